What follows belongs to an exercise in optimizing a design on an open flow for small area, a short achievable clock period and few clock cycles; a production flow would make more cautious choices. The RTL was checked by simulation tests, not by an equivalence proof against the original design. Order is by start time. A run may have started before the one above it ended, and the first run may already hold edits. Not every run is shown, and edits may drop behaviour that the tests do not exercise. Power and IR drop assume default switching activity.

<file path="flow/run.sh">
#!/bin/bash
# synth_recipe.tcl (not shown) runs the flow's synth.tcl, then flattens the netlist and writes it again
# the make line also repeats each setting of config.mk as NAME=value (left out here)
make -C /OpenROAD-flow-scripts/flow DESIGN_CONFIG=/design/flow/config.mk WORK_HOME=/design/flow/orfs CLKGATE_MAP_FILE= SYNTH_SCRIPT=/design/flow/synth_recipe.tcl finish
</file>
<file path="flow/config.mk">
export PLATFORM = sky130hd
export DESIGN_NAME = xillybus_wrapper
export DESIGN_NICKNAME = xillybus_wrapper
export VERILOG_FILES = /design/flow/design.v
export SDC_FILE = /design/flow/constraint.sdc
export NUM_CORES = 4
export LEC_CHECK = 0
export ABC_AREA = 1
export CAP_MARGIN = 20
export CORE_MARGIN = 2
export CORE_UTILIZATION = 40
export SETUP_SLACK_MARGIN = 5
export SLEW_MARGIN = 20
export SYNTH_MEMORY_MAX_BITS = 16384
</file>
<file path="flow/constraint.sdc">
create_clock -name core_clock -period 10.0 [get_ports {ap_clk}]
set_input_delay 2.0000 -clock core_clock [delete_from_list [all_inputs] [get_ports {ap_clk}]]
set_output_delay 2.0000 -clock core_clock [all_outputs]
set_load 0.01 [all_outputs]
</file>
<file path="flow/design.v">
`timescale 1 ns / 1 ps
module sin_fopi_win(input [7:0] q, output [15:0] w);
  localparam [255:0] FOPI = 256'h000000000000028be60db9391054a7f09d5f47d4d377036d8a5664f10e417f94;
  assign w = FOPI >> q;
endmodule
`timescale 1 ns / 1 ps
module sin_coef_rom(input [7:0] a, output reg [28:0] t1, output reg [22:0] s6, output reg [14:0] s8);
  always @(*) begin
    case (a)
      8'd0: t1 = 29'h10000000;
      8'd1: t1 = 29'hfffec43;
      8'd2: t1 = 29'hfffb10b;
      8'd3: t1 = 29'hfff4e5a;
      8'd4: t1 = 29'hffec430;
      8'd5: t1 = 29'hffe128f;
      8'd6: t1 = 29'hffd3978;
      8'd7: t1 = 29'hffc38ed;
      8'd8: t1 = 29'hffb10f2;
      8'd9: t1 = 29'hff9c188;
      8'd10: t1 = 29'hff84ab3;
      8'd11: t1 = 29'hff6ac76;
      8'd12: t1 = 29'hff4e6d6;
      8'd13: t1 = 29'hff2f9d7;
      8'd14: t1 = 29'hff0e57e;
      8'd15: t1 = 29'hfeea9d0;
      8'd16: t1 = 29'hfec46d2;
      8'd17: t1 = 29'hfe9bc8a;
      8'd18: t1 = 29'hfe70aff;
      8'd19: t1 = 29'hfe43236;
      8'd20: t1 = 29'hfe13238;
      8'd21: t1 = 29'hfde0b0c;
      8'd22: t1 = 29'hfdabcb9;
      8'd23: t1 = 29'hfd74747;
      8'd24: t1 = 29'hfd3aabf;
      8'd25: t1 = 29'hfcfe72b;
      8'd26: t1 = 29'hfcbfc92;
      8'd27: t1 = 29'hfc7eb00;
      8'd28: t1 = 29'hfc3b27d;
      8'd29: t1 = 29'hfbf5315;
      8'd30: t1 = 29'hfbaccd2;
      8'd31: t1 = 29'hfb61fbf;
      8'd32: t1 = 29'hfb14be8;
      8'd33: t1 = 29'hfac5159;
      8'd34: t1 = 29'hfa7301d;
      8'd35: t1 = 29'hfa1e843;
      8'd36: t1 = 29'hf9c79d6;
      8'd37: t1 = 29'hf96e4e4;
      8'd38: t1 = 29'hf91297c;
      8'd39: t1 = 29'hf8b47aa;
      8'd40: t1 = 29'hf853f7e;
      8'd41: t1 = 29'hf7f1106;
      8'd42: t1 = 29'hf78bc52;
      8'd43: t1 = 29'hf724171;
      8'd44: t1 = 29'hf6ba074;
      8'd45: t1 = 29'hf64d96a;
      8'd46: t1 = 29'hf5dec64;
      8'd47: t1 = 29'hf56d974;
      8'd48: t1 = 29'hf4fa0ab;
      8'd49: t1 = 29'hf48421b;
      8'd50: t1 = 29'hf40bdd5;
      8'd51: t1 = 29'hf3913ee;
      8'd52: t1 = 29'hf314476;
      8'd53: t1 = 29'hf294f82;
      8'd54: t1 = 29'hf213525;
      8'd55: t1 = 29'hf18f574;
      8'd56: t1 = 29'hf109082;
      8'd57: t1 = 29'hf080665;
      8'd58: t1 = 29'heff5731;
      8'd59: t1 = 29'hef682fc;
      8'd60: t1 = 29'heed89db;
      8'd61: t1 = 29'hee46be5;
      8'd62: t1 = 29'hedb2931;
      8'd63: t1 = 29'hed1c1d5;
      8'd64: t1 = 29'hec835e7;
      8'd65: t1 = 29'hebe8581;
      8'd66: t1 = 29'heb4b0ba;
      8'd67: t1 = 29'heaab7a9;
      8'd68: t1 = 29'hea09a69;
      8'd69: t1 = 29'he965910;
      8'd70: t1 = 29'he8bf3ba;
      8'd71: t1 = 29'he816a7f;
      8'd72: t1 = 29'he76bd7a;
      8'd73: t1 = 29'he6becc5;
      8'd74: t1 = 29'he60f87a;
      8'd75: t1 = 29'he55e0b5;
      8'd76: t1 = 29'he4aa590;
      8'd77: t1 = 29'he3f4729;
      8'd78: t1 = 29'he33c59a;
      8'd79: t1 = 29'he282100;
      8'd80: t1 = 29'he1c5979;
      8'd81: t1 = 29'he106f20;
      8'd82: t1 = 29'he046213;
      8'd83: t1 = 29'hdf83271;
      8'd84: t1 = 29'hdebe056;
      8'd85: t1 = 29'hddf6be2;
      8'd86: t1 = 29'hdd2d534;
      8'd87: t1 = 29'hdc61c69;
      8'd88: t1 = 29'hdb941a2;
      8'd89: t1 = 29'hdac44ff;
      8'd90: t1 = 29'hd9f269f;
      8'd91: t1 = 29'hd91e6a3;
      8'd92: t1 = 29'hd84852c;
      8'd93: t1 = 29'hd77025a;
      8'd94: t1 = 29'hd695e4f;
      8'd95: t1 = 29'hd5b992c;
      8'd96: t1 = 29'hd4db314;
      8'd97: t1 = 29'hd3fac29;
      8'd98: t1 = 29'hd31848d;
      8'd99: t1 = 29'hd233c64;
      8'd100: t1 = 29'hd14d3d0;
      8'd101: t1 = 29'hd064af5;
      8'd102: t1 = 29'hcf7a1f8;
      8'd103: t1 = 29'hce8d8fb;
      8'd104: t1 = 29'hcd9f024;
      8'd105: t1 = 29'hccae797;
      8'd106: t1 = 29'hcbbbf7a;
      8'd107: t1 = 29'hcac77f2;
      8'd108: t1 = 29'hc9d1125;
      8'd109: t1 = 29'hc8d8b38;
      8'd110: t1 = 29'hc7de652;
      8'd111: t1 = 29'hc6e2299;
      8'd112: t1 = 29'hc5e4035;
      8'd113: t1 = 29'hc4e3f4d;
      8'd114: t1 = 29'hc3e2008;
      8'd115: t1 = 29'hc2de28d;
      8'd116: t1 = 29'hc1d8706;
      8'd117: t1 = 29'hc0d0d9a;
      8'd118: t1 = 29'hbfc7672;
      8'd119: t1 = 29'hbebc1b6;
      8'd120: t1 = 29'hbdaef91;
      8'd121: t1 = 29'hbca002c;
      8'd122: t1 = 29'hbb8f3af;
      8'd123: t1 = 29'hba7ca47;
      8'd124: t1 = 29'hb96841c;
      8'd125: t1 = 29'hb85215a;
      8'd126: t1 = 29'hb73a22a;
      8'd127: t1 = 29'hb6206ba;
      8'd128: t1 = 29'hc90fdaa;
      8'd129: t1 = 29'hc90f87f;
      8'd130: t1 = 29'hc90e8fe;
      8'd131: t1 = 29'hc90cf28;
      8'd132: t1 = 29'hc90aafc;
      8'd133: t1 = 29'hc907c7a;
      8'd134: t1 = 29'hc9043a4;
      8'd135: t1 = 29'hc900078;
      8'd136: t1 = 29'hc8fb2f8;
      8'd137: t1 = 29'hc8f5b25;
      8'd138: t1 = 29'hc8ef8fd;
      8'd139: t1 = 29'hc8e8c83;
      8'd140: t1 = 29'hc8e15b7;
      8'd141: t1 = 29'hc8d9499;
      8'd142: t1 = 29'hc8d092a;
      8'd143: t1 = 29'hc8c736c;
      8'd144: t1 = 29'hc8bd35e;
      8'd145: t1 = 29'hc8b2902;
      8'd146: t1 = 29'hc8a7458;
      8'd147: t1 = 29'hc89b563;
      8'd148: t1 = 29'hc88ec22;
      8'd149: t1 = 29'hc881898;
      8'd150: t1 = 29'hc873ac5;
      8'd151: t1 = 29'hc8652aa;
      8'd152: t1 = 29'hc856049;
      8'd153: t1 = 29'hc8463a4;
      8'd154: t1 = 29'hc835cbc;
      8'd155: t1 = 29'hc824b91;
      8'd156: t1 = 29'hc813027;
      8'd157: t1 = 29'hc800a7e;
      8'd158: t1 = 29'hc7eda98;
      8'd159: t1 = 29'hc7da078;
      8'd160: t1 = 29'hc7c5c1e;
      8'd161: t1 = 29'hc7b0d8d;
      8'd162: t1 = 29'hc79b4c6;
      8'd163: t1 = 29'hc7851cc;
      8'd164: t1 = 29'hc76e4a1;
      8'd165: t1 = 29'hc756d46;
      8'd166: t1 = 29'hc73ebbf;
      8'd167: t1 = 29'hc72600c;
      8'd168: t1 = 29'hc70ca31;
      8'd169: t1 = 29'hc6f2a30;
      8'd170: t1 = 29'hc6d800b;
      8'd171: t1 = 29'hc6bcbc4;
      8'd172: t1 = 29'hc6a0d5f;
      8'd173: t1 = 29'hc6844dd;
      8'd174: t1 = 29'hc667242;
      8'd175: t1 = 29'hc649590;
      8'd176: t1 = 29'hc62aeca;
      8'd177: t1 = 29'hc60bdf2;
      8'd178: t1 = 29'hc5ec30c;
      8'd179: t1 = 29'hc5cbe1a;
      8'd180: t1 = 29'hc5aaf20;
      8'd181: t1 = 29'hc589620;
      8'd182: t1 = 29'hc56731e;
      8'd183: t1 = 29'hc54461c;
      8'd184: t1 = 29'hc520f1e;
      8'd185: t1 = 29'hc4fce28;
      8'd186: t1 = 29'hc4d833c;
      8'd187: t1 = 29'hc4b2e5e;
      8'd188: t1 = 29'hc48cf91;
      8'd189: t1 = 29'hc4666da;
      8'd190: t1 = 29'hc43f43a;
      8'd191: t1 = 29'hc4177b7;
      8'd192: t1 = 29'hc3ef153;
      8'd193: t1 = 29'hc3c6113;
      8'd194: t1 = 29'hc39c6fa;
      8'd195: t1 = 29'hc37230c;
      8'd196: t1 = 29'hc34754d;
      8'd197: t1 = 29'hc31bdc1;
      8'd198: t1 = 29'hc2efc6b;
      8'd199: t1 = 29'hc2c3151;
      8'd200: t1 = 29'hc295c76;
      8'd201: t1 = 29'hc267dde;
      8'd202: t1 = 29'hc23958e;
      8'd203: t1 = 29'hc20a389;
      8'd204: t1 = 29'hc1da7d4;
      8'd205: t1 = 29'hc1aa275;
      8'd206: t1 = 29'hc17936e;
      8'd207: t1 = 29'hc147ac4;
      8'd208: t1 = 29'hc11587d;
      8'd209: t1 = 29'hc0e2c9c;
      8'd210: t1 = 29'hc0af726;
      8'd211: t1 = 29'hc07b821;
      8'd212: t1 = 29'hc046f91;
      8'd213: t1 = 29'hc011d7a;
      8'd214: t1 = 29'hbfdc1e1;
      8'd215: t1 = 29'hbfa5ccd;
      8'd216: t1 = 29'hbf6ee41;
      8'd217: t1 = 29'hbf37642;
      8'd218: t1 = 29'hbeff4d6;
      8'd219: t1 = 29'hbec6a02;
      8'd220: t1 = 29'hbe8d5cb;
      8'd221: t1 = 29'hbe53836;
      8'd222: t1 = 29'hbe19149;
      8'd223: t1 = 29'hbdde109;
      8'd224: t1 = 29'hbda277c;
      8'd225: t1 = 29'hbd664a6;
      8'd226: t1 = 29'hbd2988e;
      8'd227: t1 = 29'hbcec338;
      8'd228: t1 = 29'hbcae4ac;
      8'd229: t1 = 29'hbc6fcee;
      8'd230: t1 = 29'hbc30c04;
      8'd231: t1 = 29'hbbf11f3;
      8'd232: t1 = 29'hbbb0ec3;
      8'd233: t1 = 29'hbb70278;
      8'd234: t1 = 29'hbb2ed19;
      8'd235: t1 = 29'hbaeceab;
      8'd236: t1 = 29'hbaaa735;
      8'd237: t1 = 29'hba676bc;
      8'd238: t1 = 29'hba23d48;
      8'd239: t1 = 29'hb9dfadd;
      8'd240: t1 = 29'hb99af83;
      8'd241: t1 = 29'hb955b3f;
      8'd242: t1 = 29'hb90fe18;
      8'd243: t1 = 29'hb8c9815;
      8'd244: t1 = 29'hb88293b;
      8'd245: t1 = 29'hb83b192;
      8'd246: t1 = 29'hb7f3120;
      8'd247: t1 = 29'hb7aa7eb;
      8'd248: t1 = 29'hb7615fa;
      8'd249: t1 = 29'hb717b54;
      8'd250: t1 = 29'hb6cd7ff;
      8'd251: t1 = 29'hb682c03;
      8'd252: t1 = 29'hb637766;
      8'd253: t1 = 29'hb5eba2e;
      8'd254: t1 = 29'hb59f464;
      8'd255: t1 = 29'hb55260e;
      default: t1 = 29'h0;
    endcase
  end
  always @(*) begin
    case (a)
      8'd0: s6 = 23'h7fffff;
      8'd1: s6 = 23'h7fb109;
      8'd2: s6 = 23'h7f6216;
      8'd3: s6 = 23'h7f1325;
      8'd4: s6 = 23'h7ec432;
      8'd5: s6 = 23'h7e7547;
      8'd6: s6 = 23'h7e265d;
      8'd7: s6 = 23'h7dd779;
      8'd8: s6 = 23'h7d8896;
      8'd9: s6 = 23'h7d39bd;
      8'd10: s6 = 23'h7ceaeb;
      8'd11: s6 = 23'h7c9c21;
      8'd12: s6 = 23'h7c4d5f;
      8'd13: s6 = 23'h7bfea6;
      8'd14: s6 = 23'h7baff5;
      8'd15: s6 = 23'h7b6150;
      8'd16: s6 = 23'h7b12b7;
      8'd17: s6 = 23'h7ac42b;
      8'd18: s6 = 23'h7a75a7;
      8'd19: s6 = 23'h7a2736;
      8'd20: s6 = 23'h79d8d1;
      8'd21: s6 = 23'h798a7b;
      8'd22: s6 = 23'h793c36;
      8'd23: s6 = 23'h78ee03;
      8'd24: s6 = 23'h789fdf;
      8'd25: s6 = 23'h7851cd;
      8'd26: s6 = 23'h7803cf;
      8'd27: s6 = 23'h77b5e5;
      8'd28: s6 = 23'h77680e;
      8'd29: s6 = 23'h771a4e;
      8'd30: s6 = 23'h76cca3;
      8'd31: s6 = 23'h767f10;
      8'd32: s6 = 23'h763194;
      8'd33: s6 = 23'h75e42d;
      8'd34: s6 = 23'h7596e4;
      8'd35: s6 = 23'h7549b3;
      8'd36: s6 = 23'h74fc99;
      8'd37: s6 = 23'h74af9f;
      8'd38: s6 = 23'h7462bc;
      8'd39: s6 = 23'h7415fc;
      8'd40: s6 = 23'h73c953;
      8'd41: s6 = 23'h737ccc;
      8'd42: s6 = 23'h733063;
      8'd43: s6 = 23'h72e418;
      8'd44: s6 = 23'h7297ee;
      8'd45: s6 = 23'h724be7;
      8'd46: s6 = 23'h720001;
      8'd47: s6 = 23'h71b43d;
      8'd48: s6 = 23'h71689d;
      8'd49: s6 = 23'h711d22;
      8'd50: s6 = 23'h70d1cb;
      8'd51: s6 = 23'h708695;
      8'd52: s6 = 23'h703b8d;
      8'd53: s6 = 23'h6ff0a4;
      8'd54: s6 = 23'h6fa5e9;
      8'd55: s6 = 23'h6f5b50;
      8'd56: s6 = 23'h6f10e7;
      8'd57: s6 = 23'h6ec6a5;
      8'd58: s6 = 23'h6e7c8c;
      8'd59: s6 = 23'h6e329e;
      8'd60: s6 = 23'h6de8de;
      8'd61: s6 = 23'h6d9f4c;
      8'd62: s6 = 23'h6d55e5;
      8'd63: s6 = 23'h6d0ca9;
      8'd64: s6 = 23'h6cc3a3;
      8'd65: s6 = 23'h6c7ac5;
      8'd66: s6 = 23'h6c321b;
      8'd67: s6 = 23'h6be9a3;
      8'd68: s6 = 23'h6ba158;
      8'd69: s6 = 23'h6b5945;
      8'd70: s6 = 23'h6b115f;
      8'd71: s6 = 23'h6ac9b2;
      8'd72: s6 = 23'h6a8236;
      8'd73: s6 = 23'h6a3af1;
      8'd74: s6 = 23'h69f3e3;
      8'd75: s6 = 23'h69ad08;
      8'd76: s6 = 23'h696667;
      8'd77: s6 = 23'h691ffd;
      8'd78: s6 = 23'h68d9c8;
      8'd79: s6 = 23'h6893d1;
      8'd80: s6 = 23'h684e10;
      8'd81: s6 = 23'h68088b;
      8'd82: s6 = 23'h67c340;
      8'd83: s6 = 23'h677e32;
      8'd84: s6 = 23'h673961;
      8'd85: s6 = 23'h66f4cd;
      8'd86: s6 = 23'h66b075;
      8'd87: s6 = 23'h666c5d;
      8'd88: s6 = 23'h662887;
      8'd89: s6 = 23'h65e4eb;
      8'd90: s6 = 23'h65a194;
      8'd91: s6 = 23'h655e7c;
      8'd92: s6 = 23'h651ba7;
      8'd93: s6 = 23'h64d910;
      8'd94: s6 = 23'h6496c2;
      8'd95: s6 = 23'h6454b5;
      8'd96: s6 = 23'h6412ed;
      8'd97: s6 = 23'h63d166;
      8'd98: s6 = 23'h639029;
      8'd99: s6 = 23'h634f32;
      8'd100: s6 = 23'h630e7e;
      8'd101: s6 = 23'h62ce15;
      8'd102: s6 = 23'h628df0;
      8'd103: s6 = 23'h624e1a;
      8'd104: s6 = 23'h620e8b;
      8'd105: s6 = 23'h61cf44;
      8'd106: s6 = 23'h619048;
      8'd107: s6 = 23'h615197;
      8'd108: s6 = 23'h611332;
      8'd109: s6 = 23'h60d51b;
      8'd110: s6 = 23'h60974e;
      8'd111: s6 = 23'h6059d0;
      8'd112: s6 = 23'h601ca1;
      8'd113: s6 = 23'h5fdfbd;
      8'd114: s6 = 23'h5fa32d;
      8'd115: s6 = 23'h5f66ea;
      8'd116: s6 = 23'h5f2af9;
      8'd117: s6 = 23'h5eef57;
      8'd118: s6 = 23'h5eb407;
      8'd119: s6 = 23'h5e790b;
      8'd120: s6 = 23'h5e3e5f;
      8'd121: s6 = 23'h5e0407;
      8'd122: s6 = 23'h5dca07;
      8'd123: s6 = 23'h5d9058;
      8'd124: s6 = 23'h5d56fd;
      8'd125: s6 = 23'h5d1df5;
      8'd126: s6 = 23'h5ce54c;
      8'd127: s6 = 23'h5cacf3;
      8'd128: s6 = 23'h2;
      8'd129: s6 = 23'h7feb56;
      8'd130: s6 = 23'h7fd6a8;
      8'd131: s6 = 23'h7fc1fc;
      8'd132: s6 = 23'h7fad50;
      8'd133: s6 = 23'h7f98a7;
      8'd134: s6 = 23'h7f83fb;
      8'd135: s6 = 23'h7f6f53;
      8'd136: s6 = 23'h7f5aac;
      8'd137: s6 = 23'h7f4603;
      8'd138: s6 = 23'h7f315f;
      8'd139: s6 = 23'h7f1cba;
      8'd140: s6 = 23'h7f0816;
      8'd141: s6 = 23'h7ef372;
      8'd142: s6 = 23'h7eded3;
      8'd143: s6 = 23'h7eca33;
      8'd144: s6 = 23'h7eb596;
      8'd145: s6 = 23'h7ea0fb;
      8'd146: s6 = 23'h7e8c63;
      8'd147: s6 = 23'h7e77cc;
      8'd148: s6 = 23'h7e6336;
      8'd149: s6 = 23'h7e4ea3;
      8'd150: s6 = 23'h7e3a11;
      8'd151: s6 = 23'h7e2584;
      8'd152: s6 = 23'h7e10fa;
      8'd153: s6 = 23'h7dfc70;
      8'd154: s6 = 23'h7de7eb;
      8'd155: s6 = 23'h7dd36b;
      8'd156: s6 = 23'h7dbeed;
      8'd157: s6 = 23'h7daa70;
      8'd158: s6 = 23'h7d95fb;
      8'd159: s6 = 23'h7d8186;
      8'd160: s6 = 23'h7d6d16;
      8'd161: s6 = 23'h7d58a7;
      8'd162: s6 = 23'h7d443e;
      8'd163: s6 = 23'h7d2fda;
      8'd164: s6 = 23'h7d1b7a;
      8'd165: s6 = 23'h7d071c;
      8'd166: s6 = 23'h7cf2c3;
      8'd167: s6 = 23'h7cde6f;
      8'd168: s6 = 23'h7cca20;
      8'd169: s6 = 23'h7cb5d7;
      8'd170: s6 = 23'h7ca191;
      8'd171: s6 = 23'h7c8d52;
      8'd172: s6 = 23'h7c7918;
      8'd173: s6 = 23'h7c64e1;
      8'd174: s6 = 23'h7c50b0;
      8'd175: s6 = 23'h7c3c87;
      8'd176: s6 = 23'h7c2861;
      8'd177: s6 = 23'h7c1443;
      8'd178: s6 = 23'h7c0027;
      8'd179: s6 = 23'h7bec12;
      8'd180: s6 = 23'h7bd805;
      8'd181: s6 = 23'h7bc3fd;
      8'd182: s6 = 23'h7baff9;
      8'd183: s6 = 23'h7b9bfe;
      8'd184: s6 = 23'h7b880c;
      8'd185: s6 = 23'h7b741e;
      8'd186: s6 = 23'h7b6032;
      8'd187: s6 = 23'h7b4c52;
      8'd188: s6 = 23'h7b387b;
      8'd189: s6 = 23'h7b24a5;
      8'd190: s6 = 23'h7b10db;
      8'd191: s6 = 23'h7afd17;
      8'd192: s6 = 23'h7ae959;
      8'd193: s6 = 23'h7ad5a6;
      8'd194: s6 = 23'h7ac1f8;
      8'd195: s6 = 23'h7aae52;
      8'd196: s6 = 23'h7a9ab2;
      8'd197: s6 = 23'h7a871c;
      8'd198: s6 = 23'h7a738f;
      8'd199: s6 = 23'h7a6008;
      8'd200: s6 = 23'h7a4c8d;
      8'd201: s6 = 23'h7a3913;
      8'd202: s6 = 23'h7a25a8;
      8'd203: s6 = 23'h7a1247;
      8'd204: s6 = 23'h79feec;
      8'd205: s6 = 23'h79eb94;
      8'd206: s6 = 23'h79d84b;
      8'd207: s6 = 23'h79c50a;
      8'd208: s6 = 23'h79b1d4;
      8'd209: s6 = 23'h799ea8;
      8'd210: s6 = 23'h798b84;
      8'd211: s6 = 23'h797865;
      8'd212: s6 = 23'h796554;
      8'd213: s6 = 23'h79524f;
      8'd214: s6 = 23'h793f52;
      8'd215: s6 = 23'h792c5c;
      8'd216: s6 = 23'h791972;
      8'd217: s6 = 23'h790690;
      8'd218: s6 = 23'h78f3bd;
      8'd219: s6 = 23'h78e0f1;
      8'd220: s6 = 23'h78ce33;
      8'd221: s6 = 23'h78bb7b;
      8'd222: s6 = 23'h78a8cf;
      8'd223: s6 = 23'h78962e;
      8'd224: s6 = 23'h788399;
      8'd225: s6 = 23'h78710f;
      8'd226: s6 = 23'h785e8f;
      8'd227: s6 = 23'h784c1d;
      8'd228: s6 = 23'h7839b2;
      8'd229: s6 = 23'h782755;
      8'd230: s6 = 23'h781501;
      8'd231: s6 = 23'h7802bc;
      8'd232: s6 = 23'h77f082;
      8'd233: s6 = 23'h77de54;
      8'd234: s6 = 23'h77cc2e;
      8'd235: s6 = 23'h77ba18;
      8'd236: s6 = 23'h77a80c;
      8'd237: s6 = 23'h77960f;
      8'd238: s6 = 23'h77841c;
      8'd239: s6 = 23'h777239;
      8'd240: s6 = 23'h77605f;
      8'd241: s6 = 23'h774e94;
      8'd242: s6 = 23'h773cd3;
      8'd243: s6 = 23'h772b21;
      8'd244: s6 = 23'h77197b;
      8'd245: s6 = 23'h7707de;
      8'd246: s6 = 23'h76f653;
      8'd247: s6 = 23'h76e4d5;
      8'd248: s6 = 23'h76d366;
      8'd249: s6 = 23'h76c201;
      8'd250: s6 = 23'h76b0ac;
      8'd251: s6 = 23'h769f63;
      8'd252: s6 = 23'h768e27;
      8'd253: s6 = 23'h767cfd;
      8'd254: s6 = 23'h766bdc;
      8'd255: s6 = 23'h765acb;
      default: s6 = 23'h0;
    endcase
  end
  always @(*) begin
    case (a)
      8'd0: s8 = 15'h5887;
      8'd1: s8 = 15'h5888;
      8'd2: s8 = 15'h5887;
      8'd3: s8 = 15'h5888;
      8'd4: s8 = 15'h588b;
      8'd5: s8 = 15'h588b;
      8'd6: s8 = 15'h588e;
      8'd7: s8 = 15'h588f;
      8'd8: s8 = 15'h5896;
      8'd9: s8 = 15'h5899;
      8'd10: s8 = 15'h589c;
      8'd11: s8 = 15'h589f;
      8'd12: s8 = 15'h58a3;
      8'd13: s8 = 15'h58a8;
      8'd14: s8 = 15'h58ae;
      8'd15: s8 = 15'h58b4;
      8'd16: s8 = 15'h58b9;
      8'd17: s8 = 15'h58be;
      8'd18: s8 = 15'h58c8;
      8'd19: s8 = 15'h58ce;
      8'd20: s8 = 15'h58d6;
      8'd21: s8 = 15'h58df;
      8'd22: s8 = 15'h58e6;
      8'd23: s8 = 15'h58ee;
      8'd24: s8 = 15'h58f8;
      8'd25: s8 = 15'h5902;
      8'd26: s8 = 15'h590c;
      8'd27: s8 = 15'h5915;
      8'd28: s8 = 15'h5921;
      8'd29: s8 = 15'h592c;
      8'd30: s8 = 15'h5937;
      8'd31: s8 = 15'h5942;
      8'd32: s8 = 15'h594d;
      8'd33: s8 = 15'h595c;
      8'd34: s8 = 15'h5967;
      8'd35: s8 = 15'h5973;
      8'd36: s8 = 15'h5983;
      8'd37: s8 = 15'h598f;
      8'd38: s8 = 15'h59a0;
      8'd39: s8 = 15'h59ab;
      8'd40: s8 = 15'h59bd;
      8'd41: s8 = 15'h59cc;
      8'd42: s8 = 15'h59db;
      8'd43: s8 = 15'h59ec;
      8'd44: s8 = 15'h59fe;
      8'd45: s8 = 15'h5a0e;
      8'd46: s8 = 15'h5a1f;
      8'd47: s8 = 15'h5a31;
      8'd48: s8 = 15'h5a42;
      8'd49: s8 = 15'h5a53;
      8'd50: s8 = 15'h5a65;
      8'd51: s8 = 15'h5a7b;
      8'd52: s8 = 15'h5a8b;
      8'd53: s8 = 15'h5aa2;
      8'd54: s8 = 15'h5ab4;
      8'd55: s8 = 15'h5acc;
      8'd56: s8 = 15'h5ade;
      8'd57: s8 = 15'h5af3;
      8'd58: s8 = 15'h5b0a;
      8'd59: s8 = 15'h5b21;
      8'd60: s8 = 15'h5b36;
      8'd61: s8 = 15'h5b4b;
      8'd62: s8 = 15'h5b62;
      8'd63: s8 = 15'h5b7c;
      8'd64: s8 = 15'h5b90;
      8'd65: s8 = 15'h5bac;
      8'd66: s8 = 15'h5bc4;
      8'd67: s8 = 15'h5bdb;
      8'd68: s8 = 15'h5bf7;
      8'd69: s8 = 15'h5c0e;
      8'd70: s8 = 15'h5c2b;
      8'd71: s8 = 15'h5c43;
      8'd72: s8 = 15'h5c5e;
      8'd73: s8 = 15'h5c79;
      8'd74: s8 = 15'h5c92;
      8'd75: s8 = 15'h5caf;
      8'd76: s8 = 15'h5cca;
      8'd77: s8 = 15'h5ce5;
      8'd78: s8 = 15'h5d04;
      8'd79: s8 = 15'h5d1f;
      8'd80: s8 = 15'h5d3d;
      8'd81: s8 = 15'h5d5b;
      8'd82: s8 = 15'h5d7a;
      8'd83: s8 = 15'h5d98;
      8'd84: s8 = 15'h5db6;
      8'd85: s8 = 15'h5dd5;
      8'd86: s8 = 15'h5df5;
      8'd87: s8 = 15'h5e15;
      8'd88: s8 = 15'h5e32;
      8'd89: s8 = 15'h5e55;
      8'd90: s8 = 15'h5e74;
      8'd91: s8 = 15'h5e95;
      8'd92: s8 = 15'h5eb5;
      8'd93: s8 = 15'h5ed9;
      8'd94: s8 = 15'h5ef9;
      8'd95: s8 = 15'h5f1b;
      8'd96: s8 = 15'h5f3c;
      8'd97: s8 = 15'h5f62;
      8'd98: s8 = 15'h5f84;
      8'd99: s8 = 15'h5fa6;
      8'd100: s8 = 15'h5fcb;
      8'd101: s8 = 15'h5fef;
      8'd102: s8 = 15'h6016;
      8'd103: s8 = 15'h6038;
      8'd104: s8 = 15'h605b;
      8'd105: s8 = 15'h6081;
      8'd106: s8 = 15'h60a7;
      8'd107: s8 = 15'h60cd;
      8'd108: s8 = 15'h60f3;
      8'd109: s8 = 15'h6118;
      8'd110: s8 = 15'h6141;
      8'd111: s8 = 15'h6168;
      8'd112: s8 = 15'h618e;
      8'd113: s8 = 15'h61b7;
      8'd114: s8 = 15'h61dd;
      8'd115: s8 = 15'h6207;
      8'd116: s8 = 15'h622e;
      8'd117: s8 = 15'h6258;
      8'd118: s8 = 15'h6281;
      8'd119: s8 = 15'h62aa;
      8'd120: s8 = 15'h62d5;
      8'd121: s8 = 15'h6300;
      8'd122: s8 = 15'h6327;
      8'd123: s8 = 15'h6351;
      8'd124: s8 = 15'h637e;
      8'd125: s8 = 15'h63ac;
      8'd126: s8 = 15'h63d2;
      8'd127: s8 = 15'h63ff;
      8'd128: s8 = 15'h75a8;
      8'd129: s8 = 15'h75a9;
      8'd130: s8 = 15'h75ab;
      8'd131: s8 = 15'h75ac;
      8'd132: s8 = 15'h75ad;
      8'd133: s8 = 15'h75ab;
      8'd134: s8 = 15'h75ae;
      8'd135: s8 = 15'h75ad;
      8'd136: s8 = 15'h75ad;
      8'd137: s8 = 15'h75ae;
      8'd138: s8 = 15'h75ad;
      8'd139: s8 = 15'h75ad;
      8'd140: s8 = 15'h75af;
      8'd141: s8 = 15'h75b0;
      8'd142: s8 = 15'h75b0;
      8'd143: s8 = 15'h75b1;
      8'd144: s8 = 15'h75b2;
      8'd145: s8 = 15'h75b2;
      8'd146: s8 = 15'h75b2;
      8'd147: s8 = 15'h75b3;
      8'd148: s8 = 15'h75b5;
      8'd149: s8 = 15'h75b7;
      8'd150: s8 = 15'h75ba;
      8'd151: s8 = 15'h75ba;
      8'd152: s8 = 15'h75bc;
      8'd153: s8 = 15'h75bf;
      8'd154: s8 = 15'h75c0;
      8'd155: s8 = 15'h75c0;
      8'd156: s8 = 15'h75c2;
      8'd157: s8 = 15'h75c4;
      8'd158: s8 = 15'h75c4;
      8'd159: s8 = 15'h75c6;
      8'd160: s8 = 15'h75c8;
      8'd161: s8 = 15'h75cc;
      8'd162: s8 = 15'h75ce;
      8'd163: s8 = 15'h75cf;
      8'd164: s8 = 15'h75d1;
      8'd165: s8 = 15'h75d5;
      8'd166: s8 = 15'h75d8;
      8'd167: s8 = 15'h75db;
      8'd168: s8 = 15'h75dd;
      8'd169: s8 = 15'h75df;
      8'd170: s8 = 15'h75e2;
      8'd171: s8 = 15'h75e3;
      8'd172: s8 = 15'h75e5;
      8'd173: s8 = 15'h75e9;
      8'd174: s8 = 15'h75eb;
      8'd175: s8 = 15'h75ed;
      8'd176: s8 = 15'h75ef;
      8'd177: s8 = 15'h75f1;
      8'd178: s8 = 15'h75f6;
      8'd179: s8 = 15'h75f9;
      8'd180: s8 = 15'h75fb;
      8'd181: s8 = 15'h75ff;
      8'd182: s8 = 15'h7604;
      8'd183: s8 = 15'h7606;
      8'd184: s8 = 15'h7607;
      8'd185: s8 = 15'h760a;
      8'd186: s8 = 15'h7612;
      8'd187: s8 = 15'h7614;
      8'd188: s8 = 15'h7615;
      8'd189: s8 = 15'h761c;
      8'd190: s8 = 15'h761e;
      8'd191: s8 = 15'h7622;
      8'd192: s8 = 15'h7626;
      8'd193: s8 = 15'h7628;
      8'd194: s8 = 15'h762c;
      8'd195: s8 = 15'h7630;
      8'd196: s8 = 15'h7636;
      8'd197: s8 = 15'h7639;
      8'd198: s8 = 15'h763d;
      8'd199: s8 = 15'h7641;
      8'd200: s8 = 15'h7643;
      8'd201: s8 = 15'h764c;
      8'd202: s8 = 15'h764e;
      8'd203: s8 = 15'h7650;
      8'd204: s8 = 15'h7654;
      8'd205: s8 = 15'h765e;
      8'd206: s8 = 15'h7662;
      8'd207: s8 = 15'h7667;
      8'd208: s8 = 15'h766a;
      8'd209: s8 = 15'h766d;
      8'd210: s8 = 15'h7671;
      8'd211: s8 = 15'h767a;
      8'd212: s8 = 15'h767e;
      8'd213: s8 = 15'h7680;
      8'd214: s8 = 15'h7685;
      8'd215: s8 = 15'h768c;
      8'd216: s8 = 15'h7690;
      8'd217: s8 = 15'h7698;
      8'd218: s8 = 15'h769a;
      8'd219: s8 = 15'h76a0;
      8'd220: s8 = 15'h76a4;
      8'd221: s8 = 15'h76ab;
      8'd222: s8 = 15'h76b1;
      8'd223: s8 = 15'h76b7;
      8'd224: s8 = 15'h76bb;
      8'd225: s8 = 15'h76c1;
      8'd226: s8 = 15'h76c6;
      8'd227: s8 = 15'h76ca;
      8'd228: s8 = 15'h76d2;
      8'd229: s8 = 15'h76d6;
      8'd230: s8 = 15'h76de;
      8'd231: s8 = 15'h76e3;
      8'd232: s8 = 15'h76e8;
      8'd233: s8 = 15'h76ed;
      8'd234: s8 = 15'h76f6;
      8'd235: s8 = 15'h76fc;
      8'd236: s8 = 15'h7703;
      8'd237: s8 = 15'h7707;
      8'd238: s8 = 15'h770e;
      8'd239: s8 = 15'h7713;
      8'd240: s8 = 15'h7719;
      8'd241: s8 = 15'h771f;
      8'd242: s8 = 15'h7726;
      8'd243: s8 = 15'h772c;
      8'd244: s8 = 15'h7732;
      8'd245: s8 = 15'h773d;
      8'd246: s8 = 15'h7743;
      8'd247: s8 = 15'h7749;
      8'd248: s8 = 15'h774d;
      8'd249: s8 = 15'h7755;
      8'd250: s8 = 15'h775c;
      8'd251: s8 = 15'h7762;
      8'd252: s8 = 15'h776a;
      8'd253: s8 = 15'h776f;
      8'd254: s8 = 15'h7778;
      8'd255: s8 = 15'h777e;
      default: s8 = 15'h0;
    endcase
  end
endmodule
`timescale 1 ns / 1 ps
module sin_csa_mul(input [29:0] a, input [15:0] c, output [46:0] ps, output [46:0] pc);
  wire t0, t1, t2, t3, t4, t5, t6, t7, t8, t9, t10, t11, t12, t13, t14, t15, t16, t17, t18, t19, t20, t21, t22, t23, t24, t25, t26, t27, t28, t29, t30, t31, t32, t33, t34, t35, t36, t37, t38, t39, t40, t41, t42, t43, t44, t45, t46, t47, t48, t49, t50, t51, t52, t53, t54, t55, t56, t57, t58, t59, t60, t61, t62, t63, t64, t65, t66, t67, t68, t69, t70, t71, t72, t73, t74, t75, t76, t77, t78, t79, t80, t81, t82, t83, t84, t85, t86, t87, t88, t89, t90, t91, t92, t93, t94, t95, t96, t97, t98, t99, t100, t101, t102, t103, t104, t105, t106, t107, t108, t109, t110, t111, t112, t113, t114, t115, t116, t117, t118, t119, t120, t121, t122, t123, t124, t125, t126, t127, t128, t129, t130, t131, t132, t133, t134, t135, t136, t137, t138, t139, t140, t141, t142, t143, t144, t145, t146, t147, t148, t149, t150, t151, t152, t153, t154, t155, t156, t157, t158, t159, t160, t161, t162, t163, t164, t165, t166, t167, t168, t169, t170, t171, t172, t173, t174, t175, t176, t177, t178, t179, t180, t181, t182, t183, t184, t185, t186, t187, t188, t189, t190, t191, t192, t193, t194, t195, t196, t197, t198, t199, t200, t201, t202, t203, t204, t205, t206, t207, t208, t209, t210, t211, t212, t213, t214, t215, t216, t217, t218, t219, t220, t221, t222, t223, t224, t225, t226, t227, t228, t229, t230, t231, t232, t233, t234, t235, t236, t237, t238, t239, t240, t241, t242, t243, t244, t245, t246, t247, t248, t249, t250, t251, t252, t253, t254, t255, t256, t257, t258, t259, t260, t261, t262, t263, t264, t265, t266, t267, t268, t269, t270, t271, t272, t273, t274, t275, t276, t277, t278, t279, t280, t281, t282, t283, t284, t285, t286, t287, t288, t289, t290, t291, t292, t293, t294, t295, t296, t297, t298, t299, t300, t301, t302, t303, t304, t305, t306, t307, t308, t309, t310, t311, t312, t313, t314, t315, t316, t317, t318, t319, t320, t321, t322, t323, t324, t325, t326, t327, t328, t329, t330, t331, t332, t333, t334, t335, t336, t337, t338, t339, t340, t341, t342, t343, t344, t345, t346, t347, t348, t349, t350, t351, t352, t353, t354, t355, t356, t357, t358, t359, t360, t361, t362, t363, t364, t365, t366, t367, t368, t369, t370, t371, t372, t373, t374, t375, t376, t377, t378, t379, t380, t381, t382, t383, t384, t385, t386, t387, t388, t389, t390, t391, t392, t393, t394, t395, t396, t397, t398, t399, t400, t401, t402, t403, t404, t405, t406, t407, t408, t409, t410, t411, t412, t413, t414, t415, t416, t417, t418, t419, t420, t421, t422, t423, t424, t425, t426, t427, t428, t429, t430, t431, t432, t433, t434, t435, t436, t437, t438, t439, t440, t441, t442, t443, t444, t445, t446, t447, t448, t449, t450, t451, t452, t453, t454, t455, t456, t457, t458, t459, t460, t461, t462, t463, t464, t465, t466, t467, t468, t469, t470, t471, t472, t473, t474, t475, t476, t477, t478, t479, t480, t481, t482, t483, t484, t485, t486, t487, t488, t489, t490, t491, t492, t493, t494, t495, t496, t497, t498, t499, t500, t501, t502, t503, t504, t505, t506, t507, t508, t509, t510, t511, t512, t513, t514, t515, t516, t517, t518, t519, t520, t521, t522, t523, t524, t525, t526, t527, t528, t529, t530, t531, t532, t533, t534, t535, t536, t537, t538, t539, t540, t541, t542, t543, t544, t545, t546, t547, t548, t549, t550, t551, t552, t553, t554, t555, t556, t557, t558, t559, t560, t561, t562, t563, t564, t565, t566, t567, t568, t569, t570, t571, t572, t573, t574, t575, t576, t577, t578, t579, t580, t581, t582, t583, t584, t585, t586, t587, t588, t589, t590, t591, t592, t593, t594, t595, t596, t597, t598, t599, t600, t601, t602, t603, t604, t605, t606, t607, t608, t609, t610, t611, t612, t613, t614, t615, t616, t617, t618, t619, t620, t621, t622, t623, t624, t625, t626, t627, t628, t629, t630, t631, t632, t633, t634, t635, t636, t637, t638, t639, t640, t641, t642, t643, t644, t645, t646, t647, t648, t649, t650, t651, t652, t653, t654, t655, t656, t657, t658, t659, t660, t661, t662, t663, t664, t665, t666, t667, t668, t669, t670, t671, t672, t673, t674, t675, t676, t677, t678, t679, t680, t681, t682, t683, t684, t685, t686, t687, t688, t689, t690, t691, t692, t693, t694, t695, t696, t697, t698, t699, t700, t701, t702, t703, t704, t705, t706, t707, t708, t709, t710, t711, t712, t713, t714, t715, t716, t717, t718, t719, t720, t721, t722, t723, t724, t725, t726, t727, t728, t729, t730, t731, t732, t733, t734, t735, t736, t737, t738, t739, t740, t741, t742, t743, t744, t745, t746, t747, t748, t749, t750, t751, t752, t753, t754, t755, t756, t757, t758, t759, t760, t761, t762, t763, t764, t765, t766, t767, t768, t769, t770, t771, t772, t773, t774, t775, t776, t777, t778, t779, t780, t781, t782, t783, t784, t785, t786, t787, t788, t789, t790, t791, t792, t793, t794, t795, t796, t797, t798, t799, t800, t801, t802, t803, t804, t805, t806, t807, t808, t809, t810, t811, t812, t813, t814, t815, t816, t817, t818, t819, t820, t821, t822, t823, t824, t825, t826, t827, t828, t829, t830, t831, t832, t833, t834, t835, t836, t837, t838, t839, t840, t841, t842, t843, t844, t845, t846, t847, t848, t849, t850, t851, t852, t853, t854, t855, t856, t857, t858, t859, t860, t861, t862, t863, t864, t865, t866, t867, t868, t869, t870, t871, t872, t873, t874, t875, t876, t877, t878, t879, t880, t881, t882, t883, t884, t885, t886, t887, t888, t889, t890, t891, t892, t893, t894, t895, t896, t897, t898, t899, t900, t901, t902, t903, t904, t905, t906, t907, t908, t909, t910, t911, t912, t913, t914, t915, t916, t917, t918, t919, t920, t921, t922, t923, t924, t925, t926, t927, t928, t929, t930, t931, t932, t933, t934, t935, t936, t937, t938, t939, t940, t941, t942, t943, t944, t945, t946, t947, t948, t949, t950, t951, t952, t953, t954, t955, t956, t957, t958, t959, t960, t961, t962, t963, t964, t965, t966, t967, t968, t969, t970, t971, t972, t973, t974, t975, t976, t977, t978, t979, t980, t981, t982, t983, t984, t985, t986, t987, t988, t989, t990, t991, t992, t993, t994, t995, t996, t997, t998, t999, t1000, t1001, t1002, t1003, t1004, t1005, t1006, t1007, t1008, t1009, t1010, t1011, t1012, t1013, t1014, t1015, t1016, t1017, t1018, t1019, t1020, t1021, t1022, t1023, t1024, t1025, t1026, t1027, t1028, t1029, t1030, t1031, t1032, t1033, t1034, t1035, t1036, t1037, t1038, t1039, t1040, t1041, t1042, t1043, t1044, t1045, t1046, t1047, t1048, t1049, t1050, t1051, t1052, t1053, t1054, t1055, t1056, t1057, t1058, t1059, t1060, t1061, t1062, t1063, t1064, t1065, t1066, t1067, t1068, t1069, t1070, t1071, t1072, t1073, t1074, t1075, t1076, t1077, t1078, t1079, t1080, t1081, t1082, t1083, t1084, t1085, t1086, t1087, t1088, t1089, t1090, t1091, t1092, t1093, t1094, t1095, t1096, t1097, t1098, t1099, t1100, t1101, t1102, t1103, t1104, t1105, t1106, t1107, t1108, t1109, t1110, t1111, t1112, t1113, t1114, t1115, t1116, t1117, t1118, t1119, t1120, t1121, t1122, t1123, t1124, t1125, t1126, t1127, t1128, t1129, t1130, t1131, t1132, t1133, t1134, t1135, t1136, t1137, t1138, t1139, t1140, t1141, t1142, t1143, t1144, t1145, t1146, t1147, t1148, t1149, t1150, t1151, t1152, t1153, t1154, t1155, t1156, t1157, t1158, t1159, t1160, t1161, t1162, t1163, t1164, t1165, t1166, t1167, t1168, t1169, t1170, t1171, t1172, t1173, t1174, t1175, t1176, t1177, t1178, t1179, t1180, t1181, t1182, t1183, t1184, t1185, t1186, t1187, t1188, t1189, t1190, t1191, t1192, t1193, t1194, t1195, t1196, t1197, t1198, t1199, t1200, t1201, t1202, t1203, t1204, t1205, t1206, t1207, t1208, t1209, t1210, t1211, t1212, t1213, t1214, t1215, t1216, t1217, t1218, t1219, t1220, t1221, t1222, t1223, t1224, t1225, t1226, t1227, t1228, t1229, t1230, t1231, t1232, t1233, t1234, t1235, t1236, t1237, t1238, t1239, t1240, t1241, t1242, t1243, t1244, t1245, t1246, t1247, t1248, t1249, t1250, t1251, t1252, t1253, t1254, t1255, t1256, t1257, t1258, t1259, t1260, t1261, t1262, t1263, t1264, t1265, t1266, t1267, t1268, t1269, t1270, t1271, t1272, t1273, t1274, t1275, t1276, t1277, t1278, t1279, t1280, t1281, t1282, t1283, t1284, t1285, t1286, t1287, t1288, t1289, t1290, t1291, t1292, t1293;
  assign t0 = (a[0] & c[0]);
  assign t1 = (a[1] & c[0]);
  assign t2 = (a[0] & c[1]);
  assign t3 = (a[2] & c[0]);
  assign t4 = (a[1] & c[1]);
  assign t5 = (a[0] & c[2]);
  assign t6 = (a[3] & c[0]);
  assign t7 = (a[2] & c[1]);
  assign t8 = (a[1] & c[2]);
  assign t9 = (a[0] & c[3]);
  assign t10 = (a[4] & c[0]);
  assign t11 = (a[3] & c[1]);
  assign t12 = (a[2] & c[2]);
  assign t13 = (a[1] & c[3]);
  assign t14 = (a[0] & c[4]);
  assign t15 = (a[5] & c[0]);
  assign t16 = (a[4] & c[1]);
  assign t17 = (a[3] & c[2]);
  assign t18 = (a[2] & c[3]);
  assign t19 = (a[1] & c[4]);
  assign t20 = (a[0] & c[5]);
  assign t21 = (a[6] & c[0]);
  assign t22 = (a[5] & c[1]);
  assign t23 = (a[4] & c[2]);
  assign t24 = (a[3] & c[3]);
  assign t25 = (a[2] & c[4]);
  assign t26 = (a[1] & c[5]);
  assign t27 = (a[0] & c[6]);
  assign t28 = (a[7] & c[0]);
  assign t29 = (a[6] & c[1]);
  assign t30 = (a[5] & c[2]);
  assign t31 = (a[4] & c[3]);
  assign t32 = (a[3] & c[4]);
  assign t33 = (a[2] & c[5]);
  assign t34 = (a[1] & c[6]);
  assign t35 = (a[0] & c[7]);
  assign t36 = (a[8] & c[0]);
  assign t37 = (a[7] & c[1]);
  assign t38 = (a[6] & c[2]);
  assign t39 = (a[5] & c[3]);
  assign t40 = (a[4] & c[4]);
  assign t41 = (a[3] & c[5]);
  assign t42 = (a[2] & c[6]);
  assign t43 = (a[1] & c[7]);
  assign t44 = (a[0] & c[8]);
  assign t45 = (a[9] & c[0]);
  assign t46 = (a[8] & c[1]);
  assign t47 = (a[7] & c[2]);
  assign t48 = (a[6] & c[3]);
  assign t49 = (a[5] & c[4]);
  assign t50 = (a[4] & c[5]);
  assign t51 = (a[3] & c[6]);
  assign t52 = (a[2] & c[7]);
  assign t53 = (a[1] & c[8]);
  assign t54 = (a[0] & c[9]);
  assign t55 = (a[10] & c[0]);
  assign t56 = (a[9] & c[1]);
  assign t57 = (a[8] & c[2]);
  assign t58 = (a[7] & c[3]);
  assign t59 = (a[6] & c[4]);
  assign t60 = (a[5] & c[5]);
  assign t61 = (a[4] & c[6]);
  assign t62 = (a[3] & c[7]);
  assign t63 = (a[2] & c[8]);
  assign t64 = (a[1] & c[9]);
  assign t65 = (a[0] & c[10]);
  assign t66 = (a[11] & c[0]);
  assign t67 = (a[10] & c[1]);
  assign t68 = (a[9] & c[2]);
  assign t69 = (a[8] & c[3]);
  assign t70 = (a[7] & c[4]);
  assign t71 = (a[6] & c[5]);
  assign t72 = (a[5] & c[6]);
  assign t73 = (a[4] & c[7]);
  assign t74 = (a[3] & c[8]);
  assign t75 = (a[2] & c[9]);
  assign t76 = (a[1] & c[10]);
  assign t77 = (a[0] & c[11]);
  assign t78 = (a[12] & c[0]);
  assign t79 = (a[11] & c[1]);
  assign t80 = (a[10] & c[2]);
  assign t81 = (a[9] & c[3]);
  assign t82 = (a[8] & c[4]);
  assign t83 = (a[7] & c[5]);
  assign t84 = (a[6] & c[6]);
  assign t85 = (a[5] & c[7]);
  assign t86 = (a[4] & c[8]);
  assign t87 = (a[3] & c[9]);
  assign t88 = (a[2] & c[10]);
  assign t89 = (a[1] & c[11]);
  assign t90 = (a[0] & c[12]);
  assign t91 = (a[13] & c[0]);
  assign t92 = (a[12] & c[1]);
  assign t93 = (a[11] & c[2]);
  assign t94 = (a[10] & c[3]);
  assign t95 = (a[9] & c[4]);
  assign t96 = (a[8] & c[5]);
  assign t97 = (a[7] & c[6]);
  assign t98 = (a[6] & c[7]);
  assign t99 = (a[5] & c[8]);
  assign t100 = (a[4] & c[9]);
  assign t101 = (a[3] & c[10]);
  assign t102 = (a[2] & c[11]);
  assign t103 = (a[1] & c[12]);
  assign t104 = (a[0] & c[13]);
  assign t105 = (a[14] & c[0]);
  assign t106 = (a[13] & c[1]);
  assign t107 = (a[12] & c[2]);
  assign t108 = (a[11] & c[3]);
  assign t109 = (a[10] & c[4]);
  assign t110 = (a[9] & c[5]);
  assign t111 = (a[8] & c[6]);
  assign t112 = (a[7] & c[7]);
  assign t113 = (a[6] & c[8]);
  assign t114 = (a[5] & c[9]);
  assign t115 = (a[4] & c[10]);
  assign t116 = (a[3] & c[11]);
  assign t117 = (a[2] & c[12]);
  assign t118 = (a[1] & c[13]);
  assign t119 = (a[0] & c[14]);
  assign t120 = (a[15] & c[0]);
  assign t121 = (a[14] & c[1]);
  assign t122 = (a[13] & c[2]);
  assign t123 = (a[12] & c[3]);
  assign t124 = (a[11] & c[4]);
  assign t125 = (a[10] & c[5]);
  assign t126 = (a[9] & c[6]);
  assign t127 = (a[8] & c[7]);
  assign t128 = (a[7] & c[8]);
  assign t129 = (a[6] & c[9]);
  assign t130 = (a[5] & c[10]);
  assign t131 = (a[4] & c[11]);
  assign t132 = (a[3] & c[12]);
  assign t133 = (a[2] & c[13]);
  assign t134 = (a[1] & c[14]);
  assign t135 = (a[0] & c[15]);
  assign t136 = (a[16] & c[0]);
  assign t137 = (a[15] & c[1]);
  assign t138 = (a[14] & c[2]);
  assign t139 = (a[13] & c[3]);
  assign t140 = (a[12] & c[4]);
  assign t141 = (a[11] & c[5]);
  assign t142 = (a[10] & c[6]);
  assign t143 = (a[9] & c[7]);
  assign t144 = (a[8] & c[8]);
  assign t145 = (a[7] & c[9]);
  assign t146 = (a[6] & c[10]);
  assign t147 = (a[5] & c[11]);
  assign t148 = (a[4] & c[12]);
  assign t149 = (a[3] & c[13]);
  assign t150 = (a[2] & c[14]);
  assign t151 = (a[1] & c[15]);
  assign t152 = (a[17] & c[0]);
  assign t153 = (a[16] & c[1]);
  assign t154 = (a[15] & c[2]);
  assign t155 = (a[14] & c[3]);
  assign t156 = (a[13] & c[4]);
  assign t157 = (a[12] & c[5]);
  assign t158 = (a[11] & c[6]);
  assign t159 = (a[10] & c[7]);
  assign t160 = (a[9] & c[8]);
  assign t161 = (a[8] & c[9]);
  assign t162 = (a[7] & c[10]);
  assign t163 = (a[6] & c[11]);
  assign t164 = (a[5] & c[12]);
  assign t165 = (a[4] & c[13]);
  assign t166 = (a[3] & c[14]);
  assign t167 = (a[2] & c[15]);
  assign t168 = (a[18] & c[0]);
  assign t169 = (a[17] & c[1]);
  assign t170 = (a[16] & c[2]);
  assign t171 = (a[15] & c[3]);
  assign t172 = (a[14] & c[4]);
  assign t173 = (a[13] & c[5]);
  assign t174 = (a[12] & c[6]);
  assign t175 = (a[11] & c[7]);
  assign t176 = (a[10] & c[8]);
  assign t177 = (a[9] & c[9]);
  assign t178 = (a[8] & c[10]);
  assign t179 = (a[7] & c[11]);
  assign t180 = (a[6] & c[12]);
  assign t181 = (a[5] & c[13]);
  assign t182 = (a[4] & c[14]);
  assign t183 = (a[3] & c[15]);
  assign t184 = (a[19] & c[0]);
  assign t185 = (a[18] & c[1]);
  assign t186 = (a[17] & c[2]);
  assign t187 = (a[16] & c[3]);
  assign t188 = (a[15] & c[4]);
  assign t189 = (a[14] & c[5]);
  assign t190 = (a[13] & c[6]);
  assign t191 = (a[12] & c[7]);
  assign t192 = (a[11] & c[8]);
  assign t193 = (a[10] & c[9]);
  assign t194 = (a[9] & c[10]);
  assign t195 = (a[8] & c[11]);
  assign t196 = (a[7] & c[12]);
  assign t197 = (a[6] & c[13]);
  assign t198 = (a[5] & c[14]);
  assign t199 = (a[4] & c[15]);
  assign t200 = (a[20] & c[0]);
  assign t201 = (a[19] & c[1]);
  assign t202 = (a[18] & c[2]);
  assign t203 = (a[17] & c[3]);
  assign t204 = (a[16] & c[4]);
  assign t205 = (a[15] & c[5]);
  assign t206 = (a[14] & c[6]);
  assign t207 = (a[13] & c[7]);
  assign t208 = (a[12] & c[8]);
  assign t209 = (a[11] & c[9]);
  assign t210 = (a[10] & c[10]);
  assign t211 = (a[9] & c[11]);
  assign t212 = (a[8] & c[12]);
  assign t213 = (a[7] & c[13]);
  assign t214 = (a[6] & c[14]);
  assign t215 = (a[5] & c[15]);
  assign t216 = (a[21] & c[0]);
  assign t217 = (a[20] & c[1]);
  assign t218 = (a[19] & c[2]);
  assign t219 = (a[18] & c[3]);
  assign t220 = (a[17] & c[4]);
  assign t221 = (a[16] & c[5]);
  assign t222 = (a[15] & c[6]);
  assign t223 = (a[14] & c[7]);
  assign t224 = (a[13] & c[8]);
  assign t225 = (a[12] & c[9]);
  assign t226 = (a[11] & c[10]);
  assign t227 = (a[10] & c[11]);
  assign t228 = (a[9] & c[12]);
  assign t229 = (a[8] & c[13]);
  assign t230 = (a[7] & c[14]);
  assign t231 = (a[6] & c[15]);
  assign t232 = (a[22] & c[0]);
  assign t233 = (a[21] & c[1]);
  assign t234 = (a[20] & c[2]);
  assign t235 = (a[19] & c[3]);
  assign t236 = (a[18] & c[4]);
  assign t237 = (a[17] & c[5]);
  assign t238 = (a[16] & c[6]);
  assign t239 = (a[15] & c[7]);
  assign t240 = (a[14] & c[8]);
  assign t241 = (a[13] & c[9]);
  assign t242 = (a[12] & c[10]);
  assign t243 = (a[11] & c[11]);
  assign t244 = (a[10] & c[12]);
  assign t245 = (a[9] & c[13]);
  assign t246 = (a[8] & c[14]);
  assign t247 = (a[7] & c[15]);
  assign t248 = (a[23] & c[0]);
  assign t249 = (a[22] & c[1]);
  assign t250 = (a[21] & c[2]);
  assign t251 = (a[20] & c[3]);
  assign t252 = (a[19] & c[4]);
  assign t253 = (a[18] & c[5]);
  assign t254 = (a[17] & c[6]);
  assign t255 = (a[16] & c[7]);
  assign t256 = (a[15] & c[8]);
  assign t257 = (a[14] & c[9]);
  assign t258 = (a[13] & c[10]);
  assign t259 = (a[12] & c[11]);
  assign t260 = (a[11] & c[12]);
  assign t261 = (a[10] & c[13]);
  assign t262 = (a[9] & c[14]);
  assign t263 = (a[8] & c[15]);
  assign t264 = (a[24] & c[0]);
  assign t265 = (a[23] & c[1]);
  assign t266 = (a[22] & c[2]);
  assign t267 = (a[21] & c[3]);
  assign t268 = (a[20] & c[4]);
  assign t269 = (a[19] & c[5]);
  assign t270 = (a[18] & c[6]);
  assign t271 = (a[17] & c[7]);
  assign t272 = (a[16] & c[8]);
  assign t273 = (a[15] & c[9]);
  assign t274 = (a[14] & c[10]);
  assign t275 = (a[13] & c[11]);
  assign t276 = (a[12] & c[12]);
  assign t277 = (a[11] & c[13]);
  assign t278 = (a[10] & c[14]);
  assign t279 = (a[9] & c[15]);
  assign t280 = (a[25] & c[0]);
  assign t281 = (a[24] & c[1]);
  assign t282 = (a[23] & c[2]);
  assign t283 = (a[22] & c[3]);
  assign t284 = (a[21] & c[4]);
  assign t285 = (a[20] & c[5]);
  assign t286 = (a[19] & c[6]);
  assign t287 = (a[18] & c[7]);
  assign t288 = (a[17] & c[8]);
  assign t289 = (a[16] & c[9]);
  assign t290 = (a[15] & c[10]);
  assign t291 = (a[14] & c[11]);
  assign t292 = (a[13] & c[12]);
  assign t293 = (a[12] & c[13]);
  assign t294 = (a[11] & c[14]);
  assign t295 = (a[10] & c[15]);
  assign t296 = (a[26] & c[0]);
  assign t297 = (a[25] & c[1]);
  assign t298 = (a[24] & c[2]);
  assign t299 = (a[23] & c[3]);
  assign t300 = (a[22] & c[4]);
  assign t301 = (a[21] & c[5]);
  assign t302 = (a[20] & c[6]);
  assign t303 = (a[19] & c[7]);
  assign t304 = (a[18] & c[8]);
  assign t305 = (a[17] & c[9]);
  assign t306 = (a[16] & c[10]);
  assign t307 = (a[15] & c[11]);
  assign t308 = (a[14] & c[12]);
  assign t309 = (a[13] & c[13]);
  assign t310 = (a[12] & c[14]);
  assign t311 = (a[11] & c[15]);
  assign t312 = (a[27] & c[0]);
  assign t313 = (a[26] & c[1]);
  assign t314 = (a[25] & c[2]);
  assign t315 = (a[24] & c[3]);
  assign t316 = (a[23] & c[4]);
  assign t317 = (a[22] & c[5]);
  assign t318 = (a[21] & c[6]);
  assign t319 = (a[20] & c[7]);
  assign t320 = (a[19] & c[8]);
  assign t321 = (a[18] & c[9]);
  assign t322 = (a[17] & c[10]);
  assign t323 = (a[16] & c[11]);
  assign t324 = (a[15] & c[12]);
  assign t325 = (a[14] & c[13]);
  assign t326 = (a[13] & c[14]);
  assign t327 = (a[12] & c[15]);
  assign t328 = (a[28] & c[0]);
  assign t329 = (a[27] & c[1]);
  assign t330 = (a[26] & c[2]);
  assign t331 = (a[25] & c[3]);
  assign t332 = (a[24] & c[4]);
  assign t333 = (a[23] & c[5]);
  assign t334 = (a[22] & c[6]);
  assign t335 = (a[21] & c[7]);
  assign t336 = (a[20] & c[8]);
  assign t337 = (a[19] & c[9]);
  assign t338 = (a[18] & c[10]);
  assign t339 = (a[17] & c[11]);
  assign t340 = (a[16] & c[12]);
  assign t341 = (a[15] & c[13]);
  assign t342 = (a[14] & c[14]);
  assign t343 = (a[13] & c[15]);
  assign t344 = ~(a[29] & c[0]);
  assign t345 = (a[28] & c[1]);
  assign t346 = (a[27] & c[2]);
  assign t347 = (a[26] & c[3]);
  assign t348 = (a[25] & c[4]);
  assign t349 = (a[24] & c[5]);
  assign t350 = (a[23] & c[6]);
  assign t351 = (a[22] & c[7]);
  assign t352 = (a[21] & c[8]);
  assign t353 = (a[20] & c[9]);
  assign t354 = (a[19] & c[10]);
  assign t355 = (a[18] & c[11]);
  assign t356 = (a[17] & c[12]);
  assign t357 = (a[16] & c[13]);
  assign t358 = (a[15] & c[14]);
  assign t359 = (a[14] & c[15]);
  assign t360 = ~(a[29] & c[1]);
  assign t361 = (a[28] & c[2]);
  assign t362 = (a[27] & c[3]);
  assign t363 = (a[26] & c[4]);
  assign t364 = (a[25] & c[5]);
  assign t365 = (a[24] & c[6]);
  assign t366 = (a[23] & c[7]);
  assign t367 = (a[22] & c[8]);
  assign t368 = (a[21] & c[9]);
  assign t369 = (a[20] & c[10]);
  assign t370 = (a[19] & c[11]);
  assign t371 = (a[18] & c[12]);
  assign t372 = (a[17] & c[13]);
  assign t373 = (a[16] & c[14]);
  assign t374 = (a[15] & c[15]);
  assign t375 = ~(a[29] & c[2]);
  assign t376 = (a[28] & c[3]);
  assign t377 = (a[27] & c[4]);
  assign t378 = (a[26] & c[5]);
  assign t379 = (a[25] & c[6]);
  assign t380 = (a[24] & c[7]);
  assign t381 = (a[23] & c[8]);
  assign t382 = (a[22] & c[9]);
  assign t383 = (a[21] & c[10]);
  assign t384 = (a[20] & c[11]);
  assign t385 = (a[19] & c[12]);
  assign t386 = (a[18] & c[13]);
  assign t387 = (a[17] & c[14]);
  assign t388 = (a[16] & c[15]);
  assign t389 = ~(a[29] & c[3]);
  assign t390 = (a[28] & c[4]);
  assign t391 = (a[27] & c[5]);
  assign t392 = (a[26] & c[6]);
  assign t393 = (a[25] & c[7]);
  assign t394 = (a[24] & c[8]);
  assign t395 = (a[23] & c[9]);
  assign t396 = (a[22] & c[10]);
  assign t397 = (a[21] & c[11]);
  assign t398 = (a[20] & c[12]);
  assign t399 = (a[19] & c[13]);
  assign t400 = (a[18] & c[14]);
  assign t401 = (a[17] & c[15]);
  assign t402 = ~(a[29] & c[4]);
  assign t403 = (a[28] & c[5]);
  assign t404 = (a[27] & c[6]);
  assign t405 = (a[26] & c[7]);
  assign t406 = (a[25] & c[8]);
  assign t407 = (a[24] & c[9]);
  assign t408 = (a[23] & c[10]);
  assign t409 = (a[22] & c[11]);
  assign t410 = (a[21] & c[12]);
  assign t411 = (a[20] & c[13]);
  assign t412 = (a[19] & c[14]);
  assign t413 = (a[18] & c[15]);
  assign t414 = ~(a[29] & c[5]);
  assign t415 = (a[28] & c[6]);
  assign t416 = (a[27] & c[7]);
  assign t417 = (a[26] & c[8]);
  assign t418 = (a[25] & c[9]);
  assign t419 = (a[24] & c[10]);
  assign t420 = (a[23] & c[11]);
  assign t421 = (a[22] & c[12]);
  assign t422 = (a[21] & c[13]);
  assign t423 = (a[20] & c[14]);
  assign t424 = (a[19] & c[15]);
  assign t425 = ~(a[29] & c[6]);
  assign t426 = (a[28] & c[7]);
  assign t427 = (a[27] & c[8]);
  assign t428 = (a[26] & c[9]);
  assign t429 = (a[25] & c[10]);
  assign t430 = (a[24] & c[11]);
  assign t431 = (a[23] & c[12]);
  assign t432 = (a[22] & c[13]);
  assign t433 = (a[21] & c[14]);
  assign t434 = (a[20] & c[15]);
  assign t435 = ~(a[29] & c[7]);
  assign t436 = (a[28] & c[8]);
  assign t437 = (a[27] & c[9]);
  assign t438 = (a[26] & c[10]);
  assign t439 = (a[25] & c[11]);
  assign t440 = (a[24] & c[12]);
  assign t441 = (a[23] & c[13]);
  assign t442 = (a[22] & c[14]);
  assign t443 = (a[21] & c[15]);
  assign t444 = ~(a[29] & c[8]);
  assign t445 = (a[28] & c[9]);
  assign t446 = (a[27] & c[10]);
  assign t447 = (a[26] & c[11]);
  assign t448 = (a[25] & c[12]);
  assign t449 = (a[24] & c[13]);
  assign t450 = (a[23] & c[14]);
  assign t451 = (a[22] & c[15]);
  assign t452 = ~(a[29] & c[9]);
  assign t453 = (a[28] & c[10]);
  assign t454 = (a[27] & c[11]);
  assign t455 = (a[26] & c[12]);
  assign t456 = (a[25] & c[13]);
  assign t457 = (a[24] & c[14]);
  assign t458 = (a[23] & c[15]);
  assign t459 = ~(a[29] & c[10]);
  assign t460 = (a[28] & c[11]);
  assign t461 = (a[27] & c[12]);
  assign t462 = (a[26] & c[13]);
  assign t463 = (a[25] & c[14]);
  assign t464 = (a[24] & c[15]);
  assign t465 = ~(a[29] & c[11]);
  assign t466 = (a[28] & c[12]);
  assign t467 = (a[27] & c[13]);
  assign t468 = (a[26] & c[14]);
  assign t469 = (a[25] & c[15]);
  assign t470 = ~(a[29] & c[12]);
  assign t471 = (a[28] & c[13]);
  assign t472 = (a[27] & c[14]);
  assign t473 = (a[26] & c[15]);
  assign t474 = ~(a[29] & c[13]);
  assign t475 = (a[28] & c[14]);
  assign t476 = (a[27] & c[15]);
  assign t477 = ~(a[29] & c[14]);
  assign t478 = (a[28] & c[15]);
  assign t479 = ~(a[29] & c[15]);
  assign t480 = t91 ^ t92;
  assign t481 = t91 & t92;
  assign t482 = t105 ^ t106 ^ t107;
  assign t483 = (t105 & t106) | (t105 & t107) | (t106 & t107);
  assign t484 = t108 ^ t109;
  assign t485 = t108 & t109;
  assign t486 = t120 ^ t121 ^ t122;
  assign t487 = (t120 & t121) | (t120 & t122) | (t121 & t122);
  assign t488 = t123 ^ t124 ^ t125;
  assign t489 = (t123 & t124) | (t123 & t125) | (t124 & t125);
  assign t490 = t126 ^ t127;
  assign t491 = t126 & t127;
  assign t492 = t136 ^ t137 ^ t138;
  assign t493 = (t136 & t137) | (t136 & t138) | (t137 & t138);
  assign t494 = t139 ^ t140 ^ t141;
  assign t495 = (t139 & t140) | (t139 & t141) | (t140 & t141);
  assign t496 = t142 ^ t143 ^ t144;
  assign t497 = (t142 & t143) | (t142 & t144) | (t143 & t144);
  assign t498 = t152 ^ t153 ^ t154;
  assign t499 = (t152 & t153) | (t152 & t154) | (t153 & t154);
  assign t500 = t155 ^ t156 ^ t157;
  assign t501 = (t155 & t156) | (t155 & t157) | (t156 & t157);
  assign t502 = t158 ^ t159 ^ t160;
  assign t503 = (t158 & t159) | (t158 & t160) | (t159 & t160);
  assign t504 = t168 ^ t169 ^ t170;
  assign t505 = (t168 & t169) | (t168 & t170) | (t169 & t170);
  assign t506 = t171 ^ t172 ^ t173;
  assign t507 = (t171 & t172) | (t171 & t173) | (t172 & t173);
  assign t508 = t174 ^ t175 ^ t176;
  assign t509 = (t174 & t175) | (t174 & t176) | (t175 & t176);
  assign t510 = t184 ^ t185 ^ t186;
  assign t511 = (t184 & t185) | (t184 & t186) | (t185 & t186);
  assign t512 = t187 ^ t188 ^ t189;
  assign t513 = (t187 & t188) | (t187 & t189) | (t188 & t189);
  assign t514 = t190 ^ t191 ^ t192;
  assign t515 = (t190 & t191) | (t190 & t192) | (t191 & t192);
  assign t516 = t200 ^ t201 ^ t202;
  assign t517 = (t200 & t201) | (t200 & t202) | (t201 & t202);
  assign t518 = t203 ^ t204 ^ t205;
  assign t519 = (t203 & t204) | (t203 & t205) | (t204 & t205);
  assign t520 = t206 ^ t207 ^ t208;
  assign t521 = (t206 & t207) | (t206 & t208) | (t207 & t208);
  assign t522 = t216 ^ t217 ^ t218;
  assign t523 = (t216 & t217) | (t216 & t218) | (t217 & t218);
  assign t524 = t219 ^ t220 ^ t221;
  assign t525 = (t219 & t220) | (t219 & t221) | (t220 & t221);
  assign t526 = t222 ^ t223 ^ t224;
  assign t527 = (t222 & t223) | (t222 & t224) | (t223 & t224);
  assign t528 = t232 ^ t233 ^ t234;
  assign t529 = (t232 & t233) | (t232 & t234) | (t233 & t234);
  assign t530 = t235 ^ t236 ^ t237;
  assign t531 = (t235 & t236) | (t235 & t237) | (t236 & t237);
  assign t532 = t238 ^ t239 ^ t240;
  assign t533 = (t238 & t239) | (t238 & t240) | (t239 & t240);
  assign t534 = t248 ^ t249 ^ t250;
  assign t535 = (t248 & t249) | (t248 & t250) | (t249 & t250);
  assign t536 = t251 ^ t252 ^ t253;
  assign t537 = (t251 & t252) | (t251 & t253) | (t252 & t253);
  assign t538 = t254 ^ t255 ^ t256;
  assign t539 = (t254 & t255) | (t254 & t256) | (t255 & t256);
  assign t540 = t264 ^ t265 ^ t266;
  assign t541 = (t264 & t265) | (t264 & t266) | (t265 & t266);
  assign t542 = t267 ^ t268 ^ t269;
  assign t543 = (t267 & t268) | (t267 & t269) | (t268 & t269);
  assign t544 = t270 ^ t271 ^ t272;
  assign t545 = (t270 & t271) | (t270 & t272) | (t271 & t272);
  assign t546 = t280 ^ t281 ^ t282;
  assign t547 = (t280 & t281) | (t280 & t282) | (t281 & t282);
  assign t548 = t283 ^ t284 ^ t285;
  assign t549 = (t283 & t284) | (t283 & t285) | (t284 & t285);
  assign t550 = t286 ^ t287 ^ t288;
  assign t551 = (t286 & t287) | (t286 & t288) | (t287 & t288);
  assign t552 = t296 ^ t297 ^ t298;
  assign t553 = (t296 & t297) | (t296 & t298) | (t297 & t298);
  assign t554 = t299 ^ t300 ^ t301;
  assign t555 = (t299 & t300) | (t299 & t301) | (t300 & t301);
  assign t556 = t302 ^ t303 ^ t304;
  assign t557 = (t302 & t303) | (t302 & t304) | (t303 & t304);
  assign t558 = t312 ^ t313 ^ t314;
  assign t559 = (t312 & t313) | (t312 & t314) | (t313 & t314);
  assign t560 = t315 ^ t316 ^ t317;
  assign t561 = (t315 & t316) | (t315 & t317) | (t316 & t317);
  assign t562 = t318 ^ t319 ^ t320;
  assign t563 = (t318 & t319) | (t318 & t320) | (t319 & t320);
  assign t564 = t328 ^ t329 ^ t330;
  assign t565 = (t328 & t329) | (t328 & t330) | (t329 & t330);
  assign t566 = t331 ^ t332 ^ t333;
  assign t567 = (t331 & t332) | (t331 & t333) | (t332 & t333);
  assign t568 = t334 ^ t335 ^ t336;
  assign t569 = (t334 & t335) | (t334 & t336) | (t335 & t336);
  assign t570 = t344 ^ t345 ^ t346;
  assign t571 = (t344 & t345) | (t344 & t346) | (t345 & t346);
  assign t572 = t347 ^ t348 ^ t349;
  assign t573 = (t347 & t348) | (t347 & t349) | (t348 & t349);
  assign t574 = t350 ^ t351 ^ t352;
  assign t575 = (t350 & t351) | (t350 & t352) | (t351 & t352);
  assign t576 = t353 ^ t354;
  assign t577 = t353 & t354;
  assign t578 = t360 ^ t361 ^ t362;
  assign t579 = (t360 & t361) | (t360 & t362) | (t361 & t362);
  assign t580 = t363 ^ t364 ^ t365;
  assign t581 = (t363 & t364) | (t363 & t365) | (t364 & t365);
  assign t582 = t366 ^ t367 ^ t368;
  assign t583 = (t366 & t367) | (t366 & t368) | (t367 & t368);
  assign t584 = t375 ^ t376 ^ t377;
  assign t585 = (t375 & t376) | (t375 & t377) | (t376 & t377);
  assign t586 = t378 ^ t379 ^ t380;
  assign t587 = (t378 & t379) | (t378 & t380) | (t379 & t380);
  assign t588 = t389 ^ t390 ^ t391;
  assign t589 = (t389 & t390) | (t389 & t391) | (t390 & t391);
  assign t590 = t45 ^ t46;
  assign t591 = t45 & t46;
  assign t592 = t55 ^ t56 ^ t57;
  assign t593 = (t55 & t56) | (t55 & t57) | (t56 & t57);
  assign t594 = t58 ^ t59;
  assign t595 = t58 & t59;
  assign t596 = t66 ^ t67 ^ t68;
  assign t597 = (t66 & t67) | (t66 & t68) | (t67 & t68);
  assign t598 = t69 ^ t70 ^ t71;
  assign t599 = (t69 & t70) | (t69 & t71) | (t70 & t71);
  assign t600 = t72 ^ t73;
  assign t601 = t72 & t73;
  assign t602 = t78 ^ t79 ^ t80;
  assign t603 = (t78 & t79) | (t78 & t80) | (t79 & t80);
  assign t604 = t81 ^ t82 ^ t83;
  assign t605 = (t81 & t82) | (t81 & t83) | (t82 & t83);
  assign t606 = t84 ^ t85 ^ t86;
  assign t607 = (t84 & t85) | (t84 & t86) | (t85 & t86);
  assign t608 = t87 ^ t88;
  assign t609 = t87 & t88;
  assign t610 = t480 ^ t93 ^ t94;
  assign t611 = (t480 & t93) | (t480 & t94) | (t93 & t94);
  assign t612 = t95 ^ t96 ^ t97;
  assign t613 = (t95 & t96) | (t95 & t97) | (t96 & t97);
  assign t614 = t98 ^ t99 ^ t100;
  assign t615 = (t98 & t99) | (t98 & t100) | (t99 & t100);
  assign t616 = t101 ^ t102 ^ t103;
  assign t617 = (t101 & t102) | (t101 & t103) | (t102 & t103);
  assign t618 = t482 ^ t484 ^ t110;
  assign t619 = (t482 & t484) | (t482 & t110) | (t484 & t110);
  assign t620 = t111 ^ t112 ^ t113;
  assign t621 = (t111 & t112) | (t111 & t113) | (t112 & t113);
  assign t622 = t114 ^ t115 ^ t116;
  assign t623 = (t114 & t115) | (t114 & t116) | (t115 & t116);
  assign t624 = t117 ^ t118 ^ t119;
  assign t625 = (t117 & t118) | (t117 & t119) | (t118 & t119);
  assign t626 = t486 ^ t488 ^ t490;
  assign t627 = (t486 & t488) | (t486 & t490) | (t488 & t490);
  assign t628 = t128 ^ t129 ^ t130;
  assign t629 = (t128 & t129) | (t128 & t130) | (t129 & t130);
  assign t630 = t131 ^ t132 ^ t133;
  assign t631 = (t131 & t132) | (t131 & t133) | (t132 & t133);
  assign t632 = t134 ^ t135 ^ t483;
  assign t633 = (t134 & t135) | (t134 & t483) | (t135 & t483);
  assign t634 = t492 ^ t494 ^ t496;
  assign t635 = (t492 & t494) | (t492 & t496) | (t494 & t496);
  assign t636 = t145 ^ t146 ^ t147;
  assign t637 = (t145 & t146) | (t145 & t147) | (t146 & t147);
  assign t638 = t148 ^ t149 ^ t150;
  assign t639 = (t148 & t149) | (t148 & t150) | (t149 & t150);
  assign t640 = t151 ^ t487 ^ t489;
  assign t641 = (t151 & t487) | (t151 & t489) | (t487 & t489);
  assign t642 = t498 ^ t500 ^ t502;
  assign t643 = (t498 & t500) | (t498 & t502) | (t500 & t502);
  assign t644 = t161 ^ t162 ^ t163;
  assign t645 = (t161 & t162) | (t161 & t163) | (t162 & t163);
  assign t646 = t164 ^ t165 ^ t166;
  assign t647 = (t164 & t165) | (t164 & t166) | (t165 & t166);
  assign t648 = t167 ^ t493 ^ t495;
  assign t649 = (t167 & t493) | (t167 & t495) | (t493 & t495);
  assign t650 = t504 ^ t506 ^ t508;
  assign t651 = (t504 & t506) | (t504 & t508) | (t506 & t508);
  assign t652 = t177 ^ t178 ^ t179;
  assign t653 = (t177 & t178) | (t177 & t179) | (t178 & t179);
  assign t654 = t180 ^ t181 ^ t182;
  assign t655 = (t180 & t181) | (t180 & t182) | (t181 & t182);
  assign t656 = t183 ^ t499 ^ t501;
  assign t657 = (t183 & t499) | (t183 & t501) | (t499 & t501);
  assign t658 = t510 ^ t512 ^ t514;
  assign t659 = (t510 & t512) | (t510 & t514) | (t512 & t514);
  assign t660 = t193 ^ t194 ^ t195;
  assign t661 = (t193 & t194) | (t193 & t195) | (t194 & t195);
  assign t662 = t196 ^ t197 ^ t198;
  assign t663 = (t196 & t197) | (t196 & t198) | (t197 & t198);
  assign t664 = t199 ^ t505 ^ t507;
  assign t665 = (t199 & t505) | (t199 & t507) | (t505 & t507);
  assign t666 = t516 ^ t518 ^ t520;
  assign t667 = (t516 & t518) | (t516 & t520) | (t518 & t520);
  assign t668 = t209 ^ t210 ^ t211;
  assign t669 = (t209 & t210) | (t209 & t211) | (t210 & t211);
  assign t670 = t212 ^ t213 ^ t214;
  assign t671 = (t212 & t213) | (t212 & t214) | (t213 & t214);
  assign t672 = t215 ^ t511 ^ t513;
  assign t673 = (t215 & t511) | (t215 & t513) | (t511 & t513);
  assign t674 = t522 ^ t524 ^ t526;
  assign t675 = (t522 & t524) | (t522 & t526) | (t524 & t526);
  assign t676 = t225 ^ t226 ^ t227;
  assign t677 = (t225 & t226) | (t225 & t227) | (t226 & t227);
  assign t678 = t228 ^ t229 ^ t230;
  assign t679 = (t228 & t229) | (t228 & t230) | (t229 & t230);
  assign t680 = t231 ^ t517 ^ t519;
  assign t681 = (t231 & t517) | (t231 & t519) | (t517 & t519);
  assign t682 = t528 ^ t530 ^ t532;
  assign t683 = (t528 & t530) | (t528 & t532) | (t530 & t532);
  assign t684 = t241 ^ t242 ^ t243;
  assign t685 = (t241 & t242) | (t241 & t243) | (t242 & t243);
  assign t686 = t244 ^ t245 ^ t246;
  assign t687 = (t244 & t245) | (t244 & t246) | (t245 & t246);
  assign t688 = t247 ^ t523 ^ t525;
  assign t689 = (t247 & t523) | (t247 & t525) | (t523 & t525);
  assign t690 = t534 ^ t536 ^ t538;
  assign t691 = (t534 & t536) | (t534 & t538) | (t536 & t538);
  assign t692 = t257 ^ t258 ^ t259;
  assign t693 = (t257 & t258) | (t257 & t259) | (t258 & t259);
  assign t694 = t260 ^ t261 ^ t262;
  assign t695 = (t260 & t261) | (t260 & t262) | (t261 & t262);
  assign t696 = t263 ^ t529 ^ t531;
  assign t697 = (t263 & t529) | (t263 & t531) | (t529 & t531);
  assign t698 = t540 ^ t542 ^ t544;
  assign t699 = (t540 & t542) | (t540 & t544) | (t542 & t544);
  assign t700 = t273 ^ t274 ^ t275;
  assign t701 = (t273 & t274) | (t273 & t275) | (t274 & t275);
  assign t702 = t276 ^ t277 ^ t278;
  assign t703 = (t276 & t277) | (t276 & t278) | (t277 & t278);
  assign t704 = t279 ^ t535 ^ t537;
  assign t705 = (t279 & t535) | (t279 & t537) | (t535 & t537);
  assign t706 = t546 ^ t548 ^ t550;
  assign t707 = (t546 & t548) | (t546 & t550) | (t548 & t550);
  assign t708 = t289 ^ t290 ^ t291;
  assign t709 = (t289 & t290) | (t289 & t291) | (t290 & t291);
  assign t710 = t292 ^ t293 ^ t294;
  assign t711 = (t292 & t293) | (t292 & t294) | (t293 & t294);
  assign t712 = t295 ^ t541 ^ t543;
  assign t713 = (t295 & t541) | (t295 & t543) | (t541 & t543);
  assign t714 = t552 ^ t554 ^ t556;
  assign t715 = (t552 & t554) | (t552 & t556) | (t554 & t556);
  assign t716 = t305 ^ t306 ^ t307;
  assign t717 = (t305 & t306) | (t305 & t307) | (t306 & t307);
  assign t718 = t308 ^ t309 ^ t310;
  assign t719 = (t308 & t309) | (t308 & t310) | (t309 & t310);
  assign t720 = t311 ^ t547 ^ t549;
  assign t721 = (t311 & t547) | (t311 & t549) | (t547 & t549);
  assign t722 = t558 ^ t560 ^ t562;
  assign t723 = (t558 & t560) | (t558 & t562) | (t560 & t562);
  assign t724 = t321 ^ t322 ^ t323;
  assign t725 = (t321 & t322) | (t321 & t323) | (t322 & t323);
  assign t726 = t324 ^ t325 ^ t326;
  assign t727 = (t324 & t325) | (t324 & t326) | (t325 & t326);
  assign t728 = t327 ^ t553 ^ t555;
  assign t729 = (t327 & t553) | (t327 & t555) | (t553 & t555);
  assign t730 = t564 ^ t566 ^ t568;
  assign t731 = (t564 & t566) | (t564 & t568) | (t566 & t568);
  assign t732 = t337 ^ t338 ^ t339;
  assign t733 = (t337 & t338) | (t337 & t339) | (t338 & t339);
  assign t734 = t340 ^ t341 ^ t342;
  assign t735 = (t340 & t341) | (t340 & t342) | (t341 & t342);
  assign t736 = t343 ^ t559 ^ t561;
  assign t737 = (t343 & t559) | (t343 & t561) | (t559 & t561);
  assign t738 = t570 ^ t572 ^ t574;
  assign t739 = (t570 & t572) | (t570 & t574) | (t572 & t574);
  assign t740 = t576 ^ t355 ^ t356;
  assign t741 = (t576 & t355) | (t576 & t356) | (t355 & t356);
  assign t742 = t357 ^ t358 ^ t359;
  assign t743 = (t357 & t358) | (t357 & t359) | (t358 & t359);
  assign t744 = 1'b1 ^ t565 ^ t567;
  assign t745 = (1'b1 & t565) | (1'b1 & t567) | (t565 & t567);
  assign t746 = t578 ^ t580 ^ t582;
  assign t747 = (t578 & t580) | (t578 & t582) | (t580 & t582);
  assign t748 = t369 ^ t370 ^ t371;
  assign t749 = (t369 & t370) | (t369 & t371) | (t370 & t371);
  assign t750 = t372 ^ t373 ^ t374;
  assign t751 = (t372 & t373) | (t372 & t374) | (t373 & t374);
  assign t752 = t571 ^ t573 ^ t575;
  assign t753 = (t571 & t573) | (t571 & t575) | (t573 & t575);
  assign t754 = t584 ^ t586 ^ t381;
  assign t755 = (t584 & t586) | (t584 & t381) | (t586 & t381);
  assign t756 = t382 ^ t383 ^ t384;
  assign t757 = (t382 & t383) | (t382 & t384) | (t383 & t384);
  assign t758 = t385 ^ t386 ^ t387;
  assign t759 = (t385 & t386) | (t385 & t387) | (t386 & t387);
  assign t760 = t388 ^ t579 ^ t581;
  assign t761 = (t388 & t579) | (t388 & t581) | (t579 & t581);
  assign t762 = t588 ^ t392 ^ t393;
  assign t763 = (t588 & t392) | (t588 & t393) | (t392 & t393);
  assign t764 = t394 ^ t395 ^ t396;
  assign t765 = (t394 & t395) | (t394 & t396) | (t395 & t396);
  assign t766 = t397 ^ t398 ^ t399;
  assign t767 = (t397 & t398) | (t397 & t399) | (t398 & t399);
  assign t768 = t400 ^ t401 ^ t585;
  assign t769 = (t400 & t401) | (t400 & t585) | (t401 & t585);
  assign t770 = t402 ^ t403 ^ t404;
  assign t771 = (t402 & t403) | (t402 & t404) | (t403 & t404);
  assign t772 = t405 ^ t406 ^ t407;
  assign t773 = (t405 & t406) | (t405 & t407) | (t406 & t407);
  assign t774 = t408 ^ t409 ^ t410;
  assign t775 = (t408 & t409) | (t408 & t410) | (t409 & t410);
  assign t776 = t411 ^ t412 ^ t413;
  assign t777 = (t411 & t412) | (t411 & t413) | (t412 & t413);
  assign t778 = t414 ^ t415 ^ t416;
  assign t779 = (t414 & t415) | (t414 & t416) | (t415 & t416);
  assign t780 = t417 ^ t418 ^ t419;
  assign t781 = (t417 & t418) | (t417 & t419) | (t418 & t419);
  assign t782 = t420 ^ t421 ^ t422;
  assign t783 = (t420 & t421) | (t420 & t422) | (t421 & t422);
  assign t784 = t425 ^ t426 ^ t427;
  assign t785 = (t425 & t426) | (t425 & t427) | (t426 & t427);
  assign t786 = t428 ^ t429 ^ t430;
  assign t787 = (t428 & t429) | (t428 & t430) | (t429 & t430);
  assign t788 = t435 ^ t436 ^ t437;
  assign t789 = (t435 & t436) | (t435 & t437) | (t436 & t437);
  assign t790 = t21 ^ t22;
  assign t791 = t21 & t22;
  assign t792 = t28 ^ t29 ^ t30;
  assign t793 = (t28 & t29) | (t28 & t30) | (t29 & t30);
  assign t794 = t31 ^ t32;
  assign t795 = t31 & t32;
  assign t796 = t36 ^ t37 ^ t38;
  assign t797 = (t36 & t37) | (t36 & t38) | (t37 & t38);
  assign t798 = t39 ^ t40 ^ t41;
  assign t799 = (t39 & t40) | (t39 & t41) | (t40 & t41);
  assign t800 = t42 ^ t43;
  assign t801 = t42 & t43;
  assign t802 = t590 ^ t47 ^ t48;
  assign t803 = (t590 & t47) | (t590 & t48) | (t47 & t48);
  assign t804 = t49 ^ t50 ^ t51;
  assign t805 = (t49 & t50) | (t49 & t51) | (t50 & t51);
  assign t806 = t52 ^ t53 ^ t54;
  assign t807 = (t52 & t53) | (t52 & t54) | (t53 & t54);
  assign t808 = t592 ^ t594 ^ t60;
  assign t809 = (t592 & t594) | (t592 & t60) | (t594 & t60);
  assign t810 = t61 ^ t62 ^ t63;
  assign t811 = (t61 & t62) | (t61 & t63) | (t62 & t63);
  assign t812 = t64 ^ t65 ^ t591;
  assign t813 = (t64 & t65) | (t64 & t591) | (t65 & t591);
  assign t814 = t596 ^ t598 ^ t600;
  assign t815 = (t596 & t598) | (t596 & t600) | (t598 & t600);
  assign t816 = t74 ^ t75 ^ t76;
  assign t817 = (t74 & t75) | (t74 & t76) | (t75 & t76);
  assign t818 = t77 ^ t593 ^ t595;
  assign t819 = (t77 & t593) | (t77 & t595) | (t593 & t595);
  assign t820 = t602 ^ t604 ^ t606;
  assign t821 = (t602 & t604) | (t602 & t606) | (t604 & t606);
  assign t822 = t608 ^ t89 ^ t90;
  assign t823 = (t608 & t89) | (t608 & t90) | (t89 & t90);
  assign t824 = t597 ^ t599 ^ t601;
  assign t825 = (t597 & t599) | (t597 & t601) | (t599 & t601);
  assign t826 = t610 ^ t612 ^ t614;
  assign t827 = (t610 & t612) | (t610 & t614) | (t612 & t614);
  assign t828 = t616 ^ t104 ^ t603;
  assign t829 = (t616 & t104) | (t616 & t603) | (t104 & t603);
  assign t830 = t605 ^ t607 ^ t609;
  assign t831 = (t605 & t607) | (t605 & t609) | (t607 & t609);
  assign t832 = t618 ^ t620 ^ t622;
  assign t833 = (t618 & t620) | (t618 & t622) | (t620 & t622);
  assign t834 = t624 ^ t481 ^ t611;
  assign t835 = (t624 & t481) | (t624 & t611) | (t481 & t611);
  assign t836 = t613 ^ t615 ^ t617;
  assign t837 = (t613 & t615) | (t613 & t617) | (t615 & t617);
  assign t838 = t626 ^ t628 ^ t630;
  assign t839 = (t626 & t628) | (t626 & t630) | (t628 & t630);
  assign t840 = t632 ^ t485 ^ t619;
  assign t841 = (t632 & t485) | (t632 & t619) | (t485 & t619);
  assign t842 = t621 ^ t623 ^ t625;
  assign t843 = (t621 & t623) | (t621 & t625) | (t623 & t625);
  assign t844 = t634 ^ t636 ^ t638;
  assign t845 = (t634 & t636) | (t634 & t638) | (t636 & t638);
  assign t846 = t640 ^ t491 ^ t627;
  assign t847 = (t640 & t491) | (t640 & t627) | (t491 & t627);
  assign t848 = t629 ^ t631 ^ t633;
  assign t849 = (t629 & t631) | (t629 & t633) | (t631 & t633);
  assign t850 = t642 ^ t644 ^ t646;
  assign t851 = (t642 & t644) | (t642 & t646) | (t644 & t646);
  assign t852 = t648 ^ t497 ^ t635;
  assign t853 = (t648 & t497) | (t648 & t635) | (t497 & t635);
  assign t854 = t637 ^ t639 ^ t641;
  assign t855 = (t637 & t639) | (t637 & t641) | (t639 & t641);
  assign t856 = t650 ^ t652 ^ t654;
  assign t857 = (t650 & t652) | (t650 & t654) | (t652 & t654);
  assign t858 = t656 ^ t503 ^ t643;
  assign t859 = (t656 & t503) | (t656 & t643) | (t503 & t643);
  assign t860 = t645 ^ t647 ^ t649;
  assign t861 = (t645 & t647) | (t645 & t649) | (t647 & t649);
  assign t862 = t658 ^ t660 ^ t662;
  assign t863 = (t658 & t660) | (t658 & t662) | (t660 & t662);
  assign t864 = t664 ^ t509 ^ t651;
  assign t865 = (t664 & t509) | (t664 & t651) | (t509 & t651);
  assign t866 = t653 ^ t655 ^ t657;
  assign t867 = (t653 & t655) | (t653 & t657) | (t655 & t657);
  assign t868 = t666 ^ t668 ^ t670;
  assign t869 = (t666 & t668) | (t666 & t670) | (t668 & t670);
  assign t870 = t672 ^ t515 ^ t659;
  assign t871 = (t672 & t515) | (t672 & t659) | (t515 & t659);
  assign t872 = t661 ^ t663 ^ t665;
  assign t873 = (t661 & t663) | (t661 & t665) | (t663 & t665);
  assign t874 = t674 ^ t676 ^ t678;
  assign t875 = (t674 & t676) | (t674 & t678) | (t676 & t678);
  assign t876 = t680 ^ t521 ^ t667;
  assign t877 = (t680 & t521) | (t680 & t667) | (t521 & t667);
  assign t878 = t669 ^ t671 ^ t673;
  assign t879 = (t669 & t671) | (t669 & t673) | (t671 & t673);
  assign t880 = t682 ^ t684 ^ t686;
  assign t881 = (t682 & t684) | (t682 & t686) | (t684 & t686);
  assign t882 = t688 ^ t527 ^ t675;
  assign t883 = (t688 & t527) | (t688 & t675) | (t527 & t675);
  assign t884 = t677 ^ t679 ^ t681;
  assign t885 = (t677 & t679) | (t677 & t681) | (t679 & t681);
  assign t886 = t690 ^ t692 ^ t694;
  assign t887 = (t690 & t692) | (t690 & t694) | (t692 & t694);
  assign t888 = t696 ^ t533 ^ t683;
  assign t889 = (t696 & t533) | (t696 & t683) | (t533 & t683);
  assign t890 = t685 ^ t687 ^ t689;
  assign t891 = (t685 & t687) | (t685 & t689) | (t687 & t689);
  assign t892 = t698 ^ t700 ^ t702;
  assign t893 = (t698 & t700) | (t698 & t702) | (t700 & t702);
  assign t894 = t704 ^ t539 ^ t691;
  assign t895 = (t704 & t539) | (t704 & t691) | (t539 & t691);
  assign t896 = t693 ^ t695 ^ t697;
  assign t897 = (t693 & t695) | (t693 & t697) | (t695 & t697);
  assign t898 = t706 ^ t708 ^ t710;
  assign t899 = (t706 & t708) | (t706 & t710) | (t708 & t710);
  assign t900 = t712 ^ t545 ^ t699;
  assign t901 = (t712 & t545) | (t712 & t699) | (t545 & t699);
  assign t902 = t701 ^ t703 ^ t705;
  assign t903 = (t701 & t703) | (t701 & t705) | (t703 & t705);
  assign t904 = t714 ^ t716 ^ t718;
  assign t905 = (t714 & t716) | (t714 & t718) | (t716 & t718);
  assign t906 = t720 ^ t551 ^ t707;
  assign t907 = (t720 & t551) | (t720 & t707) | (t551 & t707);
  assign t908 = t709 ^ t711 ^ t713;
  assign t909 = (t709 & t711) | (t709 & t713) | (t711 & t713);
  assign t910 = t722 ^ t724 ^ t726;
  assign t911 = (t722 & t724) | (t722 & t726) | (t724 & t726);
  assign t912 = t728 ^ t557 ^ t715;
  assign t913 = (t728 & t557) | (t728 & t715) | (t557 & t715);
  assign t914 = t717 ^ t719 ^ t721;
  assign t915 = (t717 & t719) | (t717 & t721) | (t719 & t721);
  assign t916 = t730 ^ t732 ^ t734;
  assign t917 = (t730 & t732) | (t730 & t734) | (t732 & t734);
  assign t918 = t736 ^ t563 ^ t723;
  assign t919 = (t736 & t563) | (t736 & t723) | (t563 & t723);
  assign t920 = t725 ^ t727 ^ t729;
  assign t921 = (t725 & t727) | (t725 & t729) | (t727 & t729);
  assign t922 = t738 ^ t740 ^ t742;
  assign t923 = (t738 & t740) | (t738 & t742) | (t740 & t742);
  assign t924 = t744 ^ t569 ^ t731;
  assign t925 = (t744 & t569) | (t744 & t731) | (t569 & t731);
  assign t926 = t733 ^ t735 ^ t737;
  assign t927 = (t733 & t735) | (t733 & t737) | (t735 & t737);
  assign t928 = t746 ^ t748 ^ t750;
  assign t929 = (t746 & t748) | (t746 & t750) | (t748 & t750);
  assign t930 = t752 ^ t577 ^ t739;
  assign t931 = (t752 & t577) | (t752 & t739) | (t577 & t739);
  assign t932 = t741 ^ t743 ^ t745;
  assign t933 = (t741 & t743) | (t741 & t745) | (t743 & t745);
  assign t934 = t754 ^ t756 ^ t758;
  assign t935 = (t754 & t756) | (t754 & t758) | (t756 & t758);
  assign t936 = t760 ^ t583 ^ t747;
  assign t937 = (t760 & t583) | (t760 & t747) | (t583 & t747);
  assign t938 = t749 ^ t751 ^ t753;
  assign t939 = (t749 & t751) | (t749 & t753) | (t751 & t753);
  assign t940 = t762 ^ t764 ^ t766;
  assign t941 = (t762 & t764) | (t762 & t766) | (t764 & t766);
  assign t942 = t768 ^ t587 ^ t755;
  assign t943 = (t768 & t587) | (t768 & t755) | (t587 & t755);
  assign t944 = t757 ^ t759 ^ t761;
  assign t945 = (t757 & t759) | (t757 & t761) | (t759 & t761);
  assign t946 = t770 ^ t772 ^ t774;
  assign t947 = (t770 & t772) | (t770 & t774) | (t772 & t774);
  assign t948 = t776 ^ t589 ^ t763;
  assign t949 = (t776 & t589) | (t776 & t763) | (t589 & t763);
  assign t950 = t765 ^ t767 ^ t769;
  assign t951 = (t765 & t767) | (t765 & t769) | (t767 & t769);
  assign t952 = t778 ^ t780 ^ t782;
  assign t953 = (t778 & t780) | (t778 & t782) | (t780 & t782);
  assign t954 = t423 ^ t424 ^ t771;
  assign t955 = (t423 & t424) | (t423 & t771) | (t424 & t771);
  assign t956 = t773 ^ t775 ^ t777;
  assign t957 = (t773 & t775) | (t773 & t777) | (t775 & t777);
  assign t958 = t784 ^ t786 ^ t431;
  assign t959 = (t784 & t786) | (t784 & t431) | (t786 & t431);
  assign t960 = t432 ^ t433 ^ t434;
  assign t961 = (t432 & t433) | (t432 & t434) | (t433 & t434);
  assign t962 = t779 ^ t781 ^ t783;
  assign t963 = (t779 & t781) | (t779 & t783) | (t781 & t783);
  assign t964 = t788 ^ t438 ^ t439;
  assign t965 = (t788 & t438) | (t788 & t439) | (t438 & t439);
  assign t966 = t440 ^ t441 ^ t442;
  assign t967 = (t440 & t441) | (t440 & t442) | (t441 & t442);
  assign t968 = t443 ^ t785 ^ t787;
  assign t969 = (t443 & t785) | (t443 & t787) | (t785 & t787);
  assign t970 = t444 ^ t445 ^ t446;
  assign t971 = (t444 & t445) | (t444 & t446) | (t445 & t446);
  assign t972 = t447 ^ t448 ^ t449;
  assign t973 = (t447 & t448) | (t447 & t449) | (t448 & t449);
  assign t974 = t450 ^ t451 ^ t789;
  assign t975 = (t450 & t451) | (t450 & t789) | (t451 & t789);
  assign t976 = t452 ^ t453 ^ t454;
  assign t977 = (t452 & t453) | (t452 & t454) | (t453 & t454);
  assign t978 = t455 ^ t456 ^ t457;
  assign t979 = (t455 & t456) | (t455 & t457) | (t456 & t457);
  assign t980 = t459 ^ t460 ^ t461;
  assign t981 = (t459 & t460) | (t459 & t461) | (t460 & t461);
  assign t982 = t10 ^ t11;
  assign t983 = t10 & t11;
  assign t984 = t15 ^ t16 ^ t17;
  assign t985 = (t15 & t16) | (t15 & t17) | (t16 & t17);
  assign t986 = t18 ^ t19;
  assign t987 = t18 & t19;
  assign t988 = t790 ^ t23 ^ t24;
  assign t989 = (t790 & t23) | (t790 & t24) | (t23 & t24);
  assign t990 = t25 ^ t26 ^ t27;
  assign t991 = (t25 & t26) | (t25 & t27) | (t26 & t27);
  assign t992 = t792 ^ t794 ^ t33;
  assign t993 = (t792 & t794) | (t792 & t33) | (t794 & t33);
  assign t994 = t34 ^ t35 ^ t791;
  assign t995 = (t34 & t35) | (t34 & t791) | (t35 & t791);
  assign t996 = t796 ^ t798 ^ t800;
  assign t997 = (t796 & t798) | (t796 & t800) | (t798 & t800);
  assign t998 = t44 ^ t793 ^ t795;
  assign t999 = (t44 & t793) | (t44 & t795) | (t793 & t795);
  assign t1000 = t802 ^ t804 ^ t806;
  assign t1001 = (t802 & t804) | (t802 & t806) | (t804 & t806);
  assign t1002 = t797 ^ t799 ^ t801;
  assign t1003 = (t797 & t799) | (t797 & t801) | (t799 & t801);
  assign t1004 = t808 ^ t810 ^ t812;
  assign t1005 = (t808 & t810) | (t808 & t812) | (t810 & t812);
  assign t1006 = t803 ^ t805 ^ t807;
  assign t1007 = (t803 & t805) | (t803 & t807) | (t805 & t807);
  assign t1008 = t814 ^ t816 ^ t818;
  assign t1009 = (t814 & t816) | (t814 & t818) | (t816 & t818);
  assign t1010 = t809 ^ t811 ^ t813;
  assign t1011 = (t809 & t811) | (t809 & t813) | (t811 & t813);
  assign t1012 = t820 ^ t822 ^ t824;
  assign t1013 = (t820 & t822) | (t820 & t824) | (t822 & t824);
  assign t1014 = t815 ^ t817 ^ t819;
  assign t1015 = (t815 & t817) | (t815 & t819) | (t817 & t819);
  assign t1016 = t826 ^ t828 ^ t830;
  assign t1017 = (t826 & t828) | (t826 & t830) | (t828 & t830);
  assign t1018 = t821 ^ t823 ^ t825;
  assign t1019 = (t821 & t823) | (t821 & t825) | (t823 & t825);
  assign t1020 = t832 ^ t834 ^ t836;
  assign t1021 = (t832 & t834) | (t832 & t836) | (t834 & t836);
  assign t1022 = t827 ^ t829 ^ t831;
  assign t1023 = (t827 & t829) | (t827 & t831) | (t829 & t831);
  assign t1024 = t838 ^ t840 ^ t842;
  assign t1025 = (t838 & t840) | (t838 & t842) | (t840 & t842);
  assign t1026 = t833 ^ t835 ^ t837;
  assign t1027 = (t833 & t835) | (t833 & t837) | (t835 & t837);
  assign t1028 = t844 ^ t846 ^ t848;
  assign t1029 = (t844 & t846) | (t844 & t848) | (t846 & t848);
  assign t1030 = t839 ^ t841 ^ t843;
  assign t1031 = (t839 & t841) | (t839 & t843) | (t841 & t843);
  assign t1032 = t850 ^ t852 ^ t854;
  assign t1033 = (t850 & t852) | (t850 & t854) | (t852 & t854);
  assign t1034 = t845 ^ t847 ^ t849;
  assign t1035 = (t845 & t847) | (t845 & t849) | (t847 & t849);
  assign t1036 = t856 ^ t858 ^ t860;
  assign t1037 = (t856 & t858) | (t856 & t860) | (t858 & t860);
  assign t1038 = t851 ^ t853 ^ t855;
  assign t1039 = (t851 & t853) | (t851 & t855) | (t853 & t855);
  assign t1040 = t862 ^ t864 ^ t866;
  assign t1041 = (t862 & t864) | (t862 & t866) | (t864 & t866);
  assign t1042 = t857 ^ t859 ^ t861;
  assign t1043 = (t857 & t859) | (t857 & t861) | (t859 & t861);
  assign t1044 = t868 ^ t870 ^ t872;
  assign t1045 = (t868 & t870) | (t868 & t872) | (t870 & t872);
  assign t1046 = t863 ^ t865 ^ t867;
  assign t1047 = (t863 & t865) | (t863 & t867) | (t865 & t867);
  assign t1048 = t874 ^ t876 ^ t878;
  assign t1049 = (t874 & t876) | (t874 & t878) | (t876 & t878);
  assign t1050 = t869 ^ t871 ^ t873;
  assign t1051 = (t869 & t871) | (t869 & t873) | (t871 & t873);
  assign t1052 = t880 ^ t882 ^ t884;
  assign t1053 = (t880 & t882) | (t880 & t884) | (t882 & t884);
  assign t1054 = t875 ^ t877 ^ t879;
  assign t1055 = (t875 & t877) | (t875 & t879) | (t877 & t879);
  assign t1056 = t886 ^ t888 ^ t890;
  assign t1057 = (t886 & t888) | (t886 & t890) | (t888 & t890);
  assign t1058 = t881 ^ t883 ^ t885;
  assign t1059 = (t881 & t883) | (t881 & t885) | (t883 & t885);
  assign t1060 = t892 ^ t894 ^ t896;
  assign t1061 = (t892 & t894) | (t892 & t896) | (t894 & t896);
  assign t1062 = t887 ^ t889 ^ t891;
  assign t1063 = (t887 & t889) | (t887 & t891) | (t889 & t891);
  assign t1064 = t898 ^ t900 ^ t902;
  assign t1065 = (t898 & t900) | (t898 & t902) | (t900 & t902);
  assign t1066 = t893 ^ t895 ^ t897;
  assign t1067 = (t893 & t895) | (t893 & t897) | (t895 & t897);
  assign t1068 = t904 ^ t906 ^ t908;
  assign t1069 = (t904 & t906) | (t904 & t908) | (t906 & t908);
  assign t1070 = t899 ^ t901 ^ t903;
  assign t1071 = (t899 & t901) | (t899 & t903) | (t901 & t903);
  assign t1072 = t910 ^ t912 ^ t914;
  assign t1073 = (t910 & t912) | (t910 & t914) | (t912 & t914);
  assign t1074 = t905 ^ t907 ^ t909;
  assign t1075 = (t905 & t907) | (t905 & t909) | (t907 & t909);
  assign t1076 = t916 ^ t918 ^ t920;
  assign t1077 = (t916 & t918) | (t916 & t920) | (t918 & t920);
  assign t1078 = t911 ^ t913 ^ t915;
  assign t1079 = (t911 & t913) | (t911 & t915) | (t913 & t915);
  assign t1080 = t922 ^ t924 ^ t926;
  assign t1081 = (t922 & t924) | (t922 & t926) | (t924 & t926);
  assign t1082 = t917 ^ t919 ^ t921;
  assign t1083 = (t917 & t919) | (t917 & t921) | (t919 & t921);
  assign t1084 = t928 ^ t930 ^ t932;
  assign t1085 = (t928 & t930) | (t928 & t932) | (t930 & t932);
  assign t1086 = t923 ^ t925 ^ t927;
  assign t1087 = (t923 & t925) | (t923 & t927) | (t925 & t927);
  assign t1088 = t934 ^ t936 ^ t938;
  assign t1089 = (t934 & t936) | (t934 & t938) | (t936 & t938);
  assign t1090 = t929 ^ t931 ^ t933;
  assign t1091 = (t929 & t931) | (t929 & t933) | (t931 & t933);
  assign t1092 = t940 ^ t942 ^ t944;
  assign t1093 = (t940 & t942) | (t940 & t944) | (t942 & t944);
  assign t1094 = t935 ^ t937 ^ t939;
  assign t1095 = (t935 & t937) | (t935 & t939) | (t937 & t939);
  assign t1096 = t946 ^ t948 ^ t950;
  assign t1097 = (t946 & t948) | (t946 & t950) | (t948 & t950);
  assign t1098 = t941 ^ t943 ^ t945;
  assign t1099 = (t941 & t943) | (t941 & t945) | (t943 & t945);
  assign t1100 = t952 ^ t954 ^ t956;
  assign t1101 = (t952 & t954) | (t952 & t956) | (t954 & t956);
  assign t1102 = t947 ^ t949 ^ t951;
  assign t1103 = (t947 & t949) | (t947 & t951) | (t949 & t951);
  assign t1104 = t958 ^ t960 ^ t962;
  assign t1105 = (t958 & t960) | (t958 & t962) | (t960 & t962);
  assign t1106 = t953 ^ t955 ^ t957;
  assign t1107 = (t953 & t955) | (t953 & t957) | (t955 & t957);
  assign t1108 = t964 ^ t966 ^ t968;
  assign t1109 = (t964 & t966) | (t964 & t968) | (t966 & t968);
  assign t1110 = t959 ^ t961 ^ t963;
  assign t1111 = (t959 & t961) | (t959 & t963) | (t961 & t963);
  assign t1112 = t970 ^ t972 ^ t974;
  assign t1113 = (t970 & t972) | (t970 & t974) | (t972 & t974);
  assign t1114 = t965 ^ t967 ^ t969;
  assign t1115 = (t965 & t967) | (t965 & t969) | (t967 & t969);
  assign t1116 = t976 ^ t978 ^ t458;
  assign t1117 = (t976 & t978) | (t976 & t458) | (t978 & t458);
  assign t1118 = t971 ^ t973 ^ t975;
  assign t1119 = (t971 & t973) | (t971 & t975) | (t973 & t975);
  assign t1120 = t980 ^ t462 ^ t463;
  assign t1121 = (t980 & t462) | (t980 & t463) | (t462 & t463);
  assign t1122 = t464 ^ t977 ^ t979;
  assign t1123 = (t464 & t977) | (t464 & t979) | (t977 & t979);
  assign t1124 = t465 ^ t466 ^ t467;
  assign t1125 = (t465 & t466) | (t465 & t467) | (t466 & t467);
  assign t1126 = t468 ^ t469 ^ t981;
  assign t1127 = (t468 & t469) | (t468 & t981) | (t469 & t981);
  assign t1128 = t470 ^ t471 ^ t472;
  assign t1129 = (t470 & t471) | (t470 & t472) | (t471 & t472);
  assign t1130 = t6 ^ t7;
  assign t1131 = t6 & t7;
  assign t1132 = t982 ^ t12 ^ t13;
  assign t1133 = (t982 & t12) | (t982 & t13) | (t12 & t13);
  assign t1134 = t984 ^ t986 ^ t20;
  assign t1135 = (t984 & t986) | (t984 & t20) | (t986 & t20);
  assign t1136 = t988 ^ t990 ^ t985;
  assign t1137 = (t988 & t990) | (t988 & t985) | (t990 & t985);
  assign t1138 = t992 ^ t994 ^ t989;
  assign t1139 = (t992 & t994) | (t992 & t989) | (t994 & t989);
  assign t1140 = t996 ^ t998 ^ t993;
  assign t1141 = (t996 & t998) | (t996 & t993) | (t998 & t993);
  assign t1142 = t1000 ^ t1002 ^ t997;
  assign t1143 = (t1000 & t1002) | (t1000 & t997) | (t1002 & t997);
  assign t1144 = t1004 ^ t1006 ^ t1001;
  assign t1145 = (t1004 & t1006) | (t1004 & t1001) | (t1006 & t1001);
  assign t1146 = t1008 ^ t1010 ^ t1005;
  assign t1147 = (t1008 & t1010) | (t1008 & t1005) | (t1010 & t1005);
  assign t1148 = t1012 ^ t1014 ^ t1009;
  assign t1149 = (t1012 & t1014) | (t1012 & t1009) | (t1014 & t1009);
  assign t1150 = t1016 ^ t1018 ^ t1013;
  assign t1151 = (t1016 & t1018) | (t1016 & t1013) | (t1018 & t1013);
  assign t1152 = t1020 ^ t1022 ^ t1017;
  assign t1153 = (t1020 & t1022) | (t1020 & t1017) | (t1022 & t1017);
  assign t1154 = t1024 ^ t1026 ^ t1021;
  assign t1155 = (t1024 & t1026) | (t1024 & t1021) | (t1026 & t1021);
  assign t1156 = t1028 ^ t1030 ^ t1025;
  assign t1157 = (t1028 & t1030) | (t1028 & t1025) | (t1030 & t1025);
  assign t1158 = t1032 ^ t1034 ^ t1029;
  assign t1159 = (t1032 & t1034) | (t1032 & t1029) | (t1034 & t1029);
  assign t1160 = t1036 ^ t1038 ^ t1033;
  assign t1161 = (t1036 & t1038) | (t1036 & t1033) | (t1038 & t1033);
  assign t1162 = t1040 ^ t1042 ^ t1037;
  assign t1163 = (t1040 & t1042) | (t1040 & t1037) | (t1042 & t1037);
  assign t1164 = t1044 ^ t1046 ^ t1041;
  assign t1165 = (t1044 & t1046) | (t1044 & t1041) | (t1046 & t1041);
  assign t1166 = t1048 ^ t1050 ^ t1045;
  assign t1167 = (t1048 & t1050) | (t1048 & t1045) | (t1050 & t1045);
  assign t1168 = t1052 ^ t1054 ^ t1049;
  assign t1169 = (t1052 & t1054) | (t1052 & t1049) | (t1054 & t1049);
  assign t1170 = t1056 ^ t1058 ^ t1053;
  assign t1171 = (t1056 & t1058) | (t1056 & t1053) | (t1058 & t1053);
  assign t1172 = t1060 ^ t1062 ^ t1057;
  assign t1173 = (t1060 & t1062) | (t1060 & t1057) | (t1062 & t1057);
  assign t1174 = t1064 ^ t1066 ^ t1061;
  assign t1175 = (t1064 & t1066) | (t1064 & t1061) | (t1066 & t1061);
  assign t1176 = t1068 ^ t1070 ^ t1065;
  assign t1177 = (t1068 & t1070) | (t1068 & t1065) | (t1070 & t1065);
  assign t1178 = t1072 ^ t1074 ^ t1069;
  assign t1179 = (t1072 & t1074) | (t1072 & t1069) | (t1074 & t1069);
  assign t1180 = t1076 ^ t1078 ^ t1073;
  assign t1181 = (t1076 & t1078) | (t1076 & t1073) | (t1078 & t1073);
  assign t1182 = t1080 ^ t1082 ^ t1077;
  assign t1183 = (t1080 & t1082) | (t1080 & t1077) | (t1082 & t1077);
  assign t1184 = t1084 ^ t1086 ^ t1081;
  assign t1185 = (t1084 & t1086) | (t1084 & t1081) | (t1086 & t1081);
  assign t1186 = t1088 ^ t1090 ^ t1085;
  assign t1187 = (t1088 & t1090) | (t1088 & t1085) | (t1090 & t1085);
  assign t1188 = t1092 ^ t1094 ^ t1089;
  assign t1189 = (t1092 & t1094) | (t1092 & t1089) | (t1094 & t1089);
  assign t1190 = t1096 ^ t1098 ^ t1093;
  assign t1191 = (t1096 & t1098) | (t1096 & t1093) | (t1098 & t1093);
  assign t1192 = t1100 ^ t1102 ^ t1097;
  assign t1193 = (t1100 & t1102) | (t1100 & t1097) | (t1102 & t1097);
  assign t1194 = t1104 ^ t1106 ^ t1101;
  assign t1195 = (t1104 & t1106) | (t1104 & t1101) | (t1106 & t1101);
  assign t1196 = t1108 ^ t1110 ^ t1105;
  assign t1197 = (t1108 & t1110) | (t1108 & t1105) | (t1110 & t1105);
  assign t1198 = t1112 ^ t1114 ^ t1109;
  assign t1199 = (t1112 & t1114) | (t1112 & t1109) | (t1114 & t1109);
  assign t1200 = t1116 ^ t1118 ^ t1113;
  assign t1201 = (t1116 & t1118) | (t1116 & t1113) | (t1118 & t1113);
  assign t1202 = t1120 ^ t1122 ^ t1117;
  assign t1203 = (t1120 & t1122) | (t1120 & t1117) | (t1122 & t1117);
  assign t1204 = t1124 ^ t1126 ^ t1121;
  assign t1205 = (t1124 & t1126) | (t1124 & t1121) | (t1126 & t1121);
  assign t1206 = t1128 ^ t473 ^ t1125;
  assign t1207 = (t1128 & t473) | (t1128 & t1125) | (t473 & t1125);
  assign t1208 = t474 ^ t475 ^ t476;
  assign t1209 = (t474 & t475) | (t474 & t476) | (t475 & t476);
  assign t1210 = t3 ^ t4;
  assign t1211 = t3 & t4;
  assign t1212 = t1130 ^ t8 ^ t9;
  assign t1213 = (t1130 & t8) | (t1130 & t9) | (t8 & t9);
  assign t1214 = t1132 ^ t14 ^ t1131;
  assign t1215 = (t1132 & t14) | (t1132 & t1131) | (t14 & t1131);
  assign t1216 = t1134 ^ t983 ^ t1133;
  assign t1217 = (t1134 & t983) | (t1134 & t1133) | (t983 & t1133);
  assign t1218 = t1136 ^ t987 ^ t1135;
  assign t1219 = (t1136 & t987) | (t1136 & t1135) | (t987 & t1135);
  assign t1220 = t1138 ^ t991 ^ t1137;
  assign t1221 = (t1138 & t991) | (t1138 & t1137) | (t991 & t1137);
  assign t1222 = t1140 ^ t995 ^ t1139;
  assign t1223 = (t1140 & t995) | (t1140 & t1139) | (t995 & t1139);
  assign t1224 = t1142 ^ t999 ^ t1141;
  assign t1225 = (t1142 & t999) | (t1142 & t1141) | (t999 & t1141);
  assign t1226 = t1144 ^ t1003 ^ t1143;
  assign t1227 = (t1144 & t1003) | (t1144 & t1143) | (t1003 & t1143);
  assign t1228 = t1146 ^ t1007 ^ t1145;
  assign t1229 = (t1146 & t1007) | (t1146 & t1145) | (t1007 & t1145);
  assign t1230 = t1148 ^ t1011 ^ t1147;
  assign t1231 = (t1148 & t1011) | (t1148 & t1147) | (t1011 & t1147);
  assign t1232 = t1150 ^ t1015 ^ t1149;
  assign t1233 = (t1150 & t1015) | (t1150 & t1149) | (t1015 & t1149);
  assign t1234 = t1152 ^ t1019 ^ t1151;
  assign t1235 = (t1152 & t1019) | (t1152 & t1151) | (t1019 & t1151);
  assign t1236 = t1154 ^ t1023 ^ t1153;
  assign t1237 = (t1154 & t1023) | (t1154 & t1153) | (t1023 & t1153);
  assign t1238 = t1156 ^ t1027 ^ t1155;
  assign t1239 = (t1156 & t1027) | (t1156 & t1155) | (t1027 & t1155);
  assign t1240 = t1158 ^ t1031 ^ t1157;
  assign t1241 = (t1158 & t1031) | (t1158 & t1157) | (t1031 & t1157);
  assign t1242 = t1160 ^ t1035 ^ t1159;
  assign t1243 = (t1160 & t1035) | (t1160 & t1159) | (t1035 & t1159);
  assign t1244 = t1162 ^ t1039 ^ t1161;
  assign t1245 = (t1162 & t1039) | (t1162 & t1161) | (t1039 & t1161);
  assign t1246 = t1164 ^ t1043 ^ t1163;
  assign t1247 = (t1164 & t1043) | (t1164 & t1163) | (t1043 & t1163);
  assign t1248 = t1166 ^ t1047 ^ t1165;
  assign t1249 = (t1166 & t1047) | (t1166 & t1165) | (t1047 & t1165);
  assign t1250 = t1168 ^ t1051 ^ t1167;
  assign t1251 = (t1168 & t1051) | (t1168 & t1167) | (t1051 & t1167);
  assign t1252 = t1170 ^ t1055 ^ t1169;
  assign t1253 = (t1170 & t1055) | (t1170 & t1169) | (t1055 & t1169);
  assign t1254 = t1172 ^ t1059 ^ t1171;
  assign t1255 = (t1172 & t1059) | (t1172 & t1171) | (t1059 & t1171);
  assign t1256 = t1174 ^ t1063 ^ t1173;
  assign t1257 = (t1174 & t1063) | (t1174 & t1173) | (t1063 & t1173);
  assign t1258 = t1176 ^ t1067 ^ t1175;
  assign t1259 = (t1176 & t1067) | (t1176 & t1175) | (t1067 & t1175);
  assign t1260 = t1178 ^ t1071 ^ t1177;
  assign t1261 = (t1178 & t1071) | (t1178 & t1177) | (t1071 & t1177);
  assign t1262 = t1180 ^ t1075 ^ t1179;
  assign t1263 = (t1180 & t1075) | (t1180 & t1179) | (t1075 & t1179);
  assign t1264 = t1182 ^ t1079 ^ t1181;
  assign t1265 = (t1182 & t1079) | (t1182 & t1181) | (t1079 & t1181);
  assign t1266 = t1184 ^ t1083 ^ t1183;
  assign t1267 = (t1184 & t1083) | (t1184 & t1183) | (t1083 & t1183);
  assign t1268 = t1186 ^ t1087 ^ t1185;
  assign t1269 = (t1186 & t1087) | (t1186 & t1185) | (t1087 & t1185);
  assign t1270 = t1188 ^ t1091 ^ t1187;
  assign t1271 = (t1188 & t1091) | (t1188 & t1187) | (t1091 & t1187);
  assign t1272 = t1190 ^ t1095 ^ t1189;
  assign t1273 = (t1190 & t1095) | (t1190 & t1189) | (t1095 & t1189);
  assign t1274 = t1192 ^ t1099 ^ t1191;
  assign t1275 = (t1192 & t1099) | (t1192 & t1191) | (t1099 & t1191);
  assign t1276 = t1194 ^ t1103 ^ t1193;
  assign t1277 = (t1194 & t1103) | (t1194 & t1193) | (t1103 & t1193);
  assign t1278 = t1196 ^ t1107 ^ t1195;
  assign t1279 = (t1196 & t1107) | (t1196 & t1195) | (t1107 & t1195);
  assign t1280 = t1198 ^ t1111 ^ t1197;
  assign t1281 = (t1198 & t1111) | (t1198 & t1197) | (t1111 & t1197);
  assign t1282 = t1200 ^ t1115 ^ t1199;
  assign t1283 = (t1200 & t1115) | (t1200 & t1199) | (t1115 & t1199);
  assign t1284 = t1202 ^ t1119 ^ t1201;
  assign t1285 = (t1202 & t1119) | (t1202 & t1201) | (t1119 & t1201);
  assign t1286 = t1204 ^ t1123 ^ t1203;
  assign t1287 = (t1204 & t1123) | (t1204 & t1203) | (t1123 & t1203);
  assign t1288 = t1206 ^ t1127 ^ t1205;
  assign t1289 = (t1206 & t1127) | (t1206 & t1205) | (t1127 & t1205);
  assign t1290 = t1208 ^ t1129 ^ t1207;
  assign t1291 = (t1208 & t1129) | (t1208 & t1207) | (t1129 & t1207);
  assign t1292 = t477 ^ t478 ^ t1209;
  assign t1293 = (t477 & t478) | (t477 & t1209) | (t478 & t1209);
  assign ps[0] = t0;
  assign pc[0] = 1'b0;
  assign ps[1] = t1;
  assign pc[1] = t2;
  assign ps[2] = t1210;
  assign pc[2] = t5;
  assign ps[3] = t1212;
  assign pc[3] = t1211;
  assign ps[4] = t1214;
  assign pc[4] = t1213;
  assign ps[5] = t1216;
  assign pc[5] = t1215;
  assign ps[6] = t1218;
  assign pc[6] = t1217;
  assign ps[7] = t1220;
  assign pc[7] = t1219;
  assign ps[8] = t1222;
  assign pc[8] = t1221;
  assign ps[9] = t1224;
  assign pc[9] = t1223;
  assign ps[10] = t1226;
  assign pc[10] = t1225;
  assign ps[11] = t1228;
  assign pc[11] = t1227;
  assign ps[12] = t1230;
  assign pc[12] = t1229;
  assign ps[13] = t1232;
  assign pc[13] = t1231;
  assign ps[14] = t1234;
  assign pc[14] = t1233;
  assign ps[15] = t1236;
  assign pc[15] = t1235;
  assign ps[16] = t1238;
  assign pc[16] = t1237;
  assign ps[17] = t1240;
  assign pc[17] = t1239;
  assign ps[18] = t1242;
  assign pc[18] = t1241;
  assign ps[19] = t1244;
  assign pc[19] = t1243;
  assign ps[20] = t1246;
  assign pc[20] = t1245;
  assign ps[21] = t1248;
  assign pc[21] = t1247;
  assign ps[22] = t1250;
  assign pc[22] = t1249;
  assign ps[23] = t1252;
  assign pc[23] = t1251;
  assign ps[24] = t1254;
  assign pc[24] = t1253;
  assign ps[25] = t1256;
  assign pc[25] = t1255;
  assign ps[26] = t1258;
  assign pc[26] = t1257;
  assign ps[27] = t1260;
  assign pc[27] = t1259;
  assign ps[28] = t1262;
  assign pc[28] = t1261;
  assign ps[29] = t1264;
  assign pc[29] = t1263;
  assign ps[30] = t1266;
  assign pc[30] = t1265;
  assign ps[31] = t1268;
  assign pc[31] = t1267;
  assign ps[32] = t1270;
  assign pc[32] = t1269;
  assign ps[33] = t1272;
  assign pc[33] = t1271;
  assign ps[34] = t1274;
  assign pc[34] = t1273;
  assign ps[35] = t1276;
  assign pc[35] = t1275;
  assign ps[36] = t1278;
  assign pc[36] = t1277;
  assign ps[37] = t1280;
  assign pc[37] = t1279;
  assign ps[38] = t1282;
  assign pc[38] = t1281;
  assign ps[39] = t1284;
  assign pc[39] = t1283;
  assign ps[40] = t1286;
  assign pc[40] = t1285;
  assign ps[41] = t1288;
  assign pc[41] = t1287;
  assign ps[42] = t1290;
  assign pc[42] = t1289;
  assign ps[43] = t1292;
  assign pc[43] = t1291;
  assign ps[44] = t479;
  assign pc[44] = t1293;
  assign ps[45] = 1'b1;
  assign pc[45] = 1'b0;
  assign ps[46] = 1'b1;
  assign pc[46] = 1'b0;
endmodule
`timescale 1 ns / 1 ps
module xillybus_wrapper (
    input  wire        ap_clk,
    input  wire        ap_rst,
    input  wire [31:0] in_r_dout,
    input  wire        in_r_empty_n,
    output wire        in_r_read,
    output wire [31:0] out_r_din,
    input  wire        out_r_full_n,
    output wire        out_r_write,
    input  wire [7:0]  debug_ready,
    output wire [7:0]  debug_out,
    output wire        debug_out_ap_vld
);
reg         inx2;      
reg         x1v;       
reg         ypend;     
reg         cpend;     
reg  [31:0] X1;
reg         osin;      
reg  [4:0]  sc;        
reg         respend;   
wire rd_x1 = ~inx2 & ~x1v;
wire rd_x2 = inx2 & (sc == 5'd0);
assign in_r_read = in_r_empty_n & (rd_x1 | rd_x2);
wire ld_x1 = in_r_read & ~inx2;
wire ld_x2 = in_r_read & inx2;
wire wr_y = ~osin & x1v & ypend;
wire wr_s = osin & respend;
assign out_r_write = out_r_full_n & (wr_y | wr_s);
wire y_done = out_r_full_n & wr_y;
wire s_done = out_r_full_n & wr_s;
reg  [57:0] R;
assign out_r_din = osin ? R[31:0] : X1 + 32'd1;
reg  [1:0]  cst;       
reg  [3:0]  cstep;
reg  [39:0] bcd;
reg  [3:0]  ptr;
function [3:0] add3;
    input [3:0] d;
    add3 = (d >= 4'd5) ? d + 4'd3 : d;
endfunction
function [39:0] dab1;
    input [39:0] b;
    input        bit_in;
    integer k;
    reg [39:0] t;
    begin
        for (k = 0; k < 10; k = k + 1) t[4*k +: 4] = add3(b[4*k +: 4]);
        dab1 = {t[38:0], bit_in};
    end
endfunction
reg  [2:0]  cb;        
reg  [2:0]  cb_n;
always @(*) begin
    case (cstep)
        4'd0: cb_n = X1[26:24]; 4'd1: cb_n = X1[23:21]; 4'd2: cb_n = X1[20:18];
        4'd3: cb_n = X1[17:15]; 4'd4: cb_n = X1[14:12]; 4'd5: cb_n = X1[11:9];
        4'd6: cb_n = X1[8:6];   4'd7: cb_n = X1[5:3];   default: cb_n = X1[2:0];
    endcase
end
wire [39:0] bcd_n = dab1(dab1(dab1(bcd, cb[2]), cb[1]), cb[0]);
reg  [3:0]  msd;
integer mi;
always @(*) begin
    msd = 4'd0;
    for (mi = 1; mi < 10; mi = mi + 1)
        if (bcd[4*mi +: 4] != 4'd0) msd = mi;
end
reg  [1:0]  dph;       
reg  [3:0]  dpos;
reg  [7:0]  ctext;
always @(*) begin
    case (dpos)
        4'd0:  ctext = 8'h48; 4'd1:  ctext = 8'h65; 4'd2:  ctext = 8'h6c;
        4'd3:  ctext = 8'h6c; 4'd4:  ctext = 8'h6f; 4'd5:  ctext = 8'h2c;
        4'd6:  ctext = 8'h20; 4'd7:  ctext = 8'h77; 4'd8:  ctext = 8'h6f;
        4'd9:  ctext = 8'h72; 4'd10: ctext = 8'h6c; 4'd11: ctext = 8'h64;
        4'd12: ctext = 8'h0a; 4'd13: ctext = 8'h78; 4'd14: ctext = 8'h31;
        default: ctext = 8'h3d;
    endcase
end
wire [3:0] digit = bcd[4*ptr +: 4];
wire dvalid = (dph != 2'd1) | (cst == 2'd3);
assign debug_out_ap_vld = debug_ready[0] & dvalid;
assign debug_out = (dph == 2'd0) ? ctext : (dph == 2'd1) ? {4'h3, digit} : 8'h0a;
wire d_emit = debug_out_ap_vld;
wire last_digit = d_emit & (dph == 2'd1) & (ptr == 4'd0);
always @(posedge ap_clk) begin
    if (ap_rst) begin
        inx2 <= 1'b0; x1v <= 1'b0; ypend <= 1'b0; cpend <= 1'b0; osin <= 1'b0;
        cst <= 2'd0; dph <= 2'd0; dpos <= 4'd0;
    end else begin
        if (ld_x1) inx2 <= 1'b1;
        if (ld_x2) inx2 <= 1'b0;
        if (y_done) osin <= 1'b1;
        if (s_done) osin <= 1'b0;
        if (ld_x1) begin
            X1 <= in_r_dout; x1v <= 1'b1; ypend <= 1'b1; cpend <= 1'b1;
        end else begin
            if (y_done) ypend <= 1'b0;
            if (cst == 2'd1 && cstep == 4'd9) cpend <= 1'b0;
            if ((~ypend | y_done) & (~cpend | (cst == 2'd1 && cstep == 4'd9))) x1v <= 1'b0;
        end
        case (cst)
            2'd0: if (x1v & cpend) begin
                bcd <= {38'd0, X1[31:30]}; cb <= X1[29:27]; cstep <= 4'd0; cst <= 2'd1;
            end
            2'd1: begin
                bcd <= bcd_n; cb <= cb_n; cstep <= cstep + 4'd1;
                if (cstep == 4'd9) cst <= 2'd2;
            end
            2'd2: begin ptr <= msd; cst <= 2'd3; end
            default: begin
                if (d_emit & (dph == 2'd1)) ptr <= ptr - 4'd1;
                if (last_digit) cst <= 2'd0;
            end
        endcase
        if (d_emit) begin
            case (dph)
                2'd0: begin dpos <= dpos + 4'd1; if (dpos == 4'd15) dph <= 2'd1; end
                2'd1: if (ptr == 4'd0) dph <= 2'd2;
                default: begin dph <= 2'd0; dpos <= 4'd0; end
            endcase
        end
    end
end
reg  signed [29:0] A;
reg         [15:0] C;
reg         [46:0] PS, PC;
reg  signed [46:0] S;
reg  [2:0]  K;
reg  [7:0]  E;
reg         SG, ZF, COSB;
reg  [7:0]  Q;
reg  signed [9:0] E9;
wire cp = (E < 8'd126);
wire [15:0] win;
sin_fopi_win u_win (.q(Q), .w(win));
wire [28:0] rt1;
wire [22:0] rs6;
wire [14:0] rs8;
sin_coef_rom u_rom (.a({~COSB, R[28:22]}), .t1(rt1), .s6(rs6), .s8(rs8));
wire [46:0] ps_n, pc_n;
sin_csa_mul u_mul (.a(A), .c(C), .ps(ps_n), .pc(pc_n));
reg  [4:0]  sc_n;
reg         acc_sh, acc_mk, acc_x, a_fwd;
wire signed [46:0] accin = acc_sh ? (S >>> 16) :
                           acc_mk ? $signed({S[46:16], 16'd0}) : 47'sd0;
wire signed [46:0] xadd  = acc_x ? $signed({{2{R[28]}}, R[28:0], 16'd0}) : 47'sd0;
wire signed [46:0] macc  = accin + xadd + $signed(PS) + $signed(PC);
wire [57:0] v58 = {S[12:0], R[47:3]};
wire [2:0]  kk = cp ? 3'd0 : S[15:13];
wire [57:0] p7 = kk[0] ? (58'd0 - v58) : v58;
function [4:0] clz29;
    input [28:0] x;
    integer i;
    begin
        clz29 = 5'd29;
        for (i = 0; i < 29; i = i + 1)
            if (x[i]) clz29 = 28 - i;
    end
endfunction
wire [28:0] hi  = R[57:29];
wire [4:0]  z   = clz29(hi);
wire [57:0] nsh = R << z;
wire [28:0] Mx  = nsh[57:29];
wire [7:0]  Ex  = (cp ? (E + 8'd131) : 8'd0) - {3'd0, z};
wire        cosb = K[0] ^ K[1];
wire [7:0]  ep  = 8'd125 - E;
wire [28:0] B   = ~cp ? hi : (ep >= 8'd29) ? 29'd0 : (hi >> ep[4:0]);
wire [28:0] mxs = cosb ? 29'h1fffffff : Mx;
wire [7:0]  Exs = cosb ? 8'd0 : Ex;
wire [28:0] rv   = S[44:16];
wire [4:0]  z2   = clz29(rv);
wire [28:0] val  = rv << z2;
wire signed [9:0] ne = E9 - $signed({5'd0, z2});
wire        uf   = ne[9] | (rv == 29'd0);
wire [7:0]  fexp = uf ? 8'd0 : ne[7:0];
wire [22:0] fman = uf ? 23'd0 : val[27:5];
wire        infn = (E == 8'hff);
reg         s271;
always @(*) begin
    case ({COSB, SG, K})
        5'h13, 5'h14, 5'h15, 5'h16, 5'h19, 5'h1a, 5'h1b, 5'h1c: s271 = 1'b1;    
        5'h02, 5'h04, 5'h05, 5'h07, 5'h08, 5'h0a, 5'h0b, 5'h0d: s271 = 1'b1;    
        default: s271 = 1'b0;
    endcase
end
wire [31:0] res = ZF   ? {SG, 31'd0} :
                  infn ? 32'h7fffffff :
                         {s271, fexp, fman};
always @(*) begin
    case (sc)
        5'd0: sc_n = ld_x2 ? 5'd1 : 5'd0;
        5'd1: sc_n = respend ? 5'd1 : 5'd2;
        5'd18: sc_n = 5'd0;
        default: sc_n = sc + 5'd1;
    endcase
end
always @(posedge ap_clk) begin
    if (ap_rst) begin
        sc <= 5'd0; respend <= 1'b0;
        acc_sh <= 1'b0; acc_mk <= 1'b0; acc_x <= 1'b0; a_fwd <= 1'b0;
    end else begin
        sc <= sc_n;
        if (s_done) respend <= 1'b0;
        if (sc == 5'd18) respend <= 1'b1;
        acc_sh <= (sc_n == 5'd4) | (sc_n == 5'd5) | (sc_n == 5'd6) | (sc_n == 5'd7) |
                  (sc_n == 5'd13) | (sc_n == 5'd17);
        acc_mk <= (sc_n == 5'd14);
        acc_x  <= (sc_n == 5'd14);
        a_fwd  <= (sc_n == 5'd14);
    end
end
always @(posedge ap_clk) begin
    PS <= ps_n;
    PC <= pc_n;
    S  <= macc;
    if (ld_x2) begin
        E  <= in_r_dout[30:23];
        SG <= in_r_dout[31];
        ZF <= (in_r_dout[30:0] == 31'd0);
        Q  <= (in_r_dout[30:23] < 8'd126) ? 8'd149 : (8'd18 - in_r_dout[30:23]);
    end else if ((sc == 5'd1 && ~respend) || sc == 5'd2 || sc == 5'd3 || sc == 5'd4) begin
        Q <= Q + 8'd16;
    end
    case (sc)
        5'd9:  C <= {1'b0, B[21:7]};
        5'd10: C <= {R[6:0], 9'd0};
        5'd11: C <= {1'b0, R[21:7]};
        5'd12: C <= {1'b0, S[29:15]};
        5'd14: C <= {R[41:29], 3'd0};
        5'd15: C <= R[57:42];
        default: C <= win;
    endcase
    if (ld_x2) A <= {6'd0, 1'b1, in_r_dout[22:0]};
    else case (sc)
        5'd9:  A <= {15'd0, B[21:7]};
        5'd10: A <= {{7{rs6[22]}}, rs6};
        5'd12: A <= {{15{rs8[14]}}, rs8};
        default: if (a_fwd) A <= macc[45:16];
    endcase
    case (sc)
        5'd5, 5'd6, 5'd7: R[47:0] <= {S[15:0], R[47:16]};
        5'd8: begin R <= p7; K <= kk; end
        5'd9: begin R <= {mxs, B}; COSB <= cosb; E9 <= 10'sd127 + $signed({{2{Exs[7]}}, Exs}); end
        5'd12: R[28:0] <= rt1;
        5'd18: R[31:0] <= res;
        default: ;
    endcase
end
endmodule
</file>
==> impl_metrics.xml, run 1 <==
<?xml version="1.0" encoding="UTF-8"?>
<metrics>
  <group name="sta">
    <metric name="share_of_the_clock_period_used_by_the_worst_path" unit="%">63.4</metric>
    <metric name="maxSlewViolCount" unit="">2</metric>
    <metric name="clock_skew" unit="ps">80.4</metric>
    <metric name="report.final.setup_viol" unit="">0</metric>
    <metric name="postLayoutSetupSlackWorst" unit="ps">3660</metric>
    <metric name="setup-tns-final" unit="ps">0</metric>
    <metric name="rsz0062_at_grt" unit="">true</metric>
    <metric name="timing_worst_slew_pin_value" unit="ps">2280</metric>
    <metric name="fmaxAchievable" unit="MHz">158</metric>
    <metric name="timing_hold_violations_final" unit="">0</metric>
    <metric name="period_minus_slack" unit="ps">6340</metric>
    <metric name="slew_headroom" unit="%">-53.8</metric>
  </group>
  <group name="hold_path">
    <metric name="min_to" unit="">S[0]</metric>
    <metric name="hold_path_startpoint" unit="">PS[0]</metric>
    <metric name="hold_path_depth" unit="">1</metric>
    <metric name="worst_hold_path_type" unit="">flop to flop</metric>
  </group>
  <group name="global_route">
    <metric name="first_global_vias" unit="">71280</metric>
    <metric name="grt_antenna_before_repair" unit="">60</metric>
    <metric name="grt_first_pass_wirelength" unit="microns">573000</metric>
    <metric name="maximum_number_of_pins_on_one_net_before_global_route_repair" unit="">86</metric>
    <metric name="grtUsageTotal" unit="%">54.3</metric>
    <metric name="globalRouteOverflowTotal" unit="">0</metric>
  </group>
  <group name="setup_path">
    <metric name="timing.critical_path.arrival" unit="ps">4340</metric>
    <metric name="critical_path.startpoint_type" unit="">flop</metric>
    <metric name="reg2reg_setup_slack" unit="ps">4330</metric>
    <metric name="regToRegStartpoint" unit="">R[25]</metric>
    <metric name="regToRegEndpoint" unit="">A[4]</metric>
    <metric name="req_time_crit_path" unit="ps">8000</metric>
    <metric name="cp-end-kind" unit="">output port</metric>
    <metric name="crit_start" unit="">X1[0]</metric>
    <metric name="cells_on_worst_reg2reg_path" unit="">13</metric>
    <metric name="path_max_fanout" unit="">3</metric>
    <metric name="timing_worst_setup_path_type" unit="">flop to output port</metric>
  </group>
  <group name="logic_synthesis">
    <metric name="ys.warnings.count" unit="">2</metric>
    <metric name="ys_dominant_reg_cell" unit="">edfxtp_1</metric>
    <metric name="synth.avg_cell_area" unit="sq um">6.46</metric>
    <metric name="synth_top_cell_area_share" unit="%">15.9</metric>
    <metric name="synthDistinctLibCells" unit="">80</metric>
    <metric name="async_reset_ff_share" unit="%">0</metric>
    <metric name="postSynthRegisterBits" unit="">382</metric>
    <metric name="synth-seq-area-share" unit="%">16.3</metric>
    <metric name="synth_area" unit="sq um">58900</metric>
    <metric name="synth_top_cells_by_area" unit="">fa_1, nand2_1, inv_1</metric>
    <metric name="synth_enable_flop_cells" unit="">195</metric>
    <metric name="synthesis.nets" unit="">9862</metric>
    <metric name="netlist_instances" unit="">9120</metric>
    <metric name="netlist.top_cell.by_area" unit="">fa_1</metric>
  </group>
  <group name="floorplanning">
    <metric name="core" unit="sq um">146000</metric>
    <metric name="floorplan.initialDensity" unit="%">40.4</metric>
    <metric name="fp.dieW" unit="microns">388</metric>
    <metric name="num_rows" unit="">140</metric>
    <metric name="dieArea" unit="sq um">150000</metric>
    <metric name="i_o_pin_count" unit="">87</metric>
    <metric name="die_height" unit="microns">388</metric>
  </group>
  <group name="power_and_ir_drop">
    <metric name="p_leak" unit="nW">32.9</metric>
    <metric name="power_per_cell_area" unit="nW/um^2">303</metric>
    <metric name="irDropWorstVdd" unit="mV">0.515</metric>
  </group>
  <group name="outcome">
    <metric name="status" unit="">finished with violations</metric>
    <metric name="layout.failed_checks" unit="">max-capacitance violations, max-slew violations</metric>
  </group>
  <group name="finish">
    <metric name="finalCoreUtilization" unit="%">45.7</metric>
    <metric name="most-common-layout-cells" unit="">nand2_1, inv_1, o21ai_0</metric>
    <metric name="nFillCells" unit="">14578</metric>
    <metric name="final_layout_size_suffix_gt1_share" unit="%">9.35</metric>
    <metric name="layout.nets" unit="">9875</metric>
    <metric name="layout.cells.most_common" unit="">nand2_1</metric>
    <metric name="flow.area_growth_from_synthesis" unit="%">13.2</metric>
  </group>
  <group name="placed_design">
    <metric name="setup_slack_after_placement" unit="ps">3730</metric>
    <metric name="dp.final_hpwl" unit="microns">311000</metric>
    <metric name="io_buffers" unit="">78</metric>
    <metric name="gp_routability_congestion" unit="">1.18</metric>
  </group>
  <group name="routing">
    <metric name="drt_first_pass_iters" unit="">13</metric>
    <metric name="detail-route-antenna-nets" unit="">0</metric>
    <metric name="totalWireLength" unit="microns">423000</metric>
    <metric name="routed.top_layer" unit="">met5</metric>
    <metric name="routed_via_density" unit="">6.78</metric>
    <metric name="initialDrtViolationCount" unit="">13990</metric>
    <metric name="route.met2.wl" unit="microns">166000</metric>
    <metric name="wl_met3" unit="microns">65300</metric>
    <metric name="via_count" unit="">75564</metric>
    <metric name="wire_length_per_cell_after_detailed_routing" unit="microns">38.0</metric>
    <metric name="m1WireLength" unit="microns">144000</metric>
    <metric name="remaining_drc_errors" unit="">0</metric>
  </group>
  <group name="clocking">
    <metric name="cts_buffers" unit="">47</metric>
    <metric name="cts-root-to-sink-buffers" unit="">3</metric>
    <metric name="cts.reportedPaths.clkPinSlew" unit="ps">70</metric>
    <metric name="h-tree-depth" unit="">2</metric>
    <metric name="clock_tree_from_tritoncts" unit="">built</metric>
    <metric name="cts_root_buffer" unit="">clkbuf_16</metric>
    <metric name="clkSinkCount" unit="">382</metric>
    <metric name="clock_latency" unit="ps">690</metric>
    <metric name="postCtsHoldBufs" unit="">0</metric>
  </group>
  <group name="job">
    <metric name="drv.max_cap_violation_count" unit="">1</metric>
  </group>
</metrics>
## synthesized netlist by cell type, types with 10 or more instances
library cell  count
nand2_1        1920
inv_1          1647
o21ai_0         757
nor2_1          724
nand3_1         684
a21oi_1         616
fa_1            468
clkbuf_1        434
ha_1            230
edfxtp_1        195
dfxtp_1         187
nor3_1          106
o211ai_1        100
xor2_1           99
a31oi_1          94
o22ai_1          87
nand4_1          57
buf_1            55
a211oi_1         45
o221ai_1         44
o2111ai_1        43
a221oi_1         37
o31ai_1          36
o311ai_0         33
a2111oi_0        31
o21ai_1          31
xnor2_1          30
nor4_1           28
mux2i_1          27
or2_2            25
clkinv_1         21
a22oi_1          18
buf_2            17
inv_2            15
a311oi_1         14
o41ai_1          13
a32oi_1          10
nor3_2           10
## where the power goes
group | switching [mW] | total (mW) | internal, mW
sequential | 0.529 | 2.98 | 2.45
combinational | 9.65 | 15.3 | 5.64
clock | 0.844 | 1.91 | 1.07
## metal layers
metal  vias up  GRT usage (%)
met5         -           1.50
met4        30           47.3
met3      2340           24.9
met2      7541           74.4
met1     35770           63.3
li1      29883              -
## worst max-delay path, cell delays in order, from the launching register on
cell and delay (ps):
edfxtp_1 480, buf_6 140, inv_4 30, nor2_2 110
inv_2 50, nor2_2 80, inv_2 60, nor2_4 110
nand3_4 90, nor3_4 170, nand4_1 170, nor3_2 210
nand4_1 210, nor3_4 280, nand4_1 220, nor2_1 180
nand2_2 100, nor3_4 170, nand4_1 210, o21ai_1 200
o21a_1 220, buf_2 160
## flip-flops by register name, summed over array words and instances (netlist names), 9 cells and up
| register | flops |
|---|---|
| R | 58 |
| S | 47 |
| PS | 45 |
| PC | 44 |
| bcd | 40 |
| X1 | 32 |
| A | 30 |
| C | 16 |
| E9 | 9 |
## metrics by stage
stage	std cells	power (mW)	hold WS (ps)	instance area, sq um
after global routing	11102	21.7	487	66600
after floorplan	9120	12.6	432	58900
after CTS	11011	19.3	468	65100
after global placement	10853	16.2	444	62300
final	11138	20.2	469	66700
after detailed placement	10853	17.1	455	62300
## logic make-up (layout without fill, tap and decap cells)
group                    count (synthesis)  after routing  share of synthesized area, %
multiplexers                            27             27                         0.459
flip-flops                             382            382                          16.3
AND/OR/NAND/NOR                       3598           3600                          25.5
buffers and inverters                 2195           2245                          14.1
XOR/XNOR                               129            129                          1.92
other                                    1             50                       0.00636
AO/OA/AOI/OAI                         2090           2090                          21.0
adder cells (fa/ha/maj)                698            698                          20.8
## how the worst max path moves through the flow
stage,cells after the start,endpoint,slack [ps]
global route,21,out_r_din[31],3540
CTS,27,out_r_din[6],3630
floorplan,23,out_r_din[30],5120
finish,21,out_r_din[31],3660
detailed placement,24,out_r_din[28],3730
global placement,16,A[9],3840
## layout make-up
cell class	instances	area, sq um	share of cell area [%]
timing repair buffer	472	3940	5.91
inverter	1683	6410	9.61
multi-input combinational	6545	42500	63.7
antenna	49	123	0.184
timing repair inverter	2	12.5	0.0188
sequential	382	9620	14.4
tap	1917	2400	3.60
clock buffer	62	1380	2.07
clock inverter	26	304	0.456
## repair_timing
item / CTS / global route
buffers inserted: 68 / 69
cloned: 2 / 6
gates resized for setup: 232 / 215
setup endpoints to repair: 116 / 156
pin swaps: 34 / 52
Testbench counts, summed over its fixed seeds: cycles 13,454.
--- run 2: outline of the changes from run 1 ---
flow/design.v: 2436 -> 1909 lines; modules unchanged: 2
  sin_csa_mul: edited, 1391 -> 863 lines, not shown
  xillybus_wrapper: edited, 252 -> 253 lines
==> module xillybus_wrapper, changes in run 2 <==
@@ -15,7 +15,8 @@
 reg         x1v;       
 reg         ypend;     
 reg         cpend;     
-reg  [31:0] X1;
+reg  [31:0] Y1;        
+wire [31:0] X1 = Y1 - 32'd1;   
 reg         osin;      
 reg  [4:0]  sc;        
 reg         respend;   
@@ -30,7 +31,7 @@
 wire y_done = out_r_full_n & wr_y;
 wire s_done = out_r_full_n & wr_s;
 reg  [57:0] R;
-assign out_r_din = osin ? R[31:0] : X1 + 32'd1;
+assign out_r_din = osin ? R[31:0] : Y1;
 reg  [1:0]  cst;       
 reg  [3:0]  cstep;
 reg  [39:0] bcd;
@@ -95,7 +96,7 @@
         if (y_done) osin <= 1'b1;
         if (s_done) osin <= 1'b0;
         if (ld_x1) begin
-            X1 <= in_r_dout; x1v <= 1'b1; ypend <= 1'b1; cpend <= 1'b1;
+            Y1 <= in_r_dout + 32'd1; x1v <= 1'b1; ypend <= 1'b1; cpend <= 1'b1;
         end else begin
             if (y_done) ypend <= 1'b0;
             if (cst == 2'd1 && cstep == 4'd9) cpend <= 1'b0;
--- a/flow/config.mk
+++ b/flow/config.mk
@@ -6,9 +6,9 @@
 export NUM_CORES = 4
 export LEC_CHECK = 0
 export ABC_AREA = 1
-export CAP_MARGIN = 20
+export CAP_MARGIN = 35
 export CORE_MARGIN = 2
 export CORE_UTILIZATION = 40
 export SETUP_SLACK_MARGIN = 5
-export SLEW_MARGIN = 20
+export SLEW_MARGIN = 35
 export SYNTH_MEMORY_MAX_BITS = 16384
==> impl_metrics.xml, run 2 <==
<?xml version="1.0" encoding="UTF-8"?>
<metrics>
  <group name="clocking">
    <metric name="cts.reportedPaths.clkPinSlew" unit="ps">80</metric>
    <metric name="cts_buffers" unit="">44</metric>
    <metric name="postCtsHoldBufs" unit="">0</metric>
    <metric name="clock_latency" unit="ps">640</metric>
    <metric name="cts_root_buffer" unit="">clkbuf_16</metric>
    <metric name="clkSinkCount" unit="">385</metric>
    <metric name="cts-root-to-sink-buffers" unit="">3</metric>
    <metric name="h-tree-depth" unit="">2</metric>
    <metric name="clock_tree_from_tritoncts" unit="">built</metric>
  </group>
  <group name="sta">
    <metric name="timing_hold_violations_final" unit="">0</metric>
    <metric name="period_minus_slack" unit="ps">5540</metric>
    <metric name="share_of_the_clock_period_used_by_the_worst_path" unit="%">55.4</metric>
    <metric name="report.final.setup_viol" unit="">0</metric>
    <metric name="clock_skew" unit="ps">33.0</metric>
    <metric name="rsz0062_at_grt" unit="">true</metric>
    <metric name="setup-tns-final" unit="ps">0</metric>
    <metric name="slew_headroom" unit="%">25.3</metric>
    <metric name="timing_worst_slew_pin_value" unit="ps">1110</metric>
    <metric name="fmaxAchievable" unit="MHz">180</metric>
    <metric name="maxSlewViolCount" unit="">0</metric>
  </group>
  <group name="hold_path">
    <metric name="hold_path_depth" unit="">2</metric>
    <metric name="worst_hold_path_type" unit="">flop to flop</metric>
    <metric name="hold_path_startpoint" unit="">ypend</metric>
    <metric name="min_to" unit="">x1v</metric>
  </group>
  <group name="logic_synthesis">
    <metric name="most_frequent_cell_after_synthesis" unit="">nand2_1</metric>
    <metric name="netlist.top_cell.by_area" unit="">edfxtp_1</metric>
    <metric name="synthDistinctLibCells" unit="">85</metric>
    <metric name="postSynthRegisterBits" unit="">385</metric>
    <metric name="synthesis.nets" unit="">9234</metric>
    <metric name="synth-seq-area-share" unit="%">17.2</metric>
    <metric name="ys_dominant_reg_cell" unit="">edfxtp_1</metric>
    <metric name="synth_area" unit="sq um">56300</metric>
    <metric name="ys.warnings.count" unit="">2</metric>
    <metric name="netlist_instances" unit="">8676</metric>
    <metric name="synth_top_cell_area_share" unit="%">10.4</metric>
    <metric name="async_reset_ff_share" unit="%">0</metric>
    <metric name="synth.avg_cell_area" unit="sq um">6.49</metric>
    <metric name="synth_top_cells_by_area" unit="">edfxtp_1, nand2_1, fa_1</metric>
    <metric name="synth_top_cells_by_count" unit="">nand2_1, inv_1, o21ai_0</metric>
    <metric name="synth_enable_flop_cells" unit="">195</metric>
  </group>
  <group name="routing">
    <metric name="wl_met3" unit="microns">64600</metric>
    <metric name="wire_length_per_cell_after_detailed_routing" unit="microns">36.4</metric>
    <metric name="routed.top_layer" unit="">met5</metric>
    <metric name="route.met2.wl" unit="microns">147000</metric>
    <metric name="detail-route-antenna-nets" unit="">0</metric>
    <metric name="drt_first_pass_iters" unit="">15</metric>
    <metric name="via_count" unit="">72779</metric>
    <metric name="remaining_drc_errors" unit="">0</metric>
    <metric name="routed_via_density" unit="">6.90</metric>
    <metric name="m1WireLength" unit="microns">139000</metric>
    <metric name="initialDrtViolationCount" unit="">13037</metric>
    <metric name="totalWireLength" unit="microns">384000</metric>
  </group>
  <group name="finish">
    <metric name="final_layout_size_suffix_gt1_share" unit="%">8.48</metric>
    <metric name="largest_registers" unit="">R (58), S (47)</metric>
    <metric name="max_flop_register" unit="">R</metric>
    <metric name="largest_register_ffs" unit="">58</metric>
    <metric name="layout.cells.most_common" unit="">nand2_1</metric>
    <metric name="flow.area_growth_from_synthesis" unit="%">11.2</metric>
    <metric name="nFillCells" unit="">14487</metric>
    <metric name="layout.nets" unit="">9158</metric>
    <metric name="layout.area.seq" unit="sq um">9680</metric>
    <metric name="finalCoreUtilization" unit="%">44.8</metric>
    <metric name="most-common-layout-cells" unit="">nand2_1, inv_1, o21ai_0</metric>
    <metric name="area_used_by_multi_input_combinational_logic" unit="sq um">41100</metric>
  </group>
  <group name="global_route">
    <metric name="grt_first_pass_wirelength" unit="microns">518000</metric>
    <metric name="grtUsageTotal" unit="%">51.2</metric>
    <metric name="maximum_number_of_pins_on_one_net_before_global_route_repair" unit="">78</metric>
    <metric name="globalRouteOverflowTotal" unit="">0</metric>
    <metric name="grt_antenna_before_repair" unit="">45</metric>
    <metric name="first_global_vias" unit="">66228</metric>
  </group>
  <group name="setup_path">
    <metric name="cp-end-kind" unit="">flop</metric>
    <metric name="critical_path.startpoint_type" unit="">flop</metric>
    <metric name="reg2reg_setup_slack" unit="ps">4460</metric>
    <metric name="path_max_fanout" unit="">68</metric>
    <metric name="timing_worst_setup_path_type" unit="">flop to flop</metric>
    <metric name="timing.critical_path.arrival" unit="ps">5910</metric>
    <metric name="regToRegEndpoint" unit="">R[13]</metric>
    <metric name="req_time_crit_path" unit="ps">10370</metric>
    <metric name="regToRegStartpoint" unit="">R[25]</metric>
    <metric name="cells_on_worst_reg2reg_path" unit="">13</metric>
  </group>
  <group name="power_and_ir_drop">
    <metric name="p_total" unit="mW">26.2</metric>
    <metric name="irDropWorstVdd" unit="mV">1.08</metric>
    <metric name="p_leak" unit="nW">27.9</metric>
    <metric name="power_per_cell_area" unit="nW/um^2">419</metric>
  </group>
  <group name="floorplanning">
    <metric name="i_o_pin_count" unit="">87</metric>
    <metric name="die_height" unit="microns">379</metric>
    <metric name="floorplan.initialDensity" unit="%">40.3</metric>
    <metric name="core" unit="sq um">140000</metric>
    <metric name="dieArea" unit="sq um">144000</metric>
    <metric name="num_rows" unit="">137</metric>
    <metric name="fp.dieW" unit="microns">379</metric>
  </group>
  <group name="job">
    <metric name="drv.max_cap_violation_count" unit="">0</metric>
  </group>
  <group name="placed_design">
    <metric name="io_buffers" unit="">78</metric>
    <metric name="gp_routability_congestion" unit="">1.16</metric>
    <metric name="dp.final_hpwl" unit="microns">289000</metric>
  </group>
  <group name="outcome">
    <metric name="status" unit="">finished clean</metric>
  </group>
</metrics>
## run 2: changes by cell type after synthesis, sizes merged, moves of 48 or more
cell	delta
buf	+48
nor2	+49
o22ai	+193
nand2	-378
fa	-195
xor2	+230
inv	-510
## run 2: worst max-delay path by stage
stage                      start     end  cells past startpoint
global placement    in_r_dout[2]  Y1[31]                     14
global route              acc_sh   A[12]                     23
floorplan                 ap_rst  bcd[0]                      4
detailed placement  in_r_dout[2]  Y1[31]                     14
CTS                        R[22]    A[8]                     21
finish                     R[25]   R[13]                     13
## run 2: per-stage QoR
stage	hold WS, ps	setup slack [ps]	std cells	cell area, sq um
2_1_floorplan	367	5170	8676	56300
3_3_place_gp	499	4030	10348	59400
4_1_cts	530	4870	10449	61500
6_report	531	4460	10548	62600
5_1_grt	562	4840	10519	62500
3_5_place_dp	516	3930	10350	59600
## run 2: cell families after synthesis
kind of cell / synth area share (%)
AO/OA/AOI/OAI: 25.2
XOR/XNOR: 5.65
adder cells (fa/ha/maj): 15.1
buffers and inverters: 11.6
flip-flops: 17.2
multiplexers: 0.465
other: 0.00666
AND/OR/NAND/NOR: 24.9
## run 2: layer usage
metal	global-route usage [%]	vias up
li1	-	29449
met1	62.4	34577
met2	69.8	6938
met3	26.6	1769
met4	32.8	46
met5	2.06	-
## run 2: worst max-delay path, cell delays in order (launching register included)
cell       delay (ps)
edfxtp_1          590
buf_12            320
inv_4             370
buf_12            400
nand2_2           470
inv_1             140
buf_4             240
nand2_1           380
o21ai_0           340
nand2_1           100
a31oi_1           450
o21ai_0           390
a2111oi_2         660
a21oi_1           150
## run 2: what timing repair did
item	in CTS	in global routing
endpoints found under the setup margin	96	93
gates resized for setup	96	127
buffers inserted	15	56
pin swaps	7	22
gates cloned	2	7
## run 2: area by class of cell
class                      count  share of cell area, %
multi-input combinational   6598                   65.7
sequential                   385                   15.5
inverter                    1175                   7.19
timing repair buffer         393                   5.32
tap                         1876                   3.75
clock buffer                  71                   2.26
antenna                       36                  0.144
clock inverter                11                  0.116
timing repair inverter         3                 0.0280
## run 2: power breakdown
part	switching, mW	internal [mW]	leakage [nW]
clock	0.768	0.971	0.746
combinational	13.0	8.16	23.7
sequential	0.492	2.79	3.38
total	14.3	11.9	27.9
Testbench counts for the RTL of run 2, summed over its fixed seeds: cycles 13,454.
==> run 3, diff against run 2 <==
--- a/flow/design.v
+++ b/flow/design.v
@@ -1,7 +1,48 @@
 `timescale 1 ns / 1 ps
 module sin_fopi_win(input [7:0] q, output [15:0] w);
-  localparam [255:0] FOPI = 256'h000000000000028be60db9391054a7f09d5f47d4d377036d8a5664f10e417f94;
-  assign w = FOPI >> q;
+  reg [15:0] lo, hi;
+  always @(*) begin
+    case (q[7:4])
+      4'd0: lo = 16'h7f94;
+      4'd1: lo = 16'h0e41;
+      4'd2: lo = 16'h64f1;
+      4'd3: lo = 16'h8a56;
+      4'd4: lo = 16'h036d;
+      4'd5: lo = 16'hd377;
+      4'd6: lo = 16'h47d4;
+      4'd7: lo = 16'h9d5f;
+      4'd8: lo = 16'ha7f0;
+      4'd9: lo = 16'h1054;
+      4'd10: lo = 16'hb939;
+      4'd11: lo = 16'he60d;
+      4'd12: lo = 16'h028b;
+      4'd13: lo = 16'h0000;
+      4'd14: lo = 16'h0000;
+      4'd15: lo = 16'h0000;
+    endcase
+  end
+  always @(*) begin
+    case (q[7:4])
+      4'd0: hi = 16'h0e41;
+      4'd1: hi = 16'h64f1;
+      4'd2: hi = 16'h8a56;
+      4'd3: hi = 16'h036d;
+      4'd4: hi = 16'hd377;
+      4'd5: hi = 16'h47d4;
+      4'd6: hi = 16'h9d5f;
+      4'd7: hi = 16'ha7f0;
+      4'd8: hi = 16'h1054;
+      4'd9: hi = 16'hb939;
+      4'd10: hi = 16'he60d;
+      4'd11: hi = 16'h028b;
+      4'd12: hi = 16'h0000;
+      4'd13: hi = 16'h0000;
+      4'd14: hi = 16'h0000;
+      4'd15: hi = 16'h0000;
+    endcase
+  end
+  wire [31:0] f = {hi, lo} >> q[3:0];
+  assign w = f[15:0];
 endmodule
 `timescale 1 ns / 1 ps
 module sin_coef_rom(input [7:0] a, output reg [28:0] t1, output reg [22:0] s6, output reg [14:0] s8);
@@ -1800,7 +1841,7 @@
 wire [46:0] ps_n, pc_n;
 sin_csa_mul u_mul (.a(A), .c(C), .ps(ps_n), .pc(pc_n));
 reg  [4:0]  sc_n;
-reg         acc_sh, acc_mk, acc_x, a_fwd;
+reg         acc_sh, acc_mk, acc_x;
 wire signed [46:0] accin = acc_sh ? (S >>> 16) :
                            acc_mk ? $signed({S[46:16], 16'd0}) : 47'sd0;
 wire signed [46:0] xadd  = acc_x ? $signed({{2{R[28]}}, R[28:0], 16'd0}) : 47'sd0;
@@ -1817,9 +1858,12 @@
             if (x[i]) clz29 = 28 - i;
     end
 endfunction
+wire        fin = (sc == 5'd19);
+wire [28:0] rv  = S[44:16];
+wire [57:0] nin = fin ? {rv, 29'd0} : R;
 wire [28:0] hi  = R[57:29];
-wire [4:0]  z   = clz29(hi);
-wire [57:0] nsh = R << z;
+wire [4:0]  z   = clz29(nin[57:29]);
+wire [57:0] nsh = nin << z;
 wire [28:0] Mx  = nsh[57:29];
 wire [7:0]  Ex  = (cp ? (E + 8'd131) : 8'd0) - {3'd0, z};
 wire        cosb = K[0] ^ K[1];
@@ -1827,9 +1871,8 @@
 wire [28:0] B   = ~cp ? hi : (ep >= 8'd29) ? 29'd0 : (hi >> ep[4:0]);
 wire [28:0] mxs = cosb ? 29'h1fffffff : Mx;
 wire [7:0]  Exs = cosb ? 8'd0 : Ex;
-wire [28:0] rv   = S[44:16];
-wire [4:0]  z2   = clz29(rv);
-wire [28:0] val  = rv << z2;
+wire [4:0]  z2   = z;
+wire [28:0] val  = Mx;
 wire signed [9:0] ne = E9 - $signed({5'd0, z2});
 wire        uf   = ne[9] | (rv == 29'd0);
 wire [7:0]  fexp = uf ? 8'd0 : ne[7:0];
@@ -1850,23 +1893,22 @@
     case (sc)
         5'd0: sc_n = ld_x2 ? 5'd1 : 5'd0;
         5'd1: sc_n = respend ? 5'd1 : 5'd2;
-        5'd18: sc_n = 5'd0;
+        5'd19: sc_n = 5'd0;
         default: sc_n = sc + 5'd1;
     endcase
 end
 always @(posedge ap_clk) begin
     if (ap_rst) begin
         sc <= 5'd0; respend <= 1'b0;
-        acc_sh <= 1'b0; acc_mk <= 1'b0; acc_x <= 1'b0; a_fwd <= 1'b0;
+        acc_sh <= 1'b0; acc_mk <= 1'b0; acc_x <= 1'b0;
     end else begin
         sc <= sc_n;
         if (s_done) respend <= 1'b0;
-        if (sc == 5'd18) respend <= 1'b1;
+        if (sc == 5'd19) respend <= 1'b1;
         acc_sh <= (sc_n == 5'd4) | (sc_n == 5'd5) | (sc_n == 5'd6) | (sc_n == 5'd7) |
-                  (sc_n == 5'd13) | (sc_n == 5'd17);
+                  (sc_n == 5'd13) | (sc_n == 5'd18);
         acc_mk <= (sc_n == 5'd14);
         acc_x  <= (sc_n == 5'd14);
-        a_fwd  <= (sc_n == 5'd14);
     end
 end
 always @(posedge ap_clk) begin
@@ -1886,8 +1928,8 @@
         5'd10: C <= {R[6:0], 9'd0};
         5'd11: C <= {1'b0, R[21:7]};
         5'd12: C <= {1'b0, S[29:15]};
-        5'd14: C <= {R[41:29], 3'd0};
-        5'd15: C <= R[57:42];
+        5'd15: C <= {R[41:29], 3'd0};
+        5'd16: C <= R[57:42];
         default: C <= win;
     endcase
     if (ld_x2) A <= {6'd0, 1'b1, in_r_dout[22:0]};
@@ -1895,14 +1937,15 @@
         5'd9:  A <= {15'd0, B[21:7]};
         5'd10: A <= {{7{rs6[22]}}, rs6};
         5'd12: A <= {{15{rs8[14]}}, rs8};
-        default: if (a_fwd) A <= macc[45:16];
+        5'd15: A <= S[45:16];
+        default: ;
     endcase
     case (sc)
         5'd5, 5'd6, 5'd7: R[47:0] <= {S[15:0], R[47:16]};
         5'd8: begin R <= p7; K <= kk; end
         5'd9: begin R <= {mxs, B}; COSB <= cosb; E9 <= 10'sd127 + $signed({{2{Exs[7]}}, Exs}); end
         5'd12: R[28:0] <= rt1;
-        5'd18: R[31:0] <= res;
+        5'd19: R[31:0] <= res;
         default: ;
     endcase
 end
==> impl_metrics.xml, run 3 <==
<?xml version="1.0" encoding="UTF-8"?>
<metrics>
  <group name="sta">
    <metric name="setup-tns-final" unit="ps">0</metric>
    <metric name="maxSlewViolCount" unit="">0</metric>
    <metric name="fmaxAchievable" unit="MHz">181</metric>
    <metric name="rsz0062_at_grt" unit="">true</metric>
    <metric name="clock_skew" unit="ps">45.6</metric>
    <metric name="timing_worst_slew_pin_value" unit="ps">1200</metric>
    <metric name="timing_hold_violations_final" unit="">0</metric>
    <metric name="share_of_the_clock_period_used_by_the_worst_path" unit="%">55.4</metric>
    <metric name="report.final.setup_viol" unit="">0</metric>
    <metric name="slew_headroom" unit="%">19.9</metric>
    <metric name="period_minus_slack" unit="ps">5540</metric>
  </group>
  <group name="logic_synthesis">
    <metric name="async_reset_ff_share" unit="%">0</metric>
    <metric name="most_frequent_cell_after_synthesis" unit="">nand2_1</metric>
    <metric name="synth_area" unit="sq um">53800</metric>
    <metric name="postSynthRegisterBits" unit="">416</metric>
    <metric name="synth_top_cell_area_share" unit="%">10.9</metric>
    <metric name="ys.warnings.count" unit="">3</metric>
    <metric name="synth_enable_flop_cells" unit="">195</metric>
    <metric name="synth_top_cells_by_count" unit="">nand2_1, inv_1, o21ai_0</metric>
    <metric name="synthesis.nets" unit="">8698</metric>
    <metric name="synth-seq-area-share" unit="%">19.1</metric>
    <metric name="netlist.top_cell.by_area" unit="">edfxtp_1</metric>
    <metric name="synthDistinctLibCells" unit="">72</metric>
    <metric name="synth.avg_cell_area" unit="sq um">6.60</metric>
    <metric name="ys_dominant_reg_cell" unit="">dfxtp_1</metric>
    <metric name="synth_top_cells_by_area" unit="">edfxtp_1, nand2_1, fa_1</metric>
    <metric name="netlist_instances" unit="">8153</metric>
  </group>
  <group name="setup_path">
    <metric name="critical_path.startpoint_type" unit="">flop</metric>
    <metric name="cp-end-kind" unit="">flop</metric>
    <metric name="critical_path.endpoint" unit="">R[20]</metric>
    <metric name="timing_worst_setup_path_type" unit="">flop to flop</metric>
    <metric name="req_time_crit_path" unit="ps">10400</metric>
    <metric name="regToRegEndpoint" unit="">R[20]</metric>
    <metric name="crit_start" unit="">R[24]</metric>
    <metric name="reg2reg_setup_slack" unit="ps">4460</metric>
    <metric name="timing.critical_path.arrival" unit="ps">5930</metric>
    <metric name="regToRegStartpoint" unit="">R[24]</metric>
    <metric name="path_max_fanout" unit="">25</metric>
    <metric name="cells_on_worst_reg2reg_path" unit="">13</metric>
  </group>
  <group name="finish">
    <metric name="final_layout_size_suffix_gt1_share" unit="%">8.28</metric>
    <metric name="largest_register_ffs" unit="">58</metric>
    <metric name="max_flop_register" unit="">R</metric>
    <metric name="layout.cells.most_common" unit="">nand2_1</metric>
    <metric name="most-common-layout-cells" unit="">nand2_1, inv_1, o21ai_0</metric>
    <metric name="layout.nets" unit="">8684</metric>
    <metric name="largest_registers" unit="">R (58), S (47)</metric>
    <metric name="flow.area_growth_from_synthesis" unit="%">12.7</metric>
    <metric name="fin_area" unit="sq um">60600</metric>
  </group>
  <group name="clocking">
    <metric name="clock_latency" unit="ps">680</metric>
    <metric name="h-tree-depth" unit="">2</metric>
    <metric name="cts_root_buffer" unit="">clkbuf_16</metric>
    <metric name="cts-root-to-sink-buffers" unit="">3</metric>
    <metric name="clock_tree_from_tritoncts" unit="">built</metric>
    <metric name="cts_buffers" unit="">53</metric>
    <metric name="clkSinkCount" unit="">416</metric>
    <metric name="cts.reportedPaths.clkPinSlew" unit="ps">70</metric>
    <metric name="postCtsHoldBufs" unit="">0</metric>
  </group>
  <group name="placed_design">
    <metric name="placed_area" unit="sq um">57100</metric>
    <metric name="gp_routability_congestion" unit="">1.27</metric>
    <metric name="io_buffers" unit="">78</metric>
    <metric name="dp.final_hpwl" unit="microns">283000</metric>
  </group>
  <group name="routing">
    <metric name="via_count" unit="">69392</metric>
    <metric name="drt_first_pass_iters" unit="">12</metric>
    <metric name="initialDrtViolationCount" unit="">13915</metric>
    <metric name="wire_length_per_cell_after_detailed_routing" unit="microns">37.9</metric>
    <metric name="detail-route-antenna-nets" unit="">0</metric>
    <metric name="totalWireLength" unit="microns">379000</metric>
    <metric name="remaining_drc_errors" unit="">0</metric>
    <metric name="routed_via_density" unit="">6.95</metric>
  </group>
  <group name="global_route">
    <metric name="grt_first_pass_wirelength" unit="microns">504000</metric>
    <metric name="globalRouteOverflowTotal" unit="">0</metric>
    <metric name="grtUsageTotal" unit="%">52.7</metric>
    <metric name="maximum_number_of_pins_on_one_net_before_global_route_repair" unit="">80</metric>
    <metric name="grt_antenna_before_repair" unit="">56</metric>
    <metric name="first_global_vias" unit="">62586</metric>
  </group>
  <group name="floorplanning">
    <metric name="core" unit="sq um">133000</metric>
    <metric name="num_rows" unit="">134</metric>
    <metric name="dieArea" unit="sq um">137000</metric>
    <metric name="i_o_pin_count" unit="">87</metric>
    <metric name="floorplan.initialDensity" unit="%">40.3</metric>
    <metric name="die_height" unit="microns">371</metric>
    <metric name="fp.dieW" unit="microns">371</metric>
  </group>
  <group name="power_and_ir_drop">
    <metric name="power_per_cell_area" unit="nW/um^2">334</metric>
    <metric name="irDropWorstVdd" unit="mV">1.09</metric>
    <metric name="p_leak" unit="nW">27.5</metric>
  </group>
  <group name="job">
    <metric name="drv.max_cap_violation_count" unit="">0</metric>
  </group>
  <group name="outcome">
    <metric name="status" unit="">finished clean</metric>
  </group>
  <group name="hold_path">
    <metric name="worst_hold_path_type" unit="">flop to flop</metric>
  </group>
</metrics>
-- run 3: metrics by stage --
step	utilization, %	setup WS [ps]	hold WS (ps)	total power [mW]	cells
2_1_floorplan	-	5180	367	12.3	8153
3_3_place_gp	42.8	3000	494	16.5	9772
3_5_place_dp	42.8	3120	511	17.2	9773
4_1_cts	44.6	4980	538	19.4	9898
5_1_grt	45.4	4840	580	21.7	9959
6_report	45.4	4460	539	20.3	9986
-- run 3: power breakdown --
group          internal [mW]  switching (mW)
Combinational           5.70            9.28
Clock                   1.21           0.897
Sequential              2.67           0.485
Total                   9.59            10.7
-- run 3: kinds of logic (layout without fill, tap and decap cells) --
kind of cell	Yosys count	count (layout)	synth area share [%]
simple gates	3054	3060	23.7
compound gates	2188	2188	23.9
buf+inv	1603	1628	11.4
fa+ha+maj	501	501	15.4
flops	416	416	19.1
xor+xnor	366	366	5.96
mux	24	24	0.446
other cells	1	35	0.00697
-- run 3: how the worst min path moves through the flow --
stage	start	to	depth (start not counted)
2_1_floorplan	C[3]	PC[2]	0
5_1_grt	inx2	inx2	2
6_report	cb[0]	bcd[0]	2
4_1_cts	cpend	cpend	2
3_5_place_dp	inx2	inx2	2
3_3_place_gp	inx2	inx2	2
-- run 3: final cells by class --
| class | instances | area, sq um |
|---|---|---|
| Antenna cell | 34 | 85.1 |
| Clock buffer | 71 | 1590 |
| Clock inverter | 29 | 307 |
| Fill cell | 13740 | 72800 |
| Inverter | 1120 | 4260 |
| Multi-Input combinational cell | 6140 | 38400 |
| Sequential cell | 416 | 10300 |
| Tap cell | 1768 | 2210 |
| Timing Repair Buffer | 405 | 3490 |
| Timing Repair inverter | 3 | 22.5 |
-- run 3: worst max-delay path, stage by stage (launching register included) --
cell	delay, ps
edfxtp_1	530
buf_6	270
clkinv_1	190
buf_4	500
ha_1	850
clkinvlp_4	620
a21oi_1	630
o21ai_0	370
nand2_1	150
nand3_1	80
nand3_1	90
a21oi_1	140
a221oi_1	540
nand3_1	150
-- run 3: timing repair --
| item | CTS | global route |
|---|---|---|
| gates resized for setup | 98 | 116 |
| setup buffers | 17 | 46 |
| pin swaps | 10 | 23 |
| setup endpoints to repair | 136 | 109 |
| gates cloned | 8 | 5 |
| endpoints found under the hold margin | 0 | 0 |
-- run 3: routing by layer --
metal / global-route usage (%) / up-vias / wire length (microns) / share of wire [%]
met1: 63.9 / 32794 / 138000 / 36
met4: 31.8 / 79 / 31200 / 8.2
met3: 31.6 / 1881 / 68400 / 18
li1: - / 27614 / - / -
met5: 8.22 / - / 2240 / 0.59
met2: 69.4 / 7024 / 139000 / 37
Testbench counts for the RTL of run 3, summed over its fixed seeds: cycles 13,454.
==> run 4: too many edits to list; what changed since run 3 <==
flow/design.v: 1952 -> 2103 lines; modules unchanged: 0
  sin_fopi_win: edited, 45 -> 45 lines
  sin_coef_rom: edited, 785 -> 785 lines, not shown
  sin_csa_mul: edited, 863 -> 956 lines, not shown
  xillybus_wrapper: edited, 255 -> 313 lines
==> module sin_fopi_win as of run 4 <==
module sin_fopi_win(input [7:0] q, output [15:0] w);
  reg [15:0] lo, hi;
  always @(*) begin
    case (~q[7:4])
      4'd15: lo = 16'h7f94;
      4'd14: lo = 16'h0e41;
      4'd13: lo = 16'h64f1;
      4'd12: lo = 16'h8a56;
      4'd11: lo = 16'h036d;
      4'd10: lo = 16'hd377;
      4'd9: lo = 16'h47d4;
      4'd8: lo = 16'h9d5f;
      4'd7: lo = 16'ha7f0;
      4'd6: lo = 16'h1054;
      4'd5: lo = 16'hb939;
      4'd4: lo = 16'he60d;
      4'd3: lo = 16'h028b;
      4'd2: lo = 16'h0000;
      4'd1: lo = 16'h0000;
      4'd0: lo = 16'h0000;
    endcase
  end
  always @(*) begin
    case (~q[7:4])
      4'd15: hi = 16'h0e41;
      4'd14: hi = 16'h64f1;
      4'd13: hi = 16'h8a56;
      4'd12: hi = 16'h036d;
      4'd11: hi = 16'hd377;
      4'd10: hi = 16'h47d4;
      4'd9: hi = 16'h9d5f;
      4'd8: hi = 16'ha7f0;
      4'd7: hi = 16'h1054;
      4'd6: hi = 16'hb939;
      4'd5: hi = 16'he60d;
      4'd4: hi = 16'h028b;
      4'd3: hi = 16'h0000;
      4'd2: hi = 16'h0000;
      4'd1: hi = 16'h0000;
      4'd0: hi = 16'h0000;
    endcase
  end
  wire [31:0] f = {hi, lo} >> q[3:0];
  assign w = f[15:0];
endmodule
==> module xillybus_wrapper as of run 4 <==
module xillybus_wrapper (
    input  wire        ap_clk,
    input  wire        ap_rst,
    input  wire [31:0] in_r_dout,
    input  wire        in_r_empty_n,
    output wire        in_r_read,
    output wire [31:0] out_r_din,
    input  wire        out_r_full_n,
    output wire        out_r_write,
    input  wire [7:0]  debug_ready,
    output wire [7:0]  debug_out,
    output wire        debug_out_ap_vld
);
reg         inx2;      
reg         x1v;       
reg         ypend;     
reg         cpend;     
reg  [31:0] Y1;        
wire [31:0] X1 = Y1 - 32'd1;   
reg  [31:0] pand;
integer ai, al;
always @(*) begin
    pand = in_r_dout;
    for (al = 1; al < 32; al = al * 2)
        for (ai = 31; ai >= al; ai = ai - 1)
            pand[ai] = pand[ai] & pand[ai - al];
end
wire [31:0] y1_in = in_r_dout ^ {pand[30:0], 1'b1};
reg         osin;      
reg  [4:0]  sc;        
reg         respend;   
wire rd_x1 = ~inx2 & ~x1v;
wire rd_x2 = inx2 & (sc == 5'd0);
assign in_r_read = in_r_empty_n & (rd_x1 | rd_x2);
wire ld_x1 = in_r_read & ~inx2;
wire ld_x2 = in_r_read & inx2;
wire wr_y = ~osin & x1v & ypend;
wire wr_s = osin & respend;
assign out_r_write = out_r_full_n & (wr_y | wr_s);
wire y_done = out_r_full_n & wr_y;
wire s_done = out_r_full_n & wr_s;
reg  [57:0] R;
assign out_r_din = osin ? R[31:0] : Y1;
reg  [1:0]  cst;       
reg  [3:0]  cstep;
reg  [39:0] bcd;
reg  [3:0]  ptr;
function [3:0] add3;
    input [3:0] d;
    add3 = (d >= 4'd5) ? d + 4'd3 : d;
endfunction
function [39:0] dab1;
    input [39:0] b;
    input        bit_in;
    integer k;
    reg [39:0] t;
    begin
        for (k = 0; k < 10; k = k + 1) t[4*k +: 4] = add3(b[4*k +: 4]);
        dab1 = {t[38:0], bit_in};
    end
endfunction
reg  [1:0]  cb;        
wire [1:0]  cb_n = X1[27 - 2*cstep -: 2];
wire [39:0] bcd_n = dab1(dab1(bcd, cb[1]), cb[0]);
reg  [3:0]  msd;
integer mi;
always @(*) begin
    msd = 4'd0;
    for (mi = 1; mi < 10; mi = mi + 1)
        if (bcd[4*mi +: 4] != 4'd0) msd = mi;
end
reg  [1:0]  dph;       
reg  [3:0]  dpos;
reg  [7:0]  ctext;
always @(*) begin
    case (~dpos)    
        4'd15: ctext = 8'h48;
        4'd14: ctext = 8'h65;
        4'd13: ctext = 8'h6c;
        4'd12: ctext = 8'h6c;
        4'd11: ctext = 8'h6f;
        4'd10: ctext = 8'h2c;
        4'd9: ctext = 8'h20;
        4'd8: ctext = 8'h77;
        4'd7: ctext = 8'h6f;
        4'd6: ctext = 8'h72;
        4'd5: ctext = 8'h6c;
        4'd4: ctext = 8'h64;
        4'd3: ctext = 8'h0a;
        4'd2: ctext = 8'h78;
        4'd1: ctext = 8'h31;
        4'd0: ctext = 8'h3d;
        default: ctext = 8'h3d;
    endcase
end
wire [3:0] digit = bcd[4*ptr +: 4];
wire dvalid = (dph != 2'd1) | (cst == 2'd3);
assign debug_out_ap_vld = debug_ready[0] & dvalid;
assign debug_out = (dph == 2'd0) ? ctext : (dph == 2'd1) ? {4'h3, digit} : 8'h0a;
wire d_emit = debug_out_ap_vld;
wire last_digit = d_emit & (dph == 2'd1) & (ptr == 4'd0);
always @(posedge ap_clk) begin
    if (ap_rst) begin
        inx2 <= 1'b0; x1v <= 1'b0; ypend <= 1'b0; cpend <= 1'b0; osin <= 1'b0;
        cst <= 2'd0; dph <= 2'd0; dpos <= 4'd0;
    end else begin
        if (ld_x1) inx2 <= 1'b1;
        if (ld_x2) inx2 <= 1'b0;
        if (y_done) osin <= 1'b1;
        if (s_done) osin <= 1'b0;
        if (ld_x1) begin
            Y1 <= y1_in; x1v <= 1'b1; ypend <= 1'b1; cpend <= 1'b1;
        end else begin
            if (y_done) ypend <= 1'b0;
            if (cst == 2'd1 && cstep == 4'd14) cpend <= 1'b0;
            if ((~ypend | y_done) & (~cpend | (cst == 2'd1 && cstep == 4'd14))) x1v <= 1'b0;
        end
        case (cst)
            2'd0: if (x1v & cpend) begin
                bcd <= {38'd0, X1[31:30]}; cb <= X1[29:28]; cstep <= 4'd0; cst <= 2'd1;
            end
            2'd1: begin
                bcd <= bcd_n; cb <= cb_n; cstep <= cstep + 4'd1;
                if (cstep == 4'd14) cst <= 2'd2;
            end
            2'd2: begin ptr <= msd; cst <= 2'd3; end
            default: begin
                if (d_emit & (dph == 2'd1)) ptr <= ptr - 4'd1;
                if (last_digit) cst <= 2'd0;
            end
        endcase
        if (d_emit) begin
            case (dph)
                2'd0: begin dpos <= dpos + 4'd1; if (dpos == 4'd15) dph <= 2'd1; end
                2'd1: if (ptr == 4'd0) dph <= 2'd2;
                default: begin dph <= 2'd0; dpos <= 4'd0; end
            endcase
        end
    end
end
reg  signed [29:0] A;
reg         [15:0] c_n;   
reg         [26:0] CB;    
reg         [46:0] PS, PC;
reg  signed [46:0] S;
reg  [2:0]  K;
reg  [7:0]  E;         
reg         CP, INF;   
reg         SG, ZF, COSB;
reg  [7:0]  Q;
reg  signed [9:0] E9;
wire [15:0] win;
sin_fopi_win u_win (.q(Q), .w(win));
wire [28:0] rt1;
wire [22:0] rs6;
wire [14:0] rs8;
reg  [7:0]  RA1, RA2, RA3;
sin_coef_rom u_rom (.a1({~RA1[7], RA1[6:0]}), .a2({~RA2[7], RA2[6:0]}), .a3({~RA3[7], RA3[6:0]}),
                    .t1(rt1), .s6(rs6), .s8(rs8));
reg         acc_sh, acc_mk, acc_x;
wire [46:0] ps_n, pc_n;
wire [46:0] xadd = acc_x ? {{2{R[28]}}, R[28:0], 16'd0} : 47'd0;    
sin_csa_mul u_mul (.a(A), .cb(CB), .x(xadd), .ps(ps_n), .pc(pc_n));
reg  [4:0]  sc_n;
wire signed [46:0] accin = acc_sh ? (S >>> 16) :
                           acc_mk ? $signed({S[46:16], 16'd0}) : 47'sd0;
wire signed [46:0] macc  = accin + $signed(PS) + $signed(PC);
wire [57:0] v58 = {S[12:0], R[47:3]};
wire [2:0]  kk = CP ? 3'd0 : S[15:13];
reg  [57:0] por;
integer pi, pl;
always @(*) begin
    por = v58;
    for (pl = 1; pl < 64; pl = pl * 2)
        for (pi = 57; pi >= pl; pi = pi - 1)
            por[pi] = por[pi] | por[pi - pl];
end
wire [57:0] p7 = v58 ^ ({58{kk[0]}} & {por[56:0], 1'b0});
function [4:0] lzc32;
    input [31:0] x;
    reg   [15:0] y16;
    reg   [7:0]  y8;
    reg   [3:0]  y4;
    reg   [1:0]  y2;
    begin
        lzc32[4] = (x[31:16] == 16'd0);  y16 = lzc32[4] ? x[15:0]  : x[31:16];
        lzc32[3] = (y16[15:8] == 8'd0);  y8  = lzc32[3] ? y16[7:0] : y16[15:8];
        lzc32[2] = (y8[7:4] == 4'd0);    y4  = lzc32[2] ? y8[3:0]  : y8[7:4];
        lzc32[1] = (y4[3:2] == 2'd0);    y2  = lzc32[1] ? y4[1:0]  : y4[3:2];
        lzc32[0] = ~y2[1];
    end
endfunction
function [26:0] benc;
    input [15:0] c;
    reg   [18:0] e;
    integer j;
    begin
        e = {2'b00, c, 1'b0};
        for (j = 0; j < 9; j = j + 1) begin
            benc[3*j+2] = e[2*j+2];
            benc[3*j+1] = e[2*j+1] ^ e[2*j];
            benc[3*j]   = (e[2*j+2] & ~e[2*j+1] & ~e[2*j]) | (~e[2*j+2] & e[2*j+1] & e[2*j]);
        end
    end
endfunction
reg         fin;       
wire [28:0] rv  = S[44:16];
wire [57:0] nin = fin ? {rv, 29'd0} : R;
wire [28:0] hi  = R[57:29];
wire [4:0]  z   = lzc32({nin[57:29], 3'b111});
wire [57:0] ns1 = z[4] ? {nin[41:0], 16'd0} : nin;
wire [57:0] ns2 = z[3] ? {ns1[49:0], 8'd0}  : ns1;
wire [57:0] ns3 = z[2] ? {ns2[53:0], 4'd0}  : ns2;
wire [57:0] ns4 = z[1] ? {ns3[55:0], 2'd0}  : ns3;
wire [57:0] nsh = z[0] ? {ns4[56:0], 1'd0}  : ns4;
wire [28:0] Mx  = nsh[57:29];
wire [7:0]  Ex  = E - {3'd0, z};
wire        cosb = K[0] ^ K[1];
wire [28:0] B   = hi >> Q[4:0];    
wire [7:0]  ep  = 8'd0 - E;         
wire [4:0]  bsh = ~CP ? 5'd0 : (ep >= 8'd29) ? 5'd29 : ep[4:0];
wire [28:0] mxs = cosb ? 29'h1fffffff : Mx;
wire [7:0]  Exs = cosb ? 8'd0 : Ex;
wire [4:0]  z2   = z;
wire [28:0] val  = Mx;
wire signed [9:0] ne = E9 - $signed({5'd0, z2});
wire        uf   = ne[9] | (rv == 29'd0);
wire [7:0]  fexp = uf ? 8'd0 : ne[7:0];
wire [22:0] fman = uf ? 23'd0 : val[27:5];
wire        infn = INF;
reg         s271;
always @(*) begin
    case ({COSB, SG, K})
        5'h13, 5'h14, 5'h15, 5'h16, 5'h19, 5'h1a, 5'h1b, 5'h1c: s271 = 1'b1;    
        5'h02, 5'h04, 5'h05, 5'h07, 5'h08, 5'h0a, 5'h0b, 5'h0d: s271 = 1'b1;    
        default: s271 = 1'b0;
    endcase
end
wire [31:0] res = ZF   ? {SG, 31'd0} :
                  infn ? 32'h7fffffff :
                         {s271, fexp, fman};
always @(*) begin
    case (sc)
        5'd0: sc_n = ld_x2 ? 5'd1 : 5'd0;
        5'd1: sc_n = respend ? 5'd1 : 5'd2;
        5'd19: sc_n = 5'd0;
        default: sc_n = sc + 5'd1;
    endcase
end
always @(posedge ap_clk) begin
    if (ap_rst) begin
        sc <= 5'd0; respend <= 1'b0;
        acc_sh <= 1'b0; acc_mk <= 1'b0; acc_x <= 1'b0; fin <= 1'b0;
    end else begin
        sc <= sc_n;
        if (s_done) respend <= 1'b0;
        if (sc == 5'd19) respend <= 1'b1;
        acc_sh <= (sc_n == 5'd4) | (sc_n == 5'd5) | (sc_n == 5'd6) | (sc_n == 5'd7) |
                  (sc_n == 5'd13) | (sc_n == 5'd18);
        acc_mk <= (sc_n == 5'd14);
        acc_x  <= (sc_n == 5'd13);
        fin    <= (sc_n == 5'd19);
    end
end
always @(*) begin
    case (sc)
        5'd9:  c_n = {1'b0, B[21:7]};
        5'd10: c_n = {R[6:0], 9'd0};
        5'd11: c_n = {1'b0, R[21:7]};
        5'd12: c_n = {1'b0, S[29:15]};
        5'd15: c_n = {R[41:29], 3'd0};
        5'd16: c_n = R[57:42];
        default: c_n = win;
    endcase
end
always @(posedge ap_clk) begin
    PS <= ps_n;
    PC <= pc_n;
    S  <= macc;
    if (ld_x2) begin
        E  <= (in_r_dout[30:23] < 8'd126) ? in_r_dout[30:23] + 8'd131 : 8'd0;
        CP <= (in_r_dout[30:23] < 8'd126);
        INF <= (in_r_dout[30:23] == 8'hff);
        SG <= in_r_dout[31];
        ZF <= (in_r_dout[30:0] == 31'd0);
        Q  <= (in_r_dout[30:23] < 8'd126) ? 8'd149 : (8'd18 - in_r_dout[30:23]);
    end else if ((sc == 5'd1 && ~respend) || sc == 5'd2 || sc == 5'd3 || sc == 5'd4) begin
        Q <= Q + 8'd16;
    end else if (sc == 5'd7) begin
        Q <= {3'd0, bsh};
    end
    CB <= benc(c_n);
    if (ld_x2) A <= {6'd0, 1'b1, in_r_dout[22:0]};
    else case (sc)
        5'd9:  A <= {15'd0, B[21:7]};
        5'd10: A <= {{7{rs6[22]}}, rs6};
        5'd12: A <= {{15{rs8[14]}}, rs8};
        5'd15: A <= S[45:16];
        default: ;
    endcase
    case (sc)
        5'd5, 5'd6, 5'd7: R[47:0] <= {S[15:0], R[47:16]};
        5'd8: begin R <= p7; K <= kk; end
        5'd9: begin
            R <= {mxs, B}; COSB <= cosb; E9 <= 10'sd127 + $signed({{2{Exs[7]}}, Exs});
            RA1 <= {cosb, B[28:22]}; RA2 <= {~cosb, ~B[28:22]}; RA3 <= {cosb, ~B[28:22]};
        end
        5'd12: R[28:0] <= rt1;
        5'd19: R[31:0] <= res;
        default: ;
    endcase
end
endmodule
==> impl_metrics.xml, run 4 <==
<?xml version="1.0" encoding="UTF-8"?>
<metrics>
  <group name="finish">
    <metric name="layout.cells.most_common" unit="">nand2_1</metric>
    <metric name="largest_register_ffs" unit="">58</metric>
    <metric name="nFillCells" unit="">13840</metric>
    <metric name="finalCoreUtilization" unit="%">44.7</metric>
    <metric name="max_flop_register" unit="">R</metric>
    <metric name="largest_registers" unit="">R (58), PS (47), S (47)</metric>
    <metric name="fin_area" unit="sq um">58700</metric>
    <metric name="final_cell_count_no_fill" unit="">9745</metric>
    <metric name="final_layout_size_suffix_gt1_share" unit="%">6.98</metric>
    <metric name="layout.nets" unit="">8465</metric>
    <metric name="flow.area_growth_from_synthesis" unit="%">10.8</metric>
    <metric name="most-common-layout-cells" unit="">nand2_1, inv_1, o21ai_0</metric>
  </group>
  <group name="routing">
    <metric name="routed_via_density" unit="">6.62</metric>
    <metric name="remaining_drc_errors" unit="">0</metric>
    <metric name="initialDrtViolationCount" unit="">10993</metric>
    <metric name="drt_first_pass_iters" unit="">10</metric>
    <metric name="wire_length_per_cell_after_detailed_routing" unit="microns">33.5</metric>
    <metric name="totalWireLength" unit="microns">326000</metric>
    <metric name="via_count" unit="">64472</metric>
    <metric name="detail-route-antenna-nets" unit="">0</metric>
  </group>
  <group name="setup_path">
    <metric name="timing.critical_path.cells" unit="">buf_4 -&gt; inv_1 -&gt; ha_1 -&gt; buf_4 -&gt; nor2_1 -&gt; buf_4 -&gt; nor2_1 -&gt; nand2_1 -&gt; a21oi_1 -&gt; o311ai_0 -&gt; nand3_1 -&gt; o221ai_1 -&gt; o22ai_1 -&gt; inv_1</metric>
    <metric name="critical_path.endpoint" unit="">A[11]</metric>
    <metric name="path_max_fanout" unit="">14</metric>
    <metric name="worst-path-buf-inv" unit="">5</metric>
    <metric name="regToRegEndpoint" unit="">A[11]</metric>
    <metric name="cpMostUsedCell" unit="">buf_4</metric>
    <metric name="crit_start" unit="">RA2[0]</metric>
    <metric name="cells_on_worst_reg2reg_path" unit="">14</metric>
    <metric name="cpMaxStageDelayCell" unit="">nor2_1</metric>
    <metric name="cp-end-kind" unit="">flop</metric>
    <metric name="worstSetupPathDepth" unit="">14</metric>
    <metric name="regToRegStartpoint" unit="">RA2[0]</metric>
    <metric name="critical_path.startpoint_type" unit="">flop</metric>
    <metric name="timing.critical_path.arrival" unit="ps">5490</metric>
    <metric name="timing_worst_setup_path_type" unit="">flop to flop</metric>
    <metric name="req_time_crit_path" unit="ps">10390</metric>
    <metric name="reg2reg_setup_slack" unit="ps">4900</metric>
    <metric name="timing.critical_path.slowest_cell_delay" unit="ps">710</metric>
    <metric name="critical_path.top_delay_family" unit="">compound AO/OA/AOI/OAI gates</metric>
  </group>
  <group name="sta">
    <metric name="maxSlewViolCount" unit="">0</metric>
    <metric name="slew_headroom" unit="%">24.7</metric>
    <metric name="postLayoutSetupSlackWorst" unit="ps">4900</metric>
    <metric name="report.final.setup_viol" unit="">0</metric>
    <metric name="setup-tns-final" unit="ps">0</metric>
    <metric name="rsz0062_at_grt" unit="">true</metric>
    <metric name="period_minus_slack" unit="ps">5100</metric>
    <metric name="timing_worst_slew_pin_value" unit="ps">1120</metric>
    <metric name="timing.hold.ws" unit="ps">463</metric>
    <metric name="timing_hold_violations_final" unit="">0</metric>
    <metric name="fmaxAchievable" unit="MHz">196</metric>
    <metric name="clock_skew" unit="ps">33.3</metric>
    <metric name="share_of_the_clock_period_used_by_the_worst_path" unit="%">51.0</metric>
  </group>
  <group name="logic_synthesis">
    <metric name="ys.warnings.count" unit="">3</metric>
    <metric name="synth-seq-area-share" unit="%">19.3</metric>
    <metric name="synth_adder_area_share" unit="%">15.2</metric>
    <metric name="netlist.top_cell.by_area" unit="">edfxtp_1</metric>
    <metric name="synthDistinctLibCells" unit="">72</metric>
    <metric name="synth_enable_flop_cells" unit="">211</metric>
    <metric name="synthesis.nets" unit="">8525</metric>
    <metric name="synth_top_cells_by_count" unit="">nand2_1, inv_1, o21ai_0</metric>
    <metric name="synth_area" unit="sq um">53000</metric>
    <metric name="ys_dominant_reg_cell" unit="">edfxtp_1</metric>
    <metric name="synthXorXnorAreaFrac" unit="%">6.46</metric>
    <metric name="synth_top_family_by_area" unit="">compound AO/OA/AOI/OAI gates</metric>
    <metric name="synth_top_cells_by_area" unit="">edfxtp_1, nand2_1, fa_1</metric>
    <metric name="synth.area.mux_share" unit="%">0.418</metric>
    <metric name="yosys.area_share.simple" unit="%">22.9</metric>
    <metric name="async_reset_ff_share" unit="%">0</metric>
    <metric name="netlist_instances" unit="">8001</metric>
    <metric name="postSynthRegisterBits" unit="">405</metric>
    <metric name="synth.avg_cell_area" unit="sq um">6.62</metric>
    <metric name="synth_compound_area_share" unit="%">25.0</metric>
    <metric name="most_frequent_cell_after_synthesis" unit="">nand2_1</metric>
    <metric name="synth_top_cell_area_share" unit="%">12.0</metric>
  </group>
  <group name="clocking">
    <metric name="cts.reportedPaths.clkPinSlew" unit="ps">70</metric>
    <metric name="clock_latency" unit="ps">650</metric>
    <metric name="cts_buffers" unit="">48</metric>
    <metric name="cts-root-to-sink-buffers" unit="">3</metric>
    <metric name="clock_tree_from_tritoncts" unit="">built</metric>
    <metric name="clkSinkCount" unit="">405</metric>
    <metric name="cts_root_buffer" unit="">clkbuf_16</metric>
    <metric name="h-tree-depth" unit="">2</metric>
  </group>
  <group name="floorplanning">
    <metric name="floorplan.initialDensity" unit="%">40.3</metric>
    <metric name="core" unit="sq um">131000</metric>
    <metric name="i_o_pin_count" unit="">87</metric>
    <metric name="num_rows" unit="">133</metric>
    <metric name="fp.dieW" unit="microns">368</metric>
    <metric name="dieArea" unit="sq um">135000</metric>
    <metric name="die_height" unit="microns">368</metric>
  </group>
  <group name="global_route">
    <metric name="grt_first_pass_wirelength" unit="microns">450000</metric>
    <metric name="gr_layer_usage_met2" unit="%">67.6</metric>
    <metric name="globalRouteOverflowTotal" unit="">0</metric>
    <metric name="maximum_number_of_pins_on_one_net_before_global_route_repair" unit="">76</metric>
    <metric name="grtUsageTotal" unit="%">46.1</metric>
    <metric name="grt.busiest_layer" unit="">met2</metric>
    <metric name="first_global_vias" unit="">59841</metric>
    <metric name="grt_antenna_before_repair" unit="">20</metric>
    <metric name="global_route.usage.met3" unit="%">13.5</metric>
    <metric name="groute.layer.met1.usage" unit="%">57.3</metric>
  </group>
  <group name="placed_design">
    <metric name="gp_routability_congestion" unit="">1.16</metric>
    <metric name="placed_area" unit="sq um">55600</metric>
    <metric name="io_buffers" unit="">78</metric>
    <metric name="setup_slack_after_placement" unit="ps">3140</metric>
    <metric name="dp.final_hpwl" unit="microns">240000</metric>
    <metric name="number_of_placed_cells_counting_well_taps" unit="">9548</metric>
  </group>
  <group name="power_and_ir_drop">
    <metric name="p_total" unit="mW">18.4</metric>
    <metric name="irDropWorstVdd" unit="mV">0.526</metric>
    <metric name="power_per_cell_area" unit="nW/um^2">313</metric>
    <metric name="p_leak" unit="nW">26.0</metric>
  </group>
  <group name="hold_path">
    <metric name="hold_path_startpoint" unit="">CB[5]</metric>
    <metric name="worst_hold_path_type" unit="">flop to flop</metric>
  </group>
  <group name="outcome">
    <metric name="status" unit="">finished clean</metric>
  </group>
  <group name="job">
    <metric name="drv.max_cap_violation_count" unit="">0</metric>
  </group>
</metrics>
-- run 4: changes by cell type in the layout (fill, tap and decap cells not counted), moves of 22 or more --
| cell | previous run | this run |
|---|---|---|
| nand3_1 | 605 | 347 |
| nand2_1 | 1495 | 1613 |
| inv_1 | 1071 | 978 |
| buf_4 | 304 | 241 |
| o22ai_1 | 276 | 330 |
| o21ai_0 | 755 | 808 |
| xor2_1 | 336 | 360 |
| diode_2 | 34 | 11 |
| nor2_1 | 632 | 654 |
-- run 4: what timing repair did --
item | CTS | global route
buffers inserted | 24 | 61
setup endpoints to repair | 84 | 65
hold buffers | 0 | 0
pin swaps | 9 | 32
cloned | 6 | 7
gates resized for setup | 59 | 111
-- run 4: how the worst min path moves through the flow --
| stage | endpoint | slack, ps | depth (start not counted) |
|---|---|---|---|
| 4_1_cts | PC[2] | 470 | 0 |
| 2_1_floorplan | PC[0] | 330 | 0 |
| 6_report | PC[2] | 460 | 0 |
| 5_1_grt | PC[2] | 470 | 0 |
| 3_3_place_gp | PC[2] | 450 | 0 |
| 3_5_place_dp | PC[2] | 460 | 0 |
-- run 4: final cells by class --
cell class,count,area (sq um),share of cell area (%)
Timing Repair inverter,1,8.76,0.0149
Timing Repair Buffer,341,3000,5.11
Clock buffer,63,1370,2.33
Multi-Input combinational cell,6099,37700,64.1
Sequential cell,405,10200,17.4
Clock inverter,25,238,0.405
Inverter,1045,3980,6.78
Tap cell,1755,2200,3.74
Antenna cell,11,27.5,0.0469
-- run 4: kinds of logic after synthesis --
| logic type | after synthesis |
|---|---|
| flops | 405 |
| fa+ha+maj | 480 |
| xor+xnor | 391 |
| mux | 22 |
| simple gates | 2945 |
| compound gates | 2254 |
| other cells | 1 |
| buf+inv | 1503 |
-- run 4: routing by layer --
metal / vias up / wire length, microns
met3: 1474 / 42200
li1: 26971 / -
met1: 30557 / 119000
met5: - / 103
met2: 5456 / 134000
met4: 14 / 31100
-- run 4: power by group --
part	internal [mW]	leakage [nW]	switching [mW]	total [mW]
clock network	1.03	0.792	0.842	1.87
registers	2.59	3.56	0.466	3.05
logic	5.24	21.6	8.22	13.5
Testbench counts for the RTL of run 4, summed over its fixed seeds: cycles 13,466.
==> run 5, diff against run 4 <==
--- a/flow/config.mk
+++ b/flow/config.mk
@@ -9,6 +9,7 @@
 export CAP_MARGIN = 35
 export CORE_MARGIN = 2
 export CORE_UTILIZATION = 40
+export CTS_BUF_LIST = sky130_fd_sc_hd__clkbuf_4 sky130_fd_sc_hd__clkbuf_8
 export SETUP_SLACK_MARGIN = 5
 export SLEW_MARGIN = 35
 export SYNTH_MEMORY_MAX_BITS = 16384
==> impl_metrics.xml, run 5 <==
<?xml version="1.0" encoding="UTF-8"?>
<metrics>
  <group name="setup_path">
    <metric name="cells_on_worst_reg2reg_path" unit="">14</metric>
    <metric name="timing_worst_setup_path_type" unit="">flop to flop</metric>
    <metric name="req_time_crit_path" unit="ps">10640</metric>
    <metric name="reg2reg_setup_slack" unit="ps">4750</metric>
    <metric name="cpMaxStageDelayCell" unit="">inv_1</metric>
    <metric name="regToRegStartpoint" unit="">RA1[1]</metric>
    <metric name="critical_path.top_delay_family" unit="">compound AO/OA/AOI/OAI gates</metric>
    <metric name="worst-path-buf-inv" unit="">4</metric>
    <metric name="timing.critical_path.cells" unit="">buf_4 -&gt; inv_1 -&gt; ha_1 -&gt; nand2_1 -&gt; inv_1 -&gt; nor2_1 -&gt; inv_1 -&gt; nor2_1 -&gt; a311oi_4 -&gt; a2111oi_0 -&gt; o221ai_1 -&gt; o21ai_0 -&gt; nor3_1 -&gt; a21oi_1</metric>
    <metric name="critical_path.startpoint_type" unit="">flop</metric>
    <metric name="timing.critical_path.arrival" unit="ps">5890</metric>
    <metric name="path_max_fanout" unit="">15</metric>
    <metric name="cp-end-kind" unit="">flop</metric>
    <metric name="cpMostUsedCell" unit="">inv_1</metric>
    <metric name="timing.critical_path.slowest_cell_delay" unit="ps">640</metric>
    <metric name="regToRegEndpoint" unit="">R[17]</metric>
  </group>
  <group name="logic_synthesis">
    <metric name="synthDistinctLibCells" unit="">72</metric>
    <metric name="synth.avg_cell_area" unit="sq um">6.62</metric>
    <metric name="synth_top_cells_by_area" unit="">edfxtp_1, nand2_1, fa_1</metric>
    <metric name="most_frequent_cell_after_synthesis" unit="">nand2_1</metric>
    <metric name="synthesis.nets" unit="">8525</metric>
    <metric name="netlist.top_cell.by_area" unit="">edfxtp_1</metric>
    <metric name="postSynthRegisterBits" unit="">405</metric>
    <metric name="async_reset_ff_share" unit="%">0</metric>
    <metric name="synth_top_cell_area_share" unit="%">12.0</metric>
    <metric name="ys_dominant_reg_cell" unit="">edfxtp_1</metric>
    <metric name="synth_area" unit="sq um">53000</metric>
    <metric name="synth_enable_flop_cells" unit="">211</metric>
    <metric name="netlist_instances" unit="">8001</metric>
    <metric name="synth-seq-area-share" unit="%">19.3</metric>
    <metric name="ys.warnings.count" unit="">3</metric>
    <metric name="synth_top_cells_by_count" unit="">nand2_1, inv_1, o21ai_0</metric>
  </group>
  <group name="routing">
    <metric name="remaining_drc_errors" unit="">0</metric>
    <metric name="via_count" unit="">64756</metric>
    <metric name="totalWireLength" unit="microns">327000</metric>
    <metric name="wire_length_per_cell_after_detailed_routing" unit="microns">33.3</metric>
    <metric name="detail-route-antenna-nets" unit="">0</metric>
    <metric name="route.met2.wl" unit="microns">134000</metric>
    <metric name="routed.top_layer" unit="">met5</metric>
    <metric name="wl_met3" unit="microns">42800</metric>
    <metric name="drt_first_pass_iters" unit="">7</metric>
    <metric name="initialDrtViolationCount" unit="">10915</metric>
    <metric name="m1WireLength" unit="microns">119000</metric>
    <metric name="routed_via_density" unit="">6.61</metric>
  </group>
  <group name="clocking">
    <metric name="h-tree-depth" unit="">3</metric>
    <metric name="clock_latency" unit="ps">800</metric>
    <metric name="clock_tree_from_tritoncts" unit="">built</metric>
    <metric name="cts_buffers" unit="">75</metric>
    <metric name="cts_root_buffer" unit="">clkbuf_8</metric>
    <metric name="cts-root-to-sink-buffers" unit="">3</metric>
    <metric name="cts.reportedPaths.clkPinSlew" unit="ps">70</metric>
    <metric name="clkSinkCount" unit="">405</metric>
  </group>
  <group name="power_and_ir_drop">
    <metric name="irDropWorstVdd" unit="mV">0.509</metric>
    <metric name="power_per_cell_area" unit="nW/um^2">313</metric>
    <metric name="p_total" unit="mW">18.4</metric>
    <metric name="p_leak" unit="nW">26.0</metric>
  </group>
  <group name="sta">
    <metric name="share_of_the_clock_period_used_by_the_worst_path" unit="%">52.5</metric>
    <metric name="clock_skew" unit="ps">85.6</metric>
    <metric name="fmaxAchievable" unit="MHz">190</metric>
    <metric name="period_minus_slack" unit="ps">5250</metric>
    <metric name="rsz0062_at_grt" unit="">true</metric>
    <metric name="timing_hold_violations_final" unit="">0</metric>
    <metric name="timing_worst_slew_pin_value" unit="ps">1050</metric>
    <metric name="maxSlewViolCount" unit="">0</metric>
    <metric name="setup-tns-final" unit="ps">0</metric>
    <metric name="slew_headroom" unit="%">28.9</metric>
    <metric name="report.final.setup_viol" unit="">0</metric>
  </group>
  <group name="finish">
    <metric name="largest_register_ffs" unit="">58</metric>
    <metric name="flow.area_growth_from_synthesis" unit="%">10.8</metric>
    <metric name="max_flop_register" unit="">R</metric>
    <metric name="final_cell_count_no_fill" unit="">9795</metric>
    <metric name="layout.cells.most_common" unit="">nand2_1</metric>
    <metric name="most-common-layout-cells" unit="">nand2_1, inv_1, o21ai_0</metric>
    <metric name="finalCoreUtilization" unit="%">44.7</metric>
    <metric name="final_layout_size_suffix_gt1_share" unit="%">7.46</metric>
    <metric name="largest_registers" unit="">R (58), PS (47), S (47)</metric>
    <metric name="layout.nets" unit="">8495</metric>
  </group>
  <group name="global_route">
    <metric name="maximum_number_of_pins_on_one_net_before_global_route_repair" unit="">76</metric>
    <metric name="globalRouteOverflowTotal" unit="">0</metric>
    <metric name="grt_first_pass_wirelength" unit="microns">451000</metric>
    <metric name="grt_antenna_before_repair" unit="">18</metric>
    <metric name="first_global_vias" unit="">60047</metric>
    <metric name="grtUsageTotal" unit="%">46.3</metric>
  </group>
  <group name="floorplanning">
    <metric name="floorplan.initialDensity" unit="%">40.3</metric>
    <metric name="die_height" unit="microns">368</metric>
    <metric name="fp.dieW" unit="microns">368</metric>
    <metric name="num_rows" unit="">133</metric>
    <metric name="core" unit="sq um">131000</metric>
    <metric name="i_o_pin_count" unit="">87</metric>
    <metric name="dieArea" unit="sq um">135000</metric>
  </group>
  <group name="placed_design">
    <metric name="io_buffers" unit="">78</metric>
    <metric name="dp.final_hpwl" unit="microns">240000</metric>
    <metric name="number_of_placed_cells_counting_well_taps" unit="">9548</metric>
    <metric name="gp_routability_congestion" unit="">1.16</metric>
  </group>
  <group name="hold_path">
    <metric name="hold_path_depth" unit="">0</metric>
    <metric name="min_to" unit="">PC[2]</metric>
    <metric name="worst_hold_path_type" unit="">flop to flop</metric>
    <metric name="hold_path_startpoint" unit="">CB[5]</metric>
  </group>
  <group name="outcome">
    <metric name="status" unit="">finished clean</metric>
  </group>
  <group name="job">
    <metric name="drv.max_cap_violation_count" unit="">0</metric>
  </group>
</metrics>
## run 5: changes by cell type in the layout (fill, tap and decap cells not counted), sizes merged
cell	delta
dlygate4sd2	-1
clkdlybuf4s50	+1
inv	-5
clkinvlp	+5
clkbuf	+31
bufinv	+6
diode	-2
buf	+6
nand2	-1
clkinv	+10
## run 5: routing by layer
metal	vias to the layer above	global-route usage, %
met5	-	0
met4	14	34.3
met3	1423	14.6
met2	5403	67.5
met1	30861	57.0
li1	27055	-
## run 5: cell families (layout without fill, tap and decap cells)
family | after synthesis | in the layout | share of synthesized area, %
adders and majority gates | 480 | 480 | 15.2
AOI/OAI and AO/OA | 2254 | 2254 | 25.0
muxes | 22 | 22 | 0.418
DFF | 405 | 405 | 19.3
xor gates and xnor gates | 391 | 391 | 6.46
and+or+nand+nor | 2945 | 2950 | 22.9
other | 1 | 10 | 0.00708
buffers and inverters | 1503 | 1528 | 10.8
## run 5: worst max-delay path by stage
stage / from / end / slack [ps] / cells after the start
final: RA1[1] / R[17] / 4750 / 14
after global routing: RA1[1] / R[26] / 4850 / 16
after CTS: R[43] / R[23] / 4990 / 32
after detailed placement: fin / R[23] / 3140 / 30
after global placement: fin / R[23] / 3120 / 30
after floorplan: ap_rst / bcd[0] / 5250 / 4
## run 5: worst reg2reg max path: stages (launching register included)
cell and delay, ps:
edfxtp_1 370, buf_4 270, inv_1 640, ha_1 540, nand2_1 460, inv_1 170
nor2_1 370, inv_1 310, nor2_1 350, a311oi_4 110, a2111oi_0 370, o221ai_1 260
o21ai_0 580, nor3_1 170, a21oi_1 210
## run 5: final cells by class
class	count	area [sq um]
Fill cell	13884	72700
Multi-Input combinational cell	6098	37700
Sequential cell	405	10200
Inverter	1045	3990
Timing Repair Buffer	345	3000
Tap cell	1755	2200
Clock buffer	96	1220
Clock inverter	41	412
Antenna cell	9	22.5
Timing Repair inverter	1	8.76
## run 5: what timing repair did
action,4_1_cts,5_1_grt
hold buffers,0,0
setup endpoints to repair,86,60
setup buffers,33,58
hold endpoints to repair,0,0
pin swaps,11,45
gates resized for setup,57,108
cloned,5,5
## run 5: metrics by stage
step           instance area [sq um]  hold slack, ps  worst slack [ps]
4_1_cts                        57800             465              4990
2_1_floorplan                  53000             329              5250
3_5_place_dp                   55600             457              3140
3_3_place_gp                   55500             448              3120
6_report                       58700             462              4750
5_1_grt                        58700             473              4850
## run 5: where the power goes
group	switching (mW)	internal [mW]
Combinational	8.21	5.24
Sequential	0.469	2.59
Clock	0.852	1.01
==> run 6, diff against run 5 <==
--- a/flow/config.mk
+++ b/flow/config.mk
@@ -6,10 +6,10 @@
 export NUM_CORES = 4
 export LEC_CHECK = 0
 export ABC_AREA = 1
-export CAP_MARGIN = 35
+export CAP_MARGIN = 28
 export CORE_MARGIN = 2
 export CORE_UTILIZATION = 40
 export CTS_BUF_LIST = sky130_fd_sc_hd__clkbuf_4 sky130_fd_sc_hd__clkbuf_8
 export SETUP_SLACK_MARGIN = 5
-export SLEW_MARGIN = 35
+export SLEW_MARGIN = 28
 export SYNTH_MEMORY_MAX_BITS = 16384
==> impl_metrics.xml, run 6 <==
<?xml version="1.0" encoding="UTF-8"?>
<metrics>
  <group name="outcome">
    <metric name="status" unit="">finished clean</metric>
  </group>
  <group name="setup_path">
    <metric name="path_max_fanout" unit="">15</metric>
    <metric name="timing.critical_path.arrival" unit="ps">5900</metric>
    <metric name="worst-path-buf-inv" unit="">5</metric>
    <metric name="timing.critical_path.cells" unit="">buf_4 -&gt; inv_1 -&gt; ha_1 -&gt; nor2_1 -&gt; buf_4 -&gt; inv_1 -&gt; nand2_1 -&gt; inv_1 -&gt; nand2_1 -&gt; nand2_1 -&gt; o211ai_1 -&gt; a21oi_1 -&gt; nor4_2 -&gt; nor3_1 -&gt; nand3_1</metric>
    <metric name="cp-end-kind" unit="">flop</metric>
    <metric name="timing.critical_path.slowest_cell_delay" unit="ps">660</metric>
    <metric name="req_time_crit_path" unit="ps">10500</metric>
    <metric name="critical_path.top_delay_family" unit="">simple AND/OR/NAND/NOR gates</metric>
    <metric name="crit_start" unit="">RA1[1]</metric>
    <metric name="timing_worst_setup_path_type" unit="">flop to flop</metric>
    <metric name="critical_path.startpoint_type" unit="">flop</metric>
    <metric name="cpMaxStageDelayCell" unit="">a21oi_1</metric>
    <metric name="regToRegStartpoint" unit="">RA1[1]</metric>
  </group>
  <group name="sta">
    <metric name="share_of_the_clock_period_used_by_the_worst_path" unit="%">54.0</metric>
    <metric name="clock_skew" unit="ps">63.4</metric>
    <metric name="slew_headroom" unit="%">20.0</metric>
    <metric name="timing_hold_violations_final" unit="">0</metric>
    <metric name="timing_worst_slew_pin_value" unit="ps">1180</metric>
    <metric name="fmaxAchievable" unit="MHz">185</metric>
    <metric name="maxSlewViolCount" unit="">0</metric>
    <metric name="rsz0062_at_grt" unit="">true</metric>
    <metric name="report.final.setup_viol" unit="">0</metric>
    <metric name="period_minus_slack" unit="ps">5400</metric>
    <metric name="timing.hold.ws" unit="ps">463</metric>
    <metric name="setup-tns-final" unit="ps">0</metric>
  </group>
  <group name="finish">
    <metric name="area_used_by_multi_input_combinational_logic" unit="sq um">37800</metric>
    <metric name="layout.cells.most_common" unit="">nand2_1</metric>
    <metric name="nFillCells" unit="">13946</metric>
    <metric name="flow.area_growth_from_synthesis" unit="%">11.4</metric>
    <metric name="max_flop_register" unit="">R</metric>
    <metric name="layout.area.seq" unit="sq um">10200</metric>
    <metric name="fin_area" unit="sq um">59000</metric>
    <metric name="most-common-layout-cells" unit="">nand2_1, inv_1, o21ai_0</metric>
    <metric name="largest_registers" unit="">R (58), PS (47), S (47)</metric>
    <metric name="final_layout_size_suffix_gt1_share" unit="%">7.86</metric>
    <metric name="layout.nets" unit="">8508</metric>
    <metric name="largest_register_ffs" unit="">58</metric>
    <metric name="final_cell_count_no_fill" unit="">9817</metric>
  </group>
  <group name="power_and_ir_drop">
    <metric name="cell_internal_pwr" unit="mW">8.75</metric>
    <metric name="switching_share" unit="%">52.1</metric>
    <metric name="clockPowerShare" unit="%">9.7</metric>
    <metric name="power_per_cell_area" unit="nW/um^2">310</metric>
    <metric name="share_comb_of_total_power" unit="%">73.6</metric>
    <metric name="p_seq_share" unit="%">16.7</metric>
    <metric name="p_leak" unit="nW">26.1</metric>
    <metric name="irDropWorstVdd" unit="mV">0.486</metric>
    <metric name="switching_power" unit="mW">9.53</metric>
  </group>
  <group name="global_route">
    <metric name="maximum_number_of_pins_on_one_net_before_global_route_repair" unit="">76</metric>
    <metric name="first_global_vias" unit="">59967</metric>
    <metric name="grt_first_pass_wirelength" unit="microns">453000</metric>
    <metric name="grt_antenna_before_repair" unit="">22</metric>
    <metric name="globalRouteOverflowTotal" unit="">0</metric>
    <metric name="grtUsageTotal" unit="%">46.5</metric>
  </group>
  <group name="routing">
    <metric name="remaining_drc_errors" unit="">0</metric>
    <metric name="routed_via_density" unit="">6.59</metric>
    <metric name="detail-route-antenna-nets" unit="">0</metric>
    <metric name="totalWireLength" unit="microns">327000</metric>
    <metric name="wire_length_per_cell_after_detailed_routing" unit="microns">33.3</metric>
    <metric name="drt_first_pass_iters" unit="">9</metric>
    <metric name="via_count" unit="">64692</metric>
    <metric name="initialDrtViolationCount" unit="">11508</metric>
  </group>
  <group name="clocking">
    <metric name="clock_tree_from_tritoncts" unit="">built</metric>
    <metric name="cts_root_buffer" unit="">clkbuf_8</metric>
    <metric name="h-tree-depth" unit="">3</metric>
    <metric name="cts_buffers" unit="">73</metric>
    <metric name="clock_latency" unit="ps">780</metric>
    <metric name="cts.reportedPaths.clkPinSlew" unit="ps">70</metric>
    <metric name="cts-root-to-sink-buffers" unit="">3</metric>
    <metric name="clkSinkCount" unit="">405</metric>
  </group>
  <group name="floorplanning">
    <metric name="i_o_pin_count" unit="">87</metric>
    <metric name="floorplan.initialDensity" unit="%">40.3</metric>
    <metric name="num_rows" unit="">133</metric>
    <metric name="die_height" unit="microns">368</metric>
    <metric name="dieArea" unit="sq um">135000</metric>
    <metric name="core" unit="sq um">131000</metric>
    <metric name="fp.dieW" unit="microns">368</metric>
  </group>
  <group name="logic_synthesis">
    <metric name="synth-seq-area-share" unit="%">19.3</metric>
    <metric name="synth.avg_cell_area" unit="sq um">6.62</metric>
    <metric name="netlist_instances" unit="">8001</metric>
    <metric name="synth_enable_flop_cells" unit="">211</metric>
    <metric name="postSynthRegisterBits" unit="">405</metric>
    <metric name="most_frequent_cell_after_synthesis" unit="">nand2_1</metric>
    <metric name="ys_dominant_reg_cell" unit="">edfxtp_1</metric>
    <metric name="netlist.top_cell.by_area" unit="">edfxtp_1</metric>
    <metric name="ys.warnings.count" unit="">3</metric>
    <metric name="synth_top_cells_by_area" unit="">edfxtp_1, nand2_1, fa_1</metric>
    <metric name="synth_top_cells_by_count" unit="">nand2_1, inv_1, o21ai_0</metric>
    <metric name="synthDistinctLibCells" unit="">72</metric>
    <metric name="synth_area" unit="sq um">53000</metric>
    <metric name="synth_top_cell_area_share" unit="%">12.0</metric>
    <metric name="async_reset_ff_share" unit="%">0</metric>
    <metric name="synthesis.nets" unit="">8525</metric>
  </group>
  <group name="hold_path">
    <metric name="worst_hold_path_type" unit="">flop to flop</metric>
    <metric name="hold_path_startpoint" unit="">CB[5]</metric>
  </group>
  <group name="placed_design">
    <metric name="io_buffers" unit="">78</metric>
    <metric name="number_of_placed_cells_counting_well_taps" unit="">9546</metric>
    <metric name="placed_area" unit="sq um">55600</metric>
    <metric name="gp_routability_congestion" unit="">1.16</metric>
    <metric name="dp.final_hpwl" unit="microns">240000</metric>
  </group>
  <group name="job">
    <metric name="drv.max_cap_violation_count" unit="">0</metric>
  </group>
</metrics>
## run 6: kinds of logic after synthesis
logic type,after synthesis,synth area share [%]
other,1,0.00708
AND/OR/NAND/NOR,2945,22.9
buffers and inverters,1503,10.8
multiplexers,22,0.418
adder cells (fa/ha/maj),480,15.2
flip-flops,405,19.3
AO/OA/AOI/OAI,2254,25.0
XOR/XNOR,391,6.46
## run 6: area by class of cell
type	instances	share of cell area [%]
Clock inverter	34	0.490
Sequential cell	405	17.3
Multi-Input combinational cell	6098	64.1
Inverter	1045	6.76
Timing Repair Buffer	360	5.36
Tap cell	1755	3.72
Antenna cell	19	0.0806
Timing Repair inverter	1	0.0148
Clock buffer	100	2.15
## run 6: final timing paths
check                to  slack [ps]  cells after the start
hold / removal    PC[2]         460                      0
setup reg to reg   R[4]        4600                     15
hold reg to reg   PC[2]         460                      0
setup / recovery   R[4]        4600                     15
## run 6: routing by layer
| metal | share of wire (%) | GRT usage, % | vias up |
|---|---|---|---|
| met4 | 9.1 | 32.7 | 16 |
| met2 | 41 | 68.4 | 5412 |
| met1 | 36 | 57.7 | 30729 |
| li1 | - | - | 27091 |
| met3 | 13 | 14.0 | 1444 |
| met5 | 0.029 | 0 | - |
## run 6: repair_timing
action                     in CTS  in global routing
hold buffers                    0                  0
setup buffers                  40                 66
pin swaps                      13                 72
cloned                          6                  5
setup endpoints to repair      84                 65
resized for setup              52                162
## run 6: worst reg2reg max path, stage by stage (launching register included)
cell	delay, ps
edfxtp_1	370
buf_4	260
inv_1	610
ha_1	460
nor2_1	90
buf_4	210
inv_1	90
nand2_1	480
inv_1	380
nand2_1	320
nand2_1	160
o211ai_1	110
a21oi_1	670
nor4_2	220
nor3_1	620
nand3_1	140
## run 6: stage by stage
| stage | power (mW) | utilization, % | setup slack [ps] |
|---|---|---|---|
| 3_5_place_dp | 16.2 | 42.3 | 3130 |
| 3_3_place_gp | 15.9 | 42.2 | 3120 |
| 4_1_cts | 18.1 | 43.9 | 4990 |
| 2_1_floorplan | 11.8 | - | 5250 |
| 5_1_grt | 20.0 | 44.9 | 4790 |
| 6_report | 18.3 | 44.9 | 4600 |
## run 6: power by group through the flow
stage,Combinational (mW),Clock [mW],Sequential (mW)
finish,13.5,1.78,3.05
global placement,12.8,0,3.07
global route,15.0,1.85,3.08
detailed placement,13.2,0,3.07
CTS,13.3,1.79,3.04
floorplan,9.00,0,2.83
==> run 7, diff against run 6 <==
--- a/flow/config.mk
+++ b/flow/config.mk
@@ -9,7 +9,6 @@
 export CAP_MARGIN = 28
 export CORE_MARGIN = 2
 export CORE_UTILIZATION = 40
-export CTS_BUF_LIST = sky130_fd_sc_hd__clkbuf_4 sky130_fd_sc_hd__clkbuf_8
 export SETUP_SLACK_MARGIN = 5
 export SLEW_MARGIN = 28
 export SYNTH_MEMORY_MAX_BITS = 16384
==> impl_metrics.xml, run 7 <==
<?xml version="1.0" encoding="UTF-8"?>
<metrics>
  <group name="outcome">
    <metric name="status" unit="">finished clean</metric>
  </group>
  <group name="finish">
    <metric name="layout.cells.most_common" unit="">nand2_1</metric>
    <metric name="largest_registers" unit="">R (58), PS (47), S (47)</metric>
    <metric name="largest_register_ffs" unit="">58</metric>
    <metric name="final_layout_size_suffix_gt1_share" unit="%">7.69</metric>
    <metric name="layout.nets" unit="">8493</metric>
    <metric name="max_flop_register" unit="">R</metric>
    <metric name="most-common-layout-cells" unit="">nand2_1, inv_1, o21ai_0</metric>
    <metric name="flow.area_growth_from_synthesis" unit="%">11.7</metric>
  </group>
  <group name="routing">
    <metric name="remaining_drc_errors" unit="">0</metric>
    <metric name="wl_met3" unit="microns">43400</metric>
    <metric name="detail-route-antenna-nets" unit="">0</metric>
    <metric name="totalWireLength" unit="microns">327000</metric>
    <metric name="m1WireLength" unit="microns">119000</metric>
    <metric name="via_count" unit="">64809</metric>
    <metric name="wire_length_per_cell_after_detailed_routing" unit="microns">33.4</metric>
    <metric name="routed.top_layer" unit="">met5</metric>
    <metric name="drt_first_pass_iters" unit="">7</metric>
    <metric name="route.met2.wl" unit="microns">135000</metric>
    <metric name="initialDrtViolationCount" unit="">11015</metric>
    <metric name="routed_via_density" unit="">6.63</metric>
  </group>
  <group name="placed_design">
    <metric name="setup_slack_after_placement" unit="ps">3130</metric>
    <metric name="io_buffers" unit="">78</metric>
    <metric name="gp_routability_congestion" unit="">1.16</metric>
    <metric name="dp.final_hpwl" unit="microns">240000</metric>
  </group>
  <group name="logic_synthesis">
    <metric name="synth_enable_flop_cells" unit="">211</metric>
    <metric name="most_frequent_cell_after_synthesis" unit="">nand2_1</metric>
    <metric name="synthDistinctLibCells" unit="">72</metric>
    <metric name="netlist.top_cell.by_area" unit="">edfxtp_1</metric>
    <metric name="ys.warnings.count" unit="">3</metric>
    <metric name="synth_top_cell_area_share" unit="%">12.0</metric>
    <metric name="synth.avg_cell_area" unit="sq um">6.62</metric>
    <metric name="synth_top_cells_by_count" unit="">nand2_1, inv_1, o21ai_0</metric>
    <metric name="ys_dominant_reg_cell" unit="">edfxtp_1</metric>
    <metric name="synth-seq-area-share" unit="%">19.3</metric>
    <metric name="synth_top_cells_by_area" unit="">edfxtp_1, nand2_1, fa_1</metric>
    <metric name="synthesis.nets" unit="">8525</metric>
    <metric name="netlist_instances" unit="">8001</metric>
    <metric name="synth_area" unit="sq um">53000</metric>
    <metric name="async_reset_ff_share" unit="%">0</metric>
    <metric name="postSynthRegisterBits" unit="">405</metric>
  </group>
  <group name="clocking">
    <metric name="cts_buffers" unit="">48</metric>
    <metric name="clock_tree_from_tritoncts" unit="">built</metric>
    <metric name="clkSinkCount" unit="">405</metric>
    <metric name="clock_latency" unit="ps">650</metric>
    <metric name="cts.reportedPaths.clkPinSlew" unit="ps">60</metric>
    <metric name="cts-root-to-sink-buffers" unit="">3</metric>
    <metric name="h-tree-depth" unit="">2</metric>
    <metric name="cts_root_buffer" unit="">clkbuf_16</metric>
    <metric name="postCtsHoldBufs" unit="">0</metric>
  </group>
  <group name="sta">
    <metric name="period_minus_slack" unit="ps">5310</metric>
    <metric name="timing_worst_slew_pin_value" unit="ps">1150</metric>
    <metric name="maxSlewViolCount" unit="">0</metric>
    <metric name="share_of_the_clock_period_used_by_the_worst_path" unit="%">53.1</metric>
    <metric name="slew_headroom" unit="%">23.4</metric>
    <metric name="report.final.setup_viol" unit="">0</metric>
    <metric name="fmaxAchievable" unit="MHz">188</metric>
    <metric name="rsz0062_at_grt" unit="">true</metric>
    <metric name="setup-tns-final" unit="ps">0</metric>
    <metric name="timing_hold_violations_final" unit="">0</metric>
    <metric name="postLayoutSetupSlackWorst" unit="ps">4690</metric>
    <metric name="clock_skew" unit="ps">33.7</metric>
  </group>
  <group name="setup_path">
    <metric name="timing_worst_setup_path_type" unit="">flop to flop</metric>
    <metric name="critical_path.startpoint_type" unit="">flop</metric>
    <metric name="req_time_crit_path" unit="ps">10370</metric>
    <metric name="reg2reg_setup_slack" unit="ps">4690</metric>
    <metric name="cp-end-kind" unit="">flop</metric>
    <metric name="path_max_fanout" unit="">15</metric>
    <metric name="timing.critical_path.arrival" unit="ps">5670</metric>
  </group>
  <group name="power_and_ir_drop">
    <metric name="p_total" unit="mW">18.4</metric>
    <metric name="p_seq_share" unit="%">16.6</metric>
    <metric name="switching_share" unit="%">51.7</metric>
    <metric name="cell_internal_pwr" unit="mW">8.90</metric>
    <metric name="irDropWorstVdd" unit="mV">0.493</metric>
    <metric name="switching_power" unit="mW">9.53</metric>
    <metric name="share_comb_of_total_power" unit="%">73.1</metric>
    <metric name="clockPowerShare" unit="%">10.4</metric>
    <metric name="p_leak" unit="nW">26.1</metric>
    <metric name="power_per_cell_area" unit="nW/um^2">311</metric>
  </group>
  <group name="global_route">
    <metric name="first_global_vias" unit="">59871</metric>
    <metric name="maximum_number_of_pins_on_one_net_before_global_route_repair" unit="">76</metric>
    <metric name="grt_antenna_before_repair" unit="">19</metric>
    <metric name="grt_first_pass_wirelength" unit="microns">452000</metric>
    <metric name="grtUsageTotal" unit="%">46.4</metric>
    <metric name="globalRouteOverflowTotal" unit="">0</metric>
  </group>
  <group name="floorplanning">
    <metric name="core" unit="sq um">131000</metric>
    <metric name="floorplan.initialDensity" unit="%">40.3</metric>
    <metric name="die_height" unit="microns">368</metric>
    <metric name="i_o_pin_count" unit="">87</metric>
    <metric name="num_rows" unit="">133</metric>
    <metric name="dieArea" unit="sq um">135000</metric>
    <metric name="fp.dieW" unit="microns">368</metric>
  </group>
  <group name="hold_path">
    <metric name="worst_hold_path_type" unit="">flop to flop</metric>
  </group>
  <group name="job">
    <metric name="drv.max_cap_violation_count" unit="">0</metric>
  </group>
</metrics>
-- run 7: changes by cell type in the layout (fill, tap and decap cells not counted), sizes merged, moves of 3 or more --
cell	delta
buf	+8
clkinv	-14
dlymetal6s2s	+3
clkdlybuf4s50	-3
clkbuf	-32
-- run 7: final cells by class --
class / instances / area (sq um)
fill: 13933 / 72200
timing repair inverter: 1 / 8.76
tap: 1755 / 2200
clock inverter: 23 / 254
clock buffer: 66 / 1380
timing repair buffer: 370 / 3210
multi-input combinational: 6098 / 37900
antenna: 17 / 42.5
sequential: 405 / 10200
inverter: 1045 / 4000
-- run 7: cell families after synthesis --
group	Yosys count	synth area share, %
AND/OR/NAND/NOR	2945	22.9
AO/OA/AOI/OAI	2254	25.0
buffers and inverters	1503	10.8
adder cells (fa/ha/maj)	480	15.2
flip-flops	405	19.3
XOR/XNOR	391	6.46
multiplexers	22	0.418
other	1	0.00708
-- run 7: worst paths after layout --
path,depth (start not counted),end,start
min,0,PC[2],CB[5]
min reg2reg,0,PC[2],CB[5]
max,15,R[4],RA1[1]
max reg2reg,15,R[4],RA1[1]
-- run 7: per-stage QoR --
step | area, sq um | hold WS [ps] | instances | util, %
after floorplan | 53000 | 329 | 8001 | -
after global placement | 55500 | 448 | 9546 | 42.2
after detailed placement | 55600 | 456 | 9546 | 42.3
after CTS | 57700 | 465 | 9673 | 43.9
after global routing | 59200 | 474 | 9764 | 45.0
final | 59200 | 462 | 9780 | 45.0
-- run 7: layer usage --
| layer | vias up | GRT usage (%) |
|---|---|---|
| met5 | - | 0 |
| met4 | 6 | 32.3 |
| met3 | 1413 | 14.5 |
| met2 | 5522 | 68.3 |
| met1 | 30797 | 57.4 |
| li1 | 27071 | - |
-- run 7: power by group through the flow --
stage	logic, mW	registers, mW	clock network (mW)
2_1_floorplan	9.00	2.83	0
3_3_place_gp	12.8	3.07	0
3_5_place_dp	13.2	3.07	0
4_1_cts	13.3	3.04	1.92
5_1_grt	15.0	3.08	1.97
6_report	13.5	3.05	1.91
-- run 7: critical path, stage by stage, from the launching register on --
cell and delay (ps):
edfxtp_1 370, buf_4 260, inv_1 580, ha_1 440, nor2_1 70, buf_4 200
inv_1 80, nand2_1 470, inv_1 380, nand2_1 330, nand2_1 160, o211ai_1 110
a21oi_1 570, nor4_2 210, nor3_1 600, nand3_1 150
-- run 7: timing repair --
action	CTS	global route
endpoints found under the setup margin	86	86
pin swaps	13	64
buffers inserted	32	82
cloned	6	5
gates resized for setup	52	190

==> what the ideal ports hide <==
How much do the figures lean on ideal ports? The routed layouts below were timed once more, with nothing changed but the port constraints. Step 1 assumes that a clkbuf_16 drives the clock port and a buf_2 every other input. Step 2 also shifts input and output timing later by t, the mid clock arrival at the registers, as if the neighbouring blocks saw the same clock. Slacks: ideal ports / drivers / drivers and shift; pairs: ideal ports / drivers.
| run | t (ns) | setup WS [ns] | hold WS [ns] | latest minus earliest clock arrival (ns) | slew at the worst register clock pin (ns) |
|---|---|---|---|---|---|
| run 1 | 0.732 | 3.662 / 3.575 / 4.307 | 0.469 / 0.469 / 0.469 | 0.085 / 0.086 | 0.07 / 0.07 |
| run 2 | 0.683 | 4.459 / 4.459 / 4.459 | 0.531 / 0.531 / 0.531 | 0.033 / 0.033 | 0.08 / 0.08 |
| run 3 | 0.748 | 4.465 / 4.465 / 4.465 | 0.539 / 0.539 / 0.539 | 0.050 / 0.050 | 0.07 / 0.07 |
| run 4 | 0.717 | 4.900 / 4.900 / 4.453 | 0.463 / 0.463 / 0.463 | 0.034 / 0.034 | 0.08 / 0.08 |
| run 5 | 0.830 | 4.749 / 4.749 / 4.393 | 0.462 / 0.462 / 0.462 | 0.086 / 0.085 | 0.09 / 0.09 |
| run 6 | 0.826 | 4.600 / 4.600 / 4.300 | 0.463 / 0.463 / 0.463 | 0.065 / 0.065 | 0.08 / 0.08 |
| run 7 | 0.716 | 4.693 / 4.693 / 4.525 | 0.462 / 0.462 / 0.462 | 0.035 / 0.035 | 0.08 / 0.08 |
The setup slack of run 4, which loses most, moves by 0.000 ns with the drivers and by -0.447 ns with both steps.
